This is an optimization exercise on Yosys and OpenROAD, whose aim is a short achievable clock period and few clock cycles, not a production implementation. Where RTL was checked, it was by simulation tests only, not by an equivalence proof against the original. The runs stand in the order in which they began. Some may have run side by side, so a run need not build on the results above it, and the first need not be the original design. Some runs may be left out. An edit can pass the tests and still lose a function that they never use. Only the layout flow was run in runs 2 to 4 and 6 to 13; the RTL was not checked for function there.

## config.mk

```make
export PLATFORM = sky130hd
export DESIGN_NAME = RISCVCore
export DESIGN_NICKNAME = RISCVCore
export VERILOG_FILES = /design/flow/design.v
export SDC_FILE = /design/flow/constraint.sdc
export NUM_CORES = 4
export LEC_CHECK = 0
export CAP_MARGIN = 20
export CORE_MARGIN = 2
export CORE_UTILIZATION = 40
export SLEW_MARGIN = 20
```

## constraint.sdc

```tcl
create_clock -name core_clock -period 10.0 [get_ports {CLK}]
set_input_delay 2.0000 -clock core_clock [delete_from_list [all_inputs] [get_ports {CLK}]]
set_output_delay 2.0000 -clock core_clock [all_outputs]
set_load 0.01 [all_outputs]
```

## design.v

```verilog
module RISCVBasicMMU32(
  input clk,
  input rst,
  output reg [31:0]ram_io_w_data,
  output reg [23:0]ram_io_addr,
  input wire [31:0]ram_io_r_data,
  output reg ram_io_w_we,
  input wire [31:0]addr,
  input wire [1:0]reqSize, 
  input wire [31:0]writeData,
  output reg [31:0]readData,
  input wire rw, 
  output reg [31:0]rdrAddr,
  output reg [31:0]wrrAddr,
  input activate,
  input TA,
  output reg oldTA
);
  reg [31:0]ram_io_w_data_r;
  reg [23:0]ram_io_addr_r;
  reg ram_io_w_we_r;
  reg [31:0]rdrAddr_r;
  reg [31:0]wrrAddr_r;
  reg oldTA_r;
  reg [7:0]Rcounter;
  reg [7:0]newRcounter;
  always @(posedge clk)
    begin
      if (rst)
        begin
          ram_io_w_data_r = 0;
          ram_io_addr_r = 0;
          ram_io_w_we_r = 0;
          rdrAddr_r = 0;
          wrrAddr_r = 0;
          oldTA_r = 0;
          Rcounter = 0;
          newRcounter = 0;
          readData <= 0;
        end
      else if (activate)
        begin
          if (rw == 0)
            begin
              if (Rcounter == 0 && oldTA_r != TA)
                begin
                  newRcounter = Rcounter + 1;
                  ram_io_w_we_r = 0;
                  ram_io_addr_r = addr >> 2; 
                  readData <= 0;
                end
              if (Rcounter == 1)
                begin
                  newRcounter = Rcounter + 1;
                  if (reqSize == 0) 
                    begin
                      if (addr[1:0] == 0)
                        begin
                          readData <= ram_io_r_data[7:0];
                        end
                      if (addr[1:0] == 1)
                        begin
                          readData <= ram_io_r_data[15:8];
                        end
                      if (addr[1:0] == 2)
                        begin
                          readData <= ram_io_r_data[23:16];
                        end
                      if (addr[1:0] == 3)
                        begin
                          readData <= ram_io_r_data[31:24];
                        end
                      rdrAddr_r = addr;
                      oldTA_r = TA;
                      newRcounter = 0;
                    end
                  if (reqSize == 1) 
                    begin
                      if (addr[1:0] == 0)
                        begin
                          readData[15:8] <= ram_io_r_data[7:0];
                          readData[7:0] <= ram_io_r_data[15:8];
                          newRcounter = 0;
                          rdrAddr_r = addr;
                          oldTA_r = TA;
                        end
                      if (addr[1:0] == 1)
                        begin
                          readData[15:8] <= ram_io_r_data[15:8];
                          readData[7:0] <= ram_io_r_data[23:16];
                          newRcounter = 0;
                          rdrAddr_r = addr;
                          oldTA_r = TA;
                        end
                      if (addr[1:0] == 2)
                        begin
                          readData[15:8] <= ram_io_r_data[23:16];
                          readData[7:0] <= ram_io_r_data[31:24];
                          newRcounter = 0;
                          rdrAddr_r = addr;
                          oldTA_r = TA;
                        end
                      if (addr[1:0] == 3)
                        begin
                          readData[15:8] <= ram_io_r_data[31:24];
                        end
                    end
                  if (reqSize == 2) 
                    begin
                      if (addr[1:0] == 0)
                        begin
                          readData[31:24] <= ram_io_r_data[7:0];
                          readData[23:16] <= ram_io_r_data[15:8];
                          readData[15:8] <= ram_io_r_data[23:16];
                          readData[7:0] <= ram_io_r_data[31:24];
                          newRcounter = 0;
                          rdrAddr_r = addr;
                      	  oldTA_r = TA;
                        end
                      if (addr[1:0] == 1)
                        begin
                          readData[31:24] <= ram_io_r_data[15:8];
                          readData[23:16] <= ram_io_r_data[23:16];
                          readData[15:8] <= ram_io_r_data[31:24];
                        end
                      if (addr[1:0] == 2)
                        begin
                          readData[31:24] <= ram_io_r_data[23:16];
                          readData[23:16] <= ram_io_r_data[31:24];
                        end
                      if (addr[1:0] == 3)
                        begin
                          readData[31:24] <= ram_io_r_data[31:24];
                        end
                    end
                  if (newRcounter != 0)
                    begin
                      ram_io_addr_r = (addr >> 2)+1;
                    end
                end
              if (Rcounter == 2)
                begin
                  if (reqSize == 1) 
                    begin
                      if (addr[1:0] == 3)
                        begin
                          readData[7:0] <= ram_io_r_data[7:0];
                        end
                    end
                  if (reqSize == 2) 
                    begin
                      if (addr[1:0] == 1)
                        begin
                          readData[7:0] <= ram_io_r_data[7:0];
                        end
                      if (addr[1:0] == 2)
                        begin
                          readData[15:8] <= ram_io_r_data[7:0];
                          readData[7:0] <= ram_io_r_data[15:8];
                        end
                      if (addr[1:0] == 3)
                        begin
                          readData[23:16] <= ram_io_r_data[7:0];
                          readData[15:8] <= ram_io_r_data[15:8];
                          readData[7:0] <= ram_io_r_data[23:16];
                        end
                    end
                  rdrAddr_r = addr;
                  oldTA_r = TA;
                  newRcounter = 0;
                end
              Rcounter = newRcounter;
            end
          else
            begin
              if (Rcounter == 0 && oldTA_r != TA)
                begin
                  newRcounter = Rcounter + 1;
                  if (reqSize == 2 && addr[1:0] == 0)
                    begin
                      ram_io_addr_r = addr >> 2;
                      ram_io_w_data_r = 0;
                      ram_io_w_data_r[31:24] = writeData[7:0];
                      ram_io_w_data_r[23:16] = writeData[15:8];
                      ram_io_w_data_r[15:8] = writeData[23:16];
                      ram_io_w_data_r[7:0] = writeData[31:24];
                      ram_io_w_we_r = 1;
                      wrrAddr_r = addr;
                      oldTA_r = TA;
                      newRcounter = 0;
                    end
                  else
                    begin
                      ram_io_w_we_r = 0;
                      ram_io_addr_r = addr >> 2;
                    end
                end
              if (Rcounter == 1)
                begin
                  ram_io_w_data_r = ram_io_r_data;
                  newRcounter = Rcounter + 1;
                  if (reqSize == 0)
                    begin
                      if (addr[1:0] == 0)
                        begin
                          ram_io_w_data_r[7:0] = writeData[7:0];
                        end
                      if (addr[1:0] == 1)
                        begin
                          ram_io_w_data_r[15:8] = writeData[7:0];
                        end
                      if (addr[1:0] == 2)
                        begin
                          ram_io_w_data_r[23:16] = writeData[7:0];
                        end
                      if (addr[1:0] == 3)
                        begin
                          ram_io_w_data_r[31:24] = writeData[7:0];
                        end
                      wrrAddr_r = addr;
                      oldTA_r = TA;
                      newRcounter = 0;
                      ram_io_addr_r = addr >> 2;
                  	  ram_io_w_we_r = 1;
                    end
                  if (reqSize == 1)
                    begin
                      if (addr[1:0] == 0)
                        begin
                          ram_io_w_data_r[7:0] = writeData[15:8];
                          ram_io_w_data_r[15:8] = writeData[7:0];
                          wrrAddr_r = addr;
                          oldTA_r = TA;
                          newRcounter = 0;
                          ram_io_addr_r = addr >> 2;
                  		  ram_io_w_we_r = 1;
                        end
                      if (addr[1:0] == 1)
                        begin
                          ram_io_w_data_r[15:8] = writeData[15:8];
                          ram_io_w_data_r[23:16] = writeData[7:0];
                          wrrAddr_r = addr;
                          oldTA_r = TA;
                          newRcounter = 0;
                          ram_io_addr_r = addr >> 2;
                  		  ram_io_w_we_r = 1;
                        end
                      if (addr[1:0] == 2)
                        begin
                          ram_io_w_data_r[23:16] = writeData[15:8];
                          ram_io_w_data_r[31:24] = writeData[7:0];
                          wrrAddr_r = addr;
                          oldTA_r = TA;
                          newRcounter = 0;
                          ram_io_addr_r = addr >> 2;
                  		  ram_io_w_we_r = 1;
                        end
                      if (addr[1:0] == 3)
                        begin
                          ram_io_w_data_r[31:24] = writeData[15:8];
                          ram_io_addr_r = addr >> 2;
                  		  ram_io_w_we_r = 1;
                        end
                    end
                  if (reqSize == 2)
                    begin
                      if (addr[1:0] == 1)
                        begin
                          ram_io_w_data_r[15:8] = writeData[31:24];
                          ram_io_w_data_r[23:16] = writeData[23:16];
                          ram_io_w_data_r[31:24] = writeData[15:8];
                          ram_io_addr_r = addr >> 2;
                  		  ram_io_w_we_r = 1;
                        end
                      if (addr[1:0] == 2)
                        begin
                          ram_io_w_data_r[23:16] = writeData[31:24];
                          ram_io_w_data_r[31:24] = writeData[23:16];
                          ram_io_addr_r = addr >> 2;
                  		  ram_io_w_we_r = 1;
                        end
                      if (addr[1:0] == 3)
                        begin
                          ram_io_w_data_r[31:24] = writeData[31:24];
                          ram_io_addr_r = addr >> 2;
                  		  ram_io_w_we_r = 1;
                        end
                    end
                end
              if (Rcounter == 2)
                begin
                  newRcounter = Rcounter + 1;
                  ram_io_w_we_r = 0;
                  ram_io_addr_r = (addr >> 2) + 1;
                end
              if (Rcounter == 3)
                begin
                  newRcounter = 0;
                  ram_io_w_data_r = ram_io_r_data;
                  if (reqSize == 1)
                    begin
                      if (addr[1:0] == 3)
                        begin
                          ram_io_w_data_r[7:0] = writeData[7:0];
                        end
                    end
                  if (reqSize == 2)
                    begin
                      if (addr[1:0] == 1)
                        begin
                          ram_io_w_data_r[7:0] = writeData[7:0];
                        end
                      if (addr[1:0] == 2)
                        begin
                          ram_io_w_data_r[7:0] = writeData[15:8];
                          ram_io_w_data_r[15:8] = writeData[7:0];
                        end
                      if (addr[1:0] == 3)
                        begin
                          ram_io_w_data_r[7:0] = writeData[23:16];
                          ram_io_w_data_r[15:8] = writeData[15:8];
                          ram_io_w_data_r[23:16] = writeData[7:0];
                        end
                    end
                  ram_io_addr_r = (addr >> 2)+1;
                  ram_io_w_we_r = 1;
                  wrrAddr_r = addr;
                  oldTA_r = TA;
                  newRcounter = 0;
                end
              Rcounter = newRcounter;
            end
        end
      else
        begin
          Rcounter = 0;
        end
      ram_io_w_data <= ram_io_w_data_r;
      ram_io_addr <= ram_io_addr_r;
      ram_io_w_we <= ram_io_w_we_r;
      rdrAddr <= rdrAddr_r;
      wrrAddr <= wrrAddr_r;
      oldTA <= oldTA_r;
    end
endmodule
module RISCVCore(
  input CLK,
  input rst, 
  output wire [23:0]mem_addr, 
  output wire [31:0]mem_wdata,
  output wire mem_we,
  input wire [31:0]mem_rdata, 
  output reg ebreak 
);
  reg [31:0]registers[0:31];
  reg [31:0]counter;
  reg [31:0]newCounter;
  reg [31:0]PC;
  reg [31:0]newPC;
  reg [31:0]instr;
  reg [6:0]op;
  reg [2:0]funct3;
  reg [6:0]funct7;
  reg [4:0]rd;
  reg [4:0]rs1;
  reg [4:0]rs2;
  reg [11:0]ItypeIMM;
  reg [20:0]JtypeIMM;
  reg [11:0]StypeIMM;
  reg [31:0]UtypeIMM;
  reg [12:0]BtypeIMMBranch;
  reg [31:0]ItypeIMMSignExtended;
  reg [31:0]JtypeIMMSignExtended;
  reg [31:0]StypeIMMSignExtended;
  reg [31:0]BtypeIMMBranchSignExtended;
  reg [31:0]rdReg;
  reg [31:0]rs1Reg;
  reg [31:0]rs2Reg;
  reg validInstr;
  reg EBREAKcalled;
  reg doneExecutingInstr;
  wire [31:0]ram_io_w_data;
  wire [23:0]ram_io_addr;
  wire [31:0]ram_io_r_data;
  wire ram_io_w_we;
  assign mem_addr = ram_io_addr;
  assign mem_wdata = ram_io_w_data;
  assign mem_we = ram_io_w_we;
  assign ram_io_r_data = mem_rdata;
  reg [31:0]addr;
  reg [1:0]reqSize; 
  reg [31:0]writeData;
  reg rw; 
  reg activate;
  reg TA;
  reg [31:0]addr_q;
  reg [1:0]reqSize_q;
  reg [31:0]writeData_q;
  reg rw_q;
  reg activate_q;
  reg TA_q;
  wire [31:0]readData;
  wire [31:0]rdrAddr;
  wire [31:0]wrrAddr;
  wire oldTA;
  RISCVBasicMMU32 rvmmu(
    CLK,
    rst,
    ram_io_w_data,
    ram_io_addr,
    ram_io_r_data,
    ram_io_w_we,
    addr_q,
    reqSize_q,
    writeData_q,
    readData,
    rw_q,
    rdrAddr,
    wrrAddr,
    activate_q,
    TA_q,
    oldTA
  );
  always @(posedge CLK)
    begin
      if (rst)
        begin
          counter = 0;
          newCounter = 0;
          PC = 0;
          newPC = 0;
          instr = 0;
          op <= 0;
          funct3 <= 0;
          funct7 <= 0;
          rd = 0;
          rs1 = 0;
          rs2 = 0;
          ItypeIMM = 0;
          JtypeIMM = 0;
          StypeIMM = 0;
          UtypeIMM = 0;
          BtypeIMMBranch = 0;
          ItypeIMMSignExtended = 0;
          JtypeIMMSignExtended = 0;
          StypeIMMSignExtended = 0;
          BtypeIMMBranchSignExtended = 0;
          rdReg = 0;
          rs1Reg = 0;
          rs2Reg = 0;
          validInstr = 0;
          EBREAKcalled = 0;
          doneExecutingInstr = 0;
          addr = 0;
          reqSize = 0;
          writeData = 0;
          rw = 0;
          activate = 0;
          TA = 0;
        end
      else
        begin
      if (counter == 0 && oldTA == TA) 
        begin
          addr = PC;
          reqSize = 2;
          rw = 0;
          activate = 1;
          TA = ~oldTA;
          newCounter = counter + 1;
        end
      if (counter == 1 && oldTA == TA)
        begin
          instr = {readData[7:0], readData[15:8], readData[23:16], readData[31:24]};
          op <= instr[6:0];
          funct3 <= instr[14:12];
          funct7 <= instr[31:25];
          rd = instr[11:7];
          rs1 = instr[19:15];
          rs2 = instr[24:20];
          ItypeIMM = instr[31:20];
          JtypeIMM = {instr[31], instr[19:12], instr[20], instr[30:21], 1'b0};
          StypeIMM = {instr[31:25], instr[11:7]};
          UtypeIMM[31:12] = instr[31:12]; 
          UtypeIMM[11:0] = 0;
          BtypeIMMBranch = {instr[31], instr[7], instr[30:25], instr[11:8], 1'b0};
          ItypeIMMSignExtended = {{20{ItypeIMM[11]}}, ItypeIMM};
          JtypeIMMSignExtended = {{11{JtypeIMM[20]}}, JtypeIMM};
          StypeIMMSignExtended = {{20{StypeIMM[11]}}, StypeIMM};
          BtypeIMMBranchSignExtended = {{20{BtypeIMMBranch[12]}}, BtypeIMMBranch};
          ;
;
          rdReg = (rd == 0) ? 32'd0 : registers[rd];
          rs1Reg = (rs1 == 0) ? 32'd0 : registers[rs1];
          rs2Reg = (rs2 == 0) ? 32'd0 : registers[rs2];
          newCounter = 2;
        end
      if (counter == 2)
        begin
          newPC = PC + 4;
          validInstr = 0;
          newCounter = 3;
          ;
          if (op == 7'b0010011) 
            begin
              if (funct3 == 3'b000) 
                begin
                  ;
                  rdReg = rs1Reg+ItypeIMMSignExtended;
                  validInstr = 1;
                end
              else if (funct3 == 3'b010) 
                begin
                  ;
                  rdReg = ($signed(rs1Reg) < $signed(ItypeIMMSignExtended));
                  validInstr = 1;
                end
              else if (funct3 == 3'b011) 
                begin
                  ;
                  rdReg = (rs1Reg<ItypeIMMSignExtended);
                  validInstr = 1;
                end
              else if (funct3 == 3'b100) 
                begin
                  ;
                  rdReg = (rs1Reg ^ ItypeIMMSignExtended);
                  validInstr = 1;
                end
              else if (funct3 == 3'b110) 
                begin
                  ;
                  rdReg = (rs1Reg | ItypeIMMSignExtended);
                  validInstr = 1;
                end
              else if (funct3 == 3'b111) 
                begin
                  ;
                  rdReg = (rs1Reg & ItypeIMMSignExtended);
                  validInstr = 1;
                end
              else if (funct3 == 3'b001) 
                begin
                  if (funct7 == 7'b0000000)
                    begin
                      ;
                      rdReg = (rs1Reg << ItypeIMMSignExtended[4:0]);
                      validInstr = 1;
                    end
                end
              else if (funct3 == 3'b101)
                begin
                  if (funct7 == 7'b0000000) 
                    begin
                      ;
                      rdReg = (rs1Reg >> ItypeIMMSignExtended[4:0]);
                      validInstr = 1;
                    end
                  else if (funct7 == 7'b0100000) 
                    begin
                      ;
                      rdReg = ($signed(rs1Reg) >>> ItypeIMMSignExtended[4:0]);
                      validInstr = 1;
                    end
                end
            end
          if (op == 7'b0110011) 
            begin
              if (funct3 == 3'b000)
                begin
                  if (funct7 == 7'b0000000) 
                	begin
                      ;
                      rdReg = rs1Reg+rs2Reg;
                      validInstr = 1;
                    end
                  else if (funct7 == 7'b0100000) 
                	begin
                      ;
                      rdReg = rs1Reg-rs2Reg;
                      validInstr = 1;
                    end
                end
              else if (funct3 == 3'b010)
                begin
                  if (funct7 == 7'b0000000) 
                	begin
                      ;
                      rdReg = ($signed(rs1Reg) < $signed(rs2Reg));
                      validInstr = 1;
                    end
                end
              else if (funct3 == 3'b011)
                begin
                  if (funct7 == 7'b0000000) 
                	begin
                      ;
                      rdReg = (rs1Reg < rs2Reg);
                      validInstr = 1;
                    end
                end
              else if (funct3 == 3'b001)
                begin
                  if (funct7 == 7'b0000000) 
                	begin
                      ;
                      rdReg = (rs1Reg << rs2Reg[4:0]);
                      validInstr = 1;
                    end
                end
              else if (funct3 == 3'b101)
                begin
                  if (funct7 == 7'b0000000) 
                	begin
                      ;
                      rdReg = (rs1Reg >> rs2Reg[4:0]);
                      validInstr = 1;
                    end
                  if (funct7 == 7'b0100000) 
                	begin
                      ;
                      rdReg = ($signed(rs1Reg) >>> rs2Reg[4:0]);
                      validInstr = 1;
                    end
                end
              else if (funct3 == 3'b100)
                begin
                  if (funct7 == 7'b0000000) 
                	begin
                      ;
                      rdReg = (rs1Reg ^ rs2Reg);
                      validInstr = 1;
                    end
                end
              else if (funct3 == 3'b110)
                begin
                  if (funct7 == 7'b0000000) 
                	begin
                      ;
                      rdReg = (rs1Reg | rs2Reg);
                      validInstr = 1;
                    end
                end
              else if (funct3 == 3'b111)
                begin
                  if (funct7 == 7'b0000000) 
                	begin
                      ;
                      rdReg = (rs1Reg & rs2Reg);
                      validInstr = 1;
                    end
                end
            end
          if (op == 7'b1100011) 
            begin
              if (funct3 == 3'b000) 
                begin
                  ;
                  if (rs1Reg == rs2Reg)
                    begin
                      newPC = PC + BtypeIMMBranchSignExtended;
                    end
                  validInstr = 1;
                end
              else if (funct3 == 3'b001) 
                begin
                  ;
                  if (rs1Reg != rs2Reg)
                    begin
                      newPC = PC + BtypeIMMBranchSignExtended;
                    end
                  validInstr = 1;
                end
              else if (funct3 == 3'b100) 
                begin
                  ;
                  if ($signed(rs1Reg) < $signed(rs2Reg))
                    begin
                      newPC = PC + BtypeIMMBranchSignExtended;
                    end
                  validInstr = 1;
                end
              else if (funct3 == 3'b101) 
                begin
                  ;
                  if ($signed(rs1Reg) >= $signed(rs2Reg))
                    begin
                      newPC = PC + BtypeIMMBranchSignExtended;
                    end
                  validInstr = 1;
                end
              else if (funct3 == 3'b110) 
                begin
                  ;
                  if (rs1Reg < rs2Reg)
                    begin
                      newPC = PC + BtypeIMMBranchSignExtended;
                    end
                  validInstr = 1;
                end
              else if (funct3 == 3'b111) 
                begin
                  ;
                  if (rs1Reg >= rs2Reg)
                    begin
                      newPC = PC + BtypeIMMBranchSignExtended;
                    end
                  validInstr = 1;
                end
            end
          else if (op == 7'b1101111) 
            begin
              ;
              rdReg = PC + 4;
              newPC = PC + JtypeIMMSignExtended;
              validInstr = 1;
            end
          else if (op == 7'b1100111) 
            begin
              if (funct3 == 3'b000)
                begin
                  ;
                  rdReg = PC + 4;
                  newPC = (rs1Reg + ItypeIMMSignExtended); 
                  validInstr = 1;
                end
            end
          else if (op == 7'b0100011) 
            begin
              if (funct3 == 3'b010) 
                begin
                  ;
                  addr = StypeIMMSignExtended+rs1Reg;
                  reqSize = 2;
                  rw = 1;
                  writeData = {rs2Reg[7:0], rs2Reg[15:8], rs2Reg[23:16], rs2Reg[31:24]};
                  activate = 1;
                  TA = ~oldTA;
                  validInstr = 1;
                end
              else if (funct3 == 3'b001) 
                begin
                  ;
                  addr = StypeIMMSignExtended+rs1Reg;
                  reqSize = 1;
                  rw = 1;
                  writeData = {rs2Reg[7:0], rs2Reg[15:8]};
                  activate = 1;
                  TA = ~oldTA;
                  validInstr = 1;
                end
              else if (funct3 == 3'b000) 
                begin
                  ;
                  addr = StypeIMMSignExtended+rs1Reg;
                  reqSize = 0;
                  rw = 1;
                  writeData = rs2Reg[7:0];
                  activate = 1;
                  TA = ~oldTA;
                  validInstr = 1;
                end
            end
          else if (op == 7'b0000011) 
            begin
              if (funct3 == 3'b010) 
                begin
                  ;
                  addr = ItypeIMMSignExtended+rs1Reg;
                  reqSize = 2;
                  rw = 0;
                  activate = 1;
                  TA = ~oldTA;
                  newCounter = 4;
                  validInstr = 1;
                end
              else if (funct3 == 3'b001) 
                begin
                  ;
                  addr = ItypeIMMSignExtended+rs1Reg;
                  reqSize = 1;
                  rw = 0;
                  activate = 1;
                  TA = ~oldTA;
                  newCounter = 4;
                  validInstr = 1;
                end
              else if (funct3 == 3'b000) 
                begin
                  ;
                  addr = ItypeIMMSignExtended+rs1Reg;
                  reqSize = 0;
                  rw = 0;
                  activate = 1;
                  TA = ~oldTA;
                  newCounter = 4;
                  validInstr = 1;
                end
              else if (funct3 == 3'b101) 
                begin
                  ;
                  addr = ItypeIMMSignExtended+rs1Reg;
                  reqSize = 1;
                  rw = 0;
                  activate = 1;
                  TA = ~oldTA;
                  newCounter = 4;
                  validInstr = 1;
                end
              else if (funct3 == 3'b100) 
                begin
                  ;
                  addr = ItypeIMMSignExtended+rs1Reg;
                  reqSize = 0;
                  rw = 0;
                  activate = 1;
                  TA = ~oldTA;
                  newCounter = 4;
                  validInstr = 1;
                end
            end
          else if (op == 7'b0110111) 
            begin
              ;
              rdReg[31:12] = UtypeIMM[31:12];
              rdReg[11:0] = 0;
              validInstr = 1;
            end
          else if (op == 7'b0010111) 
            begin
              ;
              rdReg = PC + UtypeIMM;
              validInstr = 1;
            end
          else if (instr == 32'b00000000000100000000000001110011) 
            begin
              ;
              EBREAKcalled = 1;
              validInstr = 1;
            end
          else if (instr == 32'b00000000000000000000000001110011) 
            begin
              ;
              validInstr = 1;
            end
          else if (op == 7'b0001111)
            begin
              if (funct3 == 3'b000) 
                begin
                  ;
                  validInstr = 1;
                end
              else if (funct3 == 3'b001) 
                begin
                  ;
                  validInstr = 1;
                end
            end
          if (!validInstr) 
            begin
              ;
            end
        end
      if (counter == 3)
        begin
          registers[rd] = rdReg;
          ;
          registers[0] = 0;
          doneExecutingInstr = ~doneExecutingInstr;
          newCounter = 0;
        end
      if (counter == 4 && oldTA == TA)
        begin
          newCounter = 0;
          if (op == 7'b0000011) 
            begin
              if (funct3 == 3'b010) 
                begin
                  rdReg = {readData[7:0], readData[15:8], readData[23:16], readData[31:24]};
                end
              else if (funct3 == 3'b001) 
                begin
                  rdReg = {{16{readData[7]}}, 
                           readData[7:0], 
                           readData[15:8]};
                end
              else if (funct3 == 3'b000) 
                begin
                  rdReg = {{24{readData[7]}}, 
                          readData[7:0]};
                end
              else if (funct3 == 3'b101) 
                begin
                  rdReg = {readData[7:0], readData[15:8]};
                end
              else if (funct3 == 3'b100) 
                begin
                  rdReg = readData[7:0];
                end
              else
                begin
                  ;
                end
            end
          else
            begin
              ;
            end
          registers[rd] = rdReg;
          ;
          doneExecutingInstr = ~doneExecutingInstr;
      end
      counter = newCounter;
      PC = newPC;
        end
      addr_q <= addr;
      reqSize_q <= reqSize;
      writeData_q <= writeData;
      rw_q <= rw;
      activate_q <= activate;
      TA_q <= TA;
      ebreak <= EBREAKcalled;
    end
endmodule
```

## run.sh

```bash
#!/bin/bash
# synth_recipe.tcl (not shown) runs the flow's synth.tcl, then flattens the netlist and writes it again
# the make line also repeats each setting of config.mk as NAME=value (left out here)
make -C /OpenROAD-flow-scripts/flow DESIGN_CONFIG=/design/flow/config.mk WORK_HOME=/design/flow/orfs CLKGATE_MAP_FILE= SYNTH_SCRIPT=/design/flow/synth_recipe.tcl finish
```

==> out/qor.csv, run 1 <==
stage,metric,value,unit
sta,minimum clock period,9570,ps
clocking,postcts setup bufs,0,
logic_synthesis,Post-synth top cells,"nand2_1, nor2_1, edfxtp_1, mux4_2, a21oi_1",
global_route,number of global-route vias before repair,99200,
floorplanning,Top-Level Pins,92,
layout,max reg flops,1024,
critical_path,Worst Path Required,10840,ps
global_route,Congestion Overflow GR,0,
clocking,worst-case clock buffer depth,4,
layout,fraction of layout cells with a size suffix above 1,0.195,
global_route,initial antenna violation count,57,
clocking,CTS Buf Count,183,
logic_synthesis,largest cells by area after synthesis,"edfxtp_1, mux4_2, dfxtp_1",
floorplanning,row cnt,194,
worst_hold_path,Hold Crit Depth,1,
layout,# fillers,25900,
logic_synthesis,Netlist cell types,125,
floorplanning,Die Height,533,um
logic_synthesis,Post-synth EDFFs,992,
routing,wire length per cell,41.9,um
floorplanning,die area,284000,um2
clocking,hold_buf cts,0,
logic_synthesis,YS warnings,2,
clocking,root buffer cell,clkbuf_16,
job,max cap viols,0,
sta,final hold vios,0,
sta,final worst-path cycle share,0.957,
outcome,status,no timing/DRC/antenna violations,
clocking,clock latency on the worst-skew pair,970,ps
sta,Final Slew Violations,0,
critical_path,CP Max Fanout,32,
worst_hold_path,Hold/Removal Path Class,reg2reg,
clocking,CTS tree,built,
place,GP Congestion,1.13,
logic_synthesis,most common cell in the netlist,nand2_1,
routing,Post-Route WL,620000,um
routing,1st-pass router iterations,9,
floorplanning,core area,279000,um2
critical_path,startpoint types,flip-flop,
sta,Slew Limit Headroom,0.0719,
logic_synthesis,"area leader, netlist",edfxtp_1,
sta,final clock skew,110,ps
sta,fmax,0.105,GHz
logic_synthesis,post-synth net total,11300,
place,input/output buffers,91,
logic_synthesis,post-synth top area share,0.266,
sta,Slew @ Worst Pin,1380,ps
place,dpl hpwl,450000,um
logic_synthesis,sequential area share after synthesis,0.371,
logic_synthesis,main flop type after synthesis,edfxtp_1,
logic_synthesis,"FF+latch count, synth",1577,
floorplanning,Starting Density,0.401,
critical_path,Worst Reg-to-Reg Cells,26,
critical_path,Critical Path Sink Type,flip-flop,
floorplanning,die span in x,533,um
critical_path,critical path class,reg2reg,
clocking,clock slew seen by the registers of the worst setup and hold paths,70,ps
routing,Iter 0 DRT Violations,18800,
routing,post-DR vias/cell,7.21,
global_route,gr usage total,0.422,
sta,RSZ-0062 raised after global routing,false,
sta,setup TNS,0,ps
global_route,pin count of the biggest net entering global routing,151,
critical_path,arrival time worst endpoint,10410,ps
logic_synthesis,synthesized cell area,112000,um2
clocking,# clock sinks,1577,
layout,Final #Nets,11200,
global_route,first-pass GRT wire length,838000,um
logic_synthesis,Post-Syn Instances,10900,
logic_synthesis,syn avg cell area,10.2,um2
layout,synth-to-layout area growth,12.2,%
logic_synthesis,async set-or-reset flop fraction in the synthesized netlist,0,
sta,Final setup viols,0,
clocking,post-cts gate resize count,0,
routing,via count,107000,
clocking,H-Tree Level Count,4,
routing,number of routed nets with antenna violations,0,
routing,residual DRC count,0,
-- placed cells by master, fill, tap and decap left out, types with 43 or more instances in the layout --
cell	count
xor2_1	57
a31oi_1	108
nor2_1	953
mux4_2	883
o311ai_0	44
edfxtp_1	992
or3_1	45
xnor2_1	121
nand3_1	220
o21bai_1	43
ha_1	319
clkbuf_16	186
and2_1	133
buf_4	582
a21oi_1	863
diode_2	46
mux2_2	90
a211oi_1	174
a22oi_1	132
a21o_1	144
nand4_1	48
and3_1	110
clkdlybuf4s50_1	90
nand2b_1	65
o21ai_1	53
dfxtp_1	562
o22ai_1	155
o21ai_0	587
nor4_1	44
a221oi_1	75
o211ai_1	206
nor3_1	199
o221ai_1	59
nand2_1	1019
inv_1	230
mux2i_1	371
o31ai_1	66
-- final cells by class --
type / instances / area (um2) / area share
Antenna cell: 46 / 115 / 0.000917
Clock buffer: 234 / 5000 / 0.0399
Clock inverter: 102 / 1080 / 0.00862
Inverter: 251 / 942 / 0.00750
Multi-Input combinational cell: 8160 / 66200 / 0.528
Sequential cell: 1577 / 41600 / 0.331
Tap cell: 3724 / 4660 / 0.0371
Timing Repair Buffer: 707 / 5920 / 0.0472
-- stage by stage --
step	setup WS (ps)	instance area, um2	hold slack (ps)	util	std cells
2_1_floorplan	1600	112000	421	-	10900
3_3_place_gp	923	119000	434	0.427	14400
3_5_place_dp	955	119000	436	0.428	14400
4_1_cts	894	125000	452	0.449	14800
5_1_grt	349	125000	473	0.450	14800
6_report	432	126000	447	0.450	14800
-- worst paths after layout --
kind         slack (ps)                 start                    to
max                 430             flip-flop      registers[0][26]
min                 450  rvmmu.newRcounter[4]  rvmmu.newRcounter[4]
max reg2reg         430             flip-flop      registers[0][26]
min reg2reg         450  rvmmu.newRcounter[4]  rvmmu.newRcounter[4]
-- per-layer routing --
metal	track usage	part of all wire	vias up
li1	-	-	42400
met1	0.520	0.36	53300
met2	0.612	0.42	8814
met3	0.135	0.13	2224
met4	0.328	0.097	28
met5	0.000500	0.00033	-
-- cell families (layout without fill, tap and decap cells) --
| family | count (synthesis) | after routing | share of synthesized area |
|---|---|---|---|
| other | 0 | 46 | 0 |
| DFF | 1577 | 1577 | 0.371 |
| xor gates and xnor gates | 178 | 178 | 0.0139 |
| adders and majority gates | 326 | 326 | 0.0369 |
| buffers and inverters | 1183 | 1294 | 0.0448 |
| AOI/OAI and AO/OA | 3245 | 3245 | 0.191 |
| muxes | 1348 | 1348 | 0.221 |
| and+or+nand+nor | 3063 | 3063 | 0.122 |
-- worst max-delay path, cell delays in order (launching register included) --
cell and delay, ps:
dfxtp_4 520, buf_12 240, buf_4 370, mux4_2 580, mux4_2 520, nand2_1 290, a311o_1 1010, nand2_1 170
buf_4 230, ha_1 500, nand3_1 190, nor2_1 230, nand4_1 150, or4_1 530, o211ai_1 150, o21ai_0 250
xnor2_1 380, nor2_1 530, o31ai_1 130, a221oi_1 710, o311ai_1 240, o21ai_1 130, a221o_2 320, nand2_1 110
a21oi_2 280, buf_4 390, o21a_1 180
Testbench counts, summed over its fixed seeds: cycles 480,746.
Power of run 1 is not shown: the default activity estimate is doubtful for this run.
==> run 2, diff against run 1 <==
==> design.v (replaced) <==
module RISCVCore(
  input CLK,
  input rst, 
  output wire [23:0]mem_addr, 
  output wire [31:0]mem_wdata,
  output wire mem_we,
  input wire [31:0]mem_rdata, 
  output reg ebreak 
);
  reg [23:0] maddr;
  reg [31:0] mwdata;
  reg        mwe;
  assign mem_addr  = maddr;
  assign mem_wdata = mwdata;
  assign mem_we    = mwe;
  reg [31:0] fpc;             
  reg        ir_valid;
  reg [31:0] ir;
  reg [31:0] ir_pc;
  reg        ex_valid;
  reg [31:0] ex_a, ex_b, ex_sd, ex_pre, ex_tgt;
  reg [4:0]  ex_rd;
  reg        ex_wr;           
  reg        ex_alu;          
  reg        ex_br, ex_jal, ex_jalr, ex_ld, ex_st, ex_brk;
  reg [2:0]  ex_f3;
  reg        ex_alt;          
  localparam M_IDLE = 3'd0, M_LD0 = 3'd1, M_LDL = 3'd2, M_SRD0 = 3'd3,
             M_SWR0 = 3'd4, M_SRD1 = 3'd5, M_SWL = 3'd6;
  reg [2:0]  mstate;
  reg        m_cross;
  reg [1:0]  m_off;
  reg [2:0]  m_f3;
  reg [4:0]  m_rd;
  reg [63:0] m_sd;            
  reg [7:0]  m_mask;          
  reg [31:0] ld_lo, ld_hi;
  reg        lwb_valid;
  reg [4:0]  lwb_rd;
  reg [31:0] rf [0:31];
  wire mbusy = (mstate != M_IDLE);
  wire [31:0] sum  = ex_a + ex_b;
  wire [31:0] diff = ex_a - ex_b;
  wire        eq   = (ex_a == ex_b);
  wire        lt   = ($signed(ex_a) < $signed(ex_b));
  wire        ltu  = (ex_a < ex_b);
  wire [31:0] sll  = ex_a << ex_b[4:0];
  wire [31:0] srl  = ex_a >> ex_b[4:0];
  wire [31:0] sra  = $signed(ex_a) >>> ex_b[4:0];
  reg [31:0] alu_out;
  always @(*) begin
    case (ex_f3)
      3'b000: alu_out = ex_alt ? diff : sum;
      3'b001: alu_out = sll;
      3'b010: alu_out = {31'd0, lt};
      3'b011: alu_out = {31'd0, ltu};
      3'b100: alu_out = ex_a ^ ex_b;
      3'b101: alu_out = ex_alt ? sra : srl;
      3'b110: alu_out = ex_a | ex_b;
      default: alu_out = ex_a & ex_b;
    endcase
  end
  wire [31:0] ex_result = ex_alu ? alu_out : ex_pre;
  reg taken;
  always @(*) begin
    case (ex_f3)
      3'b000: taken = eq;
      3'b001: taken = ~eq;
      3'b100: taken = lt;
      3'b101: taken = ~lt;
      3'b110: taken = ltu;
      default: taken = ~ltu;
    endcase
  end
  wire ex_fire  = ex_valid & ~mbusy;
  wire redirect = ex_fire & (ex_jal | ex_jalr | (ex_br & taken));
  wire [31:0] target = ex_jalr ? sum : ex_tgt;
  wire mem_start = ex_fire & (ex_ld | ex_st);
  wire [1:0]  a_off   = sum[1:0];
  wire [23:0] a_word  = sum[25:2];
  wire        a_cross = (ex_f3[1:0] == 2'b10 && a_off != 2'b00) ||
                        (ex_f3[1:0] == 2'b01 && a_off == 2'b11);
  wire [3:0]  a_bytes = (ex_f3[1:0] == 2'b00) ? 4'b0001 :
                        (ex_f3[1:0] == 2'b01) ? 4'b0011 : 4'b1111;
  wire [63:0] ld64 = {ld_hi, ld_lo} >> {m_off, 3'b000};
  reg  [31:0] lwb_val;
  always @(*) begin
    case (m_f3)
      3'b000: lwb_val = {{24{ld64[7]}}, ld64[7:0]};
      3'b001: lwb_val = {{16{ld64[15]}}, ld64[15:0]};
      3'b100: lwb_val = {24'd0, ld64[7:0]};
      3'b101: lwb_val = {16'd0, ld64[15:0]};
      default: lwb_val = ld64[31:0];
    endcase
  end
  wire [6:0] op  = ir[6:0];
  wire [2:0] f3  = ir[14:12];
  wire [6:0] f7  = ir[31:25];
  wire [4:0] rd  = ir[11:7];
  wire [4:0] rs1 = ir[19:15];
  wire [4:0] rs2 = ir[24:20];
  wire [31:0] immI = {{20{ir[31]}}, ir[31:20]};
  wire [31:0] immS = {{20{ir[31]}}, ir[31:25], ir[11:7]};
  wire [31:0] immB = {{19{ir[31]}}, ir[31], ir[7], ir[30:25], ir[11:8], 1'b0};
  wire [31:0] immJ = {{11{ir[31]}}, ir[31], ir[19:12], ir[20], ir[30:21], 1'b0};
  wire [31:0] immU = {ir[31:12], 12'd0};
  wire is_opimm = (op == 7'b0010011) &&
                  ((f3 != 3'b001 && f3 != 3'b101) ||
                   (f3 == 3'b001 && f7 == 7'b0000000) ||
                   (f3 == 3'b101 && (f7 == 7'b0000000 || f7 == 7'b0100000)));
  wire is_op    = (op == 7'b0110011) &&
                  (f7 == 7'b0000000 ||
                   (f7 == 7'b0100000 && (f3 == 3'b000 || f3 == 3'b101)));
  wire is_br    = (op == 7'b1100011) && (f3 != 3'b010) && (f3 != 3'b011);
  wire is_jal   = (op == 7'b1101111);
  wire is_jalr  = (op == 7'b1100111) && (f3 == 3'b000);
  wire is_ld    = (op == 7'b0000011) && (f3 != 3'b011) && (f3 != 3'b110) && (f3 != 3'b111);
  wire is_st    = (op == 7'b0100011) && (f3 == 3'b000 || f3 == 3'b001 || f3 == 3'b010);
  wire is_lui   = (op == 7'b0110111);
  wire is_auipc = (op == 7'b0010111);
  wire is_brk   = (ir == 32'h00100073);
  wire uses1 = ~(is_lui | is_auipc | is_jal);
  wire uses2 = is_op | is_br | is_st;
  wire hazard = ex_valid & ex_ld & (ex_rd != 5'd0) &
                ((uses1 & (rs1 == ex_rd)) | (uses2 & (rs2 == ex_rd)));
  wire [31:0] rv1 = (rs1 == 5'd0) ? 32'd0 :
                    (ex_valid && ex_wr && ex_rd == rs1) ? ex_result :
                    (lwb_valid && lwb_rd == rs1) ? lwb_val : rf[rs1];
  wire [31:0] rv2 = (rs2 == 5'd0) ? 32'd0 :
                    (ex_valid && ex_wr && ex_rd == rs2) ? ex_result :
                    (lwb_valid && lwb_rd == rs2) ? lwb_val : rf[rs2];
  wire [31:0] pc_imm = ir_pc + (is_jal ? immJ : is_auipc ? immU : immB);
  wire [31:0] pc_4   = ir_pc + 32'd4;
  wire id_adv  = ir_valid & ~mbusy & ~redirect & ~hazard;
  wire capture = ~mbusy & ~redirect & (~ir_valid | id_adv);
  wire [31:0] fpc_next = redirect ? target : capture ? fpc + 32'd4 : fpc;
  always @(posedge CLK) begin
    if (rst) begin
      maddr     <= 24'd0;
      mwe       <= 1'b0;
      fpc       <= 32'd0;
      ir_valid  <= 1'b0;
      ex_valid  <= 1'b0;
      mstate    <= M_IDLE;
      lwb_valid <= 1'b0;
      ebreak    <= 1'b0;
    end else begin
      if (redirect)
        ir_valid <= 1'b0;
      else if (capture) begin
        ir       <= mem_rdata;
        ir_pc    <= fpc;
        ir_valid <= 1'b1;
      end else if (id_adv)
        ir_valid <= 1'b0;
      fpc <= fpc_next;
      if (!mbusy) begin
        ex_valid <= id_adv;
        ex_a     <= rv1;
        ex_b     <= (is_op | is_br) ? rv2 : is_st ? immS : immI;
        ex_sd    <= rv2;
        ex_pre   <= is_lui ? immU : is_auipc ? pc_imm : pc_4;
        ex_tgt   <= pc_imm;
        ex_rd    <= rd;
        ex_wr    <= (is_opimm | is_op | is_lui | is_auipc | is_jal | is_jalr) & (rd != 5'd0);
        ex_alu   <= is_opimm | is_op;
        ex_br    <= is_br;
        ex_jal   <= is_jal;
        ex_jalr  <= is_jalr;
        ex_ld    <= is_ld;
        ex_st    <= is_st;
        ex_brk   <= is_brk;
        ex_f3    <= f3;
        ex_alt   <= ir[30] & (is_op | f3 == 3'b101);
      end
      if (ex_fire & ex_brk)
        ebreak <= 1'b1;
      lwb_valid <= 1'b0;
      case (mstate)
        M_IDLE: begin
          if (mem_start) begin
            maddr   <= a_word;
            m_cross <= a_cross;
            m_off   <= a_off;
            m_f3    <= ex_f3;
            m_rd    <= ex_rd;
            m_sd    <= {32'd0, ex_sd} << {a_off, 3'b000};
            m_mask  <= {4'd0, a_bytes} << a_off;
            if (ex_ld) begin
              mstate <= a_cross ? M_LD0 : M_LDL;
            end else if (ex_f3[1:0] == 2'b10 && a_off == 2'b00) begin
              mwdata <= ex_sd;
              mwe    <= 1'b1;
              mstate <= M_SWL;
            end else begin
              mstate <= M_SRD0;
            end
          end else begin
            maddr <= fpc_next[25:2];
          end
        end
        M_LD0: begin
          ld_lo  <= mem_rdata;
          maddr  <= maddr + 24'd1;
          mstate <= M_LDL;
        end
        M_LDL: begin
          if (m_cross) ld_hi <= mem_rdata;
          else         ld_lo <= mem_rdata;
          lwb_valid <= 1'b1;
          lwb_rd    <= m_rd;
          mstate    <= M_IDLE;
          maddr     <= fpc[25:2];
        end
        M_SRD0: begin
          mwdata <= {m_mask[3] ? m_sd[31:24] : mem_rdata[31:24],
                     m_mask[2] ? m_sd[23:16] : mem_rdata[23:16],
                     m_mask[1] ? m_sd[15:8]  : mem_rdata[15:8],
                     m_mask[0] ? m_sd[7:0]   : mem_rdata[7:0]};
          mwe    <= 1'b1;
          mstate <= m_cross ? M_SWR0 : M_SWL;
        end
        M_SWR0: begin
          mwe    <= 1'b0;
          maddr  <= maddr + 24'd1;
          mstate <= M_SRD1;
        end
        M_SRD1: begin
          mwdata <= {m_mask[7] ? m_sd[63:56] : mem_rdata[31:24],
                     m_mask[6] ? m_sd[55:48] : mem_rdata[23:16],
                     m_mask[5] ? m_sd[47:40] : mem_rdata[15:8],
                     m_mask[4] ? m_sd[39:32] : mem_rdata[7:0]};
          mwe    <= 1'b1;
          mstate <= M_SWL;
        end
        default: begin  
          mwe    <= 1'b0;
          mstate <= M_IDLE;
          maddr  <= fpc[25:2];
        end
      endcase
    end
  end
  always @(posedge CLK) begin
    if (lwb_valid && lwb_rd != 5'd0 && !(ex_fire && ex_wr && ex_rd == lwb_rd))
      rf[lwb_rd] <= lwb_val;
    if (ex_fire && ex_wr)
      rf[ex_rd] <= ex_result;
  end
endmodule
==> run 2 against run 1 <==
Net effect:
- final area is 19% lower
- global-route usage is 11 points lower
- hold slack worse by 26 ps
- fmax is 62% higher
- critical path depth is 11 lower
- synthesized area is 17% lower
- setup slack better by 3600 ps
==> out/qor.csv, run 2 <==
stage,metric,value,unit
logic_synthesis,Post-synth top cells,"edfxtp_1, nor2_1, a21oi_1, nand2_1, mux4_2",
clocking,# clock sinks,1506,
logic_synthesis,syn avg cell area,11.2,um2
clocking,clock latency on the worst-skew pair,840,ps
logic_synthesis,sequential area share after synthesis,0.479,
floorplanning,core area,230000,um2
clocking,root buffer cell,clkbuf_16,
global_route,pin count of the biggest net entering global routing,127,
layout,Layout Cells excl Fill,11100,
sta,fmax,0.169,GHz
sta,RSZ-0062 raised after global routing,false,
logic_synthesis,Post-synth EDFFs,1432,
place,dpl hpwl,240000,um
logic_synthesis,Netlist cell types,112,
layout,largest registers,"rf x1024, m_sd x56",
critical_path,Critical Path Sink Type,flip-flop,
layout,# fillers,20900,
clocking,worst-case clock buffer depth,3,
place,input/output buffers,91,
global_route,gr usage total,0.309,
sta,Final Slew Violations,0,
place,Placed Instances,10800,
routing,number of routed nets with antenna violations,0,
critical_path,Worst Path Required,10450,ps
global_route,number of global-route vias before repair,69200,
layout,fraction of layout cells with a size suffix above 1,0.176,
global_route,initial antenna violation count,13,
clocking,hold_buf cts,0,
critical_path,startpoint types,flip-flop,
routing,1st-pass router iterations,8,
logic_synthesis,largest cells by area after synthesis,"edfxtp_1, mux4_2, a21oi_1",
logic_synthesis,"FF+latch count, synth",1506,
routing,wire length per cell,33.6,um
logic_synthesis,post-synth net total,8426,
layout,most frequent cells in the layout,"edfxtp_1, nor2_1, a21oi_1, nand2_1, mux4_2",
critical_path,FF-to-FF setup slack,4080,ps
layout,max reg flops,1024,
outcome,status,no timing/DRC/antenna violations,
floorplanning,row cnt,176,
sta,Slew Limit Headroom,0.220,
critical_path,CP Max Fanout,64,
logic_synthesis,main flop type after synthesis,edfxtp_1,
worst_hold_path,Hold/Removal Path Class,reg2reg,
logic_synthesis,"area leader, netlist",edfxtp_1,
sta,Slew @ Worst Pin,1160,ps
layout,Final #Nets,8099,
logic_synthesis,synthesized cell area,92800,um2
critical_path,arrival time worst endpoint,6370,ps
sta,final hold vios,0,
sta,WHS,421,ps
logic_synthesis,Post-Syn Instances,8259,
logic_synthesis,YS warnings,1,
layout,final core occ,0.444,
sta,minimum clock period,5920,ps
clocking,CTS tree,built,
global_route,Congestion Overflow GR,0,
sta,Final setup viols,0,
critical_path,critical path class,reg2reg,
floorplanning,die area,236000,um2
routing,Post-Route WL,373000,um
logic_synthesis,post-synth top area share,0.463,
floorplanning,die span in x,486,um
clocking,H-Tree Level Count,4,
routing,via count,73700,
routing,Iter 0 DRT Violations,12800,
clocking,clock slew seen by the registers of the worst setup and hold paths,60,ps
job,max cap viols,0,
logic_synthesis,most common cell in the netlist,edfxtp_1,
floorplanning,Die Height,486,um
sta,setup TNS,0,ps
routing,post-DR vias/cell,6.64,
floorplanning,Starting Density,0.403,
routing,residual DRC count,0,
place,GP Congestion,0.978,
layout,"most common cell after layout, fill and taps aside",edfxtp_1,
sta,final worst-path cycle share,0.592,
clocking,post-cts gate resize count,0,
clocking,postcts setup bufs,0,
sta,final clock skew,74.8,ps
global_route,first-pass GRT wire length,525000,um
clocking,CTS Buf Count,170,
layout,synth-to-layout area growth,10.2,%
floorplanning,Top-Level Pins,92,
logic_synthesis,async set-or-reset flop fraction in the synthesized netlist,0,
## run 2: per-stage QoR
step,cell area (um2),setup WS [ps]
detailed placement,96900,4130
global placement,96800,4260
global route,102000,3800
finish,102000,4080
floorplan,92800,3470
CTS,102000,4170
## run 2: cell families after synthesis
group | after synthesis | synth area share
AO/OA/AOI/OAI | 2148 | 0.135
XOR/XNOR | 170 | 0.0160
adder cells (fa/ha/maj) | 141 | 0.0190
buffers and inverters | 970 | 0.0433
flip-flops | 1506 | 0.479
multiplexers | 988 | 0.200
AND/OR/NAND/NOR | 2336 | 0.107
## run 2: layout make-up
class                      count  area, um2  share of cell area
clock inverter                98        923             0.00903
sequential                  1506      44500               0.435
clock buffer                 210       4480              0.0438
timing repair buffer         331       2790              0.0273
multi-input combinational   5783      45300               0.442
inverter                     140        534             0.00522
tap                         3026       3790              0.0370
antenna                        3       7.51           0.0000734
## run 2: path summary, 6_finish.rpt
kind | start | end | depth (start not counted)
worst max-delay path | ex_b[1] | ir_pc[23] | 15
worst min-delay path | m_rd[4] | lwb_rd[4] | 0
worst max register to register | ex_b[1] | ir_pc[23] | 15
worst min register to register | m_rd[4] | lwb_rd[4] | 0
## run 2: worst max-delay path, stage by stage, from the launching register on
cell	delay [ps]
edfxtp_1	320
buf_4	570
inv_2	520
fa_1	560
nand2b_1	90
a21oi_1	110
o21a_1	230
o31ai_1	290
nor2b_4	230
a21boi_2	100
o2111ai_1	470
nand3_4	90
buf_4	330
or3_1	700
inv_2	110
buf_4	750
## run 2: metal layers
metal  global-route usage  part of all wire  vias to the layer above
met5                    0          0.000075                        -
met4                0.159             0.062                        4
met3               0.0659              0.12                     1030
met2                0.478              0.45                     5427
met1                0.411              0.37                    36700
li1                     -                 -                    30500
Power of run 2 is not shown: the default activity estimate is doubtful for this run.
==> run 3, diff against run 2 <==
--- a/design.v
+++ b/design.v
@@ -73,7 +73,7 @@
     endcase
   end
   wire ex_fire  = ex_valid & ~mbusy;
-  wire redirect = ex_fire & (ex_jal | ex_jalr | (ex_br & taken));
+  wire redirect = ex_fire & (ex_jalr | (ex_br & taken));
   wire [31:0] target = ex_jalr ? sum : ex_tgt;
   wire mem_start = ex_fire & (ex_ld | ex_st);
   wire [1:0]  a_off   = sum[1:0];
@@ -129,11 +129,15 @@
   wire [31:0] rv2 = (rs2 == 5'd0) ? 32'd0 :
                     (ex_valid && ex_wr && ex_rd == rs2) ? ex_result :
                     (lwb_valid && lwb_rd == rs2) ? lwb_val : rf[rs2];
-  wire [31:0] pc_imm = ir_pc + (is_jal ? immJ : is_auipc ? immU : immB);
+  wire [31:0] pc_imm = ir_pc + (is_auipc ? immU : immB);
   wire [31:0] pc_4   = ir_pc + 32'd4;
+  wire [31:0] jal_tgt = ir_pc + immJ;
   wire id_adv  = ir_valid & ~mbusy & ~redirect & ~hazard;
-  wire capture = ~mbusy & ~redirect & (~ir_valid | id_adv);
-  wire [31:0] fpc_next = redirect ? target : capture ? fpc + 32'd4 : fpc;
+  wire id_jump = id_adv & is_jal;
+  wire capture = ~mbusy & ~redirect & ~id_jump & (~ir_valid | id_adv);
+  wire ir_load = ~mbusy & (~ir_valid | ~hazard);
+  wire [31:0] fpc_next = redirect ? target : id_jump ? jal_tgt :
+                         capture ? fpc + 32'd4 : fpc;
   always @(posedge CLK) begin
     if (rst) begin
       maddr     <= 24'd0;
@@ -145,13 +149,15 @@
       lwb_valid <= 1'b0;
       ebreak    <= 1'b0;
     end else begin
-      if (redirect)
+      if (ir_load) begin
+        ir    <= mem_rdata;
+        ir_pc <= fpc;
+      end
+      if (redirect | id_jump)
         ir_valid <= 1'b0;
-      else if (capture) begin
-        ir       <= mem_rdata;
-        ir_pc    <= fpc;
+      else if (capture)
         ir_valid <= 1'b1;
-      end else if (id_adv)
+      else if (id_adv)
         ir_valid <= 1'b0;
       fpc <= fpc_next;
       if (!mbusy) begin
--- a/config.mk
+++ b/config.mk
@@ -5,7 +5,9 @@
 export SDC_FILE = /design/flow/constraint.sdc
 export NUM_CORES = 4
 export LEC_CHECK = 0
+export ABC_CLOCK_PERIOD_IN_PS = 3000
 export CAP_MARGIN = 20
 export CORE_MARGIN = 2
 export CORE_UTILIZATION = 40
+export SETUP_SLACK_MARGIN = 5
 export SLEW_MARGIN = 20
==> run 3 against run 2 <==
Net effect:
- fmax rose by 13%
- still clean
- clock skew down 18 ps
- synthesized area increased by 1.1%
- setup slack improved by 690 ps
- count of clock-buffer cells in the layout increased by 8
- register-to-register slack gained 690 ps
- sequential share of layout area fell by 1.2 points
- utilization increased by 0.72 points
==> out/qor.csv, run 3 <==
stage,metric,value,unit
layout,# fillers,21300,
routing,via count,76100,
clocking,worst-case clock buffer depth,3,
layout,Register Area,44500,um2
place,DP Area,98300,um2
logic_synthesis,main flop type after synthesis,edfxtp_1,
layout,"most common cell after layout, fill and taps aside",edfxtp_1,
sta,Final setup viols,0,
routing,post-DR vias/cell,6.62,
sta,final hold vios,0,
global_route,Congestion Overflow GR,0,
clocking,H-Tree Level Count,4,
logic_synthesis,syn avg cell area,11.1,um2
routing,Iter 0 DRT Violations,12300,
logic_synthesis,Post-synth EDFFs,1431,
clocking,hold_buf cts,0,
routing,1st-pass router iterations,9,
sta,Final Slew Violations,0,
logic_synthesis,async set-or-reset flop fraction in the synthesized netlist,0,
clocking,clock slew seen by the registers of the worst setup and hold paths,60,ps
clocking,# clock sinks,1505,
layout,multi-input combinational cell area,47000,um2
logic_synthesis,"FF+latch count, synth",1505,
floorplanning,Starting Density,0.403,
layout,final core occ,0.451,
global_route,met3 Track Usage GR,0.0916,
clocking,root buffer cell,clkbuf_16,
global_route,busiest metal layer after global routing,met2,
routing,Post-Route WL,391000,um
layout,largest registers,"rf x1024, m_sd x56",
layout,fraction of layout cells with a size suffix above 1,0.182,
layout,Final #Nets,8410,
clocking,CTS tree,built,
logic_synthesis,post-synth top area share,0.458,
logic_synthesis,post-synth net total,8679,
outcome,status,no timing/DRC/antenna violations,
routing,residual DRC count,0,
global_route,GR Util met2,0.491,
global_route,number of global-route vias before repair,71700,
sta,WHS,420,ps
global_route,pin count of the biggest net entering global routing,112,
critical_path,arrival time worst endpoint,5710,ps
layout,Final Cell Area,105000,um2
floorplanning,die area,239000,um2
global_route,met1 Track Usage GR,0.405,
sta,Slew @ Worst Pin,1230,ps
job,max cap viols,0,
logic_synthesis,synthesized cell area,93900,um2
sta,minimum clock period,5230,ps
critical_path,critical path class,reg2reg,
logic_synthesis,Post-Syn Instances,8481,
worst_hold_path,Hold/Removal Path Class,reg2reg,
layout,synth-to-layout area growth,12.0,%
floorplanning,die span in x,488,um
floorplanning,Top-Level Pins,92,
global_route,gr usage total,0.321,
sta,RSZ-0062 raised after global routing,true,
sta,Slew Limit Headroom,0.171,
place,GP Congestion,0.999,
routing,number of routed nets with antenna violations,0,
place,input/output buffers,91,
floorplanning,Die Height,488,um
logic_synthesis,sequential area share after synthesis,0.474,
routing,wire length per cell,34.1,um
clocking,CTS Buf Count,172,
global_route,initial antenna violation count,15,
critical_path,CP Max Fanout,31,
logic_synthesis,Post-synth top cells,"edfxtp_1, nor2_1, a21oi_1, nand2_1, mux4_2",
layout,max reg flops,1024,
sta,setup TNS,0,ps
sta,final worst-path cycle share,0.523,
global_route,first-pass GRT wire length,544000,um
sta,final clock skew,56.5,ps
sta,fmax,0.191,GHz
critical_path,Worst Path Required,10480,ps
logic_synthesis,most common cell in the netlist,edfxtp_1,
critical_path,Critical Path Sink Type,flip-flop,
layout,most frequent cells in the layout,"edfxtp_1, nor2_1, a21oi_1, nand2_1, mux4_2",
logic_synthesis,largest cells by area after synthesis,"edfxtp_1, mux4_2, a21oi_1",
logic_synthesis,Netlist cell types,108,
critical_path,FF-to-FF setup slack,4770,ps
floorplanning,core area,233000,um2
logic_synthesis,YS warnings,1,
clocking,clock latency on the worst-skew pair,880,ps
place,dpl hpwl,250000,um
logic_synthesis,"area leader, netlist",edfxtp_1,
critical_path,startpoint types,flip-flop,
floorplanning,row cnt,177,
## run 3: cell count changes after synthesis, moves of 12 or more
cell,previous run,this run
xor2_1,73,55
buf_4,22,8
ha_1,130,160
mux2i_1,261,235
xnor2_1,97,125
a21o_1,61,73
buf_1,80,118
o21ai_0,526,606
buf_2,114,74
nor2b_1,41,55
nand2_1,681,730
clkbuf_1,597,636
## run 3: what timing repair did
action | 4_1_cts | 5_1_grt
pin swaps | 6 | 10
setup endpoints to repair | 781 | 624
buffers inserted | 24 | 24
gates cloned | 7 | 5
resized for setup | 54 | 38
## run 3: layer usage
layer / share of wire / wire (um) / vias up
met1: 0.35 / 139000 / 37600
met3: 0.13 / 50500 / 1237
met5: 0.00026 / 103 / -
met2: 0.45 / 175000 / 5694
met4: 0.069 / 27100 / 16
li1: - / - / 31500
## run 3: path summary, 6_finish.rpt
| kind | startpoint | to | cells past startpoint |
|---|---|---|---|
| max | mstate[0] | rf[2][26] | 8 |
| min | m_rd[2] | lwb_rd[2] | 0 |
| max reg2reg | mstate[0] | rf[2][26] | 8 |
| min reg2reg | m_rd[2] | lwb_rd[2] | 0 |
## run 3: cell type report
cell class | instances | share of cell area
Tap cell | 3132 | 0.0373
Clock buffer | 218 | 0.0433
Sequential cell | 1505 | 0.423
Timing Repair Buffer | 387 | 0.0338
Antenna cell | 9 | 0.000214
Clock inverter | 94 | 0.00982
Multi-Input combinational cell | 6001 | 0.447
Inverter | 145 | 0.00544
## run 3: kinds of logic after synthesis
family	after synthesis	share of synthesized area
AND/OR/NAND/NOR	2398	0.108
XOR/XNOR	180	0.0168
adder cells (fa/ha/maj)	182	0.0241
flip-flops	1505	0.474
multiplexers	963	0.194
AO/OA/AOI/OAI	2270	0.142
buffers and inverters	983	0.0408
## run 3: critical path, cell delays in order, from the launching register on
cell     delay, ps
dfxtp_1        300
buf_4          260
nor3_2         250
and2_1         430
nand2_1        290
nor3_1         880
nand2_1       1030
o21ai_4        610
buf_4          690
## run 3: per-stage QoR
| step | instances | setup WS [ps] |
|---|---|---|
| after floorplan | 8481 | 4590 |
| after global placement | 11100 | 3960 |
| after detailed placement | 11100 | 3910 |
| after CTS | 11400 | 5000 |
| after global routing | 11500 | 4880 |
| final | 11500 | 4770 |
Power of run 3 is not shown: the default activity estimate is doubtful for this run.
==> run 4, diff against run 3 <==
==> design.v (replaced) <==
module RISCVCore(
  input CLK,
  input rst, 
  output wire [23:0]mem_addr, 
  output wire [31:0]mem_wdata,
  output wire mem_we,
  input wire [31:0]mem_rdata, 
  output reg ebreak 
);
  reg [23:0] maddr;
  reg [31:0] mwdata;
  reg        mwe;
  assign mem_addr  = maddr;
  assign mem_wdata = mwdata;
  assign mem_we    = mwe;
  reg [31:0] fpc;             
  reg        ir_valid;
  reg [31:0] ir;
  reg [31:0] ir_pc;
  reg [31:0] ir_pc4;          
  reg        ex_valid;
  reg [31:0] ex_a, ex_b;      
  reg [31:0] ex_aa, ex_ai;    
  reg [4:0]  ex_sh;           
  reg [31:0] ex_sd;           
  reg [31:0] ex_pre;          
  reg [31:0] ex_tgt;          
  reg [31:0] ex_ft;           
  reg        ex_slot;         
  reg [4:0]  ex_rd;
  reg        ex_wr;           
  reg        ex_br, ex_jalr, ex_ld, ex_st, ex_brk;
  reg [2:0]  ex_f3;
  reg        s_add, s_sub, s_sll, s_slt, s_sltu, s_xor, s_srl, s_sra, s_or, s_and, s_pre;
  localparam M_IDLE = 3'd0, M_LD0 = 3'd1, M_LDL = 3'd2, M_SRD0 = 3'd3,
             M_SWR0 = 3'd4, M_SRD1 = 3'd5, M_SWL = 3'd6;
  reg [2:0]  mstate;
  reg        m_cross;
  reg [1:0]  m_off;
  reg [2:0]  m_f3;
  reg [4:0]  m_rd;
  reg [63:0] m_sd;            
  reg [7:0]  m_mask;          
  reg [31:0] ld_lo, ld_hi;
  reg        lwb_valid;       
  reg [4:0]  lwb_rd;
  reg        wb_valid;        
  reg [4:0]  wb_rd;
  reg [31:0] wb_val;
  reg [31:0] rf [0:31];
  wire mbusy = (mstate != M_IDLE);
  wire [31:0] sum  = ex_a + ex_b;
  wire [31:0] diff = ex_a - ex_b;
  wire        eq   = (ex_a == ex_b);
  wire        lt   = ($signed(ex_a) < $signed(ex_b));
  wire        ltu  = (ex_a < ex_b);
  wire [31:0] sll  = ex_a << ex_sh;
  wire [31:0] srl  = ex_a >> ex_sh;
  wire [31:0] sra  = $signed(ex_a) >>> ex_sh;
  wire [31:0] ex_result = ({32{s_add}}  & sum)  |
                          ({32{s_sub}}  & diff) |
                          ({32{s_sll}}  & sll)  |
                          ({32{s_slt}}  & {31'd0, lt})  |
                          ({32{s_sltu}} & {31'd0, ltu}) |
                          ({32{s_xor}}  & (ex_a ^ ex_b)) |
                          ({32{s_srl}}  & srl)  |
                          ({32{s_sra}}  & sra)  |
                          ({32{s_or}}   & (ex_a | ex_b)) |
                          ({32{s_and}}  & (ex_a & ex_b)) |
                          ({32{s_pre}}  & ex_pre);
  reg taken;
  always @(*) begin
    case (ex_f3)
      3'b000: taken = eq;
      3'b001: taken = ~eq;
      3'b100: taken = lt;
      3'b101: taken = ~lt;
      3'b110: taken = ltu;
      default: taken = ~ltu;
    endcase
  end
  wire [31:0] asum = ex_aa + ex_ai;    
  wire ex_fire  = ex_valid & ~mbusy;
  wire br_taken = ex_fire & ex_br & ~ex_slot & taken;
  wire redirect = br_taken | (ex_fire & ex_jalr);
  wire slot     = ex_fire & ex_slot;
  wire slot_t   = slot & taken;
  wire slot_n   = slot & ~taken;
  wire mem_start = ex_fire & (ex_ld | ex_st);
  wire [1:0]  a_off   = asum[1:0];
  wire        a_cross = (ex_f3[1:0] == 2'b10 && a_off != 2'b00) ||
                        (ex_f3[1:0] == 2'b01 && a_off == 2'b11);
  wire [3:0]  a_bytes = (ex_f3[1:0] == 2'b00) ? 4'b0001 :
                        (ex_f3[1:0] == 2'b01) ? 4'b0011 : 4'b1111;
  wire [63:0] ld64 = {ld_hi, ld_lo} >> {m_off, 3'b000};
  reg  [31:0] lwb_val;
  always @(*) begin
    case (m_f3)
      3'b000: lwb_val = {{24{ld64[7]}}, ld64[7:0]};
      3'b001: lwb_val = {{16{ld64[15]}}, ld64[15:0]};
      3'b100: lwb_val = {24'd0, ld64[7:0]};
      3'b101: lwb_val = {16'd0, ld64[15:0]};
      default: lwb_val = ld64[31:0];
    endcase
  end
  wire        rf_we    = wb_valid | (lwb_valid & (lwb_rd != 5'd0));
  wire [4:0]  rf_wa    = wb_valid ? wb_rd : lwb_rd;
  wire [31:0] rf_wd    = wb_valid ? wb_val : lwb_val;
  wire [6:0] op  = ir[6:0];
  wire [2:0] f3  = ir[14:12];
  wire [6:0] f7  = ir[31:25];
  wire [4:0] rd  = ir[11:7];
  wire [4:0] rs1 = ir[19:15];
  wire [4:0] rs2 = ir[24:20];
  wire [31:0] immI = {{20{ir[31]}}, ir[31:20]};
  wire [31:0] immS = {{20{ir[31]}}, ir[31:25], ir[11:7]};
  wire [31:0] immB = {{19{ir[31]}}, ir[31], ir[7], ir[30:25], ir[11:8], 1'b0};
  wire [31:0] immJ = {{11{ir[31]}}, ir[31], ir[19:12], ir[20], ir[30:21], 1'b0};
  wire [31:0] immU = {ir[31:12], 12'd0};
  wire is_opimm = (op == 7'b0010011) &&
                  ((f3 != 3'b001 && f3 != 3'b101) ||
                   (f3 == 3'b001 && f7 == 7'b0000000) ||
                   (f3 == 3'b101 && (f7 == 7'b0000000 || f7 == 7'b0100000)));
  wire is_op    = (op == 7'b0110011) &&
                  (f7 == 7'b0000000 ||
                   (f7 == 7'b0100000 && (f3 == 3'b000 || f3 == 3'b101)));
  wire is_br    = (op == 7'b1100011) && (f3 != 3'b010) && (f3 != 3'b011);
  wire is_jal   = (op == 7'b1101111);
  wire is_jalr  = (op == 7'b1100111) && (f3 == 3'b000);
  wire is_ld    = (op == 7'b0000011) && (f3 != 3'b011) && (f3 != 3'b110) && (f3 != 3'b111);
  wire is_st    = (op == 7'b0100011) && (f3 == 3'b000 || f3 == 3'b001 || f3 == 3'b010);
  wire is_lui   = (op == 7'b0110111);
  wire is_auipc = (op == 7'b0010111);
  wire is_brk   = (ir == 32'h00100073);
  wire is_alu   = is_opimm | is_op;
  wire is_addr  = is_ld | is_st | is_jalr;
  wire uses1 = ~(is_lui | is_auipc | is_jal);
  wire uses2 = is_op | is_br | is_st;
  wire hazard = ex_valid & ex_ld & (ex_rd != 5'd0) &
                ((uses1 & (rs1 == ex_rd)) | (uses2 & (rs2 == ex_rd)));
  wire byp1_ex = ex_valid & ex_wr & (ex_rd == rs1);
  wire byp2_ex = ex_valid & ex_wr & (ex_rd == rs2);
  wire [31:0] rf1 = (rs1 == 5'd0) ? 32'd0 :
                    (rf_we && rf_wa == rs1) ? rf_wd : rf[rs1];
  wire [31:0] rf2 = (rs2 == 5'd0) ? 32'd0 :
                    (rf_we && rf_wa == rs2) ? rf_wd : rf[rs2];
  wire [31:0] rv1 = byp1_ex ? ex_result : rf1;
  wire [31:0] rv2 = byp2_ex ? ex_result : rf2;
  wire [31:0] pc_b    = ir_pc + immB;
  wire [31:0] pc_u    = {ir_pc[31:12] + ir[31:12], ir_pc[11:0]};
  wire [31:0] jal_tgt = ir_pc + immJ;
  wire        jalr_fast = (rs1 == 5'd0) | (byp1_ex & s_pre);
  wire [31:0] jalr_tgt  = ((rs1 == 5'd0) ? 32'd0 : ex_pre) + immI;
  wire [31:0] id_tgt    = is_jal ? jal_tgt : jalr_tgt;
  wire id_go   = ir_valid & ~mbusy & ~hazard;                   
  wire id_adv  = id_go & ~redirect & ~slot_t;
  wire id_jump = id_go & (is_jal | (is_jalr & jalr_fast));      
  wire ir_free = ~ir_valid | (~hazard & ~id_jump);               
  wire ir_load = ~mbusy & (~ir_valid | ~hazard);
  wire slot_go = is_br & ir[31];                                 
  wire [31:0] fpc4 = fpc + 32'd4;
  wire [31:0] fpc_seq  = id_jump ? id_tgt :
                         (id_go & slot_go) ? pc_b :
                         ir_free ? fpc4 : fpc;
  wire [31:0] fpc_slot = taken ? fpc4 : id_jump ? id_tgt : ex_ft;
  wire [31:0] fpc_next = slot ? fpc_slot :
                         (ex_fire & ex_jalr) ? asum :
                         br_taken ? ex_tgt : fpc_seq;
  reg [2:0]  mstate_n;
  reg [23:0] maddr_n;
  reg        mwe_n;
  always @(*) begin
    mstate_n = mstate;
    maddr_n  = maddr;
    mwe_n    = mwe;
    case (mstate)
      M_IDLE: begin
        if (mem_start) begin
          maddr_n = asum[25:2];
          if (ex_ld) begin
            mstate_n = a_cross ? M_LD0 : M_LDL;
          end else if (ex_f3[1:0] == 2'b10 && a_off == 2'b00) begin
            mwe_n    = 1'b1;
            mstate_n = M_SWL;
          end else begin
            mstate_n = M_SRD0;
          end
        end else begin
          maddr_n = fpc_next[25:2];
        end
      end
      M_LD0: begin
        maddr_n  = maddr + 24'd1;
        mstate_n = M_LDL;
      end
      M_LDL: begin
        mstate_n = M_IDLE;
        maddr_n  = fpc[25:2];
      end
      M_SRD0: begin
        mwe_n    = 1'b1;
        mstate_n = m_cross ? M_SWR0 : M_SWL;
      end
      M_SWR0: begin
        mwe_n    = 1'b0;
        maddr_n  = maddr + 24'd1;
        mstate_n = M_SRD1;
      end
      M_SRD1: begin
        mwe_n    = 1'b1;
        mstate_n = M_SWL;
      end
      default: begin  
        mwe_n    = 1'b0;
        mstate_n = M_IDLE;
        maddr_n  = fpc[25:2];
      end
    endcase
  end
  always @(posedge CLK) begin
    if (rst) begin
      maddr     <= 24'd0;
      mwe       <= 1'b0;
      fpc       <= 32'd0;
      ir_valid  <= 1'b0;
      ex_valid  <= 1'b0;
      mstate    <= M_IDLE;
      lwb_valid <= 1'b0;
      wb_valid  <= 1'b0;
      ebreak    <= 1'b0;
    end else begin
      maddr     <= maddr_n;
      mwe       <= mwe_n;
      mstate    <= mstate_n;
      if (!mbusy) begin
        ir_valid <= slot_t | ~(redirect | slot_n | id_jump);
        fpc      <= fpc_next;
        ex_valid <= id_adv;
      end
      if ((ex_fire & ex_brk) | (id_adv & is_brk & ~(ex_valid & ex_st)))
        ebreak <= 1'b1;
      wb_valid  <= ex_fire & ex_wr;
      lwb_valid <= (mstate == M_LDL);
    end
  end
  always @(posedge CLK) begin
    if (ir_load) begin
      ir    <= mem_rdata;
      ir_pc <= fpc;
      ir_pc4 <= fpc4;
    end
    if (!mbusy) begin
      ex_a     <= rv1;
      ex_b     <= (is_op | is_br) ? rv2 : immI;
      ex_aa    <= is_addr ? rv1 : 32'd0;
      ex_ai    <= is_st ? immS : immI;
      ex_sh    <= is_op ? rv2[4:0] : ir[24:20];
      ex_sd    <= rv2;
      ex_pre   <= is_lui ? immU : is_auipc ? pc_u : ir_pc4;
      ex_tgt   <= pc_b;
      ex_ft    <= fpc4;
      ex_slot  <= slot_go & ~slot_n;
      ex_rd    <= rd;
      ex_wr    <= (is_alu | is_lui | is_auipc | is_jal | is_jalr) & (rd != 5'd0);
      ex_br    <= is_br;
      ex_jalr  <= is_jalr & ~jalr_fast;
      ex_ld    <= is_ld;
      ex_st    <= is_st;
      ex_brk   <= is_brk;
      ex_f3    <= f3;
      s_add    <= is_alu & (f3 == 3'b000) & ~(is_op & ir[30]);
      s_sub    <= is_alu & (f3 == 3'b000) &  (is_op & ir[30]);
      s_sll    <= is_alu & (f3 == 3'b001);
      s_slt    <= is_alu & (f3 == 3'b010);
      s_sltu   <= is_alu & (f3 == 3'b011);
      s_xor    <= is_alu & (f3 == 3'b100);
      s_srl    <= is_alu & (f3 == 3'b101) & ~ir[30];
      s_sra    <= is_alu & (f3 == 3'b101) &  ir[30];
      s_or     <= is_alu & (f3 == 3'b110);
      s_and    <= is_alu & (f3 == 3'b111);
      s_pre    <= ~is_alu;
    end
    wb_rd  <= ex_rd;
    wb_val <= ex_result;
    case (mstate)
      M_IDLE: begin
        if (mem_start) begin
          m_cross <= a_cross;
          m_off   <= a_off;
          m_f3    <= ex_f3;
          m_rd    <= ex_rd;
          m_sd    <= {32'd0, ex_sd} << {a_off, 3'b000};
          m_mask  <= {4'd0, a_bytes} << a_off;
          mwdata  <= ex_sd;
        end
      end
      M_LD0: ld_lo <= mem_rdata;
      M_LDL: begin
        if (m_cross) ld_hi <= mem_rdata;
        else         ld_lo <= mem_rdata;
        lwb_rd <= m_rd;
      end
      M_SRD0:
        mwdata <= {m_mask[3] ? m_sd[31:24] : mem_rdata[31:24],
                   m_mask[2] ? m_sd[23:16] : mem_rdata[23:16],
                   m_mask[1] ? m_sd[15:8]  : mem_rdata[15:8],
                   m_mask[0] ? m_sd[7:0]   : mem_rdata[7:0]};
      M_SRD1:
        mwdata <= {m_mask[7] ? m_sd[63:56] : mem_rdata[31:24],
                   m_mask[6] ? m_sd[55:48] : mem_rdata[23:16],
                   m_mask[5] ? m_sd[47:40] : mem_rdata[15:8],
                   m_mask[4] ? m_sd[39:32] : mem_rdata[7:0]};
      default: ;
    endcase
  end
  always @(posedge CLK) begin
    if (rf_we)
      rf[rf_wa] <= rf_wd;
  end
endmodule
==> flow/run.sh (new file) <==
#!/bin/bash
set -euo pipefail
bash standard.sh SETUP_SLACK_MARGIN=7 ABC_CLOCK_PERIOD_IN_PS=3000 finish > standard_flow.log 2>&1
==> standard.sh (new file) <==
#!/bin/bash
# synth_recipe.tcl (not shown) runs the flow's synth.tcl, then flattens the netlist and writes it again
# the make line also repeats each setting of config.mk as NAME=value (left out here)
make -C /OpenROAD-flow-scripts/flow DESIGN_CONFIG=/design/flow/config.mk WORK_HOME=/design/flow/orfs CLKGATE_MAP_FILE= SYNTH_SCRIPT=/design/flow/synth_recipe.tcl "${@:-finish}"
--- a/config.mk
+++ b/config.mk
@@ -5,9 +5,7 @@
 export SDC_FILE = /design/flow/constraint.sdc
 export NUM_CORES = 4
 export LEC_CHECK = 0
-export ABC_CLOCK_PERIOD_IN_PS = 3000
 export CAP_MARGIN = 20
 export CORE_MARGIN = 2
 export CORE_UTILIZATION = 40
-export SETUP_SLACK_MARGIN = 5
 export SLEW_MARGIN = 20
removed: run.sh
==> run 4 against run 3 <==
Net effect:
- still clean
- global-route usage fell by 1.0 points
- fmax grew 23%
- synthesized cell count shrank 20%
- register-to-register slack improved by 980 ps
- synthesized area down 2.3%
- die area is 2.3% lower
- sequential share of layout area rose by 0.56 points
- clock skew rose by 29 ps
- via count down 8.5%
- final area increased by 8.6%
- critical path type unchanged
- critical endpoint is now fpc[14]
- highest routed layer unchanged
==> out/qor.csv, run 4 <==
stage,metric,value,unit
outcome,status,no timing/DRC/antenna violations,
critical_path,CP Max Fanout,9,
clocking,# clock sinks,1664,
layout,max reg flops,1024,
logic_synthesis,post-synth net total,7071,
sta,setup TNS,0,ps
routing,Iter 0 DRT Violations,10600,
logic_synthesis,"FF+latch count, synth",1664,
sta,Slew @ Worst Pin,1120,ps
routing,wire length per cell,35.4,um
logic_synthesis,Post-synth EDFFs,1552,
clocking,CTS tree,built,
logic_synthesis,sequential area share after synthesis,0.533,
sta,final clock skew,85.5,ps
critical_path,"slowest stage cell, crit path",edfxtp_1,
logic_synthesis,"area leader, netlist",edfxtp_1,
floorplanning,row cnt,175,
clocking,hold_buf cts,0,
critical_path,CP peak stage delay,510,ps
place,input/output buffers,91,
logic_synthesis,Post-Syn Instances,6813,
floorplanning,Starting Density,0.403,
sta,Final Slew Violations,0,
sta,RSZ-0062 raised after global routing,true,
layout,Final #Nets,7611,
global_route,Congestion Overflow GR,0,
global_route,pin count of the biggest net entering global routing,71,
clocking,H-Tree Level Count,4,
logic_synthesis,most common cell in the netlist,edfxtp_1,
logic_synthesis,YS warnings,1,
critical_path,FF-to-FF setup slack,5750,ps
place,dpl hpwl,228000,um
routing,number of routed nets with antenna violations,0,
routing,1st-pass router iterations,8,
floorplanning,Die Height,483,um
job,max cap viols,0,
sta,Final setup viols,0,
critical_path,critical path class,reg2reg,
logic_synthesis,post-synth top area share,0.508,
worst_hold_path,Hold/Removal Path Class,reg2reg,
critical_path,crit-path cells,nor3_4 -> buf_6 -> nand2_8 -> and2_4 -> ha_4 -> a21o_1 -> or3_4 -> o211ai_1 -> buf_4 -> a21oi_4 -> nor2b_1 -> mux2i_1 -> nand3_1 -> nand2_1 -> a211oi_2 -> a221oi_1 -> o31a_1 -> a21oi_1,
clocking,worst-case clock buffer depth,3,
logic_synthesis,largest cells by area after synthesis,"edfxtp_1, mux4_2, ha_1",
clocking,clock latency on the worst-skew pair,870,ps
logic_synthesis,Post-synth top cells,"edfxtp_1, mux4_2, nand2_1, nor2_1, a21oi_1",
critical_path,startpoint types,flip-flop,
clocking,root buffer cell,clkbuf_16,
floorplanning,die span in x,483,um
layout,"most common cell after layout, fill and taps aside",edfxtp_1,
global_route,first-pass GRT wire length,513000,um
clocking,clock slew seen by the registers of the worst setup and hold paths,60,ps
layout,most frequent cells in the layout,"edfxtp_1, mux4_2, nand2_1, buf_4, nor2_1",
place,GP Congestion,1.00,
critical_path,Worst Path Required,10690,ps
critical_path,Critical Path Sink Type,flip-flop,
layout,synth-to-layout area growth,24.6,%
global_route,initial antenna violation count,18,
sta,final worst-path cycle share,0.425,
logic_synthesis,synthesized cell area,91700,um2
global_route,gr usage total,0.311,
floorplanning,die area,233000,um2
logic_synthesis,syn avg cell area,13.5,um2
floorplanning,core area,228000,um2
routing,residual DRC count,0,
critical_path,arrival time worst endpoint,4940,ps
logic_synthesis,main flop type after synthesis,edfxtp_1,
logic_synthesis,Netlist cell types,107,
layout,fraction of layout cells with a size suffix above 1,0.354,
routing,via count,69600,
sta,minimum clock period,4250,ps
layout,largest registers,"rf x1024, m_sd x56",
sta,fmax,0.235,GHz
global_route,number of global-route vias before repair,66600,
clocking,CTS Buf Count,178,
sta,Slew Limit Headroom,0.249,
logic_synthesis,async set-or-reset flop fraction in the synthesized netlist,0,
sta,final hold vios,0,
floorplanning,Top-Level Pins,92,
routing,post-DR vias/cell,6.62,
routing,Post-Route WL,372000,um
-- run 4: cell count changes after synthesis, moves of 43 or more --
cell	previous run	this run
edfxtp_1	1431	1552
nand2_1	730	511
and2_1	38	81
nor2_1	1184	459
a21oi_1	1012	412
o21ai_0	606	346
clkbuf_1	636	317
ha_1	160	217
inv_1	138	193
-- run 4: final cells by class --
class	instances	area, um2
fill	19200	113000
sequential	1664	49000
multi-input combinational	4492	45900
timing repair buffer	801	8730
clock buffer	233	4790
tap	3009	3760
clock inverter	94	1050
inverter	198	865
timing repair inverter	18	176
antenna	3	7.51
-- run 4: critical path: cells and delay by family (launching register included) --
| kind | cells | cell delay, ps |
|---|---|---|
| flops | 1 | 510 |
| buf+inv | 2 | 320 |
| compound gates | 7 | 1060 |
| simple gates | 7 | 1690 |
| fa+ha+maj | 1 | 230 |
| mux | 1 | 240 |
-- run 4: final timing paths --
check                             start         to  cells past startpoint
worst max-delay path             ir[17]    fpc[14]                     18
worst min-delay path            m_rd[1]  lwb_rd[1]                      0
worst max register to register   ir[17]    fpc[14]                     18
worst min register to register  m_rd[1]  lwb_rd[1]                      0
-- run 4: cell families after synthesis --
| family | Yosys count | share of synthesized area |
|---|---|---|
| AND/OR/NAND/NOR | 1572 | 0.0797 |
| XOR/XNOR | 215 | 0.0205 |
| AO/OA/AOI/OAI | 1510 | 0.108 |
| flip-flops | 1664 | 0.533 |
| adder cells (fa/ha/maj) | 224 | 0.0311 |
| buffers and inverters | 669 | 0.0288 |
| multiplexers | 959 | 0.199 |
-- run 4: per-stage QoR --
stage                     hold WS [ps]   util  cells  setup slack (ps)  area [um2]
after floorplan                    400      -   6813              6230       92800
after global placement             404  0.426   9621              4680       97000
after detailed placement           405  0.426   9621              4570       97000
after CTS                          420  0.488  10300              5800      111000
after global routing               430  0.502  10500              5660      114000
final                              419  0.502  10500              5750      114000
-- run 4: repair_timing --
action / CTS / global route
setup buffers: 347 / 144
gates cloned: 52 / 16
endpoints found under the setup margin: 2245 / 1028
resized for setup: 1228 / 327
pin swaps: 262 / 181
-- run 4: layer usage --
metal,vias to the layer above,part of all wire,track usage,routed length [um]
li1,28200,-,-,-
met1,35800,0.36,0.398,135000
met2,4548,0.46,0.487,171000
met3,1090,0.10,0.0648,38400
met4,8,0.075,0.188,27800
met5,-,0.00012,0,46
Power of run 4 is not shown: the default activity estimate is doubtful for this run.
==> run 5, diff against run 4 <==
--- a/design.v
+++ b/design.v
@@ -17,7 +17,6 @@
   reg        ir_valid;
   reg [31:0] ir;
   reg [31:0] ir_pc;
-  reg [31:0] ir_pc4;          
   reg        ex_valid;
   reg [31:0] ex_a, ex_b;      
   reg [31:0] ex_aa, ex_ai;    
@@ -25,8 +24,6 @@
   reg [31:0] ex_sd;           
   reg [31:0] ex_pre;          
   reg [31:0] ex_tgt;          
-  reg [31:0] ex_ft;           
-  reg        ex_slot;         
   reg [4:0]  ex_rd;
   reg        ex_wr;           
   reg        ex_br, ex_jalr, ex_ld, ex_st, ex_brk;
@@ -81,11 +78,9 @@
   end
   wire [31:0] asum = ex_aa + ex_ai;    
   wire ex_fire  = ex_valid & ~mbusy;
-  wire br_taken = ex_fire & ex_br & ~ex_slot & taken;
+  wire br_taken = ex_fire & ex_br & taken;
+  wire use_asum = ex_fire & (ex_jalr | ex_ld | ex_st);
   wire redirect = br_taken | (ex_fire & ex_jalr);
-  wire slot     = ex_fire & ex_slot;
-  wire slot_t   = slot & taken;
-  wire slot_n   = slot & ~taken;
   wire mem_start = ex_fire & (ex_ld | ex_st);
   wire [1:0]  a_off   = asum[1:0];
   wire        a_cross = (ex_f3[1:0] == 2'b10 && a_off != 2'b00) ||
@@ -146,26 +141,15 @@
                     (rf_we && rf_wa == rs2) ? rf_wd : rf[rs2];
   wire [31:0] rv1 = byp1_ex ? ex_result : rf1;
   wire [31:0] rv2 = byp2_ex ? ex_result : rf2;
-  wire [31:0] pc_b    = ir_pc + immB;
-  wire [31:0] pc_u    = {ir_pc[31:12] + ir[31:12], ir_pc[11:0]};
+  wire [31:0] pc_imm  = ir_pc + (is_auipc ? immU : immB);
+  wire [31:0] pc_4    = ir_pc + 32'd4;
   wire [31:0] jal_tgt = ir_pc + immJ;
-  wire        jalr_fast = (rs1 == 5'd0) | (byp1_ex & s_pre);
-  wire [31:0] jalr_tgt  = ((rs1 == 5'd0) ? 32'd0 : ex_pre) + immI;
-  wire [31:0] id_tgt    = is_jal ? jal_tgt : jalr_tgt;
-  wire id_go   = ir_valid & ~mbusy & ~hazard;                   
-  wire id_adv  = id_go & ~redirect & ~slot_t;
-  wire id_jump = id_go & (is_jal | (is_jalr & jalr_fast));      
-  wire ir_free = ~ir_valid | (~hazard & ~id_jump);               
+  wire id_adv  = ir_valid & ~mbusy & ~redirect & ~hazard;
+  wire id_jump = ir_valid & ~mbusy & ~hazard & is_jal;           
+  wire ir_free = ~ir_valid | (~hazard & ~is_jal);                
   wire ir_load = ~mbusy & (~ir_valid | ~hazard);
-  wire slot_go = is_br & ir[31];                                 
-  wire [31:0] fpc4 = fpc + 32'd4;
-  wire [31:0] fpc_seq  = id_jump ? id_tgt :
-                         (id_go & slot_go) ? pc_b :
-                         ir_free ? fpc4 : fpc;
-  wire [31:0] fpc_slot = taken ? fpc4 : id_jump ? id_tgt : ex_ft;
-  wire [31:0] fpc_next = slot ? fpc_slot :
-                         (ex_fire & ex_jalr) ? asum :
-                         br_taken ? ex_tgt : fpc_seq;
+  wire [31:0] fpc_seq  = id_jump ? jal_tgt : (ir_free ? fpc + 32'd4 : fpc);
+  wire [31:0] fpc_next = (ex_fire & ex_jalr) ? asum : br_taken ? ex_tgt : fpc_seq;
   reg [2:0]  mstate_n;
   reg [23:0] maddr_n;
   reg        mwe_n;
@@ -233,11 +217,11 @@
       mwe       <= mwe_n;
       mstate    <= mstate_n;
       if (!mbusy) begin
-        ir_valid <= slot_t | ~(redirect | slot_n | id_jump);
+        ir_valid <= ~redirect & ~id_jump;
         fpc      <= fpc_next;
         ex_valid <= id_adv;
       end
-      if ((ex_fire & ex_brk) | (id_adv & is_brk & ~(ex_valid & ex_st)))
+      if (ex_fire & ex_brk)
         ebreak <= 1'b1;
       wb_valid  <= ex_fire & ex_wr;
       lwb_valid <= (mstate == M_LDL);
@@ -247,7 +231,6 @@
     if (ir_load) begin
       ir    <= mem_rdata;
       ir_pc <= fpc;
-      ir_pc4 <= fpc4;
     end
     if (!mbusy) begin
       ex_a     <= rv1;
@@ -256,14 +239,12 @@
       ex_ai    <= is_st ? immS : immI;
       ex_sh    <= is_op ? rv2[4:0] : ir[24:20];
       ex_sd    <= rv2;
-      ex_pre   <= is_lui ? immU : is_auipc ? pc_u : ir_pc4;
-      ex_tgt   <= pc_b;
-      ex_ft    <= fpc4;
-      ex_slot  <= slot_go & ~slot_n;
+      ex_pre   <= is_lui ? immU : is_auipc ? pc_imm : pc_4;
+      ex_tgt   <= pc_imm;
       ex_rd    <= rd;
       ex_wr    <= (is_alu | is_lui | is_auipc | is_jal | is_jalr) & (rd != 5'd0);
       ex_br    <= is_br;
-      ex_jalr  <= is_jalr & ~jalr_fast;
+      ex_jalr  <= is_jalr;
       ex_ld    <= is_ld;
       ex_st    <= is_st;
       ex_brk   <= is_brk;
==> run 5 against run 4 <==
Net effect:
- critical path depth decreased by 6
- register-to-register slack better by 400 ps
- via count is 6.3% lower
- fmax up 10%
- synthesized cell count shrank 8.2%
- still clean on timing, DRC and antenna
- utilization is 0.45 points higher
- cell count decreased by 6.3%
- global-route usage decreased by 0.82 points
- wire length fell by 7.8%
- non-clock buffer count grew 28
- final area down 3.8%
- critical path type unchanged
==> out/qor.csv, run 5 <==
stage,metric,value,unit
routing,post-DR vias/cell,6.62,
logic_synthesis,post-synth top area share,0.511,
layout,multi-input combinational cell area,43300,um2
sta,minimum clock period,3850,ps
logic_synthesis,XOR/XNOR share of the synthesized area,0.0173,
layout,most frequent cells in the layout,"edfxtp_1, mux4_2, buf_4, nand2_1, nor2_1",
sta,Slew @ Worst Pin,1090,ps
floorplanning,Top-Level Pins,92,
routing,Post-Route WL,343000,um
critical_path,arrival time worst endpoint,4500,ps
logic_synthesis,post-synthesis simple-gate area fraction,0.0712,
floorplanning,row cnt,171,
clocking,clock slew seen by the registers of the worst setup and hold paths,60,ps
logic_synthesis,sequential area share after synthesis,0.537,
outcome,status,no timing/DRC/antenna violations,
critical_path,Worst Reg-to-Reg Cells,12,
sta,WHS,417,ps
logic_synthesis,post-synth net total,6486,
worst_hold_path,Hold/Removal Path Class,reg2reg,
logic_synthesis,Post-Syn Instances,6252,
layout,Register Area,47100,um2
logic_synthesis,main flop type after synthesis,edfxtp_1,
logic_synthesis,"area leader, netlist",edfxtp_1,
layout,fraction of layout cells with a size suffix above 1,0.378,
logic_synthesis,syn avg cell area,14.0,um2
critical_path,Critical Path Sink Type,flip-flop,
floorplanning,Die Height,472,um
logic_synthesis,Post-synth top cells,"edfxtp_1, mux4_2, nand2_1, nor2_1, clkbuf_1",
critical_path,Worst Path Required,10650,ps
layout,max reg flops,1024,
logic_synthesis,Netlist cell types,98,
logic_synthesis,largest cells by area after synthesis,"edfxtp_1, mux4_2, ha_1",
critical_path,Worst R2R End,maddr[8],
critical_path,Critical Path Source,ex_b[26],
sta,Slew Limit Headroom,0.272,
routing,1st-pass router iterations,7,
critical_path,FF-to-FF setup slack,6150,ps
floorplanning,die area,222000,um2
clocking,root buffer cell,clkbuf_16,
global_route,initial antenna violation count,11,
sta,Final setup viols,0,
clocking,# clock sinks,1601,
layout,"most common cell after layout, fill and taps aside",edfxtp_1,
floorplanning,Starting Density,0.403,
place,GP Congestion,0.993,
logic_synthesis,async set-or-reset flop fraction in the synthesized netlist,0,
global_route,gr usage total,0.302,
logic_synthesis,most common cell in the netlist,edfxtp_1,
clocking,CTS Buf Count,172,
critical_path,R2R Path Start,ex_b[26],
routing,number of routed nets with antenna violations,0,
place,dpl hpwl,202000,um
layout,Final #Nets,7076,
clocking,CTS tree,built,
logic_synthesis,Post-Synth Adder-Cell Area,0.0309,
clocking,clock latency on the worst-skew pair,850,ps
sta,fmax,0.260,GHz
layout,largest registers,"rf x1024, m_sd x56",
clocking,hold_buf cts,0,
logic_synthesis,synthesized cell area,87500,um2
critical_path,CP Max Fanout,8,
logic_synthesis,Post-synth EDFFs,1489,
clocking,H-Tree Level Count,4,
sta,final clock skew,81.5,ps
logic_synthesis,largest family of logic cells by synthesized area,multiplexers,
global_route,first-pass GRT wire length,480000,um
layout,synth-to-layout area growth,25.7,%
clocking,worst-case clock buffer depth,3,
logic_synthesis,compound-gate portion of the synthesized area,0.0974,
sta,RSZ-0062 raised after global routing,true,
routing,residual DRC count,0,
routing,wire length per cell,34.9,um
logic_synthesis,post-synthesis mux area share,0.218,
place,DP Area,92600,um2
logic_synthesis,"FF+latch count, synth",1601,
sta,final worst-path cycle share,0.385,
critical_path,startpoint types,flip-flop,
critical_path,critical path class,reg2reg,
floorplanning,die span in x,472,um
global_route,number of global-route vias before repair,63200,
routing,Iter 0 DRT Violations,9293,
worst_hold_path,Hold Crit Depth,0,
logic_synthesis,YS warnings,1,
routing,via count,65200,
critical_path,Worst Setup EP,maddr[8],
place,input/output buffers,91,
job,max cap viols,0,
sta,setup TNS,0,ps
global_route,pin count of the biggest net entering global routing,76,
floorplanning,core area,217000,um2
sta,Final Slew Violations,0,
layout,# fillers,17800,
sta,final hold vios,0,
layout,Final Cell Area,110000,um2
global_route,Congestion Overflow GR,0,
## run 5: worst min-delay path by stage
stage	startpoint	end	slack, ps
2_1_floorplan	m_rd[0]	lwb_rd[0]	400
3_3_place_gp	m_rd[2]	lwb_rd[2]	400
3_5_place_dp	m_rd[2]	lwb_rd[2]	410
4_1_cts	m_rd[4]	lwb_rd[4]	420
5_1_grt	m_rd[4]	lwb_rd[4]	430
6_report	m_rd[4]	lwb_rd[4]	420
## run 5: cells by family (layout without fill, tap and decap cells)
| family | Yosys count | in the layout |
|---|---|---|
| adder cells (fa/ha/maj) | 216 | 216 |
| XOR/XNOR | 173 | 173 |
| AO/OA/AOI/OAI | 1286 | 1286 |
| buffers and inverters | 636 | 1365 |
| AND/OR/NAND/NOR | 1341 | 1347 |
| multiplexers | 999 | 999 |
| other | 0 | 5 |
| flip-flops | 1601 | 1601 |
## run 5: stage by stage
step	util	instances	worst slack, ps
final	0.506	9846	6150
after CTS	0.497	9728	6190
after detailed placement	0.426	8917	4980
after global routing	0.506	9842	6030
after floorplan	-	6252	6440
after global placement	0.426	8917	4870
## run 5: critical path, stage by stage (launching register included)
cell	delay [ps]
edfxtp_1	440
inv_2	130
ha_4	210
or3_4	370
or4_4	580
nor2_4	110
o211ai_1	160
nor3b_4	210
mux2_4	400
or2_4	380
mux2_4	340
a221oi_2	220
nor3_1	60
## run 5: final cells by class
cell class              instances  share of cell area
flip-flops and latches       1601               0.428
multi-input cells            4021               0.394
repair buffers                829              0.0853
clock buffers                 211              0.0410
well taps                    2854              0.0325
clock inverters               108              0.0101
inverters                     203             0.00798
repair inverters               14            0.000876
diodes                          5            0.000114
## run 5: what timing repair did
item / 4_1_cts / 5_1_grt
gates resized for setup: 1276 / 244
cloned: 64 / 4
pin swaps: 234 / 135
setup endpoints to repair: 2194 / 1013
buffers inserted: 428 / 109
## run 5: layer usage
| layer | vias to the layer above | part of all wire | global-route usage |
|---|---|---|---|
| met5 | - | 0.00014 | 0 |
| met4 | 8 | 0.071 | 0.174 |
| met3 | 963 | 0.11 | 0.0623 |
| met2 | 4261 | 0.46 | 0.481 |
| met1 | 33600 | 0.36 | 0.385 |
| li1 | 26300 | - | - |
Testbench counts for the RTL of run 5, summed over its fixed seeds: cycles 117,164.
Power of run 5 is not shown: the default activity estimate is doubtful for this run.
==> run 6, diff against run 5 <==
--- a/design.v
+++ b/design.v
@@ -5,18 +5,23 @@
   output wire [31:0]mem_wdata,
   output wire mem_we,
   input wire [31:0]mem_rdata, 
-  output reg ebreak 
+  output wire ebreak 
 );
   reg [23:0] maddr;
   reg [31:0] mwdata;
   reg        mwe;
   assign mem_addr  = maddr;
   assign mem_wdata = mwdata;
-  assign mem_we    = mwe;
+  reg  rst_q, rst_qq;
+  wire boot = rst_q & rst_qq & ~rst;
+  reg  ebreak_r;
+  assign ebreak = ebreak_r & ~rst_q;
+  assign mem_we = mwe & ~rst_q;
   reg [31:0] fpc;             
   reg        ir_valid;
   reg [31:0] ir;
   reg [31:0] ir_pc;
+  reg [31:0] ir_pc4;          
   reg        ex_valid;
   reg [31:0] ex_a, ex_b;      
   reg [31:0] ex_aa, ex_ai;    
@@ -24,6 +29,8 @@
   reg [31:0] ex_sd;           
   reg [31:0] ex_pre;          
   reg [31:0] ex_tgt;          
+  reg [31:0] ex_ft;           
+  reg        ex_slot;         
   reg [4:0]  ex_rd;
   reg        ex_wr;           
   reg        ex_br, ex_jalr, ex_ld, ex_st, ex_brk;
@@ -46,11 +53,49 @@
   reg [31:0] wb_val;
   reg [31:0] rf [0:31];
   wire mbusy = (mstate != M_IDLE);
-  wire [31:0] sum  = ex_a + ex_b;
-  wire [31:0] diff = ex_a - ex_b;
-  wire        eq   = (ex_a == ex_b);
-  wire        lt   = ($signed(ex_a) < $signed(ex_b));
-  wire        ltu  = (ex_a < ex_b);
+  function [31:0] ks_add;
+    input [31:0] a;
+    input [31:0] b;
+    input        cin;
+    reg   [31:0] g, p, gg, pp;
+    integer i, d;
+    begin
+      g = a & b;
+      p = a ^ b;
+      gg = g;
+      gg[0] = g[0] | (p[0] & cin);
+      pp = p;
+      for (d = 1; d < 32; d = d * 2)
+        for (i = 31; i >= d; i = i - 1) begin
+          gg[i] = gg[i] | (pp[i] & gg[i - d]);
+          pp[i] = pp[i] & pp[i - d];
+        end
+      ks_add = p ^ {gg[30:0], cin};
+    end
+  endfunction
+  function [1:0] cmp_tree;
+    input [31:0] a;
+    input [31:0] b;
+    reg   [31:0] l, e;
+    integer i, w;
+    begin
+      l = ~a & b;
+      e = ~(a ^ b);
+      for (w = 1; w < 32; w = w * 2)
+        for (i = 0; i < 32; i = i + 2 * w) begin
+          l[i] = l[i + w] | (e[i + w] & l[i]);
+          e[i] = e[i + w] & e[i];
+        end
+      cmp_tree = {l[0], e[0]};
+    end
+  endfunction
+  wire [31:0] sum  = ks_add(ex_a, ex_b, 1'b0);
+  wire [31:0] diff = ks_add(ex_a, ~ex_b, 1'b1);
+  wire [1:0]  cu   = cmp_tree(ex_a, ex_b);
+  wire [1:0]  cs   = cmp_tree({~ex_a[31], ex_a[30:0]}, {~ex_b[31], ex_b[30:0]});
+  wire        eq   = cu[0];
+  wire        lt   = cs[1];
+  wire        ltu  = cu[1];
   wire [31:0] sll  = ex_a << ex_sh;
   wire [31:0] srl  = ex_a >> ex_sh;
   wire [31:0] sra  = $signed(ex_a) >>> ex_sh;
@@ -76,11 +121,13 @@
       default: taken = ~ltu;
     endcase
   end
-  wire [31:0] asum = ex_aa + ex_ai;    
+  wire [31:0] asum = ks_add(ex_aa, ex_ai, 1'b0);    
   wire ex_fire  = ex_valid & ~mbusy;
-  wire br_taken = ex_fire & ex_br & taken;
-  wire use_asum = ex_fire & (ex_jalr | ex_ld | ex_st);
+  wire br_taken = ex_fire & ex_br & ~ex_slot & taken;
   wire redirect = br_taken | (ex_fire & ex_jalr);
+  wire slot     = ex_fire & ex_slot;
+  wire slot_t   = slot & taken;
+  wire slot_n   = slot & ~taken;
   wire mem_start = ex_fire & (ex_ld | ex_st);
   wire [1:0]  a_off   = asum[1:0];
   wire        a_cross = (ex_f3[1:0] == 2'b10 && a_off != 2'b00) ||
@@ -141,15 +188,29 @@
                     (rf_we && rf_wa == rs2) ? rf_wd : rf[rs2];
   wire [31:0] rv1 = byp1_ex ? ex_result : rf1;
   wire [31:0] rv2 = byp2_ex ? ex_result : rf2;
-  wire [31:0] pc_imm  = ir_pc + (is_auipc ? immU : immB);
-  wire [31:0] pc_4    = ir_pc + 32'd4;
+  wire [31:0] pc_b    = ir_pc + immB;
+  wire [31:0] pc_u    = {ir_pc[31:12] + ir[31:12], ir_pc[11:0]};
   wire [31:0] jal_tgt = ir_pc + immJ;
-  wire id_adv  = ir_valid & ~mbusy & ~redirect & ~hazard;
-  wire id_jump = ir_valid & ~mbusy & ~hazard & is_jal;           
-  wire ir_free = ~ir_valid | (~hazard & ~is_jal);                
+  wire        jalr_fast = (rs1 == 5'd0) | (byp1_ex & s_pre);
+  wire [31:0] jalr_sum  = ks_add(ex_pre, immI, 1'b0);
+  wire [31:0] jalr_tgt  = (rs1 == 5'd0) ? immI : jalr_sum;
+  wire [31:0] id_tgt    = is_jal ? jal_tgt : jalr_tgt;
+  wire id_go   = ir_valid & ~mbusy & ~hazard;                   
+  wire id_adv  = id_go & ~redirect & ~slot_t;
+  wire id_jump = id_go & (is_jal | (is_jalr & jalr_fast));      
+  wire ir_free = ~ir_valid | (~hazard & ~id_jump);               
   wire ir_load = ~mbusy & (~ir_valid | ~hazard);
-  wire [31:0] fpc_seq  = id_jump ? jal_tgt : (ir_free ? fpc + 32'd4 : fpc);
-  wire [31:0] fpc_next = (ex_fire & ex_jalr) ? asum : br_taken ? ex_tgt : fpc_seq;
+  wire slot_go = is_br & ir[31];                                 
+  wire [31:0] fpc4 = fpc + 32'd4;
+  wire [31:0] fpc_seq  = id_jump ? id_tgt :
+                         (id_go & slot_go) ? pc_b :
+                         ir_free ? fpc4 : fpc;
+  wire [31:0] fpc_nt   = slot ? (id_jump ? id_tgt : ex_ft) :
+                         (ex_fire & ex_jalr) ? asum : fpc_seq;
+  wire [31:0] fpc_tk   = ex_slot ? fpc4 : ex_tgt;
+  wire        brt      = ex_fire & ex_br & taken;
+  wire [31:0] fpc_next = brt ? fpc_tk : fpc_nt;
+  wire [23:0] maddr_nt = mem_start ? asum[25:2] : fpc_nt[25:2];
   reg [2:0]  mstate_n;
   reg [23:0] maddr_n;
   reg        mwe_n;
@@ -159,8 +220,8 @@
     mwe_n    = mwe;
     case (mstate)
       M_IDLE: begin
+        maddr_n = brt ? fpc_tk[25:2] : maddr_nt;
         if (mem_start) begin
-          maddr_n = asum[25:2];
           if (ex_ld) begin
             mstate_n = a_cross ? M_LD0 : M_LDL;
           end else if (ex_f3[1:0] == 2'b10 && a_off == 2'b00) begin
@@ -169,8 +230,6 @@
           end else begin
             mstate_n = M_SRD0;
           end
-        end else begin
-          maddr_n = fpc_next[25:2];
         end
       end
       M_LD0: begin
@@ -202,27 +261,29 @@
     endcase
   end
   always @(posedge CLK) begin
-    if (rst) begin
-      maddr     <= 24'd0;
+    rst_q  <= rst;
+    rst_qq <= rst_q;
+    if (rst_q) begin
+      maddr     <= {23'd0, boot};
       mwe       <= 1'b0;
-      fpc       <= 32'd0;
-      ir_valid  <= 1'b0;
+      fpc       <= {29'd0, boot, 2'b00};
+      ir_valid  <= boot;
       ex_valid  <= 1'b0;
       mstate    <= M_IDLE;
       lwb_valid <= 1'b0;
       wb_valid  <= 1'b0;
-      ebreak    <= 1'b0;
+      ebreak_r  <= 1'b0;
     end else begin
       maddr     <= maddr_n;
       mwe       <= mwe_n;
       mstate    <= mstate_n;
       if (!mbusy) begin
-        ir_valid <= ~redirect & ~id_jump;
+        ir_valid <= slot_t | ~(redirect | slot_n | id_jump);
         fpc      <= fpc_next;
         ex_valid <= id_adv;
       end
-      if (ex_fire & ex_brk)
-        ebreak <= 1'b1;
+      if ((ex_fire & ex_brk) | (id_adv & is_brk & ~(ex_valid & ex_st)))
+        ebreak_r <= 1'b1;
       wb_valid  <= ex_fire & ex_wr;
       lwb_valid <= (mstate == M_LDL);
     end
@@ -231,6 +292,7 @@
     if (ir_load) begin
       ir    <= mem_rdata;
       ir_pc <= fpc;
+      ir_pc4 <= fpc4;
     end
     if (!mbusy) begin
       ex_a     <= rv1;
@@ -239,12 +301,14 @@
       ex_ai    <= is_st ? immS : immI;
       ex_sh    <= is_op ? rv2[4:0] : ir[24:20];
       ex_sd    <= rv2;
-      ex_pre   <= is_lui ? immU : is_auipc ? pc_imm : pc_4;
-      ex_tgt   <= pc_imm;
+      ex_pre   <= is_lui ? immU : is_auipc ? pc_u : ir_pc4;
+      ex_tgt   <= pc_b;
+      ex_ft    <= fpc4;
+      ex_slot  <= slot_go & ~slot_n;
       ex_rd    <= rd;
       ex_wr    <= (is_alu | is_lui | is_auipc | is_jal | is_jalr) & (rd != 5'd0);
       ex_br    <= is_br;
-      ex_jalr  <= is_jalr;
+      ex_jalr  <= is_jalr & ~jalr_fast;
       ex_ld    <= is_ld;
       ex_st    <= is_st;
       ex_brk   <= is_brk;
==> flow/run.sh (replaced) <==
#!/bin/bash
# The standard layout (standard.sh), with two settings changed:
#  - Yosys leaves adders to ABC instead of mapping them onto full-adder
#    cells (ADDER_MAP_FILE empty); registers are untouched.
set -euo pipefail
bash standard.sh SETUP_SLACK_MARGIN=7 ADDER_MAP_FILE= finish > standard_flow.log 2>&1
==> run 6 against run 5 <==
Net effect:
- still clean
- sequential share of layout area shrank 0.77 points
- first-iteration DRC count grew 19%
- fmax shrank 6.0%
- register-to-register slack got worse by 250 ps
- synthesized cell count is 10% higher
- global-route usage is 0.90 points higher
- synthesized area rose by 4.2%
- utilization increased by 0.72 points
- highest routed layer unchanged
==> out/qor.csv, run 6 <==
stage,metric,value,unit
routing,post-DR vias/cell,6.64,
critical_path,"slowest stage cell, crit path",edfxtp_1,
logic_synthesis,sequential area share after synthesis,0.537,
critical_path,crit-path cells,nor2b_4 -> maj3_2 -> maj3_2 -> maj3_2 -> a21oi_2 -> maj3_2 -> or2_4 -> a31oi_4 -> or3_4 -> a31o_4 -> buf_4 -> a31oi_4 -> o221ai_1 -> a221oi_1,
sta,setup TNS,0,ps
global_route,number of global-route vias before repair,67400,
place,Placed Instances,9568,
sta,final worst-path cycle share,0.410,
floorplanning,core area,227000,um2
clocking,H-Tree Level Count,4,
critical_path,startpoint types,flip-flop,
logic_synthesis,Netlist cell types,109,
global_route,gr usage total,0.312,
sta,Slew @ Worst Pin,1140,ps
logic_synthesis,Post-Syn Instances,6879,
layout,largest registers,"rf x1024, m_sd x56",
worst_hold_path,Hold Path End,lwb_rd[3],
critical_path,CP Max Fanout,5,
logic_synthesis,largest cells by area after synthesis,"edfxtp_1, mux4_2, mux2i_1",
global_route,Congestion Overflow GR,0,
critical_path,Critical Path Sink Type,flip-flop,
critical_path,critical path class,reg2reg,
floorplanning,Starting Density,0.402,
routing,wire length per cell,34.8,um
clocking,hold_buf cts,0,
sta,final clock skew,91.7,ps
job,max cap viols,0,
sta,fmax,0.244,GHz
worst_hold_path,Min-Delay Startpoint,m_rd[3],
routing,residual DRC count,0,
critical_path,R2R Path Start,ex_b[24],
routing,1st-pass router iterations,9,
clocking,CTS tree,built,
layout,"most common cell after layout, fill and taps aside",edfxtp_1,
place,input/output buffers,91,
floorplanning,row cnt,175,
logic_synthesis,async set-or-reset flop fraction in the synthesized netlist,0,
layout,multi-input combinational cell area,45400,um2
routing,number of routed nets with antenna violations,0,
clocking,# clock sinks,1666,
sta,final hold vios,0,
sta,WHS,418,ps
layout,max reg flops,1024,
layout,synth-to-layout area growth,27.9,%
clocking,root buffer cell,clkbuf_16,
layout,Register Area,49000,um2
logic_synthesis,"FF+latch count, synth",1666,
critical_path,arrival time worst endpoint,4810,ps
logic_synthesis,Post-synth EDFFs,1555,
critical_path,FF-to-FF setup slack,5900,ps
place,dpl hpwl,220000,um
critical_path,Worst Reg-to-Reg Cells,14,
critical_path,Crit path depth,14,
logic_synthesis,post-synth net total,6913,
layout,Layout Cells excl Fill,10700,
critical_path,CP Buf/Inv Count,1,
logic_synthesis,Post-synth top cells,"edfxtp_1, mux4_2, nand2_1, nor2_1, clkbuf_1",
layout,Final #Nets,7590,
routing,via count,71100,
logic_synthesis,YS warnings,1,
sta,Final setup viols,0,
clocking,worst-case clock buffer depth,3,
logic_synthesis,most common cell in the netlist,edfxtp_1,
clocking,clock latency on the worst-skew pair,870,ps
floorplanning,Top-Level Pins,92,
logic_synthesis,main flop type after synthesis,edfxtp_1,
layout,# fillers,18700,
routing,Iter 0 DRT Violations,11100,
floorplanning,die area,232000,um2
sta,RSZ-0062 raised after global routing,true,
critical_path,"Top cell by count, worst path",maj3_2,
global_route,initial antenna violation count,8,
sta,Slew Limit Headroom,0.237,
floorplanning,die span in x,481,um
worst_hold_path,Hold/Removal Path Class,reg2reg,
sta,minimum clock period,4100,ps
outcome,status,no timing/DRC/antenna violations,
sta,Final Slew Violations,0,
global_route,first-pass GRT wire length,515000,um
routing,Post-Route WL,373000,um
logic_synthesis,post-synth top area share,0.512,
floorplanning,Die Height,481,um
place,GP Congestion,0.979,
critical_path,Top delay family on crit path,compound AO/OA/AOI/OAI gates,
layout,fraction of layout cells with a size suffix above 1,0.383,
clocking,CTS Buf Count,178,
critical_path,Worst Path Required,10710,ps
clocking,clock slew seen by the registers of the worst setup and hold paths,60,ps
critical_path,Worst R2R End,maddr[20],
global_route,pin count of the biggest net entering global routing,109,
logic_synthesis,synthesized cell area,91200,um2
layout,most frequent cells in the layout,"edfxtp_1, mux4_2, buf_4, nand2_1, nor2_1",
logic_synthesis,"area leader, netlist",edfxtp_1,
worst_hold_path,Hold Crit Depth,0,
critical_path,CP peak stage delay,420,ps
logic_synthesis,syn avg cell area,13.3,um2
## run 6: changes by cell type in the layout (fill, tap and decap cells not counted), moves of 54 or more
| cell | delta |
|---|---|
| ha_1 | -135 |
| buf_4 | +161 |
| edfxtp_1 | +66 |
| mux4_2 | -61 |
| xnor2_1 | +117 |
| a21o_1 | -54 |
| nand2_1 | +97 |
## run 6: timing repair
item / CTS / global route
cloned: 80 / 14
pin swaps: 260 / 231
setup endpoints to repair: 2344 / 996
gates resized for setup: 1400 / 373
setup buffers: 513 / 209
## run 6: stage by stage
stage | setup slack (ps) | area [um2] | utilization
after floorplan | 6430 | 92300 | -
after global placement | 4810 | 95900 | 0.422
after detailed placement | 4730 | 95900 | 0.422
after CTS | 5980 | 113000 | 0.498
after global routing | 5780 | 117000 | 0.513
final | 5900 | 117000 | 0.513
## run 6: metal layers
layer,global-route usage,wire [um],up-vias
met4,0.188,27600,2
met1,0.401,135000,36300
met5,0,12,-
met2,0.490,172000,5016
li1,-,-,28700
met3,0.0582,38400,1148
## run 6: final cells by class
cell class | count | share of cell area
inverters | 147 | 0.00556
clock buffers | 220 | 0.0405
clock inverters | 110 | 0.0116
multi-input cells | 4501 | 0.389
flip-flops and latches | 1666 | 0.421
diodes | 2 | 0.0000429
repair buffers | 1046 | 0.0990
repair inverters | 16 | 0.00105
well taps | 3009 | 0.0323
## run 6: how the worst max path moves through the flow
stage	endpoint	from
2_1_floorplan	ex_b[20]	ex_a[10]
3_3_place_gp	fpc[20]	mstate[0]
3_5_place_dp	fpc[16]	ex_a[23]
4_1_cts	ex_aa[28]	ex_a[0]
5_1_grt	ex_pre[31]	ir[13]
6_report	maddr[20]	ex_b[24]
## run 6: cells by family after synthesis
group	after synthesis	synth area share
buf+inv	721	0.0307
simple gates	1600	0.0818
xor+xnor	356	0.0344
mux	1011	0.202
flops	1666	0.537
fa+ha+maj	78	0.00874
compound gates	1447	0.106
Power of run 6 is not shown: the default activity estimate is doubtful for this run.
==> run 7, diff against run 6 <==
--- a/design.v
+++ b/design.v
@@ -26,6 +26,8 @@
   reg [31:0] ex_a, ex_b;      
   reg [31:0] ex_aa, ex_ai;    
   reg [4:0]  ex_sh;           
+  reg [31:0] ex_sa;           
+  reg [31:0] ex_ca, ex_cb;    
   reg [31:0] ex_sd;           
   reg [31:0] ex_pre;          
   reg [31:0] ex_tgt;          
@@ -91,14 +93,14 @@
   endfunction
   wire [31:0] sum  = ks_add(ex_a, ex_b, 1'b0);
   wire [31:0] diff = ks_add(ex_a, ~ex_b, 1'b1);
-  wire [1:0]  cu   = cmp_tree(ex_a, ex_b);
-  wire [1:0]  cs   = cmp_tree({~ex_a[31], ex_a[30:0]}, {~ex_b[31], ex_b[30:0]});
+  wire [1:0]  cu   = cmp_tree(ex_ca, ex_cb);
+  wire [1:0]  cs   = cmp_tree({~ex_ca[31], ex_ca[30:0]}, {~ex_cb[31], ex_cb[30:0]});
   wire        eq   = cu[0];
   wire        lt   = cs[1];
   wire        ltu  = cu[1];
-  wire [31:0] sll  = ex_a << ex_sh;
-  wire [31:0] srl  = ex_a >> ex_sh;
-  wire [31:0] sra  = $signed(ex_a) >>> ex_sh;
+  wire [31:0] sll  = ex_sa << ex_sh;
+  wire [31:0] srl  = ex_sa >> ex_sh;
+  wire [31:0] sra  = $signed(ex_sa) >>> ex_sh;
   wire [31:0] ex_result = ({32{s_add}}  & sum)  |
                           ({32{s_sub}}  & diff) |
                           ({32{s_sll}}  & sll)  |
@@ -176,6 +178,8 @@
   wire is_brk   = (ir == 32'h00100073);
   wire is_alu   = is_opimm | is_op;
   wire is_addr  = is_ld | is_st | is_jalr;
+  wire is_shift = is_alu & (f3[1:0] == 2'b01);
+  wire is_cmp   = is_br | (is_alu & (f3[2:1] == 2'b01));
   wire uses1 = ~(is_lui | is_auipc | is_jal);
   wire uses2 = is_op | is_br | is_st;
   wire hazard = ex_valid & ex_ld & (ex_rd != 5'd0) &
@@ -297,6 +301,9 @@
     if (!mbusy) begin
       ex_a     <= rv1;
       ex_b     <= (is_op | is_br) ? rv2 : immI;
+      ex_sa    <= is_shift ? rv1 : 32'd0;
+      ex_ca    <= is_cmp ? rv1 : 32'd0;
+      ex_cb    <= is_cmp ? ((is_op | is_br) ? rv2 : immI) : 32'd0;
       ex_aa    <= is_addr ? rv1 : 32'd0;
       ex_ai    <= is_st ? immS : immI;
       ex_sh    <= is_op ? rv2[4:0] : ir[24:20];
==> run 7 against run 6 <==
Net effect:
- die area up 4.8%
- global-route usage down 1.4 points
- flip-flop and latch count up 96
- count of clock-buffer cells in the layout up 24
- clock skew up 11 ps
- register-to-register slack worse by 30 ps
- cell count up 2.9%
- final area up 2.0%
- hold slack worse by 0.56 ps
- critical path depth unchanged
- utilization down 1.3 points
- first-iteration DRC count down 0.47%
- critical path type unchanged
- critical endpoint is now maddr[5]
- largest cell class unchanged
- highest routed layer unchanged
==> out/qor.csv, run 7 <==
stage,metric,value,unit
critical_path,critical path class,reg2reg,
clocking,H-Tree Level Count,4,
layout,largest registers,"rf x1024, m_sd x56",
place,input/output buffers,91,
logic_synthesis,compound-gate portion of the synthesized area,0.0987,
logic_synthesis,"area leader, netlist",edfxtp_1,
sta,Final setup viols,0,
sta,Slew @ Worst Pin,1180,ps
layout,most frequent cells in the layout,"edfxtp_1, mux4_2, nand2_1, nor2_1, buf_4",
global_route,gr usage total,0.297,
floorplanning,die area,243000,um2
clocking,clock slew seen by the registers of the worst setup and hold paths,60,ps
layout,Register Area,51900,um2
layout,final core occ,0.500,
floorplanning,Die Height,493,um
sta,RSZ-0062 raised after global routing,true,
clocking,hold_buf cts,0,
routing,Post-Route WL,374000,um
critical_path,arrival time worst endpoint,4850,ps
global_route,initial antenna violation count,12,
critical_path,Critical Path Sink Type,flip-flop,
clocking,clock latency on the worst-skew pair,880,ps
logic_synthesis,Post-Syn Instances,7172,
logic_synthesis,largest family of logic cells by synthesized area,multiplexers,
logic_synthesis,syn avg cell area,13.3,um2
logic_synthesis,"FF+latch count, synth",1762,
logic_synthesis,synthesized cell area,95600,um2
critical_path,Worst Path Required,10720,ps
worst_hold_path,Hold/Removal Path Class,reg2reg,
job,max cap viols,0,
logic_synthesis,most common cell in the netlist,edfxtp_1,
logic_synthesis,XOR/XNOR share of the synthesized area,0.0363,
clocking,CTS tree,built,
place,dpl hpwl,223000,um
critical_path,CP Max Fanout,6,
routing,via count,72700,
sta,fmax,0.243,GHz
logic_synthesis,post-synth top area share,0.518,
logic_synthesis,YS warnings,1,
layout,# fillers,19800,
logic_synthesis,async set-or-reset flop fraction in the synthesized netlist,0,
layout,fraction of layout cells with a size suffix above 1,0.358,
outcome,status,no timing/DRC/antenna violations,
sta,setup TNS,0,ps
logic_synthesis,post-synthesis simple-gate area fraction,0.0863,
routing,residual DRC count,0,
place,GP Congestion,0.972,
global_route,pin count of the biggest net entering global routing,90,
clocking,# clock sinks,1762,
logic_synthesis,largest cells by area after synthesis,"edfxtp_1, mux4_2, xnor2_1",
logic_synthesis,main flop type after synthesis,edfxtp_1,
floorplanning,die span in x,493,um
routing,number of routed nets with antenna violations,0,
routing,Iter 0 DRT Violations,11000,
sta,minimum clock period,4120,ps
floorplanning,Top-Level Pins,92,
layout,"most common cell after layout, fill and taps aside",edfxtp_1,
sta,Final Slew Violations,0,
global_route,Congestion Overflow GR,0,
logic_synthesis,post-synthesis mux area share,0.199,
routing,wire length per cell,34.0,um
logic_synthesis,sequential area share after synthesis,0.542,
global_route,number of global-route vias before repair,69800,
logic_synthesis,Post-synth EDFFs,1651,
clocking,CTS Buf Count,183,
floorplanning,core area,238000,um2
logic_synthesis,Post-synth top cells,"edfxtp_1, mux4_2, nor2_1, nand2_1, clkbuf_1",
clocking,root buffer cell,clkbuf_16,
global_route,first-pass GRT wire length,521000,um
sta,final hold vios,0,
sta,Slew Limit Headroom,0.207,
floorplanning,Starting Density,0.402,
layout,multi-input combinational cell area,46200,um2
sta,final clock skew,103,ps
routing,post-DR vias/cell,6.59,
logic_synthesis,post-synth net total,7206,
layout,synth-to-layout area growth,24.4,%
logic_synthesis,Post-Synth Adder-Cell Area,0.00780,
routing,1st-pass router iterations,26,
sta,final worst-path cycle share,0.412,
critical_path,FF-to-FF setup slack,5880,ps
logic_synthesis,Netlist cell types,106,
layout,max reg flops,1024,
clocking,worst-case clock buffer depth,3,
critical_path,startpoint types,flip-flop,
floorplanning,row cnt,179,
layout,Final #Nets,7730,
## run 7: path summary, 6_finish.rpt
| path | startpoint | end | depth (start not counted) |
|---|---|---|---|
| worst max-delay path | ex_cb[31] | maddr[5] | 14 |
| worst min-delay path | m_rd[2] | lwb_rd[2] | 0 |
| worst max register to register | ex_cb[31] | maddr[5] | 14 |
| worst min register to register | m_rd[2] | lwb_rd[2] | 0 |
## run 7: logic make-up (layout without fill, tap and decap cells)
kind of cell | after synthesis | after routing
xor+xnor | 396 | 396
compound gates | 1411 | 1413
other cells | 0 | 5
flops | 1762 | 1762
mux | 995 | 995
buf+inv | 751 | 1425
simple gates | 1783 | 1787
fa+ha+maj | 74 | 74
## run 7: routing by layer
layer  part of all wire  global-route usage  vias to the layer above  routed length (um)
li1                   -                   -                    29400                   -
met1               0.36               0.380                    37000              135000
met2               0.46               0.473                     5111              173000
met3               0.11              0.0669                     1142               41900
met4              0.067               0.157                       12               25000
met5            0.00021                   0                        -                  77
## run 7: area by class of cell
class	instances	share of cell area
Clock buffer	244	0.0411
Antenna cell	5	0.000105
Multi-Input combinational cell	4665	0.389
Tap cell	3167	0.0333
Clock inverter	97	0.00905
Inverter	189	0.00711
Timing Repair Buffer	876	0.0827
Sequential cell	1762	0.437
Timing Repair inverter	19	0.00120
## run 7: critical path, cell delays in order, from the launching register on
cell and delay, ps:
edfxtp_1 480, xor2_4 260, or4_4 460, and4b_2 390
nand3_2 130, nor4_4 320, o22ai_2 160, xor2_4 210
a21o_1 260, or3_4 400, buf_12 150, clkbuf_16 160
o311ai_2 340, a21oi_1 140, o21a_1 130
## run 7: repair_timing
action                                  in CTS  in global routing
cloned                                      58                 14
resized for setup                         1264                500
pin swaps                                  252                273
endpoints found under the setup margin    2510               1434
setup buffers                              417                151
## run 7: per-stage QoR
step                setup WS, ps  std cells  instance area, um2  hold WS (ps)
detailed placement          4760      10000              100000           405
CTS                         5920      10900              115000           419
global placement            4310      10000              100000           404
floorplan                   6030       7172               96200           350
global route                5820      11000              119000           429
finish                      5880      11000              119000           418
Power of run 7 is not shown: the default activity estimate is doubtful for this run.
==> run 8, diff against run 7 <==
==> flow/run.sh (replaced) <==
#!/bin/bash
# The standard layout (standard.sh), with two settings changed:
#  - Yosys leaves adders to ABC instead of mapping them onto full-adder
#    cells (ADDER_MAP_FILE empty); registers are untouched.
set -euo pipefail
bash standard.sh SETUP_SLACK_MARGIN=7 ADDER_MAP_FILE= CORE_UTILIZATION=60 PLACE_DENSITY=0.72 finish > standard_flow.log 2>&1
==> run 8 against run 7 <==
Net effect:
- hold slack gained 8.9 ps
- still clean
- register-to-register slack gained 90 ps
- count of clock-buffer cells in the layout fell by 7
- first-iteration DRC count up 38%
- fmax up 2.3%
- via count up 9.0%
- critical path depth rose by 1
- critical path type unchanged
- sequential share of layout area is 0.22 points lower
- setup slack improved by 93 ps
- global-route usage rose by 20 points
- utilization increased by 25 points
==> out/qor.csv, run 8 <==
stage,metric,value,unit
logic_synthesis,"area leader, netlist",edfxtp_1,
global_route,number of global-route vias before repair,75200,
critical_path,CP Max Fanout,8,
sta,final hold vios,0,
logic_synthesis,post-synth top area share,0.518,
clocking,clock slew seen by the registers of the worst setup and hold paths,70,ps
critical_path,"slowest stage cell, crit path",edfxtp_1,
layout,synth-to-layout area growth,25.0,%
sta,Final Slew Violations,0,
sta,fmax,0.248,GHz
global_route,pin count of the biggest net entering global routing,76,
critical_path,Critical Path Sink Type,flip-flop,
logic_synthesis,largest cells by area after synthesis,"edfxtp_1, mux4_2, xnor2_1",
routing,via count,79200,
layout,fraction of layout cells with a size suffix above 1,0.380,
floorplanning,die span in x,403,um
layout,Layout Cells excl Fill,10100,
layout,Final Cell Area,119000,um2
critical_path,Worst Reg-to-Reg Cells,15,
place,GP Congestion,1.03,
floorplanning,die area,163000,um2
routing,wire length per cell,41.0,um
clocking,clock latency on the worst-skew pair,890,ps
layout,"most common cell after layout, fill and taps aside",edfxtp_1,
routing,residual DRC count,0,
logic_synthesis,sequential area share after synthesis,0.542,
sta,WHS,427,ps
logic_synthesis,main flop type after synthesis,edfxtp_1,
sta,Slew Limit Headroom,0.127,
floorplanning,row cnt,146,
layout,multi-input combinational cell area,46800,um2
clocking,worst-case clock buffer depth,3,
logic_synthesis,YS warnings,1,
critical_path,CP peak stage delay,560,ps
critical_path,CP Buf/Inv Count,4,
sta,Final setup viols,0,
clocking,root buffer cell,clkbuf_16,
place,input/output buffers,91,
critical_path,startpoint types,flip-flop,
layout,Register Area,51900,um2
routing,number of routed nets with antenna violations,0,
critical_path,Top delay family on crit path,simple AND/OR/NAND/NOR gates,
layout,most frequent cells in the layout,"edfxtp_1, mux4_2, buf_4, nand2_1, nor2_1",
clocking,# clock sinks,1762,
layout,Final #Nets,7859,
place,dpl hpwl,219000,um
logic_synthesis,async set-or-reset flop fraction in the synthesized netlist,0,
critical_path,crit-path cells,buf_4 -> nor2b_1 -> nor2_1 -> nand2_1 -> nor4_2 -> nand4_1 -> buf_4 -> a31oi_4 -> o211ai_1 -> buf_4 -> mux2i_4 -> o2111ai_4 -> a22oi_2 -> buf_6 -> nor2_1,
layout,# fillers,9023,
clocking,H-Tree Level Count,4,
floorplanning,core area,158000,um2
critical_path,Worst Path Required,10600,ps
layout,largest registers,"rf x1024, m_sd x56",
worst_hold_path,Hold/Removal Path Class,reg2reg,
logic_synthesis,synthesized cell area,95600,um2
critical_path,critical path class,reg2reg,
floorplanning,Die Height,403,um
job,max cap viols,0,
clocking,CTS tree,built,
sta,minimum clock period,4030,ps
clocking,hold_buf cts,0,
global_route,first-pass GRT wire length,562000,um
logic_synthesis,most common cell in the netlist,edfxtp_1,
sta,final worst-path cycle share,0.403,
global_route,gr usage total,0.492,
critical_path,Worst Setup EP,ex_sa[29],
routing,Iter 0 DRT Violations,15200,
global_route,initial antenna violation count,13,
logic_synthesis,Post-synth top cells,"edfxtp_1, mux4_2, nor2_1, nand2_1, clkbuf_1",
sta,RSZ-0062 raised after global routing,true,
outcome,status,no timing/DRC/antenna violations,
logic_synthesis,Post-Syn Instances,7172,
logic_synthesis,Netlist cell types,106,
sta,Slew @ Worst Pin,1300,ps
critical_path,arrival time worst endpoint,4630,ps
routing,Post-Route WL,412000,um
global_route,Congestion Overflow GR,0,
clocking,CTS Buf Count,181,
critical_path,R2R Path Start,ex_a[19],
floorplanning,Top-Level Pins,92,
routing,post-DR vias/cell,7.87,
critical_path,Worst R2R End,ex_sa[29],
critical_path,"Top cell by count, worst path",buf_4,
place,DP Area,98900,um2
place,Placed Instances,8945,
logic_synthesis,"FF+latch count, synth",1762,
critical_path,Critical Path Source,ex_a[19],
critical_path,FF-to-FF setup slack,5970,ps
layout,max reg flops,1024,
routing,1st-pass router iterations,14,
logic_synthesis,post-synth net total,7206,
logic_synthesis,Post-synth EDFFs,1651,
sta,setup TNS,0,ps
floorplanning,Starting Density,0.604,
sta,final clock skew,61.9,ps
critical_path,Crit path depth,15,
logic_synthesis,syn avg cell area,13.3,um2
[run 8: cell counts after synthesis]
No cell type changed its count.
[run 8: per-layer routing]
layer,track usage,part of all wire,routed length (um)
met5,0.00803,0.0010,413
met4,0.429,0.11,46900
met3,0.174,0.15,63700
met2,0.727,0.43,178000
met1,0.572,0.30,123000
[run 8: how the worst min path moves through the flow]
| stage | cells after the start | startpoint | end |
|---|---|---|---|
| final | 0 | m_rd[4] | lwb_rd[4] |
| after floorplan | 0 | rst_q | rst_qq |
| after global placement | 0 | m_rd[1] | lwb_rd[1] |
| after CTS | 0 | m_rd[4] | lwb_rd[4] |
| after global routing | 0 | m_rd[2] | lwb_rd[2] |
| after detailed placement | 0 | m_rd[1] | lwb_rd[1] |
[run 8: through the flow]
| stage | utilization | setup WS [ps] |
|---|---|---|
| global placement | 0.624 | 3440 |
| finish | 0.754 | 5970 |
| floorplan | - | 6030 |
| global route | 0.754 | 5920 |
| CTS | 0.730 | 6140 |
| detailed placement | 0.625 | 4400 |
[run 8: layout make-up]
type	instances	area share
diodes	11	0.000230
clock buffers	237	0.0410
clock inverters	97	0.00846
inverters	189	0.00713
multi-input cells	4663	0.392
flip-flops and latches	1762	0.434
well taps	2072	0.0217
repair buffers	1007	0.0941
repair inverters	21	0.00134
[run 8: what timing repair did]
action                     in CTS  in global routing
setup endpoints to repair    2423               1594
gates resized for setup      1385                495
gates cloned                   83                 12
setup buffers                 479                193
pin swaps                     321                261
[run 8: logic make-up after synthesis]
group	share of synthesized area
simple gates	0.0863
flops	0.542
compound gates	0.0987
mux	0.199
buf+inv	0.0304
xor+xnor	0.0363
fa+ha+maj	0.00780
Power of run 8 is not shown: the default activity estimate is doubtful for this run.
==> run 9, diff against run 8 <==
--- a/design.v
+++ b/design.v
@@ -7,7 +7,9 @@
   input wire [31:0]mem_rdata, 
   output wire ebreak 
 );
-  reg [23:0] maddr;
+  reg [23:0] maddr_a, maddr_b;
+  reg        psel;
+  wire [23:0] maddr = psel ? maddr_b : maddr_a;
   reg [31:0] mwdata;
   reg        mwe;
   assign mem_addr  = maddr;
@@ -17,7 +19,8 @@
   reg  ebreak_r;
   assign ebreak = ebreak_r & ~rst_q;
   assign mem_we = mwe & ~rst_q;
-  reg [31:0] fpc;             
+  reg [31:0] fpc_a, fpc_b;    
+  wire [31:0] fpc = psel ? fpc_b : fpc_a;
   reg        ir_valid;
   reg [31:0] ir;
   reg [31:0] ir_pc;
@@ -205,7 +208,9 @@
   wire ir_free = ~ir_valid | (~hazard & ~id_jump);               
   wire ir_load = ~mbusy & (~ir_valid | ~hazard);
   wire slot_go = is_br & ir[31];                                 
-  wire [31:0] fpc4 = fpc + 32'd4;
+  wire [31:0] fpc_a4 = fpc_a + 32'd4;
+  wire [31:0] fpc_b4 = fpc_b + 32'd4;
+  wire [31:0] fpc4 = psel ? fpc_b4 : fpc_a4;
   wire [31:0] fpc_seq  = id_jump ? id_tgt :
                          (id_go & slot_go) ? pc_b :
                          ir_free ? fpc4 : fpc;
@@ -213,18 +218,17 @@
                          (ex_fire & ex_jalr) ? asum : fpc_seq;
   wire [31:0] fpc_tk   = ex_slot ? fpc4 : ex_tgt;
   wire        brt      = ex_fire & ex_br & taken;
-  wire [31:0] fpc_next = brt ? fpc_tk : fpc_nt;
   wire [23:0] maddr_nt = mem_start ? asum[25:2] : fpc_nt[25:2];
   reg [2:0]  mstate_n;
   reg [23:0] maddr_n;
   reg        mwe_n;
   always @(*) begin
     mstate_n = mstate;
-    maddr_n  = maddr;
+    maddr_n  = maddr_a;
     mwe_n    = mwe;
     case (mstate)
       M_IDLE: begin
-        maddr_n = brt ? fpc_tk[25:2] : maddr_nt;
+        maddr_n = maddr_nt;
         if (mem_start) begin
           if (ex_ld) begin
             mstate_n = a_cross ? M_LD0 : M_LDL;
@@ -237,7 +241,7 @@
         end
       end
       M_LD0: begin
-        maddr_n  = maddr + 24'd1;
+        maddr_n  = maddr_a + 24'd1;
         mstate_n = M_LDL;
       end
       M_LDL: begin
@@ -250,7 +254,7 @@
       end
       M_SWR0: begin
         mwe_n    = 1'b0;
-        maddr_n  = maddr + 24'd1;
+        maddr_n  = maddr_a + 24'd1;
         mstate_n = M_SRD1;
       end
       M_SRD1: begin
@@ -268,9 +272,10 @@
     rst_q  <= rst;
     rst_qq <= rst_q;
     if (rst_q) begin
-      maddr     <= {23'd0, boot};
+      maddr_a   <= {23'd0, boot};
+      psel      <= 1'b0;
       mwe       <= 1'b0;
-      fpc       <= {29'd0, boot, 2'b00};
+      fpc_a     <= {29'd0, boot, 2'b00};
       ir_valid  <= boot;
       ex_valid  <= 1'b0;
       mstate    <= M_IDLE;
@@ -278,12 +283,13 @@
       wb_valid  <= 1'b0;
       ebreak_r  <= 1'b0;
     end else begin
-      maddr     <= maddr_n;
+      maddr_a   <= maddr_n;
       mwe       <= mwe_n;
       mstate    <= mstate_n;
       if (!mbusy) begin
         ir_valid <= slot_t | ~(redirect | slot_n | id_jump);
-        fpc      <= fpc_next;
+        fpc_a    <= fpc_nt;
+        psel     <= brt;
         ex_valid <= id_adv;
       end
       if ((ex_fire & ex_brk) | (id_adv & is_brk & ~(ex_valid & ex_st)))
@@ -293,6 +299,10 @@
     end
   end
   always @(posedge CLK) begin
+    if (!mbusy) begin
+      fpc_b   <= fpc_tk;
+      maddr_b <= fpc_tk[25:2];
+    end
     if (ir_load) begin
       ir    <= mem_rdata;
       ir_pc <= fpc;
==> run 9 against run 8 <==
Net effect:
- first-iteration DRC count down 3.7%
- via count up 0.70%
- global-route usage down 1.8 points
- critical endpoint is now maddr_a[4]
==> out/qor.csv, run 9 <==
stage,metric,value,unit
global_route,pin count of the biggest net entering global routing,80,
routing,residual DRC count,0,
critical_path,Worst Path Required,10790,ps
logic_synthesis,syn avg cell area,13.3,um2
floorplanning,die area,165000,um2
critical_path,critical path class,reg2reg,
layout,# fillers,9278,
routing,wire length per cell,39.9,um
outcome,status,no timing/DRC/antenna violations,
global_route,initial antenna violation count,18,
global_route,Congestion Overflow GR,0,
sta,final hold vios,0,
job,max cap viols,0,
global_route,first-pass GRT wire length,551000,um
clocking,clock latency on the worst-skew pair,920,ps
logic_synthesis,main flop type after synthesis,edfxtp_1,
routing,post-DR vias/cell,7.75,
critical_path,startpoint types,flip-flop,
critical_path,CP Max Fanout,4,
logic_synthesis,Post-Syn Instances,7328,
logic_synthesis,YS warnings,1,
sta,Slew Limit Headroom,0.0765,
floorplanning,core area,161000,um2
logic_synthesis,"area leader, netlist",edfxtp_1,
clocking,clock slew seen by the registers of the worst setup and hold paths,60,ps
clocking,root buffer cell,clkbuf_16,
sta,final clock skew,94.9,ps
worst_hold_path,Hold/Removal Path Class,reg2reg,
floorplanning,Top-Level Pins,92,
routing,Iter 0 DRT Violations,14600,
floorplanning,Starting Density,0.605,
floorplanning,die span in x,407,um
logic_synthesis,post-synth net total,7362,
layout,max reg flops,1024,
clocking,H-Tree Level Count,4,
logic_synthesis,most common cell in the netlist,edfxtp_1,
layout,most frequent cells in the layout,"edfxtp_1, mux4_2, nand2_1, buf_4, nor2_1",
sta,setup TNS,0,ps
critical_path,crit-path cells,a21oi_1 -> o31ai_2 -> maj3_2 -> maj3_1 -> maj3_1 -> xor2_1 -> a21oi_1 -> a211oi_1 -> o21ai_1 -> a211oi_2,
logic_synthesis,async set-or-reset flop fraction in the synthesized netlist,0,
layout,largest registers,"rf x1024, m_sd x56",
clocking,CTS tree,built,
sta,Slew @ Worst Pin,1390,ps
sta,final worst-path cycle share,0.426,
logic_synthesis,"FF+latch count, synth",1795,
routing,1st-pass router iterations,8,
layout,synth-to-layout area growth,24.8,%
clocking,CTS Buf Count,187,
layout,fraction of layout cells with a size suffix above 1,0.369,
clocking,hold_buf cts,0,
logic_synthesis,Post-synth EDFFs,1683,
global_route,gr usage total,0.475,
critical_path,arrival time worst endpoint,5050,ps
layout,"most common cell after layout, fill and taps aside",edfxtp_1,
logic_synthesis,synthesized cell area,97200,um2
layout,Final #Nets,7990,
routing,Post-Route WL,411000,um
global_route,number of global-route vias before repair,74300,
layout,Register Area,52800,um2
clocking,# clock sinks,1795,
logic_synthesis,largest cells by area after synthesis,"edfxtp_1, mux4_2, xnor2_1",
logic_synthesis,Netlist cell types,110,
critical_path,CP Buf/Inv Count,0,
place,pre-CTS WS,4360,ps
logic_synthesis,post-synth top area share,0.520,
logic_synthesis,sequential area share after synthesis,0.543,
routing,via count,79800,
clocking,worst-case clock buffer depth,3,
sta,Final setup viols,0,
floorplanning,row cnt,147,
place,GP Congestion,1.06,
critical_path,Top delay family on crit path,compound AO/OA/AOI/OAI gates,
sta,WHS,408,ps
place,dpl hpwl,218000,um
floorplanning,Die Height,407,um
sta,fmax,0.235,GHz
layout,multi-input combinational cell area,47500,um2
sta,Final WS setup,5740,ps
critical_path,CP peak stage delay,800,ps
sta,minimum clock period,4260,ps
sta,RSZ-0062 raised after global routing,true,
place,DP Area,101000,um2
critical_path,Critical Path Sink Type,flip-flop,
logic_synthesis,Post-synth top cells,"edfxtp_1, mux4_2, nor2_1, nand2_1, clkbuf_1",
layout,Final Cell Area,121000,um2
routing,number of routed nets with antenna violations,0,
critical_path,"slowest stage cell, crit path",xor2_1,
place,input/output buffers,91,
sta,Final Slew Violations,0,
## run 9: cell count changes in the layout (fill, tap and decap cells not counted), moves of 15 or more
cell and delta:
a221oi_2 -17, nand2_4 +15, nand2b_1 -20, nor2_1 +22
clkinv_1 +17, inv_1 +60, buf_4 -75, o21ai_0 +31
buf_6 +27, mux2i_1 +31, edfxtp_1 +32, dfxtp_1 +23
xor2_1 -25, mux2_2 +33
## run 9: per-layer routing
metal  up-vias  wire length [um]  GRT usage
li1      30000                 -          -
met1     38700            123000      0.571
met2      8570            179000      0.705
met3      2483             61600      0.145
met4        16             46700      0.396
met5         -                92   0.000892
## run 9: cell families after synthesis
| logic type | after synthesis | share of synthesized area |
|---|---|---|
| mux | 1060 | 0.202 |
| buf+inv | 784 | 0.0310 |
| simple gates | 1824 | 0.0869 |
| flops | 1795 | 0.543 |
| compound gates | 1414 | 0.0955 |
| fa+ha+maj | 77 | 0.00802 |
| xor+xnor | 374 | 0.0337 |
## run 9: cell type report
cell class                      count  area share
Multi-Input combinational cell   4759       0.391
Timing Repair inverter             20     0.00127
Antenna cell                        9    0.000186
Clock inverter                    124      0.0110
Tap cell                         2160      0.0223
Clock buffer                      227      0.0411
Sequential cell                  1795       0.435
Inverter                          234     0.00824
Timing Repair Buffer              959      0.0893
## run 9: path summary, 6_finish.rpt
kind / startpoint / endpoint / slack, ps / depth (start not counted)
worst max-delay path: ex_aa[1] / maddr_a[4] / 5740 / 10
worst min-delay path: m_rd[1] / lwb_rd[1] / 410 / 0
worst max register to register: ex_aa[1] / maddr_a[4] / 5740 / 10
worst min register to register: m_rd[1] / lwb_rd[1] / 410 / 0
## run 9: metrics by stage
stage          cells   util
6_report       10300  0.755
4_1_cts        10000  0.724
3_3_place_gp    9202  0.627
2_1_floorplan   7328      -
3_5_place_dp    9202  0.627
5_1_grt        10300  0.755
## run 9: timing repair
action / CTS / global route
buffers inserted: 371 / 248
gates cloned: 81 / 24
setup endpoints to repair: 2890 / 1761
gates resized for setup: 1247 / 571
pin swaps: 331 / 309
Power of run 9 is not shown: the default activity estimate is doubtful for this run.
==> run 10, diff against run 9 <==
--- a/design.v
+++ b/design.v
@@ -24,18 +24,13 @@
   reg        ir_valid;
   reg [31:0] ir;
   reg [31:0] ir_pc;
-  reg [31:0] ir_pc4;          
   reg        ex_valid;
   reg [31:0] ex_a, ex_b;      
   reg [31:0] ex_aa, ex_ai;    
   reg [4:0]  ex_sh;           
-  reg [31:0] ex_sa;           
-  reg [31:0] ex_ca, ex_cb;    
   reg [31:0] ex_sd;           
   reg [31:0] ex_pre;          
   reg [31:0] ex_tgt;          
-  reg [31:0] ex_ft;           
-  reg        ex_slot;         
   reg [4:0]  ex_rd;
   reg        ex_wr;           
   reg        ex_br, ex_jalr, ex_ld, ex_st, ex_brk;
@@ -58,52 +53,14 @@
   reg [31:0] wb_val;
   reg [31:0] rf [0:31];
   wire mbusy = (mstate != M_IDLE);
-  function [31:0] ks_add;
-    input [31:0] a;
-    input [31:0] b;
-    input        cin;
-    reg   [31:0] g, p, gg, pp;
-    integer i, d;
-    begin
-      g = a & b;
-      p = a ^ b;
-      gg = g;
-      gg[0] = g[0] | (p[0] & cin);
-      pp = p;
-      for (d = 1; d < 32; d = d * 2)
-        for (i = 31; i >= d; i = i - 1) begin
-          gg[i] = gg[i] | (pp[i] & gg[i - d]);
-          pp[i] = pp[i] & pp[i - d];
-        end
-      ks_add = p ^ {gg[30:0], cin};
-    end
-  endfunction
-  function [1:0] cmp_tree;
-    input [31:0] a;
-    input [31:0] b;
-    reg   [31:0] l, e;
-    integer i, w;
-    begin
-      l = ~a & b;
-      e = ~(a ^ b);
-      for (w = 1; w < 32; w = w * 2)
-        for (i = 0; i < 32; i = i + 2 * w) begin
-          l[i] = l[i + w] | (e[i + w] & l[i]);
-          e[i] = e[i + w] & e[i];
-        end
-      cmp_tree = {l[0], e[0]};
-    end
-  endfunction
-  wire [31:0] sum  = ks_add(ex_a, ex_b, 1'b0);
-  wire [31:0] diff = ks_add(ex_a, ~ex_b, 1'b1);
-  wire [1:0]  cu   = cmp_tree(ex_ca, ex_cb);
-  wire [1:0]  cs   = cmp_tree({~ex_ca[31], ex_ca[30:0]}, {~ex_cb[31], ex_cb[30:0]});
-  wire        eq   = cu[0];
-  wire        lt   = cs[1];
-  wire        ltu  = cu[1];
-  wire [31:0] sll  = ex_sa << ex_sh;
-  wire [31:0] srl  = ex_sa >> ex_sh;
-  wire [31:0] sra  = $signed(ex_sa) >>> ex_sh;
+  wire [31:0] sum  = ex_a + ex_b;
+  wire [31:0] diff = ex_a - ex_b;
+  wire        eq   = (ex_a == ex_b);
+  wire        lt   = ($signed(ex_a) < $signed(ex_b));
+  wire        ltu  = (ex_a < ex_b);
+  wire [31:0] sll  = ex_a << ex_sh;
+  wire [31:0] srl  = ex_a >> ex_sh;
+  wire [31:0] sra  = $signed(ex_a) >>> ex_sh;
   wire [31:0] ex_result = ({32{s_add}}  & sum)  |
                           ({32{s_sub}}  & diff) |
                           ({32{s_sll}}  & sll)  |
@@ -126,13 +83,11 @@
       default: taken = ~ltu;
     endcase
   end
-  wire [31:0] asum = ks_add(ex_aa, ex_ai, 1'b0);    
+  wire [31:0] asum = ex_aa + ex_ai;    
   wire ex_fire  = ex_valid & ~mbusy;
-  wire br_taken = ex_fire & ex_br & ~ex_slot & taken;
+  wire br_taken = ex_fire & ex_br & taken;
+  wire use_asum = ex_fire & (ex_jalr | ex_ld | ex_st);
   wire redirect = br_taken | (ex_fire & ex_jalr);
-  wire slot     = ex_fire & ex_slot;
-  wire slot_t   = slot & taken;
-  wire slot_n   = slot & ~taken;
   wire mem_start = ex_fire & (ex_ld | ex_st);
   wire [1:0]  a_off   = asum[1:0];
   wire        a_cross = (ex_f3[1:0] == 2'b10 && a_off != 2'b00) ||
@@ -181,8 +136,6 @@
   wire is_brk   = (ir == 32'h00100073);
   wire is_alu   = is_opimm | is_op;
   wire is_addr  = is_ld | is_st | is_jalr;
-  wire is_shift = is_alu & (f3[1:0] == 2'b01);
-  wire is_cmp   = is_br | (is_alu & (f3[2:1] == 2'b01));
   wire uses1 = ~(is_lui | is_auipc | is_jal);
   wire uses2 = is_op | is_br | is_st;
   wire hazard = ex_valid & ex_ld & (ex_rd != 5'd0) &
@@ -195,30 +148,16 @@
                     (rf_we && rf_wa == rs2) ? rf_wd : rf[rs2];
   wire [31:0] rv1 = byp1_ex ? ex_result : rf1;
   wire [31:0] rv2 = byp2_ex ? ex_result : rf2;
-  wire [31:0] pc_b    = ir_pc + immB;
-  wire [31:0] pc_u    = {ir_pc[31:12] + ir[31:12], ir_pc[11:0]};
+  wire [31:0] pc_imm  = ir_pc + (is_auipc ? immU : immB);
+  wire [31:0] pc_4    = ir_pc + 32'd4;
   wire [31:0] jal_tgt = ir_pc + immJ;
-  wire        jalr_fast = (rs1 == 5'd0) | (byp1_ex & s_pre);
-  wire [31:0] jalr_sum  = ks_add(ex_pre, immI, 1'b0);
-  wire [31:0] jalr_tgt  = (rs1 == 5'd0) ? immI : jalr_sum;
-  wire [31:0] id_tgt    = is_jal ? jal_tgt : jalr_tgt;
-  wire id_go   = ir_valid & ~mbusy & ~hazard;                   
-  wire id_adv  = id_go & ~redirect & ~slot_t;
-  wire id_jump = id_go & (is_jal | (is_jalr & jalr_fast));      
-  wire ir_free = ~ir_valid | (~hazard & ~id_jump);               
+  wire id_adv  = ir_valid & ~mbusy & ~redirect & ~hazard;
+  wire id_jump = ir_valid & ~mbusy & ~hazard & is_jal;           
+  wire ir_free = ~ir_valid | (~hazard & ~is_jal);                
   wire ir_load = ~mbusy & (~ir_valid | ~hazard);
-  wire slot_go = is_br & ir[31];                                 
-  wire [31:0] fpc_a4 = fpc_a + 32'd4;
-  wire [31:0] fpc_b4 = fpc_b + 32'd4;
-  wire [31:0] fpc4 = psel ? fpc_b4 : fpc_a4;
-  wire [31:0] fpc_seq  = id_jump ? id_tgt :
-                         (id_go & slot_go) ? pc_b :
-                         ir_free ? fpc4 : fpc;
-  wire [31:0] fpc_nt   = slot ? (id_jump ? id_tgt : ex_ft) :
-                         (ex_fire & ex_jalr) ? asum : fpc_seq;
-  wire [31:0] fpc_tk   = ex_slot ? fpc4 : ex_tgt;
-  wire        brt      = ex_fire & ex_br & taken;
-  wire [23:0] maddr_nt = mem_start ? asum[25:2] : fpc_nt[25:2];
+  wire [31:0] fpc4     = psel ? fpc_b + 32'd4 : fpc_a + 32'd4;
+  wire [31:0] fpc_seq  = id_jump ? jal_tgt : (ir_free ? fpc4 : fpc);
+  wire [31:0] fpc_nt   = (ex_fire & ex_jalr) ? asum : fpc_seq;
   reg [2:0]  mstate_n;
   reg [23:0] maddr_n;
   reg        mwe_n;
@@ -228,7 +167,7 @@
     mwe_n    = mwe;
     case (mstate)
       M_IDLE: begin
-        maddr_n = maddr_nt;
+        maddr_n = mem_start ? asum[25:2] : fpc_nt[25:2];
         if (mem_start) begin
           if (ex_ld) begin
             mstate_n = a_cross ? M_LD0 : M_LDL;
@@ -287,12 +226,12 @@
       mwe       <= mwe_n;
       mstate    <= mstate_n;
       if (!mbusy) begin
-        ir_valid <= slot_t | ~(redirect | slot_n | id_jump);
+        ir_valid <= ~redirect & ~id_jump;
         fpc_a    <= fpc_nt;
-        psel     <= brt;
+        psel     <= br_taken;
         ex_valid <= id_adv;
       end
-      if ((ex_fire & ex_brk) | (id_adv & is_brk & ~(ex_valid & ex_st)))
+      if (ex_fire & ex_brk)
         ebreak_r <= 1'b1;
       wb_valid  <= ex_fire & ex_wr;
       lwb_valid <= (mstate == M_LDL);
@@ -300,32 +239,26 @@
   end
   always @(posedge CLK) begin
     if (!mbusy) begin
-      fpc_b   <= fpc_tk;
-      maddr_b <= fpc_tk[25:2];
+      fpc_b   <= ex_tgt;
+      maddr_b <= ex_tgt[25:2];
     end
     if (ir_load) begin
       ir    <= mem_rdata;
       ir_pc <= fpc;
-      ir_pc4 <= fpc4;
     end
     if (!mbusy) begin
       ex_a     <= rv1;
       ex_b     <= (is_op | is_br) ? rv2 : immI;
-      ex_sa    <= is_shift ? rv1 : 32'd0;
-      ex_ca    <= is_cmp ? rv1 : 32'd0;
-      ex_cb    <= is_cmp ? ((is_op | is_br) ? rv2 : immI) : 32'd0;
       ex_aa    <= is_addr ? rv1 : 32'd0;
       ex_ai    <= is_st ? immS : immI;
       ex_sh    <= is_op ? rv2[4:0] : ir[24:20];
       ex_sd    <= rv2;
-      ex_pre   <= is_lui ? immU : is_auipc ? pc_u : ir_pc4;
-      ex_tgt   <= pc_b;
-      ex_ft    <= fpc4;
-      ex_slot  <= slot_go & ~slot_n;
+      ex_pre   <= is_lui ? immU : is_auipc ? pc_imm : pc_4;
+      ex_tgt   <= pc_imm;
       ex_rd    <= rd;
       ex_wr    <= (is_alu | is_lui | is_auipc | is_jal | is_jalr) & (rd != 5'd0);
       ex_br    <= is_br;
-      ex_jalr  <= is_jalr & ~jalr_fast;
+      ex_jalr  <= is_jalr;
       ex_ld    <= is_ld;
       ex_st    <= is_st;
       ex_brk   <= is_brk;
==> flow/run.sh (replaced) <==
#!/bin/bash
# The standard layout (standard.sh), with two settings changed:
#  - Yosys leaves adders to ABC instead of mapping them onto full-adder
#    cells (ADDER_MAP_FILE empty); registers are untouched.
set -euo pipefail
bash standard.sh SETUP_SLACK_MARGIN=7 CORE_UTILIZATION=60 PLACE_DENSITY=0.72 finish > standard_flow.log 2>&1
==> run 10 against run 9 <==
Net effect:
- synthesized cell count fell by 14%
- utilization rose by 0.69 points
- flip-flop and latch count fell by 159
- setup slack improved by 230 ps
- synthesized area fell by 8.5%
- first-iteration DRC count fell by 20%
- die area fell by 8.4%
- wire length fell by 9.1%
- sequential share of layout area fell by 0.77 points
- count of clock-buffer cells in the layout fell by 13
- critical path depth fell by 6
- cell count fell by 12%
==> out/qor.csv, run 10 <==
stage,metric,value,unit
sta,Final setup viols,0,
layout,most frequent cells in the layout,"edfxtp_1, mux4_2, buf_4, nand2_1, nor2_1",
sta,final worst-path cycle share,0.402,
layout,Layout Cells excl Fill,9083,
critical_path,"slowest stage cell, crit path",dfxtp_4,
logic_synthesis,Netlist cell types,99,
routing,1st-pass router iterations,7,
logic_synthesis,syn avg cell area,14.1,um2
logic_synthesis,Post-synth EDFFs,1524,
layout,"most common cell after layout, fill and taps aside",edfxtp_1,
layout,synth-to-layout area growth,26.2,%
logic_synthesis,async set-or-reset flop fraction in the synthesized netlist,0,
clocking,clock latency on the worst-skew pair,890,ps
logic_synthesis,Post-Syn Instances,6304,
layout,Final #Nets,7237,
layout,max reg flops,1024,
sta,final clock skew,124,ps
place,Placed Instances,8066,
clocking,# clock sinks,1636,
global_route,number of global-route vias before repair,67300,
floorplanning,Starting Density,0.604,
clocking,root buffer cell,clkbuf_16,
logic_synthesis,most common cell in the netlist,edfxtp_1,
critical_path,crit-path cells,buf_12 -> buf_16 -> mux2_4 -> buf_6,
logic_synthesis,Post-synth top cells,"edfxtp_1, mux4_2, nand2_1, nor2_1, a21oi_1",
logic_synthesis,sequential area share after synthesis,0.539,
logic_synthesis,"area leader, netlist",edfxtp_1,
global_route,initial antenna violation count,21,
logic_synthesis,post-synth net total,6547,
critical_path,CP peak stage delay,450,ps
layout,largest registers,"rf x1024, m_sd x56",
floorplanning,Top-Level Pins,92,
critical_path,Critical Path Sink Type,output pin,
clocking,clock slew seen by the registers of the worst setup and hold paths,60,ps
floorplanning,core area,147000,um2
clocking,H-Tree Level Count,4,
clocking,CTS Buf Count,171,
global_route,gr usage total,0.477,
sta,Slew @ Worst Pin,1230,ps
worst_hold_path,Hold/Removal Path Class,reg2reg,
outcome,status,no timing/DRC/antenna violations,
routing,residual DRC count,0,
logic_synthesis,largest cells by area after synthesis,"edfxtp_1, mux4_2, ha_1",
routing,via count,70500,
logic_synthesis,synthesized cell area,89000,um2
routing,number of routed nets with antenna violations,0,
critical_path,CP Max Fanout,8,
routing,post-DR vias/cell,7.76,
critical_path,critical path class,reg2out,
critical_path,Worst Path Required,8000,ps
sta,final hold vios,0,
logic_synthesis,post-synth top area share,0.514,
floorplanning,Die Height,389,um
logic_synthesis,main flop type after synthesis,edfxtp_1,
critical_path,startpoint types,flip-flop,
sta,WHS,403,ps
floorplanning,die area,151000,um2
floorplanning,row cnt,141,
place,dpl hpwl,204000,um
sta,Final Slew Violations,0,
job,max cap viols,0,
critical_path,arrival time worst endpoint,2020,ps
global_route,Congestion Overflow GR,0,
global_route,first-pass GRT wire length,507000,um
sta,fmax,0.249,GHz
sta,setup TNS,0,ps
layout,fraction of layout cells with a size suffix above 1,0.405,
sta,RSZ-0062 raised after global routing,true,
floorplanning,die span in x,389,um
clocking,worst-case clock buffer depth,3,
logic_synthesis,YS warnings,1,
place,input/output buffers,91,
sta,minimum clock period,4020,ps
routing,Post-Route WL,374000,um
place,GP Congestion,1.03,
logic_synthesis,"FF+latch count, synth",1636,
sta,Slew Limit Headroom,0.178,
global_route,pin count of the biggest net entering global routing,95,
routing,wire length per cell,41.1,um
routing,Iter 0 DRT Violations,11700,
clocking,CTS tree,built,
==> run 10: cell count changes in the layout (fill, tap and decap cells not counted), sizes merged, moves of 45 or more <==
cell	before	now
nor2	592	374
ha	0	204
edfxtp	1683	1524
xnor2	276	147
nand2	562	456
maj3	77	11
o21ai	356	292
a21o	22	69
o31ai	63	18
==> run 10: final timing paths <==
path / startpoint / end / slack [ps] / depth (start not counted)
setup / recovery: psel / mem_addr[20] / 5980 / 4
hold / removal: ex_tgt[19] / maddr_b[17] / 400 / 0
setup reg to reg: ir[0] / ex_pre[29] / 6130 / 18
hold reg to reg: ex_tgt[19] / maddr_b[17] / 400 / 0
==> run 10: layout make-up <==
class                   instances  area (um2)
clock inverters               108        1430
inverters                     230         998
repair buffers                913       10100
fillers                      8440       35100
repair inverters               17         125
flip-flops and latches       1636       48100
well taps                    1930        2410
diodes                         10        25.0
multi-input cells            4025       44700
clock buffers                 214        4510
==> run 10: cells by family (layout without fill, tap and decap cells) <==
logic type,Yosys count,in the layout,synth area share
flops,1636,1636,0.539
simple gates,1319,1322,0.0681
compound gates,1236,1237,0.0915
mux,1036,1036,0.220
buf+inv,647,1482,0.0294
fa+ha+maj,220,220,0.0310
xor+xnor,210,210,0.0207
other cells,0,10,0
==> run 10: worst max-delay path: cells and delay by family (launching register included) <==
| family | cells | cell delay [ps] |
|---|---|---|
| DFF | 1 | 450 |
| buffers and inverters | 3 | 380 |
| muxes | 1 | 320 |
==> run 10: metrics by stage <==
stage	utilization	cell area, um2	setup slack [ps]
finish	0.762	112000	5980
global route	0.762	112000	5960
CTS	0.735	108000	5980
detailed placement	0.629	92800	5020
global placement	0.629	92700	5050
floorplan	-	89900	6290
==> run 10: timing repair <==
action	4_1_cts	5_1_grt
pin swaps	300	294
hold buffers	0	0
setup endpoints to repair	2347	1327
gates cloned	57	15
gates resized for setup	1306	482
buffers inserted	423	190
==> run 10: metal layers <==
metal  GRT usage  part of all wire  vias up
met2       0.713              0.44     7093
met1       0.578              0.31    34700
li1            -                 -    26500
met5           0           0.00055        -
met4       0.370              0.10       28
met3       0.154              0.15     2163
Power of run 10 is not shown: the default activity estimate is doubtful for this run.
==> run 11, diff against run 10 <==
==> flow/run.sh (replaced) <==
#!/bin/bash
# The standard layout (standard.sh), with two settings changed:
#  - Yosys leaves adders to ABC instead of mapping them onto full-adder
#    cells (ADDER_MAP_FILE empty); registers are untouched.
set -euo pipefail
bash standard.sh SETUP_SLACK_MARGIN=7 finish > standard_flow.log 2>&1
==> run 11 against run 10 <==
Net effect:
- still clean
- setup slack improved by 81 ps
- utilization decreased by 25 points
- fmax increased by 2.0%
- wire length decreased by 6.4%
- sequential share of layout area decreased by 0.19 points
- final area increased by 0.45%
- critical endpoint is now mem_addr[15]
- largest cell class unchanged
==> out/qor.csv, run 11 <==
stage,metric,value,unit
outcome,status,no timing/DRC/antenna violations,
place,DP Area,94200,um2
logic_synthesis,"area leader, netlist",edfxtp_1,
sta,final clock skew,69.8,ps
clocking,H-Tree Level Count,4,
logic_synthesis,Post-Syn Instances,6304,
logic_synthesis,sequential area share after synthesis,0.539,
sta,Final Slew Violations,0,
critical_path,arrival time worst endpoint,1940,ps
logic_synthesis,async set-or-reset flop fraction in the synthesized netlist,0,
routing,number of routed nets with antenna violations,0,
critical_path,Critical Path Sink Type,output pin,
layout,synth-to-layout area growth,26.8,%
sta,final hold vios,0,
logic_synthesis,post-synth net total,6547,
layout,most frequent cells in the layout,"edfxtp_1, mux4_2, buf_4, nand2_1, nor2_1",
clocking,# clock sinks,1636,
layout,Final #Nets,7214,
clocking,root buffer cell,clkbuf_16,
routing,1st-pass router iterations,8,
critical_path,CP Max Fanout,8,
place,GP Congestion,1.03,
floorplanning,Die Height,476,um
routing,residual DRC count,0,
worst_hold_path,Hold/Removal Path Class,reg2reg,
global_route,number of global-route vias before repair,63900,
routing,via count,66100,
job,max cap viols,0,
logic_synthesis,syn avg cell area,14.1,um2
logic_synthesis,main flop type after synthesis,edfxtp_1,
floorplanning,row cnt,173,
logic_synthesis,YS warnings,1,
sta,minimum clock period,3940,ps
sta,Final WS setup,6060,ps
layout,largest registers,"rf x1024, m_sd x56",
floorplanning,Top-Level Pins,92,
sta,fmax,0.254,GHz
sta,Final setup viols,0,
logic_synthesis,Netlist cell types,99,
logic_synthesis,synthesized cell area,89000,um2
clocking,worst-case clock buffer depth,3,
logic_synthesis,Post-synth top cells,"edfxtp_1, mux4_2, nand2_1, nor2_1, a21oi_1",
logic_synthesis,most common cell in the netlist,edfxtp_1,
clocking,hold_buf cts,0,
floorplanning,core area,222000,um2
layout,Final Cell Area,113000,um2
sta,final worst-path cycle share,0.394,
layout,# fillers,18400,
logic_synthesis,"FF+latch count, synth",1636,
global_route,Congestion Overflow GR,0,
critical_path,critical path class,reg2out,
routing,wire length per cell,34.6,um
critical_path,startpoint types,flip-flop,
place,input/output buffers,91,
logic_synthesis,largest cells by area after synthesis,"edfxtp_1, mux4_2, ha_1",
clocking,clock slew seen by the registers of the worst setup and hold paths,60,ps
clocking,CTS Buf Count,173,
routing,Post-Route WL,349000,um
routing,post-DR vias/cell,6.54,
sta,setup TNS,0,ps
layout,fraction of layout cells with a size suffix above 1,0.396,
floorplanning,Starting Density,0.402,
global_route,first-pass GRT wire length,485000,um
global_route,initial antenna violation count,16,
global_route,gr usage total,0.303,
logic_synthesis,Post-synth EDFFs,1524,
layout,max reg flops,1024,
global_route,pin count of the biggest net entering global routing,79,
sta,RSZ-0062 raised after global routing,true,
sta,Slew Limit Headroom,0.238,
critical_path,Worst Path Required,8000,ps
floorplanning,die area,226000,um2
clocking,clock latency on the worst-skew pair,860,ps
layout,"most common cell after layout, fill and taps aside",edfxtp_1,
floorplanning,die span in x,476,um
place,dpl hpwl,206000,um
logic_synthesis,post-synth top area share,0.514,
routing,Iter 0 DRT Violations,9697,
clocking,CTS tree,built,
place,pre-CTS WS,5000,ps
sta,Slew @ Worst Pin,1140,ps
==> run 11: cell types whose count changed in the layout (fill, tap and decap cells not counted), sizes merged <==
cell	delta
a21oi	-1
buf	-19
bufbuf	+1
bufinv	-9
clkbuf	+3
clkinv	+1
clkinvlp	-3
inv	+3
nand2	+1
nor2	-2
o31a	+1
==> run 11: layout make-up <==
cell class,instances,area [um2],share of cell area
Timing Repair inverter,17,126,0.00112
Antenna cell,10,25.0,0.000222
Clock buffer,223,4650,0.0412
Tap cell,2975,3720,0.0330
Multi-Input combinational cell,4024,44400,0.393
Sequential cell,1636,48100,0.426
Inverter,230,993,0.00880
Clock inverter,100,1060,0.00939
Timing Repair Buffer,889,9830,0.0871
==> run 11: repair_timing <==
| item | 4_1_cts | 5_1_grt |
|---|---|---|
| pin swaps | 338 | 242 |
| gates cloned | 66 | 4 |
| hold endpoints to repair | 0 | 0 |
| setup buffers | 435 | 155 |
| resized for setup | 1355 | 358 |
| endpoints found under the setup margin | 2301 | 822 |
==> run 11: critical path, stage by stage, from the launching register on <==
cell and delay [ps]:
dfxtp_4 390, buf_12 140, buf_16 150, mux2_4 320, buf_6 120
==> run 11: path summary, 6_finish.rpt <==
path                   start      endpoint  slack [ps]  cells past startpoint
setup / recovery        psel  mem_addr[15]        6060                      4
hold / removal    ex_tgt[10]    maddr_b[8]         420                      0
setup reg to reg       ir[6]    ex_pre[31]        6170                     17
hold reg to reg   ex_tgt[10]    maddr_b[8]         420                      0
==> run 11: metal layers <==
metal | vias to the layer above | global-route usage | wire [um]
met5 | - | 0 | 53
met4 | 8 | 0.172 | 23900
met3 | 1021 | 0.0677 | 37700
met2 | 4423 | 0.481 | 163000
met1 | 34100 | 0.383 | 125000
li1 | 26500 | - | -
==> run 11: cells by family after synthesis <==
family / synth area share
flip-flops: 0.539
buffers and inverters: 0.0294
AND/OR/NAND/NOR: 0.0681
AO/OA/AOI/OAI: 0.0915
multiplexers: 0.220
adder cells (fa/ha/maj): 0.0310
XOR/XNOR: 0.0207
==> run 11: per-stage QoR <==
step	hold WS (ps)	cells	utilization
floorplan	341	6304	-
global placement	402	9109	0.425
detailed placement	405	9110	0.425
CTS	413	9934	0.496
global route	415	10100	0.509
finish	420	10100	0.509
Power of run 11 is not shown: the default activity estimate is doubtful for this run.
==> run 12, diff against run 11 <==
--- a/design.v
+++ b/design.v
@@ -24,13 +24,18 @@
   reg        ir_valid;
   reg [31:0] ir;
   reg [31:0] ir_pc;
+  reg [31:0] ir_pc4;          
   reg        ex_valid;
   reg [31:0] ex_a, ex_b;      
   reg [31:0] ex_aa, ex_ai;    
   reg [4:0]  ex_sh;           
+  reg [31:0] ex_sa;           
+  reg [31:0] ex_ca, ex_cb;    
   reg [31:0] ex_sd;           
   reg [31:0] ex_pre;          
   reg [31:0] ex_tgt;          
+  reg [31:0] ex_ft;           
+  reg        ex_slot;         
   reg [4:0]  ex_rd;
   reg        ex_wr;           
   reg        ex_br, ex_jalr, ex_ld, ex_st, ex_brk;
@@ -55,12 +60,12 @@
   wire mbusy = (mstate != M_IDLE);
   wire [31:0] sum  = ex_a + ex_b;
   wire [31:0] diff = ex_a - ex_b;
-  wire        eq   = (ex_a == ex_b);
-  wire        lt   = ($signed(ex_a) < $signed(ex_b));
-  wire        ltu  = (ex_a < ex_b);
-  wire [31:0] sll  = ex_a << ex_sh;
-  wire [31:0] srl  = ex_a >> ex_sh;
-  wire [31:0] sra  = $signed(ex_a) >>> ex_sh;
+  wire        eq   = (ex_ca == ex_cb);
+  wire        lt   = ($signed(ex_ca) < $signed(ex_cb));
+  wire        ltu  = (ex_ca < ex_cb);
+  wire [31:0] sll  = ex_sa << ex_sh;
+  wire [31:0] srl  = ex_sa >> ex_sh;
+  wire [31:0] sra  = $signed(ex_sa) >>> ex_sh;
   wire [31:0] ex_result = ({32{s_add}}  & sum)  |
                           ({32{s_sub}}  & diff) |
                           ({32{s_sll}}  & sll)  |
@@ -85,9 +90,11 @@
   end
   wire [31:0] asum = ex_aa + ex_ai;    
   wire ex_fire  = ex_valid & ~mbusy;
-  wire br_taken = ex_fire & ex_br & taken;
-  wire use_asum = ex_fire & (ex_jalr | ex_ld | ex_st);
+  wire br_taken = ex_fire & ex_br & ~ex_slot & taken;
   wire redirect = br_taken | (ex_fire & ex_jalr);
+  wire slot     = ex_fire & ex_slot;
+  wire slot_t   = slot & taken;
+  wire slot_n   = slot & ~taken;
   wire mem_start = ex_fire & (ex_ld | ex_st);
   wire [1:0]  a_off   = asum[1:0];
   wire        a_cross = (ex_f3[1:0] == 2'b10 && a_off != 2'b00) ||
@@ -136,6 +143,8 @@
   wire is_brk   = (ir == 32'h00100073);
   wire is_alu   = is_opimm | is_op;
   wire is_addr  = is_ld | is_st | is_jalr;
+  wire is_shift = is_alu & (f3[1:0] == 2'b01);
+  wire is_cmp   = is_br | (is_alu & (f3[2:1] == 2'b01));
   wire uses1 = ~(is_lui | is_auipc | is_jal);
   wire uses2 = is_op | is_br | is_st;
   wire hazard = ex_valid & ex_ld & (ex_rd != 5'd0) &
@@ -148,16 +157,30 @@
                     (rf_we && rf_wa == rs2) ? rf_wd : rf[rs2];
   wire [31:0] rv1 = byp1_ex ? ex_result : rf1;
   wire [31:0] rv2 = byp2_ex ? ex_result : rf2;
-  wire [31:0] pc_imm  = ir_pc + (is_auipc ? immU : immB);
-  wire [31:0] pc_4    = ir_pc + 32'd4;
+  wire [31:0] pc_b    = ir_pc + immB;
+  wire [31:0] pc_u    = {ir_pc[31:12] + ir[31:12], ir_pc[11:0]};
   wire [31:0] jal_tgt = ir_pc + immJ;
-  wire id_adv  = ir_valid & ~mbusy & ~redirect & ~hazard;
-  wire id_jump = ir_valid & ~mbusy & ~hazard & is_jal;           
-  wire ir_free = ~ir_valid | (~hazard & ~is_jal);                
+  wire        jalr_fast = (rs1 == 5'd0) | (byp1_ex & s_pre);
+  wire [31:0] jalr_sum  = ex_pre + immI;
+  wire [31:0] jalr_tgt  = (rs1 == 5'd0) ? immI : jalr_sum;
+  wire [31:0] id_tgt    = is_jal ? jal_tgt : jalr_tgt;
+  wire id_go   = ir_valid & ~mbusy & ~hazard;                   
+  wire id_adv  = id_go & ~redirect & ~slot_t;
+  wire id_jump = id_go & (is_jal | (is_jalr & jalr_fast));      
+  wire ir_free = ~ir_valid | (~hazard & ~id_jump);               
   wire ir_load = ~mbusy & (~ir_valid | ~hazard);
-  wire [31:0] fpc4     = psel ? fpc_b + 32'd4 : fpc_a + 32'd4;
-  wire [31:0] fpc_seq  = id_jump ? jal_tgt : (ir_free ? fpc4 : fpc);
-  wire [31:0] fpc_nt   = (ex_fire & ex_jalr) ? asum : fpc_seq;
+  wire slot_go = is_br & ir[31];                                 
+  wire [31:0] fpc_a4 = fpc_a + 32'd4;
+  wire [31:0] fpc_b4 = fpc_b + 32'd4;
+  wire [31:0] fpc4 = psel ? fpc_b4 : fpc_a4;
+  wire [31:0] fpc_seq  = id_jump ? id_tgt :
+                         (id_go & slot_go) ? pc_b :
+                         ir_free ? fpc4 : fpc;
+  wire [31:0] fpc_nt   = slot ? (id_jump ? id_tgt : ex_ft) :
+                         (ex_fire & ex_jalr) ? asum : fpc_seq;
+  wire [31:0] fpc_tk   = ex_slot ? fpc4 : ex_tgt;
+  wire        brt      = ex_fire & ex_br & taken;
+  wire [23:0] maddr_nt = mem_start ? asum[25:2] : fpc_nt[25:2];
   reg [2:0]  mstate_n;
   reg [23:0] maddr_n;
   reg        mwe_n;
@@ -167,7 +190,7 @@
     mwe_n    = mwe;
     case (mstate)
       M_IDLE: begin
-        maddr_n = mem_start ? asum[25:2] : fpc_nt[25:2];
+        maddr_n = maddr_nt;
         if (mem_start) begin
           if (ex_ld) begin
             mstate_n = a_cross ? M_LD0 : M_LDL;
@@ -226,12 +249,12 @@
       mwe       <= mwe_n;
       mstate    <= mstate_n;
       if (!mbusy) begin
-        ir_valid <= ~redirect & ~id_jump;
+        ir_valid <= slot_t | ~(redirect | slot_n | id_jump);
         fpc_a    <= fpc_nt;
-        psel     <= br_taken;
+        psel     <= brt;
         ex_valid <= id_adv;
       end
-      if (ex_fire & ex_brk)
+      if ((ex_fire & ex_brk) | (id_adv & is_brk & ~(ex_valid & ex_st)))
         ebreak_r <= 1'b1;
       wb_valid  <= ex_fire & ex_wr;
       lwb_valid <= (mstate == M_LDL);
@@ -239,26 +262,32 @@
   end
   always @(posedge CLK) begin
     if (!mbusy) begin
-      fpc_b   <= ex_tgt;
-      maddr_b <= ex_tgt[25:2];
+      fpc_b   <= fpc_tk;
+      maddr_b <= fpc_tk[25:2];
     end
     if (ir_load) begin
       ir    <= mem_rdata;
       ir_pc <= fpc;
+      ir_pc4 <= fpc4;
     end
     if (!mbusy) begin
       ex_a     <= rv1;
       ex_b     <= (is_op | is_br) ? rv2 : immI;
+      ex_sa    <= is_shift ? rv1 : 32'd0;
+      ex_ca    <= is_cmp ? rv1 : 32'd0;
+      ex_cb    <= is_cmp ? ((is_op | is_br) ? rv2 : immI) : 32'd0;
       ex_aa    <= is_addr ? rv1 : 32'd0;
       ex_ai    <= is_st ? immS : immI;
       ex_sh    <= is_op ? rv2[4:0] : ir[24:20];
       ex_sd    <= rv2;
-      ex_pre   <= is_lui ? immU : is_auipc ? pc_imm : pc_4;
-      ex_tgt   <= pc_imm;
+      ex_pre   <= is_lui ? immU : is_auipc ? pc_u : ir_pc4;
+      ex_tgt   <= pc_b;
+      ex_ft    <= fpc4;
+      ex_slot  <= slot_go & ~slot_n;
       ex_rd    <= rd;
       ex_wr    <= (is_alu | is_lui | is_auipc | is_jal | is_jalr) & (rd != 5'd0);
       ex_br    <= is_br;
-      ex_jalr  <= is_jalr;
+      ex_jalr  <= is_jalr & ~jalr_fast;
       ex_ld    <= is_ld;
       ex_st    <= is_st;
       ex_brk   <= is_brk;
==> flow/run.sh (replaced) <==
#!/bin/bash

# Synthesis is the standard one, unchanged. The full tool output goes to
# standard_flow.log in this folder.
set -euo pipefail
bash standard.sh SETUP_SLACK_MARGIN=7 finish > standard_flow.log 2>&1
==> run 12 against run 11 <==
Net effect:
- flip-flop and latch count is 159 higher
- critical endpoint is now ex_aa[24]
- sequential share of layout area increased by 0.23 points
- highest routed layer unchanged
- critical path type is now reg2reg
- utilization shrank 0.22 points
==> out/qor.csv, run 12 <==
stage,metric,value,unit
outcome,status,no timing/DRC/antenna violations,
sta,Final setup viols,0,
layout,max reg flops,1024,
sta,final hold vios,0,
logic_synthesis,main flop type after synthesis,edfxtp_1,
critical_path,critical path class,reg2reg,
logic_synthesis,post-synth top area share,0.515,
clocking,clock slew seen by the registers of the worst setup and hold paths,70,ps
critical_path,R2R Path Start,ex_b[0],
logic_synthesis,Post-synth top cells,"edfxtp_1, mux4_2, nor2_1, nand2_1, a21oi_1",
sta,RSZ-0062 raised after global routing,true,
routing,Post-Route WL,384000,um
floorplanning,die span in x,499,um
logic_synthesis,Netlist cell types,111,
critical_path,Worst R2R End,ex_aa[24],
clocking,worst-case clock buffer depth,3,
layout,most frequent cells in the layout,"edfxtp_1, mux4_2, nand2_1, buf_4, nor2_1",
global_route,pin count of the biggest net entering global routing,182,
floorplanning,Top-Level Pins,92,
logic_synthesis,async set-or-reset flop fraction in the synthesized netlist,0,
logic_synthesis,post-synth net total,7510,
sta,Slew @ Worst Pin,1110,ps
routing,via count,73200,
clocking,root buffer cell,clkbuf_16,
place,dpl hpwl,229000,um
routing,wire length per cell,34.3,um
logic_synthesis,synthesized cell area,98100,um2
logic_synthesis,syn avg cell area,13.6,um2
routing,number of routed nets with antenna violations,0,
floorplanning,die area,249000,um2
global_route,Congestion Overflow GR,0,
logic_synthesis,YS warnings,1,
sta,fmax,0.247,GHz
floorplanning,core area,243000,um2
job,max cap viols,0,
clocking,CTS tree,built,
worst_hold_path,Hold/Removal Path Class,reg2reg,
place,input/output buffers,91,
logic_synthesis,Post-synth EDFFs,1683,
clocking,clock latency on the worst-skew pair,890,ps
critical_path,arrival time worst endpoint,4570,ps
critical_path,startpoint types,flip-flop,
layout,fraction of layout cells with a size suffix above 1,0.372,
routing,residual DRC count,0,
global_route,initial antenna violation count,8,
layout,"most common cell after layout, fill and taps aside",edfxtp_1,
logic_synthesis,largest cells by area after synthesis,"edfxtp_1, mux4_2, ha_1",
routing,post-DR vias/cell,6.53,
clocking,# clock sinks,1795,
sta,Final Slew Violations,0,
critical_path,CP Max Fanout,4,
layout,synth-to-layout area growth,25.8,%
clocking,CTS Buf Count,190,
logic_synthesis,most common cell in the netlist,edfxtp_1,
floorplanning,Die Height,499,um
worst_hold_path,Hold Crit Depth,0,
layout,largest registers,"rf x1024, m_sd x56",
sta,Slew Limit Headroom,0.260,
global_route,first-pass GRT wire length,531000,um
logic_synthesis,"FF+latch count, synth",1795,
layout,Register Area,52800,um2
critical_path,FF-to-FF setup slack,5960,ps
sta,setup TNS,0,ps
global_route,number of global-route vias before repair,70800,
logic_synthesis,"area leader, netlist",edfxtp_1,
layout,Final #Nets,8110,
logic_synthesis,sequential area share after synthesis,0.538,
floorplanning,Starting Density,0.403,
critical_path,Critical Path Sink Type,flip-flop,
routing,1st-pass router iterations,8,
critical_path,Worst Reg-to-Reg Cells,15,
sta,minimum clock period,4040,ps
logic_synthesis,Post-Syn Instances,7224,
clocking,H-Tree Level Count,4,
sta,final worst-path cycle share,0.404,
place,GP Congestion,1.00,
routing,Iter 0 DRT Violations,10400,
worst_hold_path,Min-Delay Startpoint,m_rd[2],
worst_hold_path,Hold Path End,lwb_rd[2],
global_route,gr usage total,0.298,
layout,multi-input combinational cell area,48800,um2
layout,# fillers,20000,
sta,final clock skew,97.8,ps
floorplanning,row cnt,181,
critical_path,Worst Path Required,10530,ps
-- run 12: cell types whose count changed after synthesis, sizes merged, moves of 43 or more --
cell    before   now
nor2       372   540
edfxtp    1524  1683
inv        227   316
o21ai      292   368
clkbuf     261   320
a21oi      306   360
o22ai       74    20
a22oi       18    61
-- run 12: kinds of logic after synthesis --
family / count (synthesis) / synth area share
XOR/XNOR: 230 / 0.0205
AO/OA/AOI/OAI: 1512 / 0.103
adder cells (fa/ha/maj): 252 / 0.0327
flip-flops: 1795 / 0.538
AND/OR/NAND/NOR: 1592 / 0.0755
multiplexers: 1041 / 0.198
buffers and inverters: 802 / 0.0322
-- run 12: metal layers --
| metal | part of all wire | global-route usage |
|---|---|---|
| met4 | 0.072 | 0.177 |
| met5 | 0.000029 | 0 |
| met1 | 0.37 | 0.383 |
| met3 | 0.10 | 0.0611 |
| met2 | 0.46 | 0.468 |
-- run 12: worst max-delay path, stage by stage, from the launching register on --
cell	delay, ps
edfxtp_1	490
ha_4	220
fa_2	390
a211oi_4	250
o21bai_1	100
a21o_1	240
a2111oi_4	300
buf_4	210
nor2_4	70
a31oi_4	250
mux2i_1	120
a221oi_2	350
o21ai_4	180
a22oi_2	280
buf_12	190
nor2_1	60
-- run 12: what timing repair did --
action                     in CTS  in global routing
gates cloned                   65                  8
setup endpoints to repair    2445               1099
resized for setup            1542                442
buffers inserted              414                125
pin swaps                     394                295
hold buffers                    0                  0
-- run 12: worst max path at each step --
stage,end,startpoint,slack (ps)
after CTS,mem_addr[23],psel,5950
after detailed placement,ex_ca[20],ex_sh[0],4780
after global placement,ex_cb[8],ex_sh[2],4670
after global routing,ex_aa[24],ex_b[0],5910
after floorplan,ir[0],ir[31],5540
final,ex_aa[24],ex_b[0],5960
-- run 12: layout make-up --
| type | count | area share |
|---|---|---|
| Antenna cell | 4 | 0.0000811 |
| Clock buffer | 249 | 0.0414 |
| Clock inverter | 109 | 0.0106 |
| Inverter | 320 | 0.0104 |
| Multi-Input combinational cell | 4632 | 0.395 |
| Sequential cell | 1795 | 0.428 |
| Tap cell | 3202 | 0.0325 |
| Timing Repair Buffer | 871 | 0.0808 |
| Timing Repair inverter | 14 | 0.000882 |
-- run 12: per-stage QoR --
| stage | area, um2 | hold slack (ps) | cells | util | worst slack (ps) |
|---|---|---|---|---|---|
| 6_report | 123000 | 420 | 11200 | 0.507 | 5960 |
| 5_1_grt | 123000 | 428 | 11200 | 0.507 | 5910 |
| 4_1_cts | 120000 | 420 | 11100 | 0.494 | 5950 |
| 3_5_place_dp | 103000 | 406 | 10200 | 0.425 | 4780 |
| 3_3_place_gp | 103000 | 402 | 10200 | 0.425 | 4670 |
| 2_1_floorplan | 98700 | 371 | 7224 | - | 5540 |
Power of run 12 is not shown: the default activity estimate is doubtful for this run.
==> run 13, diff against run 12 <==
--- a/design.v
+++ b/design.v
@@ -7,9 +7,8 @@
   input wire [31:0]mem_rdata, 
   output wire ebreak 
 );
-  reg [23:0] maddr_a, maddr_b;
+  reg [23:0] maddr;
   reg        psel;
-  wire [23:0] maddr = psel ? maddr_b : maddr_a;
   reg [31:0] mwdata;
   reg        mwe;
   assign mem_addr  = maddr;
@@ -186,11 +185,11 @@
   reg        mwe_n;
   always @(*) begin
     mstate_n = mstate;
-    maddr_n  = maddr_a;
+    maddr_n  = maddr;
     mwe_n    = mwe;
     case (mstate)
       M_IDLE: begin
-        maddr_n = maddr_nt;
+        maddr_n = brt ? fpc_tk[25:2] : maddr_nt;
         if (mem_start) begin
           if (ex_ld) begin
             mstate_n = a_cross ? M_LD0 : M_LDL;
@@ -203,7 +202,7 @@
         end
       end
       M_LD0: begin
-        maddr_n  = maddr_a + 24'd1;
+        maddr_n  = maddr + 24'd1;
         mstate_n = M_LDL;
       end
       M_LDL: begin
@@ -216,7 +215,7 @@
       end
       M_SWR0: begin
         mwe_n    = 1'b0;
-        maddr_n  = maddr_a + 24'd1;
+        maddr_n  = maddr + 24'd1;
         mstate_n = M_SRD1;
       end
       M_SRD1: begin
@@ -234,7 +233,7 @@
     rst_q  <= rst;
     rst_qq <= rst_q;
     if (rst_q) begin
-      maddr_a   <= {23'd0, boot};
+      maddr     <= {23'd0, boot};
       psel      <= 1'b0;
       mwe       <= 1'b0;
       fpc_a     <= {29'd0, boot, 2'b00};
@@ -245,7 +244,7 @@
       wb_valid  <= 1'b0;
       ebreak_r  <= 1'b0;
     end else begin
-      maddr_a   <= maddr_n;
+      maddr     <= maddr_n;
       mwe       <= mwe_n;
       mstate    <= mstate_n;
       if (!mbusy) begin
@@ -263,7 +262,6 @@
   always @(posedge CLK) begin
     if (!mbusy) begin
       fpc_b   <= fpc_tk;
-      maddr_b <= fpc_tk[25:2];
     end
     if (ir_load) begin
       ir    <= mem_rdata;
==> run 13 against run 12 <==
Net effect:
- setup slack improved by 56 ps
- clock skew up 5.9 ps
- register-to-register slack better by 60 ps
- cell count increased by 0.93%
- first-iteration DRC count grew 7.2%
- utilization rose by 0.76 points
- critical path depth stayed put
- count of clock-buffer cells in the layout down 15
- via count rose by 1.4%
- critical endpoint is now ex_aa[28]
==> out/qor.csv, run 13 <==
stage,metric,value,unit
outcome,status,no timing/DRC/antenna violations,
logic_synthesis,post-synth net total,7474,
routing,wire length per cell,35.0,um
sta,Slew Limit Headroom,0.288,
routing,residual DRC count,0,
worst_hold_path,Hold/Removal Path Class,reg2reg,
clocking,root buffer cell,clkbuf_16,
critical_path,arrival time worst endpoint,4520,ps
routing,Met3 Wirelength,41400,um
routing,post-DR vias/cell,6.57,
layout,fraction of layout cells with a size suffix above 1,0.385,
sta,Final setup viols,0,
place,input/output buffers,91,
clocking,CTS tree,built,
clocking,H-Tree Level Count,4,
critical_path,Critical Path Sink Type,flip-flop,
logic_synthesis,most common cell in the netlist,edfxtp_1,
logic_synthesis,Post-Syn Instances,7188,
routing,Iter 0 DRT Violations,11100,
routing,number of routed nets with antenna violations,0,
sta,final hold vios,0,
logic_synthesis,Post-synth EDFFs,1683,
routing,Top Metal Used,met5,
sta,Final Slew Violations,0,
job,max cap viols,0,
floorplanning,die span in x,498,um
layout,# fillers,20000,
clocking,# clock sinks,1795,
logic_synthesis,largest cells by area after synthesis,"edfxtp_1, mux4_2, ha_1",
critical_path,critical path class,reg2reg,
clocking,worst-case clock buffer depth,3,
sta,final worst-path cycle share,0.399,
floorplanning,Die Height,498,um
sta,final clock skew,104,ps
layout,largest registers,"rf x1024, m_sd x56",
floorplanning,Top-Level Pins,92,
clocking,CTS Buf Count,191,
sta,Slew @ Worst Pin,1060,ps
global_route,first-pass GRT wire length,547000,um
floorplanning,core area,243000,um2
clocking,clock latency on the worst-skew pair,890,ps
layout,"most common cell after layout, fill and taps aside",edfxtp_1,
logic_synthesis,"area leader, netlist",edfxtp_1,
global_route,Congestion Overflow GR,0,
logic_synthesis,post-synth top area share,0.517,
critical_path,startpoint types,flip-flop,
sta,RSZ-0062 raised after global routing,true,
logic_synthesis,YS warnings,1,
global_route,pin count of the biggest net entering global routing,72,
sta,minimum clock period,3990,ps
global_route,gr usage total,0.307,
sta,fmax,0.251,GHz
logic_synthesis,sequential area share after synthesis,0.540,
worst_hold_path,Min-Delay Startpoint,m_rd[1],
place,dpl hpwl,232000,um
logic_synthesis,"FF+latch count, synth",1795,
clocking,clock slew seen by the registers of the worst setup and hold paths,70,ps
logic_synthesis,Netlist cell types,111,
layout,max reg flops,1024,
critical_path,Worst Path Required,10530,ps
layout,synth-to-layout area growth,28.0,%
routing,metal1 wirelength,144000,um
place,pre-CTS WS,4340,ps
logic_synthesis,syn avg cell area,13.6,um2
routing,1st-pass router iterations,6,
logic_synthesis,main flop type after synthesis,edfxtp_1,
logic_synthesis,async set-or-reset flop fraction in the synthesized netlist,0,
sta,Final WS setup,6010,ps
floorplanning,die area,248000,um2
global_route,initial antenna violation count,11,
critical_path,R2R Path Start,ex_b[0],
global_route,number of global-route vias before repair,71800,
critical_path,CP Max Fanout,4,
critical_path,Critical Path Source,ex_b[0],
sta,setup TNS,0,ps
layout,Final #Nets,8214,
floorplanning,row cnt,181,
layout,most frequent cells in the layout,"edfxtp_1, mux4_2, nand2_1, buf_4, nor2_1",
floorplanning,Starting Density,0.402,
routing,Met2 Routed Length,182000,um
routing,Post-Route WL,395000,um
place,GP Congestion,0.958,
logic_synthesis,synthesized cell area,97800,um2
logic_synthesis,Post-synth top cells,"edfxtp_1, mux4_2, nor2_1, nand2_1, a21oi_1",
routing,via count,74200,
## run 13: cell count changes in the layout (fill, tap and decap cells not counted), sizes merged, moves of 16 or more
cell	delta
a21o	-23
a21oi	+30
a22oi	-16
buf	+109
inv	-40
nand2	+35
o21ai	-20
o22ai	+17
xnor2	+18
## run 13: repair_timing
action,4_1_cts,5_1_grt
gates cloned,69,14
buffers inserted,495,168
setup endpoints to repair,2479,1568
pin swaps,397,320
gates resized for setup,1652,490
hold buffers,0,0
endpoints found under the hold margin,0,0
## run 13: per-stage QoR
stage / hold slack (ps) / cells / util / area, um2
CTS: 403 / 11100 / 0.499 / 121000
detailed placement: 405 / 10200 / 0.423 / 103000
global placement: 401 / 10200 / 0.422 / 103000
floorplan: 329 / 7188 / - / 98100
finish: 399 / 11300 / 0.514 / 125000
global route: 409 / 11300 / 0.514 / 125000
## run 13: cell families (layout without fill, tap and decap cells)
family / count (synthesis) / count (layout) / share of synthesized area
flip-flops: 1795 / 1795 / 0.540
AND/OR/NAND/NOR: 1602 / 1606 / 0.0749
AO/OA/AOI/OAI: 1477 / 1480 / 0.0996
multiplexers: 1060 / 1060 / 0.200
buffers and inverters: 754 / 1651 / 0.0306
adder cells (fa/ha/maj): 252 / 252 / 0.0328
XOR/XNOR: 248 / 248 / 0.0222
other: 0 / 6 / 0
## run 13: area by class of cell
class	count	area (um2)	area share
multi-input combinational	4646	49000	0.391
sequential	1795	52900	0.423
timing repair inverter	14	108	0.000860
antenna	6	15.0	0.000120
tap	3202	4010	0.0320
clock inverter	123	1380	0.0110
timing repair buffer	997	11500	0.0921
clock buffer	234	5050	0.0404
inverter	283	1190	0.00955
## run 13: worst paths after layout
kind / end / slack [ps] / depth (start not counted)
setup / recovery: ex_aa[28] / 6010 / 15
hold / removal: lwb_rd[1] / 400 / 0
setup reg to reg: ex_aa[28] / 6010 / 15
hold reg to reg: lwb_rd[1] / 400 / 0
## run 13: critical path, stage by stage, from the launching register on
cell and delay [ps]:
edfxtp_1 470, ha_4 210, inv_2 50, fa_2 200, nor2b_4 160, o221ai_2 120, o211ai_1 360, o32ai_2 130
buf_4 180, a211oi_4 270, nor2_2 80, o221ai_2 190, mux2_4 340, a221o_2 480, a21oi_4 330, nor2_1 90
## run 13: layer usage
layer | global-route usage | vias up
met5 | 0 | -
met4 | 0.170 | 6
met3 | 0.0636 | 1206
met2 | 0.485 | 4982
met1 | 0.397 | 38000
li1 | - | 30000
Power of run 13 is not shown: the default activity estimate is doubtful for this run.
==> run 14, diff against run 13 <==
--- a/design.v
+++ b/design.v
@@ -7,8 +7,10 @@
   input wire [31:0]mem_rdata, 
   output wire ebreak 
 );
-  reg [23:0] maddr;
+  reg [23:0] maddr_a, maddr_b;
   reg        psel;
+  reg        psel_o;          
+  wire [23:0] maddr = psel_o ? maddr_b : maddr_a;
   reg [31:0] mwdata;
   reg        mwe;
   assign mem_addr  = maddr;
@@ -23,18 +25,13 @@
   reg        ir_valid;
   reg [31:0] ir;
   reg [31:0] ir_pc;
-  reg [31:0] ir_pc4;          
   reg        ex_valid;
   reg [31:0] ex_a, ex_b;      
   reg [31:0] ex_aa, ex_ai;    
   reg [4:0]  ex_sh;           
-  reg [31:0] ex_sa;           
-  reg [31:0] ex_ca, ex_cb;    
   reg [31:0] ex_sd;           
   reg [31:0] ex_pre;          
   reg [31:0] ex_tgt;          
-  reg [31:0] ex_ft;           
-  reg        ex_slot;         
   reg [4:0]  ex_rd;
   reg        ex_wr;           
   reg        ex_br, ex_jalr, ex_ld, ex_st, ex_brk;
@@ -59,12 +56,12 @@
   wire mbusy = (mstate != M_IDLE);
   wire [31:0] sum  = ex_a + ex_b;
   wire [31:0] diff = ex_a - ex_b;
-  wire        eq   = (ex_ca == ex_cb);
-  wire        lt   = ($signed(ex_ca) < $signed(ex_cb));
-  wire        ltu  = (ex_ca < ex_cb);
-  wire [31:0] sll  = ex_sa << ex_sh;
-  wire [31:0] srl  = ex_sa >> ex_sh;
-  wire [31:0] sra  = $signed(ex_sa) >>> ex_sh;
+  wire        eq   = (ex_a == ex_b);
+  wire        lt   = ($signed(ex_a) < $signed(ex_b));
+  wire        ltu  = (ex_a < ex_b);
+  wire [31:0] sll  = ex_a << ex_sh;
+  wire [31:0] srl  = ex_a >> ex_sh;
+  wire [31:0] sra  = $signed(ex_a) >>> ex_sh;
   wire [31:0] ex_result = ({32{s_add}}  & sum)  |
                           ({32{s_sub}}  & diff) |
                           ({32{s_sll}}  & sll)  |
@@ -89,11 +86,9 @@
   end
   wire [31:0] asum = ex_aa + ex_ai;    
   wire ex_fire  = ex_valid & ~mbusy;
-  wire br_taken = ex_fire & ex_br & ~ex_slot & taken;
+  wire br_taken = ex_fire & ex_br & taken;
+  wire use_asum = ex_fire & (ex_jalr | ex_ld | ex_st);
   wire redirect = br_taken | (ex_fire & ex_jalr);
-  wire slot     = ex_fire & ex_slot;
-  wire slot_t   = slot & taken;
-  wire slot_n   = slot & ~taken;
   wire mem_start = ex_fire & (ex_ld | ex_st);
   wire [1:0]  a_off   = asum[1:0];
   wire        a_cross = (ex_f3[1:0] == 2'b10 && a_off != 2'b00) ||
@@ -142,8 +137,6 @@
   wire is_brk   = (ir == 32'h00100073);
   wire is_alu   = is_opimm | is_op;
   wire is_addr  = is_ld | is_st | is_jalr;
-  wire is_shift = is_alu & (f3[1:0] == 2'b01);
-  wire is_cmp   = is_br | (is_alu & (f3[2:1] == 2'b01));
   wire uses1 = ~(is_lui | is_auipc | is_jal);
   wire uses2 = is_op | is_br | is_st;
   wire hazard = ex_valid & ex_ld & (ex_rd != 5'd0) &
@@ -156,40 +149,26 @@
                     (rf_we && rf_wa == rs2) ? rf_wd : rf[rs2];
   wire [31:0] rv1 = byp1_ex ? ex_result : rf1;
   wire [31:0] rv2 = byp2_ex ? ex_result : rf2;
-  wire [31:0] pc_b    = ir_pc + immB;
-  wire [31:0] pc_u    = {ir_pc[31:12] + ir[31:12], ir_pc[11:0]};
+  wire [31:0] pc_imm  = ir_pc + (is_auipc ? immU : immB);
+  wire [31:0] pc_4    = ir_pc + 32'd4;
   wire [31:0] jal_tgt = ir_pc + immJ;
-  wire        jalr_fast = (rs1 == 5'd0) | (byp1_ex & s_pre);
-  wire [31:0] jalr_sum  = ex_pre + immI;
-  wire [31:0] jalr_tgt  = (rs1 == 5'd0) ? immI : jalr_sum;
-  wire [31:0] id_tgt    = is_jal ? jal_tgt : jalr_tgt;
-  wire id_go   = ir_valid & ~mbusy & ~hazard;                   
-  wire id_adv  = id_go & ~redirect & ~slot_t;
-  wire id_jump = id_go & (is_jal | (is_jalr & jalr_fast));      
-  wire ir_free = ~ir_valid | (~hazard & ~id_jump);               
+  wire id_adv  = ir_valid & ~mbusy & ~redirect & ~hazard;
+  wire id_jump = ir_valid & ~mbusy & ~hazard & is_jal;           
+  wire ir_free = ~ir_valid | (~hazard & ~is_jal);                
   wire ir_load = ~mbusy & (~ir_valid | ~hazard);
-  wire slot_go = is_br & ir[31];                                 
-  wire [31:0] fpc_a4 = fpc_a + 32'd4;
-  wire [31:0] fpc_b4 = fpc_b + 32'd4;
-  wire [31:0] fpc4 = psel ? fpc_b4 : fpc_a4;
-  wire [31:0] fpc_seq  = id_jump ? id_tgt :
-                         (id_go & slot_go) ? pc_b :
-                         ir_free ? fpc4 : fpc;
-  wire [31:0] fpc_nt   = slot ? (id_jump ? id_tgt : ex_ft) :
-                         (ex_fire & ex_jalr) ? asum : fpc_seq;
-  wire [31:0] fpc_tk   = ex_slot ? fpc4 : ex_tgt;
-  wire        brt      = ex_fire & ex_br & taken;
-  wire [23:0] maddr_nt = mem_start ? asum[25:2] : fpc_nt[25:2];
+  wire [31:0] fpc4     = psel ? fpc_b + 32'd4 : fpc_a + 32'd4;
+  wire [31:0] fpc_seq  = id_jump ? jal_tgt : (ir_free ? fpc4 : fpc);
+  wire [31:0] fpc_nt   = (ex_fire & ex_jalr) ? asum : fpc_seq;
   reg [2:0]  mstate_n;
   reg [23:0] maddr_n;
   reg        mwe_n;
   always @(*) begin
     mstate_n = mstate;
-    maddr_n  = maddr;
+    maddr_n  = maddr_a;
     mwe_n    = mwe;
     case (mstate)
       M_IDLE: begin
-        maddr_n = brt ? fpc_tk[25:2] : maddr_nt;
+        maddr_n = mem_start ? asum[25:2] : fpc_nt[25:2];
         if (mem_start) begin
           if (ex_ld) begin
             mstate_n = a_cross ? M_LD0 : M_LDL;
@@ -202,7 +181,7 @@
         end
       end
       M_LD0: begin
-        maddr_n  = maddr + 24'd1;
+        maddr_n  = maddr_a + 24'd1;
         mstate_n = M_LDL;
       end
       M_LDL: begin
@@ -215,7 +194,7 @@
       end
       M_SWR0: begin
         mwe_n    = 1'b0;
-        maddr_n  = maddr + 24'd1;
+        maddr_n  = maddr_a + 24'd1;
         mstate_n = M_SRD1;
       end
       M_SRD1: begin
@@ -233,8 +212,9 @@
     rst_q  <= rst;
     rst_qq <= rst_q;
     if (rst_q) begin
-      maddr     <= {23'd0, boot};
+      maddr_a   <= {23'd0, boot};
       psel      <= 1'b0;
+      psel_o    <= 1'b0;
       mwe       <= 1'b0;
       fpc_a     <= {29'd0, boot, 2'b00};
       ir_valid  <= boot;
@@ -244,16 +224,17 @@
       wb_valid  <= 1'b0;
       ebreak_r  <= 1'b0;
     end else begin
-      maddr     <= maddr_n;
+      maddr_a   <= maddr_n;
       mwe       <= mwe_n;
       mstate    <= mstate_n;
       if (!mbusy) begin
-        ir_valid <= slot_t | ~(redirect | slot_n | id_jump);
+        ir_valid <= ~redirect & ~id_jump;
         fpc_a    <= fpc_nt;
-        psel     <= brt;
+        psel     <= br_taken;
+        psel_o   <= redirect & ~ex_jalr;    
         ex_valid <= id_adv;
       end
-      if ((ex_fire & ex_brk) | (id_adv & is_brk & ~(ex_valid & ex_st)))
+      if (ex_fire & ex_brk)
         ebreak_r <= 1'b1;
       wb_valid  <= ex_fire & ex_wr;
       lwb_valid <= (mstate == M_LDL);
@@ -261,31 +242,26 @@
   end
   always @(posedge CLK) begin
     if (!mbusy) begin
-      fpc_b   <= fpc_tk;
+      fpc_b   <= ex_tgt;
+      maddr_b <= ex_tgt[25:2];
     end
     if (ir_load) begin
       ir    <= mem_rdata;
       ir_pc <= fpc;
-      ir_pc4 <= fpc4;
     end
     if (!mbusy) begin
       ex_a     <= rv1;
       ex_b     <= (is_op | is_br) ? rv2 : immI;
-      ex_sa    <= is_shift ? rv1 : 32'd0;
-      ex_ca    <= is_cmp ? rv1 : 32'd0;
-      ex_cb    <= is_cmp ? ((is_op | is_br) ? rv2 : immI) : 32'd0;
       ex_aa    <= is_addr ? rv1 : 32'd0;
       ex_ai    <= is_st ? immS : immI;
       ex_sh    <= is_op ? rv2[4:0] : ir[24:20];
       ex_sd    <= rv2;
-      ex_pre   <= is_lui ? immU : is_auipc ? pc_u : ir_pc4;
-      ex_tgt   <= pc_b;
-      ex_ft    <= fpc4;
-      ex_slot  <= slot_go & ~slot_n;
+      ex_pre   <= is_lui ? immU : is_auipc ? pc_imm : pc_4;
+      ex_tgt   <= pc_imm;
       ex_rd    <= rd;
       ex_wr    <= (is_alu | is_lui | is_auipc | is_jal | is_jalr) & (rd != 5'd0);
       ex_br    <= is_br;
-      ex_jalr  <= is_jalr & ~jalr_fast;
+      ex_jalr  <= is_jalr;
       ex_ld    <= is_ld;
       ex_st    <= is_st;
       ex_brk   <= is_brk;
==> flow/run.sh (replaced) <==
#!/bin/bash
set -euo pipefail
bash standard.sh SETUP_SLACK_MARGIN=7 finish > standard_flow.log 2>&1
==> run 14 against run 13 <==
Net effect:
- die area down 9.0%
- still clean on timing, DRC and antenna
- count of clock-buffer cells in the layout down 8
- setup slack worse by 100 ps
- utilization down 0.67 points
- wire length down 11%
- critical path type unchanged
- synthesized cell count down 13%
- global-route usage down 0.18 points
- final area down 10%
- sequential share of layout area up 0.44 points
==> out/qor.csv, run 14 <==
stage,metric,value,unit
global_route,pin count of the biggest net entering global routing,81,
logic_synthesis,Post-Syn Instances,6257,
floorplanning,row cnt,173,
logic_synthesis,synthesized cell area,88900,um2
worst_hold_path,Hold Path End,maddr_b[1],
logic_synthesis,post-synth top area share,0.515,
floorplanning,Top-Level Pins,92,
clocking,hold_buf cts,0,
routing,Post-Route WL,353000,um
clocking,clock latency on the worst-skew pair,880,ps
place,pre-CTS WS,5040,ps
place,DP Area,93900,um2
logic_synthesis,most common cell in the netlist,edfxtp_1,
sta,RSZ-0062 raised after global routing,true,
routing,via count,66600,
global_route,initial antenna violation count,18,
layout,Register Area,48100,um2
critical_path,FF-to-FF setup slack,5910,ps
clocking,root buffer cell,clkbuf_16,
critical_path,R2R Path Start,ir[6],
layout,synth-to-layout area growth,26.6,%
critical_path,arrival time worst endpoint,4670,ps
logic_synthesis,post-synth net total,6500,
logic_synthesis,Post-synth top cells,"edfxtp_1, mux4_2, nand2_1, nor2_1, a21oi_1",
logic_synthesis,largest cells by area after synthesis,"edfxtp_1, mux4_2, ha_1",
clocking,H-Tree Level Count,4,
sta,Final Slew Violations,0,
sta,setup TNS,0,ps
sta,final hold vios,0,
worst_hold_path,Hold/Removal Path Class,reg2reg,
critical_path,startpoint types,flip-flop,
sta,Final setup viols,0,
logic_synthesis,YS warnings,1,
routing,post-DR vias/cell,6.66,
worst_hold_path,Min-Delay Startpoint,ex_tgt[3],
sta,final clock skew,110,ps
critical_path,Critical Path Sink Type,flip-flop,
routing,1st-pass router iterations,6,
routing,wire length per cell,35.3,um
routing,Iter 0 DRT Violations,10100,
place,input/output buffers,91,
sta,Final WS setup,5910,ps
critical_path,CP peak stage delay,430,ps
sta,Slew @ Worst Pin,1190,ps
critical_path,critical path class,reg2reg,
floorplanning,Die Height,475,um
job,max cap viols,0,
place,dpl hpwl,207000,um
critical_path,Worst R2R End,ex_pre[31],
logic_synthesis,sequential area share after synthesis,0.540,
global_route,gr usage total,0.306,
routing,residual DRC count,0,
layout,Final Cell Area,113000,um2
floorplanning,core area,222000,um2
global_route,number of global-route vias before repair,63800,
sta,fmax,0.245,GHz
sta,minimum clock period,4090,ps
logic_synthesis,"FF+latch count, synth",1637,
critical_path,Worst Path Required,10580,ps
routing,number of routed nets with antenna violations,0,
worst_hold_path,Hold Crit Depth,0,
logic_synthesis,async set-or-reset flop fraction in the synthesized netlist,0,
floorplanning,die area,226000,um2
layout,"most common cell after layout, fill and taps aside",edfxtp_1,
logic_synthesis,Netlist cell types,99,
logic_synthesis,syn avg cell area,14.2,um2
clocking,worst-case clock buffer depth,3,
sta,Slew Limit Headroom,0.205,
global_route,Congestion Overflow GR,0,
clocking,# clock sinks,1637,
layout,largest registers,"rf x1024, m_sd x56",
clocking,CTS Buf Count,174,
critical_path,CP Max Fanout,3,
global_route,first-pass GRT wire length,489000,um
floorplanning,Starting Density,0.401,
critical_path,crit-path cells,nor2b_4 -> and4bb_2 -> buf_12 -> nand2_8 -> and2_4 -> ha_4 -> inv_2 -> fa_2 -> nor2b_4 -> o31a_1 -> o31ai_4 -> a211oi_4 -> o41ai_4 -> o21ai_1 -> o22a_1 -> buf_4 -> o211ai_1 -> o211ai_1 -> a311oi_1,
place,GP Congestion,1.03,
critical_path,Worst Reg-to-Reg Cells,19,
layout,multi-input combinational cell area,44000,um2
layout,fraction of layout cells with a size suffix above 1,0.394,
outcome,status,no timing/DRC/antenna violations,
floorplanning,die span in x,475,um
critical_path,"slowest stage cell, crit path",edfxtp_1,
logic_synthesis,"area leader, netlist",edfxtp_1,
clocking,clock slew seen by the registers of the worst setup and hold paths,60,ps
layout,# fillers,18400,
sta,final worst-path cycle share,0.409,
clocking,CTS tree,built,
logic_synthesis,main flop type after synthesis,edfxtp_1,
layout,Final #Nets,7109,
layout,max reg flops,1024,
logic_synthesis,Post-synth EDFFs,1524,
layout,most frequent cells in the layout,"edfxtp_1, mux4_2, buf_4, nand2_1, nor2_1",
==> run 14: cells by family (layout without fill, tap and decap cells) <==
family | Yosys count | in the layout | synth area share
flip-flops | 1637 | 1637 | 0.540
AND/OR/NAND/NOR | 1266 | 1270 | 0.0660
AO/OA/AOI/OAI | 1245 | 1245 | 0.0936
multiplexers | 1037 | 1037 | 0.220
buffers and inverters | 639 | 1394 | 0.0284
adder cells (fa/ha/maj) | 221 | 221 | 0.0312
XOR/XNOR | 212 | 212 | 0.0209
other | 0 | 11 | 0
==> run 14: how the worst max path moves through the flow <==
| stage | startpoint | to | slack (ps) | depth (start not counted) |
|---|---|---|---|---|
| 2_1_floorplan | ir[6] | ex_pre[31] | 6190 | 17 |
| 3_3_place_gp | ir[6] | ex_pre[31] | 5040 | 18 |
| 3_5_place_dp | ir[6] | ex_pre[31] | 5040 | 18 |
| 4_1_cts | psel_o | mem_addr[10] | 6020 | 4 |
| 5_1_grt | ir[6] | ex_pre[31] | 5800 | 18 |
| 6_report | ir[6] | ex_pre[31] | 5910 | 19 |
==> run 14: worst max-delay path, delay by kind of cell, from the launching register on <==
family / cells / cell delay [ps]
AOI/OAI and AO/OA: 9 / 1880
and+or+nand+nor: 5 / 810
DFF: 1 / 430
adders and majority gates: 2 / 370
buffers and inverters: 3 / 340
==> run 14: area by class of cell <==
class,count,share of cell area
Multi-Input combinational cell,3985,0.391
Timing Repair inverter,18,0.00114
Clock buffer,226,0.0422
Inverter,214,0.00851
Tap cell,2975,0.0331
Clock inverter,100,0.00964
Sequential cell,1637,0.427
Timing Repair Buffer,836,0.0868
Antenna cell,11,0.000245
==> run 14: routing by layer <==
metal  part of all wire  wire length, um  up-vias  GRT usage
met5            0.00022               76        -          0
met4              0.068            24000       10      0.163
met3               0.11            38800     1079     0.0663
met2               0.46           162000     4856      0.480
met1               0.36           129000    34300      0.398
li1                   -                -    26400          -
==> run 14: what timing repair did <==
action                                  4_1_cts  5_1_grt
cloned                                       74       13
buffers inserted                            420      108
endpoints found under the hold margin         0        0
endpoints found under the setup margin     2160     1100
gates resized for setup                    1360      326
pin swaps                                   332      218
==> run 14: stage by stage <==
stage / hold WS, ps / util / std cells
detailed placement: 406 / 0.424 / 9049
global placement: 401 / 0.424 / 9049
CTS: 417 / 0.496 / 9869
global route: 426 / 0.508 / 9992
finish: 418 / 0.508 / 10000
floorplan: 329 / - / 6257
Testbench counts for the RTL of run 14, summed over its fixed seeds: cycles 117,164.
Power of run 14 is not shown: the default activity estimate is doubtful for this run.
==> run 15, diff against run 14 <==
==> flow/run.sh (replaced) <==
#!/bin/bash
set -euo pipefail
bash standard.sh SETUP_SLACK_MARGIN=7 CORE_UTILIZATION=50 finish > standard_flow.log 2>&1
==> run 15 against run 14 <==
Net effect:
- non-clock buffer count is 4 higher
- sequential share of layout area is 0.58 points higher
- fmax increased by 2.3%
- final area shrank 1.3%
- synthesized cell count unchanged
- setup slack better by 92 ps
- critical path depth shrank 16
- count of clock-buffer cells in the layout rose by 6
- utilization up 12 points
- first-iteration DRC count shrank 16%
- wire length decreased by 2.4%
- die area fell by 20%
- highest routed layer unchanged
==> out/qor.csv, run 15 <==
stage,metric,value,unit
logic_synthesis,"area leader, netlist",edfxtp_1,
layout,# fillers,13100,
logic_synthesis,YS warnings,1,
clocking,worst-case clock buffer depth,3,
global_route,Congestion Overflow GR,0,
logic_synthesis,Post-Syn Instances,6257,
sta,final clock skew,84.2,ps
sta,final hold vios,0,
clocking,hold_buf cts,0,
routing,wire length per cell,36.9,um
floorplanning,Starting Density,0.504,
routing,Post-Route WL,345000,um
floorplanning,die area,181000,um2
logic_synthesis,synthesized cell area,88900,um2
worst_hold_path,Hold/Removal Path Class,reg2reg,
sta,final worst-path cycle share,0.400,
place,pre-CTS WS,4640,ps
layout,synth-to-layout area growth,24.9,%
clocking,H-Tree Level Count,4,
clocking,CTS tree,built,
outcome,status,no timing/DRC/antenna violations,
sta,Final Slew Violations,0,
logic_synthesis,post-synth net total,6500,
layout,"most common cell after layout, fill and taps aside",edfxtp_1,
global_route,initial antenna violation count,8,
floorplanning,core area,176000,um2
critical_path,critical path class,reg2out,
logic_synthesis,Post-synth EDFFs,1524,
place,GP Congestion,0.979,
layout,largest registers,"rf x1024, m_sd x56",
worst_hold_path,Hold Crit Depth,0,
clocking,clock slew seen by the registers of the worst setup and hold paths,60,ps
global_route,number of global-route vias before repair,63000,
job,max cap viols,0,
global_route,gr usage total,0.377,
critical_path,startpoint types,flip-flop,
clocking,# clock sinks,1637,
logic_synthesis,sequential area share after synthesis,0.540,
floorplanning,die span in x,426,um
floorplanning,row cnt,154,
logic_synthesis,Post-synth top cells,"edfxtp_1, mux4_2, nand2_1, nor2_1, a21oi_1",
sta,Final setup viols,0,
logic_synthesis,most common cell in the netlist,edfxtp_1,
layout,Final Cell Area,111000,um2
sta,RSZ-0062 raised after global routing,true,
layout,multi-input combinational cell area,44200,um2
global_route,pin count of the biggest net entering global routing,80,
critical_path,Critical Path Sink Type,output pin,
global_route,first-pass GRT wire length,479000,um
clocking,CTS Buf Count,176,
floorplanning,Top-Level Pins,92,
place,dpl hpwl,210000,um
routing,Iter 0 DRT Violations,8478,
layout,max reg flops,1024,
critical_path,Worst Path Required,8000,ps
sta,WHS,388,ps
logic_synthesis,post-synth top area share,0.515,
routing,residual DRC count,0,
sta,setup TNS,0,ps
routing,post-DR vias/cell,6.92,
critical_path,Worst Reg-to-Reg Cells,17,
logic_synthesis,main flop type after synthesis,edfxtp_1,
clocking,root buffer cell,clkbuf_16,
logic_synthesis,largest cells by area after synthesis,"edfxtp_1, mux4_2, ha_1",
sta,Slew Limit Headroom,0.286,
critical_path,CP Max Fanout,13,
place,input/output buffers,91,
clocking,clock latency on the worst-skew pair,860,ps
logic_synthesis,syn avg cell area,14.2,um2
logic_synthesis,Netlist cell types,99,
sta,Final WS setup,6000,ps
logic_synthesis,async set-or-reset flop fraction in the synthesized netlist,0,
sta,fmax,0.250,GHz
critical_path,arrival time worst endpoint,2000,ps
layout,most frequent cells in the layout,"edfxtp_1, mux4_2, buf_4, nand2_1, nor2_1",
routing,number of routed nets with antenna violations,0,
routing,1st-pass router iterations,6,
sta,minimum clock period,4000,ps
floorplanning,Die Height,426,um
place,DP Area,93300,um2
layout,Register Area,48100,um2
layout,Final #Nets,7114,
routing,via count,64700,
logic_synthesis,"FF+latch count, synth",1637,
sta,Slew @ Worst Pin,1070,ps
layout,fraction of layout cells with a size suffix above 1,0.393,
run 15: cell counts after synthesis:
Identical to the previous run, type by type.
run 15: per-stage QoR:
stage / utilization / instances
after global routing: 0.629 / 9355
final: 0.629 / 9358
after global placement: 0.528 / 8427
after CTS: 0.614 / 9221
after floorplan: - / 6257
after detailed placement: 0.528 / 8430
run 15: cell type report:
class / count / area share
clock inverter: 90 / 0.00914
antenna: 3 / 0.0000676
tap: 2340 / 0.0264
timing repair buffer: 840 / 0.0809
timing repair inverter: 17 / 0.00113
multi-input combinational: 3985 / 0.398
sequential: 1637 / 0.433
inverter: 214 / 0.00841
clock buffer: 232 / 0.0429
run 15: cell families (layout without fill, tap and decap cells):
group	count (synthesis)	in the layout	share of synthesized area
buf+inv	639	1393	0.0284
compound gates	1245	1246	0.0936
other cells	0	3	0
simple gates	1266	1269	0.0660
mux	1037	1037	0.220
flops	1637	1637	0.540
xor+xnor	212	212	0.0209
fa+ha+maj	221	221	0.0312
run 15: worst paths after layout:
check,from,to,slack (ps)
setup / recovery,psel_o,mem_addr[9],6000
setup reg to reg,ir[4],ex_pre[31],6070
hold / removal,ex_tgt[30],fpc_b[30],390
hold reg to reg,ex_tgt[30],fpc_b[30],390
run 15: routing by layer:
| layer | up-vias | part of all wire | global-route usage |
|---|---|---|---|
| met2 | 3867 | 0.47 | 0.602 |
| met5 | - | 0.000020 | 0 |
| met3 | 954 | 0.095 | 0.0707 |
| met4 | 2 | 0.072 | 0.223 |
| li1 | 26400 | - | - |
| met1 | 33500 | 0.36 | 0.484 |
run 15: repair_timing:
item,4_1_cts,5_1_grt
endpoints found under the hold margin,0,0
setup endpoints to repair,2157,954
pin swaps,371,258
gates resized for setup,1247,324
buffers inserted,416,129
cloned,53,5
run 15: worst max-delay path, stage by stage (launching register included):
cell           delay, ps
dfxtp_4              370
buf_12               150
mux2_2               340
dlygate4sd2_1        300
Power of run 15 is not shown: the default activity estimate is doubtful for this run.

==> re-timing with driven ports <==
The results above use ideal ports. As a check the final layouts listed here were re-extracted and re-timed, cells and wires unchanged.
Step 1, drivers: a clkbuf_16 drives CLK and a buf_2 each remaining input, both assumed.
Step 2 moves the port delays by t, midway between the first and last clock arrival at a register: inputs arrive t later, outputs are due t later. That takes back most of the time a late clock gives input paths.
Three values: ideal ports, drivers, drivers and shift; two values: the first two.
run | shift t [ns] | setup WS [ns] | hold slack, ns | worst slew at a driven data input, ns
run 1 | 1.026 | 0.432 / 0.432 / 0.432 | 0.447 / 0.447 / 0.447 | 0.06
run 2 | 0.897 | 4.079 / 4.079 / 4.079 | 0.421 / 0.421 / 0.421 | 0.05
run 3 | 0.950 | 4.772 / 4.772 / 4.772 | 0.420 / 0.420 / 0.420 | 0.04
run 4 | 0.917 | 5.751 / 5.751 / 5.504 | 0.419 / 0.419 / 0.419 | 0.04
run 5 | 0.902 | 6.148 / 6.148 / 6.054 | 0.417 / 0.417 / 0.417 | 0.05
run 6 | 0.914 | 5.902 / 5.902 / 5.902 | 0.418 / 0.418 / 0.418 | 0.07
run 7 | 0.918 | 5.877 / 5.877 / 5.877 | 0.418 / 0.418 / 0.418 | 0.06
run 8 | 0.957 | 5.970 / 5.970 / 5.970 | 0.427 / 0.427 / 0.427 | 0.06
run 9 | 0.966 | 5.743 / 5.743 / 5.743 | 0.408 / 0.408 / 0.408 | 0.05
run 10 | 0.917 | 5.976 / 5.889 / 6.132 | 0.403 / 0.403 / 0.403 | 0.04
run 11 | 0.914 | 6.057 / 5.967 / 6.168 | 0.420 / 0.420 / 0.420 | 0.04
run 12 | 0.930 | 5.956 / 5.888 / 5.956 | 0.420 / 0.420 / 0.420 | 0.06
run 13 | 0.929 | 6.012 / 6.012 / 6.012 | 0.399 / 0.399 / 0.399 | 0.05
run 14 | 0.915 | 5.910 / 5.910 / 5.910 | 0.418 / 0.418 / 0.418 | 0.04
run 15 | 0.917 | 6.002 / 5.905 / 6.074 | 0.388 / 0.388 / 0.388 | 0.05
After both steps setup and hold are still met in every run listed. For run 4, which loses most, drivers alone change the setup slack by 0.000 ns; drivers and shift together by -0.247 ns.
